This design comes from an exercise in tuning for a short achievable clock period and few clock cycles on the open sky130 flow, not from production work. At most, simulation tests tie the RTL to the original design; equivalence was not proved. The runs stand in the order in which they began. Some may have run side by side, so a run need not build on the results above it, and the first need not be the original design. The series may have gaps, and a smaller design here may also do less where the tests do not look. Function not checked in runs 1 and 3: the RTL went through the layout flow alone. Power is estimated from default activity; no workload was simulated.

**flow/design.v**
```verilog
`timescale 1ns / 1ns
module alu (
    input [3:0] op_code,
    input [31:0] operand1,
    input [31:0] operand2,
    output reg [31:0] result,
    output reg branch
);
    always @(*) begin
        result = 32'h0;
        branch = 0;
        case (op_code)
            4'h0: result = operand1 + operand2;
            4'h1: result = operand1 - operand2;
            4'h2: result = operand1 & operand2;
            4'h3: result = operand1 | operand2;
            4'h4: result = operand1 ^ operand2;
            4'h5: result = operand1 << operand2[4:0];
            4'h6: result = $signed(operand1) >>> operand2[4:0];
            4'h7: result = operand1 >> operand2[4:0];
            4'h8: if ($signed(operand1) < $signed(operand2)) result = 32'h1;
            4'h9: if (operand1 < operand2) result = 32'h1;
            4'ha: if (operand1 == operand2) branch = 1;
            4'hb: if (operand1 != operand2) branch = 1;
            4'hc: if ($signed(operand1) >= $signed(operand2)) branch = 1;
            4'hd: if (operand1 >= operand2) branch = 1;
            4'he: if ($signed(operand1) < $signed(operand2)) branch = 1;
            4'hf: if (operand1 < operand2) branch = 1;
        endcase
    end
endmodule
`timescale 1ns / 1ns
module controller (
    input  [31:0] inst,
    output [ 2:0] d_con,
    output [ 8:0] e_con,
    output [ 6:0] m_con,
    output [ 5:0] w_con
);
    wire [6:0] opcode, funct7;
    wire [2:0] funct3;
    assign opcode = inst[6:0];
    assign funct3 = inst[14:12];
    assign funct7 = inst[31:25];
    reg [2:0] imm_type;
    assign d_con = imm_type;
    reg [3:0] alu_opcode;
    reg alu_pc, alu_imm, write_imm, jalx, branch_target_sel;
    assign e_con[3:0] = alu_opcode;
    assign e_con[4]   = alu_pc;
    assign e_con[5]   = alu_imm;
    assign e_con[6]   = write_imm;
    assign e_con[7]   = jalx;
    assign e_con[8]   = branch_target_sel;
    reg [1:0] reg_write_sel, mem_read_en;
    reg [1:0] mem_write_en;
    reg mem_sign;
    assign m_con[1:0] = reg_write_sel;
    assign m_con[3:2] = mem_read_en;
    assign m_con[5:4] = mem_write_en;
    assign m_con [6] = mem_sign;
    reg regfile_we;
    assign w_con[4:0] = inst[11:7];
    assign w_con[5] = regfile_we;
    always @(*) begin
        case (opcode)
            7'b0000011: begin   
                imm_type   = 3'b000;
                alu_opcode = 0;
                alu_pc = 0;
                alu_imm = 1;
                write_imm = 0;
                jalx = 0;
                reg_write_sel = 2'b10;
                branch_target_sel = 0;
                mem_write_en = 0;
                regfile_we = 1;
                case (funct3)
                    3'b000: begin  
                        mem_read_en = 2'b01;
                        mem_sign = 1;
                    end
                    3'b001: begin  
                        mem_read_en = 2'b10;
                        mem_sign = 1;
                    end
                    3'b010: begin  
                        mem_read_en = 2'b11;
                        mem_sign = 1;
                    end
                    3'b100: begin  
                        mem_read_en = 2'b01;
                        mem_sign = 0;
                    end
                    3'b101: begin  
                        mem_read_en = 2'b10;
                        mem_sign = 0;
                    end
                    default: begin
                        mem_read_en = 0;
                        mem_sign = 0;
                    end
                endcase
            end
            7'b0001111: begin   
                imm_type   = 0;
                alu_opcode = 0;
                alu_pc = 0;
                alu_imm = 0;
                write_imm = 0;
                jalx = 0;
                reg_write_sel = 0;
                branch_target_sel = 0;
                mem_read_en = 0;
                mem_write_en = 0;
                regfile_we = 0;
                mem_sign = 0;
                case (funct3)
                    3'b000:  ;   
                    3'b001:  ;   
                    default: ;
                endcase
            end
            7'b0010011: begin   
                imm_type = 3'b000;
                alu_pc = 0;
                alu_imm = 1;
                write_imm = 0;
                jalx = 0;
                reg_write_sel = 2'b01;
                branch_target_sel = 0;
                mem_read_en = 0;
                mem_write_en = 0;
                regfile_we = 1;
                mem_sign = 0;
                case (funct3)
                    3'b000: alu_opcode = 0;   
                    3'b001: alu_opcode = 5;   
                    3'b010: alu_opcode = 8;   
                    3'b011: alu_opcode = 9;   
                    3'b100: alu_opcode = 4;   
                    3'b101:
                    case (funct7)
                        7'b0000000: alu_opcode = 7;   
                        7'b0100000: alu_opcode = 6;   
                        default: alu_opcode = 0;
                    endcase
                    3'b110: alu_opcode = 3;   
                    3'b111: alu_opcode = 2;   
                endcase
            end
            7'b0010111: begin   
                imm_type   = 3'b011;
                alu_opcode = 0;
                alu_pc = 1;
                alu_imm = 1;
                write_imm = 0;
                jalx = 0;
                reg_write_sel = 2'b01;
                branch_target_sel = 0;
                mem_read_en = 0;
                mem_write_en = 0;
                regfile_we = 1;
                mem_sign = 0;
            end
            7'b0100011: begin   
                imm_type   = 3'b001;
                alu_opcode = 0;
                alu_pc = 0;
                alu_imm = 1;
                write_imm = 0;
                jalx = 0;
                reg_write_sel = 0;
                branch_target_sel = 0;
                mem_read_en = 0;
                regfile_we = 0;
                mem_sign = 1;
                case (funct3)
                    3'b000: mem_write_en = 2'b01;  
                    3'b001: mem_write_en = 2'b10;  
                    3'b010: mem_write_en = 2'b11;  
                    default: mem_write_en = 0;
                endcase
            end
            7'b0110011: begin   
                imm_type = 0;
                alu_pc = 0;
                alu_imm = 0;
                write_imm = 0;
                jalx = 0;
                reg_write_sel = 2'b01;
                branch_target_sel = 0;
                mem_read_en = 0;
                mem_write_en = 0;
                regfile_we = 1;
                mem_sign = 0;
                case (funct3)
                    3'b000:
                    case (funct7)
                        7'b0000000: alu_opcode = 0;   
                        7'b0100000: alu_opcode = 1;   
                        default: alu_opcode = 0;
                    endcase
                    3'b001: alu_opcode = 5;   
                    3'b010: alu_opcode = 8;   
                    3'b011: alu_opcode = 9;   
                    3'b100: alu_opcode = 4;   
                    3'b101:
                    case (funct7)
                        7'b0000000: alu_opcode = 7;   
                        7'b0100000: alu_opcode = 6;   
                        default: alu_opcode = 0;
                    endcase
                    3'b110: alu_opcode = 3;   
                    3'b111: alu_opcode = 2;   
                endcase
            end
            7'b0110111: begin   
                imm_type   = 3'b011;
                alu_opcode = 0;
                alu_pc = 0;
                alu_imm = 0;
                write_imm = 1;
                jalx = 0;
                reg_write_sel = 2'b01;
                branch_target_sel = 0;
                mem_read_en = 0;
                mem_write_en = 0;
                regfile_we = 1;
                mem_sign = 0;
            end
            7'b1100011: begin   
                imm_type = 3'b010;
                alu_pc = 0;
                alu_imm = 0;
                write_imm = 0;
                jalx = 0;
                reg_write_sel = 0;
                branch_target_sel = 0;
                mem_read_en = 0;
                mem_write_en = 0;
                regfile_we = 0;
                mem_sign = 0;
                case (funct3)
                    3'b000:  alu_opcode = 4'ha;   
                    3'b001:  alu_opcode = 4'hb;   
                    3'b100:  alu_opcode = 4'he;   
                    3'b101:  alu_opcode = 4'hc;   
                    3'b110:  alu_opcode = 4'hf;   
                    3'b111:  alu_opcode = 4'hd;   
                    default: alu_opcode = 0;
                endcase
            end
            7'b1100111: begin   
                imm_type   = 3'b000;
                alu_opcode = 0;
                alu_pc = 0;
                alu_imm = 1;
                write_imm = 0;
                jalx = 1;
                reg_write_sel = 2'b00;
                branch_target_sel = 1;
                mem_read_en = 0;
                mem_write_en = 0;
                regfile_we = 1;
                mem_sign = 0;
            end
            7'b1101111: begin   
                imm_type   = 3'b100;
                alu_opcode = 0;
                alu_pc = 0;
                alu_imm = 0;
                write_imm = 0;
                jalx = 1;
                reg_write_sel = 2'b00;
                branch_target_sel = 0;
                mem_read_en = 0;
                mem_write_en = 0;
                regfile_we = 1;
                mem_sign = 0;
            end
            7'b1110011: begin   
                imm_type   = 3'b000;
                alu_opcode = 0;
                alu_pc = 0;
                alu_imm = 0;
                write_imm = 0;
                jalx = 0;
                reg_write_sel = 0;
                branch_target_sel = 0;
                mem_read_en = 0;
                mem_write_en = 0;
                regfile_we = 0;
                mem_sign = 0;
                case (funct3)
                    3'b000:
                    case (funct7)
                        7'b0000000: ;   
                        7'b0000001: ;   
                        default: ;
                    endcase
                    3'b001: ;   
                    3'b010: ;   
                    3'b011: ;   
                    3'b101: ;   
                    3'b110: ;   
                    3'b111: ;   
                    default: ;
                endcase
            end
            default begin
                imm_type   = 3'b000;
                alu_opcode = 0;
                alu_pc = 0;
                alu_imm = 0;
                write_imm = 0;
                jalx = 0;
                reg_write_sel = 0;
                branch_target_sel = 0;
                mem_read_en = 0;
                mem_write_en = 0;
                regfile_we = 0;
                mem_sign = 0;
            end
        endcase
    end
endmodule
`timescale 1ns / 1ns
module forwarding_unit (
    input em_regfile_we,
    input [4:0] em_rd,
    input mw_regfile_we,
    input [4:0] mw_rd,
    input [4:0] rs1,
    input [4:0] rs2,
    output reg [1:0] forward1,
    output reg [1:0] forward2
);
    always @(*) begin
        forward1 = 0;
        forward2 = 0;
        if (em_regfile_we && |em_rd && em_rd == rs1) forward1 = 2'b10;
        else if (mw_regfile_we && |mw_rd && mw_rd == rs1) forward1 = 2'b01;
        if (em_regfile_we && |em_rd && em_rd == rs2) forward2 = 2'b10;
        else if (mw_regfile_we && |mw_rd && mw_rd == rs2) forward2 = 2'b01;
    end
endmodule
`timescale 1ns / 1ns
module hazard_unit (
    input de_mem_read_en,
    input rs2_valid,
    input [4:0] de_rd,
    input [4:0] rs1,
    input [4:0] rs2,
    output stall
);
    assign stall = de_mem_read_en & (de_rd == rs1 | (de_rd == rs2 & rs2_valid));
endmodule
`timescale 1ns / 1ns
module imm_gen (
    input [31:0] inst,
    input [2:0] imm_type,
    output reg [31:0] imm
);
    always @(*) begin
        case (imm_type)
            3'b000:  imm = {{21{inst[31]}}, inst[30:25], inst[24:20]};
            3'b001:  imm = {{21{inst[31]}}, inst[30:25], inst[11:7]};
            3'b010:  imm = {{20{inst[31]}}, inst[7], inst[30:25], inst[11:8], 1'b0};
            3'b011:  imm = {inst[31:12], 12'b0};
            3'b100:  imm = {{12{inst[31]}}, inst[19:12], inst[20], inst[30:21], 1'b0};
            default: imm = 0;
        endcase
    end
endmodule
`timescale 1ns / 1ns
module reg_file (
    input clk,
    input we,
    input [4:0] rs1,
    input [4:0] rs2,
    input [4:0] rd,
    input [31:0] rd_in,
    output reg [31:0] rs1_out,
    output reg [31:0] rs2_out
);
    reg [31:0] regfile[1:31];
    always @(posedge clk) if (we && rd != 0) regfile[rd] <= rd_in;
    always @(*) begin
        if (|rs1) begin
            if (we && rs1 == rd) rs1_out = rd_in;
            else rs1_out = regfile[rs1];
        end else rs1_out = 0;
        if (|rs2) begin
            if (we && rs2 == rd) rs2_out = rd_in;
            else rs2_out = regfile[rs2];
        end else rs2_out = 0;
    end
endmodule
`timescale 1ns / 1ns
module d_stage (
    input clk,
    input rst,
    input flush,
    input [31:0] inst,
    input [31:0] rs1_out,
    input [31:0] rs2_out,
    input [31:0] pc,
    output reg [31:0] opr1,
    output reg [31:0] opr2,
    output reg [31:0] imm,
    output reg [31:0] pc_out,
    output [4:0] rs1,
    output [4:0] rs2,
    output reg [5:0] w_con,
    output reg [8:0] e_con,
    output reg [6:0] m_con,
    output reg [4:0] de_rs1,
    output reg [4:0] de_rs2,
    output stall
);
    wire [2:0] imm_type;
    wire [8:0] e_con_wire;
    wire [6:0] m_con_wire;
    wire [5:0] w_con_wire;
    wire [31:0] imm_wire;
    assign rs1 = inst[19:15];
    assign rs2 = inst[24:20];
    controller controller_0 (
        .inst (inst),
        .d_con(imm_type),
        .e_con(e_con_wire),
        .m_con(m_con_wire),
        .w_con(w_con_wire)
    );
    hazard_unit hazard_detector (
        .de_mem_read_en(w_con[5]),
        .rs2_valid(~e_con_wire[5]),
        .de_rd(w_con[4:0]),
        .rs1(rs1),
        .rs2(rs2),
        .stall(stall)
    );
    imm_gen imm_generator (
        .inst(inst),
        .imm_type(imm_type),
        .imm(imm_wire)
    );
    always @(posedge clk) begin
        if (rst | stall | flush) begin
            e_con <= 0;
            m_con <= 0;
            w_con <= 0;
        end else begin
            e_con <= e_con_wire;
            m_con <= m_con_wire;
            w_con <= w_con_wire;
        end
        opr1 <= rs1_out;
        opr2 <= rs2_out;
        imm <= imm_wire;
        pc_out <= pc;
        de_rs1 <= rs1;
        de_rs2 <= rs2;
    end
endmodule
`timescale 1ns / 1ns
module e_stage (
    input clk,
    input rst,
    input [31:0] opr1,
    input [31:0] opr2,
    input [31:0] imm,
    input [31:0] pc,
    input [8:0] e_con,
    input [6:0] m_con_in,
    input [5:0] w_con_in,
    input em_regfile_we,
    input [4:0] em_rd,
    input mw_regfile_we,
    input [4:0] mw_rd,
    input [4:0] rs1,
    input [4:0] rs2,
    input [31:0] em_data,
    input [31:0] mw_data,
    output reg branch,
    output reg [31:0] alu_result,
    output reg [31:0] branch_target,
    output reg [31:0] write_data,
    output reg [31:0] pc_out,
    output reg [5:0] w_con_out,
    output reg [6:0] m_con_out,
    output reg [4:0] em_rs2
);
    wire [3:0] alu_opcode;
    wire alu_pc, alu_imm, branch_wire, write_imm, jalx, branch_target_sel;
    wire [1:0] forward1, forward2;
    wire [31:0] result_wire;
    reg [31:0] operand1, operand2, opr1_wire, opr2_wire;
    assign alu_opcode = e_con[3:0];
    assign alu_pc = e_con[4];
    assign alu_imm = e_con[5];
    assign write_imm = e_con[6];
    assign jalx = e_con[7];
    assign branch_target_sel = e_con[8];
    forwarding_unit forwarding_unit_0 (
        .em_regfile_we(em_regfile_we),
        .em_rd(em_rd),
        .mw_regfile_we(mw_regfile_we),
        .mw_rd(mw_rd),
        .rs1(rs1),
        .rs2(rs2),
        .forward1(forward1),
        .forward2(forward2)
    );
    always @(*) begin
        case (forward1)
            2'b00: opr1_wire = opr1;
            2'b10: opr1_wire = em_data;
            2'b01: opr1_wire = mw_data;
            default opr1_wire = opr1;
        endcase
        case (forward2)
            2'b00: opr2_wire = opr2;
            2'b10: opr2_wire = em_data;
            2'b01: opr2_wire = mw_data;
            default: opr2_wire = opr2;
        endcase
        if (alu_pc) operand1 = pc;
        else operand1 = opr1_wire;
        if (alu_imm) operand2 = imm;
        else operand2 = opr2_wire;
        branch = jalx | branch_wire;
        if (branch_target_sel) branch_target = {result_wire[31:1], 1'b0};
        else branch_target = imm + pc;
    end
    alu alu_0 (
        .op_code (alu_opcode),
        .operand1(operand1),
        .operand2(operand2),
        .result  (result_wire),
        .branch  (branch_wire)
    );
    always @(posedge clk) begin
        if (rst) begin
            m_con_out <= 0;
            w_con_out <= 0;
        end else begin
            m_con_out <= m_con_in;
            w_con_out <= w_con_in;
        end
        write_data <= opr2_wire;
        pc_out <= pc;
        em_rs2 <= rs2;
        if (write_imm) alu_result <= imm;
        else alu_result <= result_wire;
    end
endmodule
`timescale 1ns / 1ns
module m_stage (
    input clk,
    input rst,
    input [31:0] alu_result,
    input [31:0] pc,
    input [6:0] m_con,
    input [5:0] w_con_in,
    output [31:0] data_addr,
    output [1:0] mem_read_en,
    output [1:0] mem_write_en,
    input [31:0] mem_data_l,
    output reg [31:0] reg_write_data,
    output reg [5:0] w_con_out
);
    wire mem_sign;
    wire [1:0] reg_write_sel;
    assign reg_write_sel = m_con[1:0];
    assign mem_read_en = m_con[3:2];
    assign mem_write_en = m_con[5:4];
    assign mem_sign = m_con[6];
    assign data_addr = alu_result;
    always @(posedge clk) begin
        case (reg_write_sel)
            2'b00:   reg_write_data <= pc + 4;
            2'b01:   reg_write_data <= alu_result;
            2'b10:   begin
                if (mem_sign) begin
                    case (mem_read_en)
                        2'b11: reg_write_data <= mem_data_l;
                        2'b10: reg_write_data <= {{16{mem_data_l[15]}}, mem_data_l[15:0]};
                        2'b01: reg_write_data <= {{24{mem_data_l[7]}}, mem_data_l[7:0]};
                        2'b00: reg_write_data <= 0;
                    endcase
                end else reg_write_data <= mem_data_l;
            end
            default: reg_write_data <= 0;
        endcase
        if (rst) w_con_out <= 0;
        else w_con_out <= w_con_in;
    end
endmodule
`timescale 1ns / 1ns
module datapath (
    input clk,
    input rst,
    input [31:0] data_in,
    input [31:0] inst_in,
    output [1:0] read_en,
    output [1:0] write_en,
    output [31:0] data_addr,
    output reg [31:0] inst_addr,
    output reg [31:0] data_out
);
    wire stall, branch;
    wire [31:0] branch_target;
    wire [5:0] mw_w_con;
    wire regfile_we;
    wire [4:0] rs1, rs2, rd;
    wire [31:0] rd_in, rs1_out, rs2_out;
    reg_file regfile (
        .clk(clk),
        .we(regfile_we),
        .rs1(rs1),
        .rs2(rs2),
        .rd(rd),
        .rd_in(rd_in),
        .rs1_out(rs1_out),
        .rs2_out(rs2_out)
    );
    wire pc_sel;
    reg [31:0] pc, inst_reg, pc_wire, fd_pc;
    always @(posedge clk) begin
        if (rst) begin
            pc <= 0;
            inst_reg <= 0;
            fd_pc <= 0;
        end else if (branch) begin
            pc <= branch_target + 4;
            inst_reg <= inst_in;
            fd_pc <= branch_target;
        end else if (stall) begin
            pc <= pc;
            inst_reg <= inst_reg;
            fd_pc <= fd_pc;
        end else begin
            pc <= pc + 4;
            inst_reg <= inst_in;
            fd_pc <= pc;
        end
    end
    always @(*) begin
        if (branch) inst_addr = branch_target;
        else inst_addr = pc;
    end
    wire [31:0] opr1, opr2, imm, de_pc;
    wire [8:0] de_e_con;
    wire [7:0] de_m_con;
    wire [6:0] de_w_con;
    wire [4:0] de_rs1, de_rs2;
    d_stage decode (
        .clk(clk),
        .rst(rst),
        .flush(branch),
        .inst(inst_reg),
        .rs1_out(rs1_out),
        .rs2_out(rs2_out),
        .pc(fd_pc),
        .opr1(opr1),
        .opr2(opr2),
        .imm(imm),
        .pc_out(de_pc),
        .rs1(rs1),
        .rs2(rs2),
        .e_con(de_e_con),
        .m_con(de_m_con),
        .w_con(de_w_con),
        .de_rs1(de_rs1),
        .de_rs2(de_rs2),
        .stall(stall)
    );
    wire [31:0] alu_result, em_pc, write_data_wire;
    wire [6:0] em_m_con;
    wire [5:0] em_w_con;
    wire [4:0] em_rs2;
    e_stage execute (
        .clk(clk),
        .rst(rst),
        .opr1(opr1),
        .opr2(opr2),
        .imm(imm),
        .pc(de_pc),
        .e_con(de_e_con),
        .m_con_in(de_m_con),
        .w_con_in(de_w_con),
        .em_regfile_we(em_w_con[5]),
        .em_rd(em_w_con[4:0]),
        .mw_regfile_we(mw_w_con[5]),
        .mw_rd(mw_w_con[4:0]),
        .rs1(de_rs1),
        .rs2(de_rs2),
        .em_data(alu_result),
        .mw_data(rd_in),
        .branch(branch),
        .alu_result(alu_result),
        .branch_target(branch_target),
        .write_data(write_data_wire),
        .pc_out(em_pc),
        .m_con_out(em_m_con),
        .w_con_out(em_w_con),
        .em_rs2(em_rs2)
    );
    m_stage memory (
        .clk(clk),
        .rst(rst),
        .alu_result(alu_result),
        .pc(em_pc),
        .m_con(em_m_con),
        .w_con_in(em_w_con),
        .data_addr(data_addr),
        .mem_read_en(read_en),
        .mem_write_en(write_en),
        .mem_data_l(data_in),
        .reg_write_data(rd_in),
        .w_con_out(mw_w_con)
    );
    always @(*) begin
        if (regfile_we & (|rd) & rd == em_rs2) data_out = rd_in;
        else data_out = write_data_wire;
    end
    assign rd = mw_w_con[4:0];
    assign regfile_we = mw_w_con[5];
endmodule
```
**flow/run.sh**
```bash
#!/bin/bash
# synth_recipe.tcl (not shown) runs the flow's synth.tcl, then flattens the netlist and writes it again
# the make line also repeats each setting of config.mk as NAME=value (left out here)
make -C /OpenROAD-flow-scripts/flow DESIGN_CONFIG=/design/flow/config.mk WORK_HOME=/design/flow/orfs CLKGATE_MAP_FILE= SYNTH_SCRIPT=/design/flow/synth_recipe.tcl finish
```
**flow/config.mk**
```make
export PLATFORM = sky130hd
export DESIGN_NAME = datapath
export DESIGN_NICKNAME = datapath
export VERILOG_FILES = /design/flow/design.v
export SDC_FILE = /design/flow/constraint.sdc
export NUM_CORES = 4
export LEC_CHECK = 0
export CAP_MARGIN = 20
export CORE_MARGIN = 2
export CORE_UTILIZATION = 40
export PLACE_DENSITY = 0.6
export SETUP_SLACK_MARGIN = 0.2
export SLEW_MARGIN = 20
```
**flow/constraint.sdc**
```tcl
create_clock -name core_clock -period 10.0 [get_ports {clk}]
set_input_delay 2.0000 -clock core_clock [delete_from_list [all_inputs] [get_ports {clk}]]
set_output_delay 2.0000 -clock core_clock [all_outputs]
set_load 0.01 [all_outputs]
```
==> results of run 1 <==
==> cells in the mapped netlist, types with 40 or more instances <==
master | number | share of area
sky130_fd_sc_hd__o21ai_0 | 280 | 0.019
sky130_fd_sc_hd__a221oi_1 | 98 | 0.012
sky130_fd_sc_hd__nand2_1 | 369 | 0.019
sky130_fd_sc_hd__edfxtp_1 | 992 | 0.40
sky130_fd_sc_hd__clkbuf_1 | 325 | 0.016
sky130_fd_sc_hd__mux2i_1 | 246 | 0.033
sky130_fd_sc_hd__buf_1 | 88 | 0.0045
sky130_fd_sc_hd__mux4_2 | 450 | 0.14
sky130_fd_sc_hd__a311oi_1 | 43 | 0.0051
sky130_fd_sc_hd__nor3_1 | 194 | 0.013
sky130_fd_sc_hd__xnor2_1 | 93 | 0.011
sky130_fd_sc_hd__a211oi_1 | 106 | 0.011
sky130_fd_sc_hd__xor2_1 | 43 | 0.0051
sky130_fd_sc_hd__nor2_1 | 411 | 0.021
sky130_fd_sc_hd__a21o_1 | 49 | 0.0050
sky130_fd_sc_hd__mux2_2 | 139 | 0.021
sky130_fd_sc_hd__o221ai_1 | 63 | 0.0075
sky130_fd_sc_hd__a31oi_1 | 45 | 0.0038
sky130_fd_sc_hd__nor2b_1 | 73 | 0.0062
sky130_fd_sc_hd__inv_1 | 147 | 0.0075
sky130_fd_sc_hd__nand3_1 | 127 | 0.0086
sky130_fd_sc_hd__a21oi_1 | 434 | 0.029
sky130_fd_sc_hd__dfxtp_1 | 408 | 0.11
sky130_fd_sc_hd__and2_1 | 43 | 0.0036
sky130_fd_sc_hd__ha_1 | 130 | 0.022
sky130_fd_sc_hd__nor4_1 | 62 | 0.0052
sky130_fd_sc_hd__o211ai_1 | 40 | 0.0041
==> metrics by stage <==
step	TNS, ps	util
after global routing	0	0.4713
after floorplan	0	-
after CTS	0	0.4691
final	0	0.4714
after global placement	0	0.4400
after detailed placement	-34.05	0.4400
==> area by class of cell <==
class,count,area [um2]
sequential,1400,38010
multi-input combinational,3991,34520
fill,16490,96990
clock inverter,76,820.8
tap,2464,3083
clock buffer,211,4239
antenna,6,15.01
inverter,153,579.3
timing repair buffer,624,5228
==> cell families (layout without fill, tap and decap cells) <==
group | count (synthesis) | after routing | share of synthesized area
other | 0 | 6 | 0
XOR/XNOR | 136 | 136 | 0.01611
flip-flops | 1400 | 1400 | 0.5132
multiplexers | 836 | 836 | 0.1917
adder cells (fa/ha/maj) | 133 | 133 | 0.02280
AO/OA/AOI/OAI | 1460 | 1460 | 0.1321
buffers and inverters | 614 | 1064 | 0.03272
AND/OR/NAND/NOR | 1424 | 1426 | 0.09137
==> repair_timing <==
item / CTS / global route
setup buffers: 11 / 16
endpoints found under the setup margin: 32 / 32
gates cloned: 2 / 0
pin swaps: 8 / 13
resized for setup: 44 / 64
==> worst min path at each step <==
stage,endpoint,cells past startpoint
floorplan,decode.de_rs1[0]$_DFF_P_,0
global placement,decode.pc_out[21]$_DFF_P_,0
detailed placement,decode.pc_out[24]$_DFF_P_,0
CTS,decode.pc_out[15]$_DFF_P_,0
global route,decode.pc_out[15]$_DFF_P_,0
finish,decode.pc_out[15]$_DFF_P_,0
==> worst max-delay path, delay by kind of cell, from the launching register on <==
kind	cells	cell delay (ps)
AO/OA/AOI/OAI	10	3350
adder cells (fa/ha/maj)	1	300
buffers and inverters	9	1920
flip-flops	1	330
AND/OR/NAND/NOR	4	970
==> power groups by stage <==
stage / sequential (mW) / clock, mW / combinational, mW
floorplan: 6.54 / 0 / 1.62
global placement: 6.82 / 0 / 3.24
detailed placement: 6.81 / 0 / 3.21
CTS: 6.69 / 5.79 / 3.25
finish: 6.72 / 5.73 / 3.41
global route: 6.68 / 6.02 / 3.50
==> routing by layer <==
| metal | GRT usage | routed length (um) |
|---|---|---|
| met5 | 0 | 198 |
| met4 | 0.2007 | 22140 |
| met3 | 0.08762 | 34970 |
| met2 | 0.5186 | 146300 |
| met1 | 0.4858 | 136600 |
==> impl_metrics.json, run 1 <==
{
  "status": "complete, no violations",
  "worstPathCellList": "buf_4 -> or3_4 -> o311ai_4 -> buf_6 -> o21ai_0 -> a311oi_2 -> nor2_2 -> inv_1 -> ha_1 -> buf_4 -> and3_1 -> a311o_1 -> o2111ai_1 -> a21oi_1 -> o21ai_0 -> nor3_1 -> o41ai_1 -> buf_4 -> o211ai_1 -> buf_4 -> a222oi_1 -> buf_4 -> inv_1 -> clkdlybuf4s50_1",
  "p_comb_frac": 0.215,
  "final_cell_mix": "992 x sky130_fd_sc_hd__edfxtp_1, 450 x sky130_fd_sc_hd__mux4_2, 447 x sky130_fd_sc_hd__buf_4",
  "cts_num_sinks": 1400,
  "switching_share": 0.3219,
  "cts_htree_levels": 4,
  "final_min_period_over_clock_period": 0.9728,
  "powerDensity_mw_per_mm2": 183.4,
  "worstSetupEndpointType": "output port",
  "vdd_drop_max_uv": 191.0,
  "vias": 58910,
  "postSynthAreaPerCell_um2": 12.32,
  "detail_route.first_pass.iterations": 8,
  "gp_congestion": 1.105,
  "arrival_ps": 7730,
  "final_cell_area_mm2": 0.08649,
  "min-delay-start": "fd_pc[15]$_SDFFE_PP0P_",
  "final_max_slew_viol_count": 0,
  "grt_pass1_wl_um": 463700,
  "postPlaceCellArea_mm2": 0.08072,
  "crit_reg_reg_startpoint": "memory.w_con_out[2]$_SDFF_PP0_",
  "p_total_mw": 15.86,
  "initial_utilization": 0.4031,
  "timing.critical_path.slowest_stage_cell": "sky130_fd_sc_hd__o41ai_1",
  "hold_violations": 0,
  "drt_total_wl_um": 340200,
  "dp_hpwl_um": 237100,
  "yosys_register_bits": 1400,
  "f_max_mhz": 102.8,
  "max_cap_violations": 0,
  "finalCriticalPeriod_ps": 9728,
  "max_stage_delay_ps": 590,
  "power.sequential.fraction": 0.423,
  "cts_inserted_buffers": 154,
  "routedWlPerCell_um": 38.12,
  "clk_transition_reported_paths_ps": 60,
  "number_of_rows_in_the_core_area": 157,
  "crit_path_frequent_cell": "sky130_fd_sc_hd__buf_4",
  "largest-register": "regfile.regfile",
  "synth_edf_count": 992,
  "first_iter_violations": 8560,
  "timing.critical_path.to": "inst_addr[23]",
  "reg2reg_setup_slack_ps": 1790,
  "io_pins": 166,
  "power_switching_mw": 5.105,
  "reg2reg_path_depth": 31,
  "ctsLongestPathBuffers": 3,
  "ctsRootBufferMaster": "sky130_fd_sc_hd__clkbuf_16",
  "die-area_mm2": 0.1884,
  "worst_slack_ps": 271.5,
  "setup_viol": 0,
  "grt_pass1_vias": 57000,
  "holdBufCountCts": 0,
  "synthesis.area_mm2": 0.07396,
  "p_leak_nw": 29.65,
  "globalRoute.totalOverflow": 0,
  "synth_fp_nets": 6202,
  "yosys_warnings": 13,
  "routed_via_density": 6.600,
  "area.growth.synth_to_final_pct": 16.94,
  "intPower_mw": 10.75,
  "fin_worst_skew_ps": 59.12,
  "final-instance-count-excl-fill": 8925,
  "core_region_area_mm2": 0.1835,
  "post_synthesis_sequential_area_ratio": 0.5132,
  "fraction_of_layout_cells_with_a_size_suffix_above_1": 0.2333,
  "post-place-cells": 8602,
  "track_usage": 0.3563,
  "rsz0062_at_grt": "yes",
  "route.antenna.remaining_nets": 0,
  "worst-slew-pin-transition_ps": 1342,
  "largest_reg_flops": 992,
  "cts_tree": "done",
  "crit_type": "register to output port",
  "synthFlopType": "sky130_fd_sc_hd__edfxtp_1",
  "placement.io_buffers": 165,
  "clock_power_share": 0.362,
  "clock_insertion_delay_worst_skew_ps": 840,
  "grt_max_degree": 89,
  "critical_path_required_ps": 8000,
  "timing.slew.headroom": 0.09620,
  "whs_ps": 340.4,
  "antenna_found_initial": 29,
  "synthArstFlopShare": 0,
  "synth_cells": 6003,
  "nNetsFinal": 6523,
  "final_routed_drc_violation_total": 0,
  "critPathMaxFanout": 19,
  "die_x_um": 434.0,
  "hold_path.class": "register to register",
  "chipHeight_um": 434.0,
  "crit_start": "memory.w_con_out[3]$_SDFF_PP0_",
  "place_ws_ps": -34.05,
  "regToRegEndpoint": "pc[24]$_SDFFE_PP0P_",
  "startpoint_types": "register",
  "mostFrequentLayoutCell": "sky130_fd_sc_hd__edfxtp_1",
  "ys_types": 112
}
==> run 2: changes to the inputs <==
==> flow/design.v (replaced) <==
`timescale 1ns / 1ns
module datapath (
    input clk,
    input rst,
    input [31:0] data_in,
    input [31:0] inst_in,
    output [1:0] read_en,
    output [1:0] write_en,
    output [31:0] data_addr,
    output [31:0] inst_addr,
    output [31:0] data_out
);
    wire stall;                  
    wire redirect;               
    wire [31:0] redirect_pc;
    reg [31:0] rf[1:31];
    reg [31:0] pc;
    assign inst_addr = pc;
    wire [6:0] f_opc = inst_in[6:0];
    wire [2:0] f_f3 = inst_in[14:12];
    wire f_jal = (f_opc == 7'b1101111);
    wire f_br = (f_opc == 7'b1100011);
    wire f_same = (inst_in[19:15] == inst_in[24:20]);
    reg f_hint;
    always @(*) begin
        case (f_f3)
            3'b000:  f_hint = f_same;                   
            3'b001:  f_hint = ~f_same;                  
            3'b100:  f_hint = ~f_same;                  
            3'b101:  f_hint = 1'b1;                     
            3'b110:  f_hint = ~f_same;                  
            3'b111:  f_hint = f_same | inst_in[31];     
            default: f_hint = 1'b0;
        endcase
    end
    wire f_take = f_jal | (f_br & (f_hint | (inst_in[31] & ~f_same)));
    wire [31:0] f_immb = {{20{inst_in[31]}}, inst_in[7], inst_in[30:25], inst_in[11:8], 1'b0};
    wire [31:0] f_immj = {{12{inst_in[31]}}, inst_in[19:12], inst_in[20], inst_in[30:21], 1'b0};
    wire [31:0] f_imm = inst_in[3] ? f_immj : f_immb;
    wire [31:0] f_target = pc + f_imm;
    wire [31:0] pc_base = redirect ? redirect_pc : (stall ? pc : pc + 32'd4);
    wire f_use_target = f_take & ~stall & ~redirect;
    always @(posedge clk) begin
        if (rst) pc <= 32'd0;
        else if (f_use_target) pc <= f_target;
        else pc <= pc_base;
    end
    reg d_valid, d_pred;
    reg [31:0] d_ir, d_pc;
    always @(posedge clk) begin
        if (rst | redirect) d_valid <= 1'b0;
        else if (~stall) d_valid <= 1'b1;
        if (~stall) begin
            d_ir <= inst_in;
            d_pc <= pc;
            d_pred <= f_take;
        end
    end
    wire [6:0] d_opc = d_ir[6:0];
    wire [2:0] d_f3 = d_ir[14:12];
    wire [4:0] d_rs1 = d_ir[19:15];
    wire [4:0] d_rs2 = d_ir[24:20];
    wire [4:0] d_rd = d_ir[11:7];
    wire d_lui = (d_opc == 7'b0110111);
    wire d_auipc = (d_opc == 7'b0010111);
    wire d_jal = (d_opc == 7'b1101111);
    wire d_jalr = (d_opc == 7'b1100111);
    wire d_br = (d_opc == 7'b1100011);
    wire d_ld = (d_opc == 7'b0000011);
    wire d_st = (d_opc == 7'b0100011);
    wire d_opi = (d_opc == 7'b0010011);
    wire d_opr = (d_opc == 7'b0110011);
    wire d_use1 = d_jalr | d_br | d_ld | d_st | d_opi | d_opr;
    wire d_use2 = d_br | d_opr;          
    wire d_we = (d_lui | d_auipc | d_jal | d_jalr | d_ld | d_opi | d_opr) & (|d_rd);
    wire [31:0] d_immi = {{20{d_ir[31]}}, d_ir[31:20]};
    wire [31:0] d_imms = {{20{d_ir[31]}}, d_ir[31:25], d_ir[11:7]};
    wire [31:0] d_immb = {{20{d_ir[31]}}, d_ir[7], d_ir[30:25], d_ir[11:8], 1'b0};
    wire [31:0] d_immu = {d_ir[31:12], 12'b0};
    reg w_we;
    reg [4:0] w_rd;
    reg [31:0] w_data;
    wire [31:0] d_r1 = (d_rs1 == 5'd0) ? 32'd0 :
                       (w_we && w_rd == d_rs1) ? w_data : rf[d_rs1];
    wire [31:0] d_r2 = (d_rs2 == 5'd0) ? 32'd0 :
                       (w_we && w_rd == d_rs2) ? w_data : rf[d_rs2];
    wire [31:0] d_a = d_lui ? 32'd0 : d_auipc ? d_pc : d_r1;
    wire [31:0] d_b = (d_opr | d_br) ? d_r2 :
                      (d_lui | d_auipc) ? d_immu :
                      d_st ? d_imms : d_immi;
    wire [31:0] d_pc4 = d_pc + 32'd4;
    wire [31:0] d_alt = d_pred ? d_pc4 : d_pc + d_immb;
    reg e_we, e_ld;
    reg [4:0] e_rd;
    reg m_we;
    reg [4:0] m_rd;
    assign stall = d_valid & e_ld & e_we &
                   ((d_use1 & (d_rs1 == e_rd)) | (d_use2 & (d_rs2 == e_rd)));
    wire d_a_reg = d_use1 & (|d_rs1);
    wire d_b_reg = d_use2 & (|d_rs2);
    wire d_s_reg = d_st & (|d_rs2);
    wire e_hit1 = e_we & (e_rd == d_rs1);
    wire e_hit2 = e_we & (e_rd == d_rs2);
    wire m_hit1 = m_we & (m_rd == d_rs1);
    wire m_hit2 = m_we & (m_rd == d_rs2);
    wire d_alu = d_opi | d_opr;
    wire d_sub = (d_opr & d_f3 == 3'b000 & d_ir[30]) | (d_alu & (d_f3 == 3'b010 | d_f3 == 3'b011)) | d_br;
    wire d_link = d_jal | d_jalr;
    wire d_sel_add = ~d_link & (~d_alu | d_f3 == 3'b000);
    wire d_sel_sll = d_alu & d_f3 == 3'b001;
    wire d_sel_slt = d_alu & d_f3 == 3'b010;
    wire d_sel_sltu = d_alu & d_f3 == 3'b011;
    wire d_sel_xor = d_alu & d_f3 == 3'b100;
    wire d_sel_sr = d_alu & d_f3 == 3'b101;
    wire d_sel_or = d_alu & d_f3 == 3'b110;
    wire d_sel_and = d_alu & d_f3 == 3'b111;
    wire [1:0] d_rsize = (d_f3 == 3'b000 | d_f3 == 3'b100) ? 2'b01 :
                         (d_f3 == 3'b001 | d_f3 == 3'b101) ? 2'b10 :
                         (d_f3 == 3'b010) ? 2'b11 : 2'b00;
    wire [1:0] d_wsize = (d_f3 == 3'b000) ? 2'b01 :
                         (d_f3 == 3'b001) ? 2'b10 :
                         (d_f3 == 3'b010) ? 2'b11 : 2'b00;
    wire d_go = d_valid & ~stall & ~redirect;
    reg e_st, e_br, e_jalr, e_pred;
    reg [1:0] e_size;
    reg e_sign;
    reg [2:0] e_f3;
    reg e_sub, e_arith;
    reg e_sel_add, e_sel_sll, e_sel_slt, e_sel_sltu, e_sel_xor, e_sel_sr, e_sel_or, e_sel_and, e_sel_link;
    reg e_fa_e, e_fa_m, e_fb_e, e_fb_m, e_fs_e, e_fs_l, e_fs_m;
    reg [31:0] e_a, e_b, e_s, e_pc4, e_alt;
    always @(posedge clk) begin
        if (rst | ~d_go) begin
            e_we <= 1'b0;
            e_ld <= 1'b0;
            e_st <= 1'b0;
            e_br <= 1'b0;
            e_jalr <= 1'b0;
        end else begin
            e_we <= d_we;
            e_ld <= d_ld;
            e_st <= d_st;
            e_br <= d_br;
            e_jalr <= d_jalr;
        end
        e_rd <= d_rd;
        e_pred <= d_pred;
        e_size <= d_ld ? d_rsize : d_wsize;
        e_sign <= ~d_f3[2];
        e_f3 <= d_f3;
        e_sub <= d_sub;
        e_arith <= d_ir[30];
        e_sel_add <= d_sel_add;
        e_sel_sll <= d_sel_sll;
        e_sel_slt <= d_sel_slt;
        e_sel_sltu <= d_sel_sltu;
        e_sel_xor <= d_sel_xor;
        e_sel_sr <= d_sel_sr;
        e_sel_or <= d_sel_or;
        e_sel_and <= d_sel_and;
        e_sel_link <= d_link;
        e_fa_e <= d_a_reg & e_hit1;
        e_fa_m <= d_a_reg & ~e_hit1 & m_hit1;
        e_fb_e <= d_b_reg & e_hit2;
        e_fb_m <= d_b_reg & ~e_hit2 & m_hit2;
        e_fs_e <= d_s_reg & e_hit2 & ~e_ld;
        e_fs_l <= d_s_reg & e_hit2 & e_ld;
        e_fs_m <= d_s_reg & ~e_hit2 & m_hit2;
        e_a <= d_a;
        e_b <= d_b;
        e_s <= d_r2;
        e_pc4 <= d_pc4;
        e_alt <= d_alt;
    end
    reg [31:0] m_res;
    reg m_ld, m_sign;
    reg [1:0] m_rden, m_wren;
    wire [31:0] ld_ext;
    wire [31:0] a = e_fa_e ? m_res : e_fa_m ? w_data : e_a;
    wire [31:0] b = e_fb_e ? m_res : e_fb_m ? w_data : e_b;
    wire [31:0] s = e_fs_e ? m_res : e_fs_l ? ld_ext : e_fs_m ? w_data : e_s;
    wire [32:0] sum = {1'b0, a} + {1'b0, b ^ {32{e_sub}}} + {32'd0, e_sub};
    wire ltu = ~sum[32];
    wire lt = (a[31] ^ b[31]) ? a[31] : sum[31];
    wire eq = (a == b);
    wire [31:0] sll = a << b[4:0];
    wire [32:0] sr33 = $signed({e_arith & a[31], a}) >>> b[4:0];
    wire [31:0] e_result =
        ({32{e_sel_add}} & sum[31:0]) |
        ({32{e_sel_sll}} & sll) |
        ({32{e_sel_slt}} & {31'd0, lt}) |
        ({32{e_sel_sltu}} & {31'd0, ltu}) |
        ({32{e_sel_xor}} & (a ^ b)) |
        ({32{e_sel_sr}} & sr33[31:0]) |
        ({32{e_sel_or}} & (a | b)) |
        ({32{e_sel_and}} & (a & b)) |
        ({32{e_sel_link}} & e_pc4);
    reg taken;
    always @(*) begin
        case (e_f3)
            3'b000:  taken = eq;
            3'b001:  taken = ~eq;
            3'b100:  taken = lt;
            3'b101:  taken = ~lt;
            3'b110:  taken = ltu;
            3'b111:  taken = ~ltu;
            default: taken = 1'b0;
        endcase
    end
    assign redirect = (e_br & (taken ^ e_pred)) | e_jalr;
    assign redirect_pc = e_jalr ? {sum[31:1], 1'b0} : e_alt;
    reg [31:0] m_sd;
    always @(posedge clk) begin
        if (rst) begin
            m_we <= 1'b0;
            m_ld <= 1'b0;
            m_rden <= 2'b00;
            m_wren <= 2'b00;
        end else begin
            m_we <= e_we;
            m_ld <= e_ld;
            m_rden <= e_ld ? e_size : 2'b00;
            m_wren <= e_st ? e_size : 2'b00;
        end
        m_rd <= e_rd;
        m_sign <= e_sign;
        m_res <= e_result;
        m_sd <= s;
    end
    assign data_addr = m_res;
    assign data_out = m_sd;
    assign read_en = m_rden;
    assign write_en = m_wren;
    assign ld_ext = (m_sign & m_rden == 2'b01) ? {{24{data_in[7]}}, data_in[7:0]} :
                    (m_sign & m_rden == 2'b10) ? {{16{data_in[15]}}, data_in[15:0]} :
                    data_in;
    always @(posedge clk) begin
        if (rst) w_we <= 1'b0;
        else w_we <= m_we;
        w_rd <= m_rd;
        w_data <= m_ld ? ld_ext : m_res;
    end
    always @(posedge clk) begin
        if (w_we) rf[w_rd] <= w_data;
    end
endmodule
--- a/flow/config.mk
+++ b/flow/config.mk
@@ -5,9 +5,10 @@
 export SDC_FILE = /design/flow/constraint.sdc
 export NUM_CORES = 4
 export LEC_CHECK = 0
+export ABC_CLOCK_PERIOD_IN_PS = 3000
 export CAP_MARGIN = 20
 export CORE_MARGIN = 2
 export CORE_UTILIZATION = 40
 export PLACE_DENSITY = 0.6
-export SETUP_SLACK_MARGIN = 0.2
+export SETUP_SLACK_MARGIN = 5
 export SLEW_MARGIN = 20
==> run 2 against run 1 <==
Clock power increased by 3.7%. Total power rose by 0.97%. Worst hold slack worse by 5.8 ps. Sequential power rose by 11%.
==> impl_metrics.json, run 2 <==
{
  "hold_path.class": "register to register",
  "synth_cells": 5476,
  "largest_reg_flops": 992,
  "crit_type": "register to register",
  "cts_inserted_buffers": 153,
  "p_leak_nw": 28.57,
  "largest-register": "rf",
  "final-instance-count-excl-fill": 8086,
  "grt_pass1_wl_um": 372200,
  "track_usage": 0.2816,
  "dp_hpwl_um": 173800,
  "drt_total_wl_um": 264700,
  "synth_xor_area_frac": 0.02400,
  "postSynthAreaPerCell_um2": 13.26,
  "hold_violations": 0,
  "synth_common_cells": "1057 x sky130_fd_sc_hd__edfxtp_1, 552 x sky130_fd_sc_hd__mux4_2, 459 x sky130_fd_sc_hd__nand2_1, 431 x sky130_fd_sc_hd__nor2_1, 351 x sky130_fd_sc_hd__dfxtp_1",
  "grt_pass1_vias": 50230,
  "antenna_found_initial": 8,
  "highest_routing_layer_actually_used": "met5",
  "rsz0062_at_grt": "no",
  "buffers_inverters_on_critical_path": 2,
  "detail_route.first_pass.iterations": 6,
  "clk_transition_reported_paths_ps": 60,
  "post_synthesis_sequential_area_ratio": 0.5339,
  "setup_viol": 0,
  "mostFrequentLayoutCell": "sky130_fd_sc_hd__edfxtp_1",
  "synth_compound_area_frac": 0.1016,
  "max_cap_violations": 0,
  "area.growth.synth_to_final_pct": 14.75,
  "final_max_slew_viol_count": 0,
  "gp_congestion": 0.9658,
  "synthFlopType": "sky130_fd_sc_hd__edfxtp_1",
  "final_cell_mix": "1057 x sky130_fd_sc_hd__edfxtp_1, 552 x sky130_fd_sc_hd__mux4_2, 457 x sky130_fd_sc_hd__nand2_1",
  "routedWlPerCell_um": 32.74,
  "critical_path_required_ps": 10680,
  "routed_length_on_met3_um": 21410,
  "chipHeight_um": 430.1,
  "layout_fillers": 15910,
  "postPlaceCellArea_mm2": 0.07711,
  "synthTopCellsByArea": "sky130_fd_sc_hd__edfxtp_1 44%, sky130_fd_sc_hd__mux4_2 17%, sky130_fd_sc_hd__dfxtp_1 9.7%, sky130_fd_sc_hd__mux2i_1 3.2%, sky130_fd_sc_hd__ha_1 2.7%",
  "core_region_area_mm2": 0.1805,
  "post_synth_adder_cell_area": 0.02805,
  "ys_types": 93,
  "setup-tns-final_ps": 0,
  "timing.critical_path.slowest_stage_cell": "sky130_fd_sc_hd__a311oi_1",
  "status": "complete, no violations",
  "vias": 50950,
  "startpoint_types": "register",
  "crit_path_frequent_cell": "sky130_fd_sc_hd__a21oi_1",
  "arrival_ps": 5580,
  "yosys.area_share.simple": 0.07321,
  "synthMuxAreaShare": 0.2122,
  "clock_insertion_delay_worst_skew_ps": 850,
  "crit_family": "compound AO/OA/AOI/OAI gates",
  "synth_fp_nets": 5703,
  "synth_top_area_share": 0.4371,
  "initial_utilization": 0.4022,
  "synthesis.area_mm2": 0.07261,
  "largest_family_of_logic_cells_by_synthesized_area": "multiplexers",
  "number_of_rows_in_the_core_area": 156,
  "worstPathCellList": "bufbuf_16 -> mux2i_1 -> nor2_1 -> a21oi_1 -> xnor2_1 -> ha_1 -> a21oi_1 -> o21ai_0 -> a311oi_1 -> and3b_1 -> o21ai_1 -> nand3_4 -> nor3_4 -> buf_2 -> or4_1 -> a31oi_2 -> a211oi_2",
  "final_routed_drc_violation_total": 0,
  "m1WireLength_um": 96950,
  "synthMostInstantiatedCell": "sky130_fd_sc_hd__edfxtp_1",
  "ctsLongestPathBuffers": 3,
  "routed_via_density": 6.301,
  "cts_tree": "done",
  "yosys_warnings": 1,
  "fraction_of_layout_cells_with_a_size_suffix_above_1": 0.2070,
  "route.antenna.remaining_nets": 0,
  "synth_top_area_cell": "sky130_fd_sc_hd__edfxtp_1",
  "vdd_drop_max_uv": 176.9,
  "grt_max_degree": 129,
  "f_max_mhz": 203.8,
  "worst-slew-pin-transition_ps": 1307,
  "holdBufCountCts": 0,
  "io_pins": 166,
  "die_x_um": 430.1,
  "post-place-cells": 7755,
  "placement.io_buffers": 165,
  "final_min_period_over_clock_period": 0.4907,
  "yosys_register_bits": 1408,
  "ctsRootBufferMaster": "sky130_fd_sc_hd__clkbuf_16",
  "nNetsFinal": 5822,
  "worstSetupEndpointType": "register",
  "synth_edf_count": 1057,
  "cts_htree_levels": 4,
  "synthArstFlopShare": 0,
  "cts_num_sinks": 1408,
  "detailroute.wirelength.met2_um": 125400,
  "finalCriticalPeriod_ps": 4907,
  "powerDensity_mw_per_mm2": 192.2,
  "fin_worst_skew_ps": 60.85,
  "max_stage_delay_ps": 610,
  "timing.slew.headroom": 0.1260,
  "whs_ps": 334.7,
  "final_cell_area_mm2": 0.08332,
  "die-area_mm2": 0.1850,
  "globalRoute.totalOverflow": 0,
  "critPathMaxFanout": 16,
  "first_iter_violations": 6308
}
[run 2: cell types whose count changed in the layout (fill, tap and decap cells not counted), moves of 36 or more]
cell | previous run | this run
sky130_fd_sc_hd__a21oi_1 | 426 | 305
sky130_fd_sc_hd__a221oi_1 | 91 | 15
sky130_fd_sc_hd__buf_4 | 447 | 156
sky130_fd_sc_hd__dfxtp_1 | 392 | 321
sky130_fd_sc_hd__edfxtp_1 | 992 | 1057
sky130_fd_sc_hd__inv_1 | 145 | 109
sky130_fd_sc_hd__mux2_2 | 139 | 53
sky130_fd_sc_hd__mux4_2 | 450 | 552
sky130_fd_sc_hd__nand2_1 | 364 | 457
sky130_fd_sc_hd__nand3_1 | 127 | 88
sky130_fd_sc_hd__nor2b_1 | 70 | 19
sky130_fd_sc_hd__nor3_1 | 187 | 47
sky130_fd_sc_hd__o221ai_1 | 63 | 4
[run 2: path summary, 6_finish.rpt]
check                      start                  end  slack [ps]  cells past startpoint
setup / recovery  e_fb_m$_DFF_P_  pc[31]$_SDFFE_PP0P_        5090                     17
hold / removal    e_sign$_DFF_P_       m_sign$_DFF_P_         330                      0
setup reg to reg  e_fb_m$_DFF_P_  pc[31]$_SDFFE_PP0P_        5090                     17
hold reg to reg   e_sign$_DFF_P_       m_sign$_DFF_P_         330                      0
[run 2: cells by family (layout without fill, tap and decap cells)]
kind of cell / count (synthesis) / in the layout
and+or+nand+nor: 1215 / 1217
adders and majority gates: 161 / 161
buffers and inverters: 502 / 737
AOI/OAI and AO/OA: 1151 / 1152
DFF: 1408 / 1408
muxes: 840 / 840
other: 0 / 2
xor gates and xnor gates: 199 / 199
[run 2: layout make-up]
class	instances	area (um2)	area share
tap	2370	2965	0.03559
sequential	1408	38850	0.4662
timing repair buffer	349	3321	0.03985
multi-input combinational	3569	32510	0.3902
clock buffer	191	4113	0.04936
antenna	2	5.005	0.00006007
clock inverter	83	1131	0.01357
inverter	114	427.9	0.005136
[run 2: metal layers]
layer,up-vias,global-route usage
met1,25960,0.3452
met3,707,0.05023
li1,21620,-
met4,4,0.1916
met5,-,0
met2,2667,0.4550
[run 2: worst reg2reg max path, cell delays in order, from the launching register on]
cell,delay (ps)
sky130_fd_sc_hd__dfxtp_2,390
sky130_fd_sc_hd__bufbuf_16,350
sky130_fd_sc_hd__mux2i_1,300
sky130_fd_sc_hd__nor2_1,90
sky130_fd_sc_hd__a21oi_1,440
sky130_fd_sc_hd__xnor2_1,140
sky130_fd_sc_hd__ha_1,430
sky130_fd_sc_hd__a21oi_1,260
sky130_fd_sc_hd__o21ai_0,110
sky130_fd_sc_hd__a311oi_1,610
sky130_fd_sc_hd__and3b_1,240
sky130_fd_sc_hd__o21ai_1,110
sky130_fd_sc_hd__nand3_4,210
sky130_fd_sc_hd__nor3_4,80
sky130_fd_sc_hd__buf_2,170
sky130_fd_sc_hd__or4_1,530
sky130_fd_sc_hd__a31oi_2,250
sky130_fd_sc_hd__a211oi_2,50
[run 2: where the power goes]
group          internal (mW)  switching (mW)
Combinational          0.917            1.71
Sequential              6.98           0.466
Clock                   3.46            2.48
[run 2: repair_timing]
item                       CTS  global route
buffers inserted            16            30
setup endpoints to repair   44            40
gates resized for setup     52            72
cloned                       4             3
pin swaps                   11            17
[run 2: metrics by stage]
stage | util | setup slack, ps | total power [mW]
floorplan | - | 5004 | 8.688
global placement | 0.4271 | 3149 | 10.03
detailed placement | 0.4271 | 3132 | 10.05
CTS | 0.4583 | 4981 | 15.97
global route | 0.4615 | 4926 | 16.44
finish | 0.4615 | 5093 | 16.01
Testbench counts for the RTL of run 2, summed over its fixed seeds: cycles 93,449.
==> run 3: changes to the inputs <==
--- a/flow/design.v
+++ b/flow/design.v
@@ -1,3 +1,25 @@
+`timescale 1ns / 1ns
+module br_cmp (
+    input [31:0] a,
+    input [31:0] b,
+    input [2:0] f3,
+    output reg taken
+);
+    wire eq = (a == b);
+    wire lt = ($signed(a) < $signed(b));
+    wire ltu = (a < b);
+    always @(*) begin
+        case (f3)
+            3'b000:  taken = eq;
+            3'b001:  taken = ~eq;
+            3'b100:  taken = lt;
+            3'b101:  taken = ~lt;
+            3'b110:  taken = ltu;
+            3'b111:  taken = ~ltu;
+            default: taken = 1'b0;
+        endcase
+    end
+endmodule
 `timescale 1ns / 1ns
 module datapath (
     input clk,
@@ -34,16 +56,27 @@
         endcase
     end
     wire f_take = f_jal | (f_br & (f_hint | (inst_in[31] & ~f_same)));
-    wire [31:0] f_immb = {{20{inst_in[31]}}, inst_in[7], inst_in[30:25], inst_in[11:8], 1'b0};
-    wire [31:0] f_immj = {{12{inst_in[31]}}, inst_in[19:12], inst_in[20], inst_in[30:21], 1'b0};
-    wire [31:0] f_imm = inst_in[3] ? f_immj : f_immb;
-    wire [31:0] f_target = pc + f_imm;
-    wire [31:0] pc_base = redirect ? redirect_pc : (stall ? pc : pc + 32'd4);
-    wire f_use_target = f_take & ~stall & ~redirect;
+    wire [11:0] f_offb = {inst_in[31], inst_in[7], inst_in[30:25], inst_in[11:8]};                
+    wire [19:0] f_offj = {inst_in[31], inst_in[19:12], inst_in[20], inst_in[30:21]};              
+    wire [12:0] f_lowb = {1'b0, pc[12:1]} + {1'b0, f_offb};
+    wire [20:0] f_lowj = {1'b0, pc[20:1]} + {1'b0, f_offj};
+    wire [18:0] pc_hib = pc[31:13];
+    wire [18:0] pc_hib_inc = pc[31:13] + 19'd1;
+    wire [18:0] pc_hib_dec = pc[31:13] - 19'd1;
+    wire [10:0] pc_hij = pc[31:21];
+    wire [10:0] pc_hij_inc = pc[31:21] + 11'd1;
+    wire [10:0] pc_hij_dec = pc[31:21] - 11'd1;
+    wire [18:0] f_upb = (inst_in[31] == f_lowb[12]) ? pc_hib : (f_lowb[12] ? pc_hib_inc : pc_hib_dec);
+    wire [10:0] f_upj = (inst_in[31] == f_lowj[20]) ? pc_hij : (f_lowj[20] ? pc_hij_inc : pc_hij_dec);
+    wire [31:0] f_targb = {f_upb, f_lowb[11:0], 1'b0};
+    wire [31:0] f_targj = {f_upj, f_lowj[19:0], 1'b0};
+    wire [31:0] f_target = inst_in[3] ? f_targj : f_targb;
+    wire [31:0] pc_seq = stall ? pc : pc + 32'd4;
+    wire [31:0] pc_fetch = (f_take & ~stall) ? f_target : pc_seq;
     always @(posedge clk) begin
         if (rst) pc <= 32'd0;
-        else if (f_use_target) pc <= f_target;
-        else pc <= pc_base;
+        else if (redirect) pc <= redirect_pc;
+        else pc <= pc_fetch;
     end
     reg d_valid, d_pred;
     reg [31:0] d_ir, d_pc;
@@ -182,7 +215,6 @@
     wire [32:0] sum = {1'b0, a} + {1'b0, b ^ {32{e_sub}}} + {32'd0, e_sub};
     wire ltu = ~sum[32];
     wire lt = (a[31] ^ b[31]) ? a[31] : sum[31];
-    wire eq = (a == b);
     wire [31:0] sll = a << b[4:0];
     wire [32:0] sr33 = $signed({e_arith & a[31], a}) >>> b[4:0];
     wire [31:0] e_result =
@@ -195,20 +227,27 @@
         ({32{e_sel_or}} & (a | b)) |
         ({32{e_sel_and}} & (a & b)) |
         ({32{e_sel_link}} & e_pc4);
-    reg taken;
-    always @(*) begin
-        case (e_f3)
-            3'b000:  taken = eq;
-            3'b001:  taken = ~eq;
-            3'b100:  taken = lt;
-            3'b101:  taken = ~lt;
-            3'b110:  taken = ltu;
-            3'b111:  taken = ~ltu;
-            default: taken = 1'b0;
-        endcase
-    end
+    wire t_ee, t_em, t_er, t_me, t_mm, t_mr, t_re, t_rm, t_rr;
+    br_cmp c_ee (.a(m_res),  .b(m_res),  .f3(e_f3), .taken(t_ee));
+    br_cmp c_em (.a(m_res),  .b(w_data), .f3(e_f3), .taken(t_em));
+    br_cmp c_er (.a(m_res),  .b(e_b),    .f3(e_f3), .taken(t_er));
+    br_cmp c_me (.a(w_data), .b(m_res),  .f3(e_f3), .taken(t_me));
+    br_cmp c_mm (.a(w_data), .b(w_data), .f3(e_f3), .taken(t_mm));
+    br_cmp c_mr (.a(w_data), .b(e_b),    .f3(e_f3), .taken(t_mr));
+    br_cmp c_re (.a(e_a),    .b(m_res),  .f3(e_f3), .taken(t_re));
+    br_cmp c_rm (.a(e_a),    .b(w_data), .f3(e_f3), .taken(t_rm));
+    br_cmp c_rr (.a(e_a),    .b(e_b),    .f3(e_f3), .taken(t_rr));
+    wire e_fa_r = ~e_fa_e & ~e_fa_m;
+    wire e_fb_r = ~e_fb_e & ~e_fb_m;
+    wire taken = (e_fa_e & e_fb_e & t_ee) | (e_fa_e & e_fb_m & t_em) | (e_fa_e & e_fb_r & t_er) |
+                 (e_fa_m & e_fb_e & t_me) | (e_fa_m & e_fb_m & t_mm) | (e_fa_m & e_fb_r & t_mr) |
+                 (e_fa_r & e_fb_e & t_re) | (e_fa_r & e_fb_m & t_rm) | (e_fa_r & e_fb_r & t_rr);
+    wire [31:0] j_e = m_res + e_b;
+    wire [31:0] j_m = w_data + e_b;
+    wire [31:0] j_r = e_a + e_b;
+    wire [31:0] j_target = e_fa_e ? j_e : e_fa_m ? j_m : j_r;
     assign redirect = (e_br & (taken ^ e_pred)) | e_jalr;
-    assign redirect_pc = e_jalr ? {sum[31:1], 1'b0} : e_alt;
+    assign redirect_pc = e_jalr ? {j_target[31:1], 1'b0} : e_alt;
     reg [31:0] m_sd;
     always @(posedge clk) begin
         if (rst) begin
==> flow/flow/run.sh (new file) <==
#!/bin/bash
set -euo pipefail
MARGIN=7
sed -E "s/SETUP_SLACK_MARGIN=[0-9.]+/SETUP_SLACK_MARGIN=${MARGIN}/" standard.sh > standard_margin.sh
grep -q "SETUP_SLACK_MARGIN=${MARGIN}" standard_margin.sh
bash standard_margin.sh > make_finish.log 2>&1
==> flow/standard.sh (new file) <==
#!/bin/bash
# synth_recipe.tcl (not shown) runs the flow's synth.tcl, then flattens the netlist and writes it again
# the make line also repeats each setting of config.mk as NAME=value (left out here)
make -C /OpenROAD-flow-scripts/flow DESIGN_CONFIG=/design/flow/config.mk WORK_HOME=/design/flow/orfs CLKGATE_MAP_FILE= SYNTH_SCRIPT=/design/flow/synth_recipe.tcl "${@:-finish}"
removed: flow/run.sh
==> run 3 against run 2 <==
Largest cell class is now multi-input gates. Synthesized area grew 10%. Sequential power is 3.9% higher. Critical endpoint unchanged. Synthesized cell count increased by 18%. Highest routed layer unchanged. Still clean.
==> impl_metrics.json, run 3 <==
{
  "synthArstFlopShare": 0,
  "detail_route.first_pass.iterations": 6,
  "synthTopCellsByArea": "sky130_fd_sc_hd__edfxtp_1 40%, sky130_fd_sc_hd__mux4_2 15%, sky130_fd_sc_hd__dfxtp_1 8.8%, sky130_fd_sc_hd__ha_1 6.8%, sky130_fd_sc_hd__mux2i_1 3.4%",
  "area.growth.synth_to_final_pct": 23.82,
  "postSynthAreaPerCell_um2": 12.34,
  "rsz0062_at_grt": "yes",
  "routed_via_density": 6.431,
  "reg2reg_setup_slack_ps": 5060,
  "crit_type": "primary input to register",
  "yosys_warnings": 2,
  "hold_path_end": "m_sign$_DFF_P_",
  "crit_family": "compound AO/OA/AOI/OAI gates",
  "fin_worst_skew_ps": 70.17,
  "chipHeight_um": 451.3,
  "timing.slew.headroom": 0.2388,
  "synth_fp_nets": 6990,
  "post_synthesis_sequential_area_ratio": 0.4845,
  "initial_utilization": 0.4016,
  "critical_path_required_ps": 10740,
  "min-delay-start": "e_sign$_DFF_P_",
  "critPathMaxFanout": 4,
  "hold_path.class": "register to register",
  "routedWlPerCell_um": 33.97,
  "finalCriticalPeriod_ps": 5348,
  "nNetsFinal": 7511,
  "core_region_area_mm2": 0.1992,
  "grt_max_degree": 68,
  "io_pins": 166,
  "hold_violations": 0,
  "largest_reg_flops": 992,
  "reg2reg_path_depth": 16,
  "clock_insertion_delay_worst_skew_ps": 870,
  "final_routed_drc_violation_total": 0,
  "route.antenna.remaining_nets": 0,
  "worstSetupEndpointType": "register",
  "grt_pass1_vias": 60740,
  "synth_top_area_share": 0.3967,
  "first_iter_violations": 8127,
  "synthMostInstantiatedCell": "sky130_fd_sc_hd__edfxtp_1",
  "setup_viol": 0,
  "fraction_of_layout_cells_with_a_size_suffix_above_1": 0.2964,
  "status": "complete, no violations",
  "synth_common_cells": "1057 x sky130_fd_sc_hd__edfxtp_1, 534 x sky130_fd_sc_hd__mux4_2, 483 x sky130_fd_sc_hd__nand2_1, 462 x sky130_fd_sc_hd__nor2_1, 446 x sky130_fd_sc_hd__a21oi_1",
  "die_x_um": 451.3,
  "clk_transition_reported_paths_ps": 60,
  "cts_htree_levels": 4,
  "cts_tree": "done",
  "grt_pass1_wl_um": 458700,
  "synth_cells": 6483,
  "cts_num_sinks": 1408,
  "synth_top_area_cell": "sky130_fd_sc_hd__edfxtp_1",
  "ctsLongestPathBuffers": 3,
  "p_leak_nw": 35.94,
  "yosys_register_bits": 1408,
  "synthFlopType": "sky130_fd_sc_hd__edfxtp_1",
  "buffers_inverters_on_critical_path": 5,
  "vdd_drop_max_uv": 191.4,
  "number_of_rows_in_the_core_area": 164,
  "timing.critical_path.slowest_stage_cell": "sky130_fd_sc_hd__fa_2",
  "vias": 62970,
  "synthesis.area_mm2": 0.08002,
  "globalRoute.totalOverflow": 0,
  "antenna_found_initial": 21,
  "layout_fillers": 17110,
  "drt_total_wl_um": 332600,
  "mostFrequentLayoutCell": "sky130_fd_sc_hd__edfxtp_1",
  "largest-register": "rf",
  "placement.io_buffers": 165,
  "arrival_ps": 6090,
  "cts_inserted_buffers": 157,
  "max_cap_violations": 0,
  "setup-tns-final_ps": 0,
  "min_delay_path_depth": 0,
  "ctsRootBufferMaster": "sky130_fd_sc_hd__clkbuf_16",
  "holdBufCountCts": 0,
  "whs_ps": 342.6,
  "startpoint_types": "primary input",
  "final_min_period_over_clock_period": 0.5348,
  "regToRegEndpoint": "pc[30]$_SDFFE_PP0P_",
  "worst-slew-pin-transition_ps": 1138,
  "final_cell_mix": "1057 x sky130_fd_sc_hd__edfxtp_1, 534 x sky130_fd_sc_hd__mux4_2, 477 x sky130_fd_sc_hd__nand2_1",
  "powerDensity_mw_per_mm2": 184.4,
  "f_max_mhz": 187.0,
  "gp_congestion": 0.9564,
  "synth_edf_count": 1057,
  "track_usage": 0.3160,
  "max_stage_delay_ps": 340,
  "die-area_mm2": 0.2036,
  "dp_hpwl_um": 205000,
  "crit_reg_reg_startpoint": "e_fa_m$_DFF_P_",
  "worstSetupPathDepth": 25,
  "ys_types": 92,
  "final_max_slew_viol_count": 0
}
-- run 3: changes by cell type after synthesis, moves of 25 or more --
cell / previous run / this run
sky130_fd_sc_hd__nand4_1: 24 / 50
sky130_fd_sc_hd__a211oi_1: 126 / 235
sky130_fd_sc_hd__ha_1: 158 / 434
sky130_fd_sc_hd__a21oi_1: 323 / 446
sky130_fd_sc_hd__o21ai_0: 294 / 356
sky130_fd_sc_hd__nor2_1: 431 / 462
sky130_fd_sc_hd__mux2i_1: 232 / 274
sky130_fd_sc_hd__mux2_2: 53 / 18
sky130_fd_sc_hd__a21o_1: 51 / 76
sky130_fd_sc_hd__inv_1: 110 / 222
-- run 3: logic make-up (layout without fill, tap and decap cells) --
logic type	count (synthesis)	after routing	share of synthesized area
AOI/OAI and AO/OA	1554	1554	0.1246
DFF	1408	1408	0.4845
and+or+nand+nor	1398	1399	0.07928
muxes	826	826	0.1871
buffers and inverters	629	1274	0.03004
adders and majority gates	441	441	0.06962
xor gates and xnor gates	227	227	0.02485
other	0	7	0
-- run 3: metal layers --
metal	global-route usage	vias to the layer above	part of all wire
met2	0.4961	3722	0.46
met4	0.2020	4	0.075
met3	0.06367	792	0.096
met5	0	-	0.000084
li1	-	26420	-
met1	0.3992	32040	0.37
-- run 3: layout make-up --
class,instances,area [um2],area share
clock inverters,81,985.9,0.009951
diodes,7,17.52,0.0001768
flip-flops and latches,1408,39230,0.3959
repair buffers,764,8508,0.08587
well taps,2656,3323,0.03354
clock buffers,203,4289,0.04329
multi-input cells,4447,41860,0.4225
inverters,226,869.6,0.008777
-- run 3: how the worst max path moves through the flow --
stage / start / end
after global placement: inst_in[8] / pc[30]$_SDFFE_PP0P_
after CTS: inst_in[8] / pc[31]$_SDFFE_PP0P_
after floorplan: inst_in[8] / pc[31]$_SDFFE_PP0P_
final: inst_in[8] / pc[31]$_SDFFE_PP0P_
after global routing: inst_in[8] / pc[31]$_SDFFE_PP0P_
after detailed placement: inst_in[8] / pc[30]$_SDFFE_PP0P_
-- run 3: repair_timing --
item / in CTS / in global routing
pin swaps: 155 / 134
endpoints found under the setup margin: 416 / 263
cloned: 28 / 9
resized for setup: 1145 / 272
buffers inserted: 324 / 116
-- run 3: worst register-to-register path, stage by stage, from the launching register on --
cell and delay [ps]:
sky130_fd_sc_hd__dfxtp_4 370, sky130_fd_sc_hd__buf_12 110, sky130_fd_sc_hd__mux2i_1 190, sky130_fd_sc_hd__o21a_1 260, sky130_fd_sc_hd__inv_2 130, sky130_fd_sc_hd__ha_1 370
sky130_fd_sc_hd__a2111o_1 420, sky130_fd_sc_hd__o211ai_1 440, sky130_fd_sc_hd__a21oi_1 150, sky130_fd_sc_hd__a211oi_2 600, sky130_fd_sc_hd__o211ai_1 220, sky130_fd_sc_hd__and4b_1 260
sky130_fd_sc_hd__a2111oi_1 580, sky130_fd_sc_hd__a21oi_1 170, sky130_fd_sc_hd__xnor2_1 270, sky130_fd_sc_hd__a21oi_1 110, sky130_fd_sc_hd__o31a_1 130
-- run 3: where the power goes --
part / internal (mW) / switching, mW
combinational: 1.91 / 2.65
clock: 3.36 / 2.61
sequential: 6.96 / 0.777
-- run 3: metrics by stage --
step                      area, um2    util  instances  worst slack, ps  power (mW)
after floorplan               80880       -       6483             4133       9.575
after global placement        85390  0.4286       9024             2517       11.14
after detailed placement      85400  0.4286       9024             2546       11.20
after CTS                     96920  0.4864       9660             4542       17.92
after global routing          99070  0.4972       9788             4453       18.81
final                         99080  0.4973       9792             4652       18.27
==> run 4: changes to the inputs <==
--- a/flow/design.v
+++ b/flow/design.v
@@ -19,6 +19,30 @@
             default: taken = 1'b0;
         endcase
     end
+endmodule
+`timescale 1ns / 1ns
+module ks_add #(
+    parameter W = 32
+) (
+    input  [W-1:0] a,
+    input  [W-1:0] b,
+    output [W-1:0] s
+);
+    wire [W-1:0] ones = {W{1'b1}};
+    wire [W-1:0] g0 = a & b;
+    wire [W-1:0] p0 = a ^ b;
+    wire [W-1:0] g1 = g0 | (p0 & (g0 << 1));
+    wire [W-1:0] q1 = p0 & ((p0 << 1) | ~(ones << 1));
+    wire [W-1:0] g2 = g1 | (q1 & (g1 << 2));
+    wire [W-1:0] q2 = q1 & ((q1 << 2) | ~(ones << 2));
+    wire [W-1:0] g3 = g2 | (q2 & (g2 << 4));
+    wire [W-1:0] q3 = q2 & ((q2 << 4) | ~(ones << 4));
+    wire [W-1:0] g4 = g3 | (q3 & (g3 << 8));
+    wire [W-1:0] q4 = q3 & ((q3 << 8) | ~(ones << 8));
+    wire [W-1:0] g5 = g4 | (q4 & (g4 << 16));
+    wire [W-1:0] q5 = q4 & ((q4 << 16) | ~(ones << 16));
+    wire [W-1:0] g6 = g5 | (q5 & (g5 << 32));
+    assign s = p0 ^ (g6 << 1);
 endmodule
 `timescale 1ns / 1ns
 module datapath (
@@ -56,21 +80,11 @@
         endcase
     end
     wire f_take = f_jal | (f_br & (f_hint | (inst_in[31] & ~f_same)));
-    wire [11:0] f_offb = {inst_in[31], inst_in[7], inst_in[30:25], inst_in[11:8]};                
-    wire [19:0] f_offj = {inst_in[31], inst_in[19:12], inst_in[20], inst_in[30:21]};              
-    wire [12:0] f_lowb = {1'b0, pc[12:1]} + {1'b0, f_offb};
-    wire [20:0] f_lowj = {1'b0, pc[20:1]} + {1'b0, f_offj};
-    wire [18:0] pc_hib = pc[31:13];
-    wire [18:0] pc_hib_inc = pc[31:13] + 19'd1;
-    wire [18:0] pc_hib_dec = pc[31:13] - 19'd1;
-    wire [10:0] pc_hij = pc[31:21];
-    wire [10:0] pc_hij_inc = pc[31:21] + 11'd1;
-    wire [10:0] pc_hij_dec = pc[31:21] - 11'd1;
-    wire [18:0] f_upb = (inst_in[31] == f_lowb[12]) ? pc_hib : (f_lowb[12] ? pc_hib_inc : pc_hib_dec);
-    wire [10:0] f_upj = (inst_in[31] == f_lowj[20]) ? pc_hij : (f_lowj[20] ? pc_hij_inc : pc_hij_dec);
-    wire [31:0] f_targb = {f_upb, f_lowb[11:0], 1'b0};
-    wire [31:0] f_targj = {f_upj, f_lowj[19:0], 1'b0};
-    wire [31:0] f_target = inst_in[3] ? f_targj : f_targb;
+    wire [31:0] f_immb = {{20{inst_in[31]}}, inst_in[7], inst_in[30:25], inst_in[11:8], 1'b0};
+    wire [31:0] f_immj = {{12{inst_in[31]}}, inst_in[19:12], inst_in[20], inst_in[30:21], 1'b0};
+    wire [31:0] f_imm = inst_in[3] ? f_immj : f_immb;
+    wire [31:0] f_target;
+    ks_add #(.W(32)) f_add (.a(pc), .b(f_imm), .s(f_target));
     wire [31:0] pc_seq = stall ? pc : pc + 32'd4;
     wire [31:0] pc_fetch = (f_take & ~stall) ? f_target : pc_seq;
     always @(posedge clk) begin
@@ -212,7 +226,9 @@
     wire [31:0] a = e_fa_e ? m_res : e_fa_m ? w_data : e_a;
     wire [31:0] b = e_fb_e ? m_res : e_fb_m ? w_data : e_b;
     wire [31:0] s = e_fs_e ? m_res : e_fs_l ? ld_ext : e_fs_m ? w_data : e_s;
-    wire [32:0] sum = {1'b0, a} + {1'b0, b ^ {32{e_sub}}} + {32'd0, e_sub};
+    wire [33:0] sum_x;
+    ks_add #(.W(34)) alu_add (.a({1'b0, a, e_sub}), .b({1'b0, b ^ {32{e_sub}}, e_sub}), .s(sum_x));
+    wire [32:0] sum = sum_x[33:1];
     wire ltu = ~sum[32];
     wire lt = (a[31] ^ b[31]) ? a[31] : sum[31];
     wire [31:0] sll = a << b[4:0];
@@ -242,9 +258,10 @@
     wire taken = (e_fa_e & e_fb_e & t_ee) | (e_fa_e & e_fb_m & t_em) | (e_fa_e & e_fb_r & t_er) |
                  (e_fa_m & e_fb_e & t_me) | (e_fa_m & e_fb_m & t_mm) | (e_fa_m & e_fb_r & t_mr) |
                  (e_fa_r & e_fb_e & t_re) | (e_fa_r & e_fb_m & t_rm) | (e_fa_r & e_fb_r & t_rr);
-    wire [31:0] j_e = m_res + e_b;
-    wire [31:0] j_m = w_data + e_b;
-    wire [31:0] j_r = e_a + e_b;
+    wire [31:0] j_e, j_m, j_r;
+    ks_add #(.W(32)) j_add_e (.a(m_res), .b(e_b), .s(j_e));
+    ks_add #(.W(32)) j_add_m (.a(w_data), .b(e_b), .s(j_m));
+    ks_add #(.W(32)) j_add_r (.a(e_a), .b(e_b), .s(j_r));
     wire [31:0] j_target = e_fa_e ? j_e : e_fa_m ? j_m : j_r;
     assign redirect = (e_br & (taken ^ e_pred)) | e_jalr;
     assign redirect_pc = e_jalr ? {j_target[31:1], 1'b0} : e_alt;
==> run 4 against run 3 <==
Synthesized cell count increased by 7.4%. Count of clock-buffer cells in the layout shrank 11. Final cell count increased by 6.8%. Routed wire length is 8.8% higher. Clock skew grew 9.3 ps. Via count is 8.3% higher. Worst hold slack lost 13 ps. Highest routed layer unchanged.
==> impl_metrics.json, run 4 <==
{
  "crit_type": "register to register",
  "routedWlPerCell_um": 34.59,
  "vias": 68200,
  "f_max_mhz": 228.1,
  "worstSetupEndpointType": "register",
  "yosys_register_bits": 1408,
  "status": "complete, no violations",
  "cts_tree": "done",
  "routed_via_density": 6.520,
  "layout_fillers": 17510,
  "drt_total_wl_um": 361800,
  "grt_pass1_vias": 65490,
  "synth_top_area_share": 0.3825,
  "powerDensity_mw_per_mm2": 190.5,
  "nNetsFinal": 8172,
  "dp_hpwl_um": 214400,
  "hold_violations": 0,
  "synth_edf_count": 1057,
  "gp_congestion": 1.022,
  "io_pins": 166,
  "final_routed_drc_violation_total": 0,
  "area.growth.synth_to_final_pct": 26.40,
  "max_cap_violations": 0,
  "worst_slack_ps": 5617,
  "number_of_rows_in_the_core_area": 167,
  "detail_route.first_pass.iterations": 8,
  "synth_common_cells": "1057 x sky130_fd_sc_hd__edfxtp_1, 545 x sky130_fd_sc_hd__nor2_1, 532 x sky130_fd_sc_hd__mux4_2, 526 x sky130_fd_sc_hd__nand2_1, 489 x sky130_fd_sc_hd__a21oi_1",
  "postSynthAreaPerCell_um2": 11.92,
  "synthesis.area_mm2": 0.08297,
  "grt_max_degree": 69,
  "grt_pass1_wl_um": 495900,
  "holdBufCountCts": 0,
  "fin_worst_skew_ps": 79.48,
  "largest-register": "rf",
  "use_met1": 0.4144,
  "hold_path.class": "register to register",
  "die-area_mm2": 0.2111,
  "finalCriticalPeriod_ps": 4383,
  "synth_top_area_cell": "sky130_fd_sc_hd__edfxtp_1",
  "top_usage_layer": "met2",
  "post_synthesis_sequential_area_ratio": 0.4672,
  "ctsRootBufferMaster": "sky130_fd_sc_hd__clkbuf_16",
  "ctsLongestPathBuffers": 3,
  "vdd_drop_max_uv": 190.3,
  "worst-slew-pin-transition_ps": 1292,
  "clk_transition_reported_paths_ps": 60,
  "yosys_warnings": 2,
  "final_max_slew_viol_count": 0,
  "multi_input_comb_area_mm2": 0.04575,
  "initial_utilization": 0.4015,
  "mostFrequentLayoutCell": "sky130_fd_sc_hd__edfxtp_1",
  "timing.slew.headroom": 0.1370,
  "setup-tns-final_ps": 0,
  "arrival_ps": 5050,
  "chipHeight_um": 459.5,
  "place_ws_ps": 3777,
  "synthFlopType": "sky130_fd_sc_hd__edfxtp_1",
  "final_cell_mix": "1057 x sky130_fd_sc_hd__edfxtp_1, 532 x sky130_fd_sc_hd__mux4_2, 513 x sky130_fd_sc_hd__buf_4",
  "finish.utilization": 0.5075,
  "grt_use_met3": 0.07350,
  "placement.io_buffers": 165,
  "ys_types": 100,
  "cts_inserted_buffers": 157,
  "cts_num_sinks": 1408,
  "clock_insertion_delay_worst_skew_ps": 850,
  "first_iter_violations": 9278,
  "largest_reg_flops": 992,
  "antenna_found_initial": 21,
  "synthTopCellsByArea": "sky130_fd_sc_hd__edfxtp_1 38%, sky130_fd_sc_hd__mux4_2 14%, sky130_fd_sc_hd__dfxtp_1 8.5%, sky130_fd_sc_hd__ha_1 7.2%, sky130_fd_sc_hd__mux2i_1 3.1%",
  "setup_viol": 0,
  "critical_path_required_ps": 10670,
  "fraction_of_layout_cells_with_a_size_suffix_above_1": 0.3320,
  "synthArstFlopShare": 0,
  "layout.area.seq_mm2": 0.03930,
  "die_x_um": 459.5,
  "cts_htree_levels": 4,
  "route.antenna.remaining_nets": 0,
  "gr-usage-met2": 0.5142,
  "synth_fp_nets": 7510,
  "critPathMaxFanout": 7,
  "globalRoute.totalOverflow": 0,
  "startpoint_types": "register",
  "core_region_area_mm2": 0.2067,
  "final_min_period_over_clock_period": 0.4383,
  "rsz0062_at_grt": "yes",
  "synthMostInstantiatedCell": "sky130_fd_sc_hd__edfxtp_1",
  "p_leak_nw": 38.22,
  "track_usage": 0.3312,
  "synth_cells": 6963
}
## run 4: changes by cell type after synthesis, sizes merged, moves of 18 or more
cell    previous run  this run
a211oi           235       260
a21oi            447       489
a311oi             4        23
clkbuf           288       337
ha               434       476
inv              224       292
mux2              18        37
mux2i            274       256
nand2            483       527
nor2             463       546
nor3              51        71
o21bai            13        35
o31ai             11        34
xnor2            135       169
## run 4: routing by layer
| metal | routed length (um) | part of all wire |
|---|---|---|
| met1 | 130800 | 0.36 |
| met2 | 162400 | 0.45 |
| met3 | 37970 | 0.10 |
| met4 | 30570 | 0.084 |
| met5 | 48 | 0.00013 |
## run 4: repair_timing
item | CTS | global route
gates cloned | 39 | 11
buffers inserted | 442 | 152
resized for setup | 1473 | 343
pin swaps | 204 | 126
endpoints found under the setup margin | 395 | 301
## run 4: cell families after synthesis
kind of cell	count (synthesis)	synth area share
AOI/OAI and AO/OA	1713	0.1341
xor gates and xnor gates	252	0.02660
adders and majority gates	481	0.07298
buffers and inverters	731	0.03526
DFF	1408	0.4672
muxes	825	0.1803
and+or+nand+nor	1553	0.08355
## run 4: worst paths after layout
check                             to         startpoint  depth (start not counted)  slack (ps)
setup reg to reg  pc[7]$_SDFFE_PP0P_  w_data[6]$_DFF_P_                         15        5620
hold / removal        m_sign$_DFF_P_     e_sign$_DFF_P_                          0         330
setup / recovery  pc[7]$_SDFFE_PP0P_  w_data[6]$_DFF_P_                         15        5620
hold reg to reg       m_sign$_DFF_P_     e_sign$_DFF_P_                          0         330
## run 4: power breakdown
part           internal [mW]  switching [mW]
registers               6.95           0.490
clock network           3.29            2.59
logic                   2.68            3.98
## run 4: critical path: stages (launching register included)
cell and delay, ps:
sky130_fd_sc_hd__dfxtp_4 380, sky130_fd_sc_hd__buf_4 210, sky130_fd_sc_hd__ha_1 330, sky130_fd_sc_hd__nand4_1 250, sky130_fd_sc_hd__or3_4 440, sky130_fd_sc_hd__nor3_4 290, sky130_fd_sc_hd__a21oi_1 170, sky130_fd_sc_hd__o2111ai_1 220
sky130_fd_sc_hd__or3_4 170, sky130_fd_sc_hd__o311ai_4 120, sky130_fd_sc_hd__or4_4 490, sky130_fd_sc_hd__o31a_4 380, sky130_fd_sc_hd__nor2_8 220, sky130_fd_sc_hd__buf_12 170, sky130_fd_sc_hd__o221ai_2 90, sky130_fd_sc_hd__a311oi_1 300
## run 4: layout make-up
cell class                      count  area share
Multi-Input combinational cell   4827      0.4362
Antenna cell                       10   0.0002386
Clock buffer                      192     0.03919
Timing Repair Buffer              937     0.09639
Clock inverter                     88    0.009663
Sequential cell                  1408      0.3747
Inverter                          294     0.01140
Tap cell                         2704     0.03226
## run 4: per-stage QoR
stage                     std cells  hold WS (ps)  cell area [um2]  total power [mW]
after global placement         9526         317.1            88330             12.08
after CTS                     10290         330.3           102000             19.41
after floorplan                6963         309.6            84020             10.26
after global routing          10460         345.7           104900             20.54
final                         10460         329.8           104900             19.98
after detailed placement       9526         320.7            88340             12.13
Testbench counts for the RTL of run 4, summed over its fixed seeds: cycles 93,449.
==> run 5: changes to the inputs <==
==> flow/design.v: back to that of run 2 <==
==> run 5 against run 4 <==
Still clean on timing, DRC and antenna. Sequential power about the same. Worst hold slack better by 3.2 ps. Synthesized area down 12%. Register-to-register slack worse by 230 ps. Global-route usage down 3.3 points. Via count down 20%. Setup slack worse by 230 ps. Flip-flop and latch count unchanged. Non-clock buffer count down 189. Synthesized cell count down 21%. Fmax down 4.9%. Combinational power down 47%. Critical path type unchanged. Critical endpoint is now pc[16]$_SDFFE_PP0P_.
==> impl_metrics.json, run 5 <==
{
  "status": "complete, no violations",
  "synth_common_cells": "1057 x sky130_fd_sc_hd__edfxtp_1, 552 x sky130_fd_sc_hd__mux4_2, 459 x sky130_fd_sc_hd__nand2_1, 431 x sky130_fd_sc_hd__nor2_1, 351 x sky130_fd_sc_hd__dfxtp_1",
  "initial_utilization": 0.4022,
  "clk_transition_reported_paths_ps": 60,
  "dp_hpwl_um": 170700,
  "cts_tree": "done",
  "max_cap_violations": 0,
  "grt_max_degree": 82,
  "grt_pass1_wl_um": 392500,
  "synth_top_area_share": 0.4371,
  "ctsRootBufferMaster": "sky130_fd_sc_hd__clkbuf_16",
  "arrival_ps": 5340,
  "use_met1": 0.3661,
  "power_switching_mw": 4.973,
  "synthMostInstantiatedCell": "sky130_fd_sc_hd__edfxtp_1",
  "buffers_inverters_on_critical_path": 3,
  "post-place-cells": 7744,
  "first_iter_violations": 7054,
  "io_pins": 166,
  "route.antenna.remaining_nets": 0,
  "setup-tns-final_ps": 0,
  "hold_path.class": "register to register",
  "fin_worst_skew_ps": 47.71,
  "startpoint_types": "register",
  "grt_use_met3": 0.05891,
  "detail_route.first_pass.iterations": 6,
  "setup_viol": 0,
  "gr-usage-met2": 0.4806,
  "nNetsFinal": 6230,
  "finalCriticalPeriod_ps": 4611,
  "intPower_mw": 11.50,
  "number_of_rows_in_the_core_area": 156,
  "power.sequential.fraction": 0.453,
  "powerDensity_mw_per_mm2": 180.5,
  "postSynthAreaPerCell_um2": 13.26,
  "vdd_drop_max_uv": 182.1,
  "worst-slew-pin-transition_ps": 1212,
  "critical_path_required_ps": 10730,
  "synthTopCellsByArea": "sky130_fd_sc_hd__edfxtp_1 44%, sky130_fd_sc_hd__mux4_2 17%, sky130_fd_sc_hd__dfxtp_1 9.7%, sky130_fd_sc_hd__mux2i_1 3.2%, sky130_fd_sc_hd__ha_1 2.7%",
  "die-area_mm2": 0.1850,
  "timing.slew.headroom": 0.1861,
  "cts_num_sinks": 1408,
  "fraction_of_layout_cells_with_a_size_suffix_above_1": 0.3570,
  "synth_cells": 5476,
  "timing.critical_path.slowest_stage_cell": "sky130_fd_sc_hd__ha_1",
  "worstPathCellList": "bufbuf_16 -> mux2i_2 -> o21a_2 -> inv_1 -> ha_1 -> a21oi_1 -> o21ai_0 -> a311oi_2 -> and3b_1 -> o21ai_4 -> nand3_4 -> buf_6 -> or3_4 -> nand3_4 -> o221a_4 -> a211oi_2",
  "chipHeight_um": 430.1,
  "antenna_found_initial": 10,
  "post_synthesis_sequential_area_ratio": 0.5339,
  "synthFlopType": "sky130_fd_sc_hd__edfxtp_1",
  "routedWlPerCell_um": 33.67,
  "vias": 54380,
  "cts_inserted_buffers": 150,
  "p_total_mw": 16.47,
  "core_region_area_mm2": 0.1805,
  "worst_slack_ps": 5389,
  "switching_share": 0.3019,
  "p_leak_nw": 31.93,
  "placement.io_buffers": 165,
  "clock_power_share": 0.332,
  "final_routed_drc_violation_total": 0,
  "mostFrequentLayoutCell": "sky130_fd_sc_hd__edfxtp_1",
  "ctsLongestPathBuffers": 3,
  "critPathMaxFanout": 16,
  "die_x_um": 430.1,
  "synth_top_area_cell": "sky130_fd_sc_hd__edfxtp_1",
  "clock_insertion_delay_worst_skew_ps": 830,
  "rsz0062_at_grt": "yes",
  "synthArstFlopShare": 0,
  "area.growth.synth_to_final_pct": 25.63,
  "cts_htree_levels": 4,
  "synthesis.area_mm2": 0.07261,
  "crit_family": "compound AO/OA/AOI/OAI gates",
  "final_cell_mix": "1057 x sky130_fd_sc_hd__edfxtp_1, 552 x sky130_fd_sc_hd__mux4_2, 440 x sky130_fd_sc_hd__nand2_1",
  "grt_pass1_vias": 52700,
  "final_max_slew_viol_count": 0,
  "ys_types": 93,
  "synth_fp_nets": 5703,
  "globalRoute.totalOverflow": 0,
  "finish.utilization": 0.5053,
  "max_stage_delay_ps": 490,
  "hold_violations": 0,
  "final-instance-count-excl-fill": 8497,
  "yosys_warnings": 1,
  "top_usage_layer": "met2",
  "largest-register": "rf",
  "yosys_register_bits": 1408,
  "worstSetupEndpointType": "register",
  "place_ws_ps": 3644,
  "final_min_period_over_clock_period": 0.4611,
  "gp_congestion": 0.9810,
  "synth_edf_count": 1057,
  "crit_type": "register to register",
  "crit_path_frequent_cell": "sky130_fd_sc_hd__nand3_4",
  "f_max_mhz": 216.9,
  "largest_reg_flops": 992,
  "routed_via_density": 6.399,
  "p_comb_frac": 0.214,
  "track_usage": 0.2980,
  "drt_total_wl_um": 286100
}
## run 5: changes by cell type in the layout (fill, tap and decap cells not counted), sizes merged, moves of 22 or more
cell    change
a21oi     -165
o21bai     -25
xnor2      -43
nand3      -25
inv       -166
nand4      -26
nor2      -113
o21ai      -70
buf       -197
nand2      -68
ha        -318
mux2i      -22
a211oi    -134
nand2b     -26
## run 5: metal layers
metal | share of wire | wire length, um | vias up
met2 | 0.47 | 133900 | 3197
li1 | - | - | 22550
met1 | 0.36 | 103400 | 27730
met3 | 0.091 | 25960 | 893
met4 | 0.080 | 22880 | 4
met5 | 0.000098 | 28 | -
## run 5: repair_timing
action | CTS | global route
resized for setup | 1231 | 318
hold buffers | 0 | 0
setup buffers | 297 | 123
pin swaps | 147 | 163
cloned | 43 | 14
setup endpoints to repair | 390 | 313
## run 5: logic make-up after synthesis
| kind of cell | after synthesis | synth area share |
|---|---|---|
| adders and majority gates | 161 | 0.02805 |
| muxes | 840 | 0.2122 |
| xor gates and xnor gates | 199 | 0.02400 |
| buffers and inverters | 502 | 0.02697 |
| DFF | 1408 | 0.5339 |
| AOI/OAI and AO/OA | 1151 | 0.1016 |
| and+or+nand+nor | 1215 | 0.07321 |
## run 5: per-stage QoR
step / hold slack, ps / area, um2
3_3_place_gp: 315.8 / 77440
3_5_place_dp: 313.6 / 77450
5_1_grt: 328.0 / 91220
2_1_floorplan: 309.6 / 73350
4_1_cts: 326.3 / 88770
6_report: 333.0 / 91230
## run 5: power by group through the flow
stage / clock network (mW) / registers [mW] / logic (mW)
after CTS: 5.52 / 7.44 / 3.24
after global routing: 5.76 / 7.47 / 3.64
after detailed placement: 0 / 7.65 / 2.41
after floorplan: 0 / 7.52 / 1.20
after global placement: 0 / 7.64 / 2.39
final: 5.47 / 7.47 / 3.53
## run 5: worst register-to-register path: cells and delay by family, from the launching register on
kind	cells	cell delay, ps
adders and majority gates	1	490
DFF	1	390
muxes	1	290
buffers and inverters	3	670
and+or+nand+nor	4	850
AOI/OAI and AO/OA	7	1850
## run 5: final timing paths
| path | endpoint | cells past startpoint | start | slack (ps) |
|---|---|---|---|---|
| hold / removal | m_sign$_DFF_P_ | 0 | e_sign$_DFF_P_ | 330 |
| setup reg to reg | pc[16]$_SDFFE_PP0P_ | 16 | e_fa_m$_DFF_P_ | 5390 |
| hold reg to reg | m_sign$_DFF_P_ | 0 | e_sign$_DFF_P_ | 330 |
| setup / recovery | pc[16]$_SDFFE_PP0P_ | 16 | e_fa_m$_DFF_P_ | 5390 |
## run 5: final cells by class
type                            instances  area [um2]
Antenna cell                            3       7.507
Clock buffer                          203        4076
Clock inverter                         70       630.6
Fill cell                           15040       89320
Inverter                              114       449.2
Multi-Input combinational cell       3580       35630
Sequential cell                      1408       39140
Tap cell                             2370        2965
Timing Repair Buffer                  748        8319
Timing Repair inverter                  1       7.507
Testbench counts for the RTL of run 5, summed over its fixed seeds: cycles 93,449.
==> run 6: changes to the inputs <==
==> flow/design.v: back to that of run 4 <==
==> flow/flow/run.sh (replaced) <==
#!/bin/bash
set -euo pipefail
MARGIN=7
sed -E "s/SETUP_SLACK_MARGIN=[0-9.]+/SETUP_SLACK_MARGIN=${MARGIN} MATCH_CELL_FOOTPRINT=0/" standard.sh > standard_margin.sh
grep -q "SETUP_SLACK_MARGIN=${MARGIN} MATCH_CELL_FOOTPRINT=0" standard_margin.sh
bash standard_margin.sh > make_finish.log 2>&1
==> run 6 against run 5 <==
Setup slack improved by 160 ps. Register-to-register slack improved by 160 ps. Die area increased by 14%. Synthesized area increased by 14%. Global-route usage increased by 3.7 points. Sequential share of layout area decreased by 5.4 points. Non-clock buffer count increased by 167.
==> impl_metrics.json, run 6 <==
{
  "grt_pass1_wl_um": 499700,
  "detail_route.first_pass.iterations": 6,
  "core_region_area_mm2": 0.2067,
  "yosys_register_bits": 1408,
  "dp_hpwl_um": 217800,
  "p_leak_nw": 38.28,
  "grt_max_degree": 98,
  "critPathMaxFanout": 12,
  "route.antenna.remaining_nets": 0,
  "synth_fp_nets": 7510,
  "synth_top_area_cell": "sky130_fd_sc_hd__edfxtp_1",
  "clk_transition_reported_paths_ps": 70,
  "final_cell_mix": "1057 x sky130_fd_sc_hd__edfxtp_1, 532 x sky130_fd_sc_hd__mux4_2, 507 x sky130_fd_sc_hd__nand2_1",
  "power_switching_mw": 7.011,
  "synth_edf_count": 1057,
  "switching_share": 0.3553,
  "cts_inserted_buffers": 157,
  "cts_tree": "done",
  "critical_path_required_ps": 10720,
  "synth_cells": 6963,
  "vias": 68020,
  "reg2reg_setup_slack_ps": 5550,
  "crit_reg_reg_startpoint": "e_b[6]$_DFF_P_",
  "intPower_mw": 12.72,
  "crit_start": "e_b[6]$_DFF_P_",
  "track_usage": 0.3352,
  "multi_input_comb_area_mm2": 0.04561,
  "worst-slew-pin-transition_ps": 1243,
  "antenna_found_initial": 21,
  "setup-tns-final_ps": 0,
  "routedWlPerCell_um": 35.10,
  "yosys_warnings": 2,
  "fraction_of_layout_cells_with_a_size_suffix_above_1": 0.3257,
  "gp_congestion": 1.018,
  "synthFlopType": "sky130_fd_sc_hd__edfxtp_1",
  "placement.io_buffers": 165,
  "max_stage_delay_ps": 590,
  "final-instance-count-excl-fill": 10450,
  "synth_common_cells": "1057 x sky130_fd_sc_hd__edfxtp_1, 545 x sky130_fd_sc_hd__nor2_1, 532 x sky130_fd_sc_hd__mux4_2, 526 x sky130_fd_sc_hd__nand2_1, 489 x sky130_fd_sc_hd__a21oi_1",
  "timing.critical_path.slowest_stage_cell": "sky130_fd_sc_hd__or4_4",
  "post_synthesis_sequential_area_ratio": 0.4672,
  "holdBufCountCts": 0,
  "startpoint_types": "register",
  "worstPathCellList": "inv_1 -> ha_2 -> nand4_1 -> or4_4 -> o221ai_4 -> a21oi_4 -> mux2_2 -> o311ai_2 -> or4_4 -> buf_6 -> o31ai_4 -> buf_6 -> nand2_8 -> buf_12 -> a211o_1 -> a311oi_1",
  "synthesis.area_mm2": 0.08297,
  "globalRoute.totalOverflow": 0,
  "post-place-cells": 9534,
  "ctsRootBufferMaster": "sky130_fd_sc_hd__clkbuf_16",
  "mostFrequentLayoutCell": "sky130_fd_sc_hd__edfxtp_1",
  "power.sequential.fraction": 0.376,
  "cts_htree_levels": 4,
  "ctsLongestPathBuffers": 3,
  "finalCriticalPeriod_ps": 4451,
  "hold_path.class": "register to register",
  "rsz0062_at_grt": "yes",
  "routed_via_density": 6.508,
  "largest-register": "rf",
  "largest_reg_flops": 992,
  "arrival_ps": 5170,
  "ys_types": 100,
  "number_of_rows_in_the_core_area": 167,
  "vdd_drop_max_uv": 213.0,
  "postSynthAreaPerCell_um2": 11.92,
  "hold_violations": 0,
  "cts_num_sinks": 1408,
  "layout_fillers": 17630,
  "synthMostInstantiatedCell": "sky130_fd_sc_hd__edfxtp_1",
  "clock_power_share": 0.291,
  "die_x_um": 459.5,
  "final_routed_drc_violation_total": 0,
  "synthArstFlopShare": 0,
  "timing.critical_path.to": "pc[19]$_SDFFE_PP0P_",
  "first_iter_violations": 8742,
  "fin_worst_skew_ps": 73.28,
  "setup_viol": 0,
  "final_min_period_over_clock_period": 0.4451,
  "nNetsFinal": 8153,
  "timing.slew.headroom": 0.1473,
  "area.growth.synth_to_final_pct": 26.22,
  "drt_total_wl_um": 366900,
  "crit_type": "register to register",
  "regToRegEndpoint": "pc[19]$_SDFFE_PP0P_",
  "io_pins": 166,
  "synth_top_area_share": 0.3825,
  "status": "complete, no violations",
  "buffers_inverters_on_critical_path": 4,
  "synthTopCellsByArea": "sky130_fd_sc_hd__edfxtp_1 38%, sky130_fd_sc_hd__mux4_2 14%, sky130_fd_sc_hd__dfxtp_1 8.5%, sky130_fd_sc_hd__ha_1 7.2%, sky130_fd_sc_hd__mux2i_1 3.1%",
  "reg2reg_path_depth": 16,
  "die-area_mm2": 0.2111,
  "worstSetupPathDepth": 16,
  "clock_insertion_delay_worst_skew_ps": 850,
  "initial_utilization": 0.4015,
  "p_comb_frac": 0.334,
  "chipHeight_um": 459.5,
  "layout.area.seq_mm2": 0.03926,
  "f_max_mhz": 224.7,
  "max_cap_violations": 0,
  "powerDensity_mw_per_mm2": 188.4,
  "worstSetupEndpointType": "register",
  "final_max_slew_viol_count": 0,
  "crit_family": "simple AND/OR/NAND/NOR gates",
  "grt_pass1_vias": 65570
}
==> run 6: final cells by class <==
cell class | instances | area share
multi-input cells | 4829 | 0.4355
well taps | 2704 | 0.03231
diodes | 13 | 0.0003106
repair buffers | 915 | 0.09773
flip-flops and latches | 1408 | 0.3749
repair inverters | 1 | 0.0001075
clock inverters | 86 | 0.007133
clock buffers | 202 | 0.04072
inverters | 294 | 0.01127
==> run 6: worst reg2reg max path: cells and delay by family, from the launching register on <==
family	cells	cell delay, ps
AND/OR/NAND/NOR	4	1400
AO/OA/AOI/OAI	6	1310
adder cells (fa/ha/maj)	1	410
buffers and inverters	4	580
multiplexers	1	270
flip-flops	1	390
==> run 6: cells by family after synthesis <==
| group | share of synthesized area |
|---|---|
| buffers and inverters | 0.03526 |
| AO/OA/AOI/OAI | 0.1341 |
| AND/OR/NAND/NOR | 0.08355 |
| flip-flops | 0.4672 |
| multiplexers | 0.1803 |
| adder cells (fa/ha/maj) | 0.07298 |
| XOR/XNOR | 0.02660 |
==> run 6: power groups by stage <==
stage | Clock, mW | Combinational (mW) | Sequential (mW)
detailed placement | 0 | 4.21 | 7.97
finish | 5.74 | 6.58 | 7.41
global placement | 0 | 4.21 | 7.94
CTS | 5.77 | 5.89 | 7.43
floorplan | 0 | 2.72 | 7.53
global route | 6.00 | 6.88 | 7.41
==> run 6: worst min-delay path by stage <==
stage | startpoint | endpoint | slack, ps | cells after the start
2_1_floorplan | e_sign$_DFF_P_ | m_sign$_DFF_P_ | 310 | 0
3_3_place_gp | e_sign$_DFF_P_ | m_sign$_DFF_P_ | 320 | 0
3_5_place_dp | e_sign$_DFF_P_ | m_sign$_DFF_P_ | 310 | 0
4_1_cts | e_sign$_DFF_P_ | m_sign$_DFF_P_ | 350 | 0
5_1_grt | e_sign$_DFF_P_ | m_sign$_DFF_P_ | 360 | 0
6_report | e_sign$_DFF_P_ | m_sign$_DFF_P_ | 350 | 0
==> run 6: timing repair <==
item                       in CTS  in global routing
pin swaps                     204                185
gates resized for setup      1318                371
gates cloned                   59                 17
setup buffers                 393                148
setup endpoints to repair     389                396
==> run 6: routing by layer <==
metal	vias to the layer above	wire (um)	global-route usage
li1	28260	-	-
met1	34540	133600	0.4210
met2	4191	167400	0.5297
met3	1026	34620	0.05786
met4	8	31300	0.2275
met5	-	43	0
==> run 6: metrics by stage <==
step	hold slack [ps]	utilization	setup slack, ps	power, mW	area, um2
after global routing	359.3	0.5066	5493	20.29	104700
after floorplan	309.6	-	5061	10.25	83950
final	350.0	0.5068	5549	19.73	104700
after detailed placement	313.6	0.4277	3687	12.17	88390
after global placement	319.5	0.4276	3642	12.15	88370
after CTS	353.0	0.4920	5622	19.09	101700
Testbench counts for the RTL of run 6, summed over its fixed seeds: cycles 93,449.
==> run 7: changes to the inputs <==
--- a/flow/design.v
+++ b/flow/design.v
@@ -57,8 +57,10 @@
     output [31:0] data_out
 );
     wire stall;                  
-    wire redirect;               
+    wire mispredict;             
     wire [31:0] redirect_pc;
+    reg redirect;                
+    reg [31:0] redirect_q;
     reg [31:0] rf[1:31];
     reg [31:0] pc;
     assign inst_addr = pc;
@@ -82,14 +84,15 @@
     wire f_take = f_jal | (f_br & (f_hint | (inst_in[31] & ~f_same)));
     wire [31:0] f_immb = {{20{inst_in[31]}}, inst_in[7], inst_in[30:25], inst_in[11:8], 1'b0};
     wire [31:0] f_immj = {{12{inst_in[31]}}, inst_in[19:12], inst_in[20], inst_in[30:21], 1'b0};
-    wire [31:0] f_imm = inst_in[3] ? f_immj : f_immb;
-    wire [31:0] f_target;
-    ks_add #(.W(32)) f_add (.a(pc), .b(f_imm), .s(f_target));
+    wire [31:0] f_targb, f_targj;
+    ks_add #(.W(32)) f_add_b (.a(pc), .b(f_immb), .s(f_targb));
+    ks_add #(.W(32)) f_add_j (.a(pc), .b(f_immj), .s(f_targj));
+    wire [31:0] f_target = inst_in[3] ? f_targj : f_targb;
     wire [31:0] pc_seq = stall ? pc : pc + 32'd4;
     wire [31:0] pc_fetch = (f_take & ~stall) ? f_target : pc_seq;
     always @(posedge clk) begin
         if (rst) pc <= 32'd0;
-        else if (redirect) pc <= redirect_pc;
+        else if (redirect) pc <= redirect_q;
         else pc <= pc_fetch;
     end
     reg d_valid, d_pred;
@@ -263,8 +266,13 @@
     ks_add #(.W(32)) j_add_m (.a(w_data), .b(e_b), .s(j_m));
     ks_add #(.W(32)) j_add_r (.a(e_a), .b(e_b), .s(j_r));
     wire [31:0] j_target = e_fa_e ? j_e : e_fa_m ? j_m : j_r;
-    assign redirect = (e_br & (taken ^ e_pred)) | e_jalr;
+    assign mispredict = ((e_br & (taken ^ e_pred)) | e_jalr) & ~redirect;
     assign redirect_pc = e_jalr ? {j_target[31:1], 1'b0} : e_alt;
+    always @(posedge clk) begin
+        if (rst) redirect <= 1'b0;
+        else redirect <= mispredict;
+        redirect_q <= redirect_pc;
+    end
     reg [31:0] m_sd;
     always @(posedge clk) begin
         if (rst) begin
@@ -273,10 +281,10 @@
             m_rden <= 2'b00;
             m_wren <= 2'b00;
         end else begin
-            m_we <= e_we;
-            m_ld <= e_ld;
-            m_rden <= e_ld ? e_size : 2'b00;
-            m_wren <= e_st ? e_size : 2'b00;
+            m_we <= e_we & ~redirect;
+            m_ld <= e_ld & ~redirect;
+            m_rden <= (e_ld & ~redirect) ? e_size : 2'b00;
+            m_wren <= (e_st & ~redirect) ? e_size : 2'b00;
         end
         m_rd <= e_rd;
         m_sign <= e_sign;
==> run 7 against run 6 <==
Still clean on timing, DRC and antenna. Critical path type unchanged. Critical endpoint is now redirect$_SDFF_PP0_. Sequential share of layout area grew 0.13 points. Total power grew 2.1%. Routed wire length is 0.15% lower.
==> impl_metrics.json, run 7 <==
{
  "ctsRootBufferMaster": "sky130_fd_sc_hd__clkbuf_16",
  "startpoint_types": "register",
  "reg2reg_path_depth": 12,
  "io_pins": 166,
  "grt_max_degree": 68,
  "initial_utilization": 0.4013,
  "hold_path.class": "register to register",
  "grt_use_met3": 0.04853,
  "cts_tree": "done",
  "timing.slew.headroom": 0.1355,
  "yosys_register_bits": 1441,
  "max_cap_violations": 0,
  "yosys.area_share.simple": 0.08181,
  "gp_congestion": 0.9931,
  "drt_total_wl_um": 366400,
  "area.growth.synth_to_final_pct": 25.11,
  "reg2reg_setup_slack_ps": 6140,
  "fraction_of_layout_cells_with_a_size_suffix_above_1": 0.3270,
  "final_cell_mix": "1057 x sky130_fd_sc_hd__edfxtp_1, 534 x sky130_fd_sc_hd__mux4_2, 473 x sky130_fd_sc_hd__nand2_1",
  "cts_inserted_buffers": 159,
  "worstSetupEndpointType": "register",
  "synth_fp_nets": 7672,
  "nNetsFinal": 8225,
  "post_synthesis_sequential_area_ratio": 0.4647,
  "final_max_slew_viol_count": 0,
  "routedWlPerCell_um": 34.48,
  "synth_common_cells": "1057 x sky130_fd_sc_hd__edfxtp_1, 534 x sky130_fd_sc_hd__mux4_2, 521 x sky130_fd_sc_hd__nor2_1, 503 x sky130_fd_sc_hd__a21oi_1, 491 x sky130_fd_sc_hd__nand2_1",
  "first_iter_violations": 9139,
  "synth_top_area_cell": "sky130_fd_sc_hd__edfxtp_1",
  "route.antenna.remaining_nets": 0,
  "gr-usage-met2": 0.5179,
  "synth_edf_count": 1057,
  "ys_types": 93,
  "largest-register": "rf",
  "final_routed_drc_violation_total": 0,
  "globalRoute.totalOverflow": 0,
  "dp_hpwl_um": 230300,
  "hold_path_end": "m_sign$_DFF_P_",
  "setup-tns-final_ps": 0,
  "powerDensity_mw_per_mm2": 189.7,
  "synthMostInstantiatedCell": "sky130_fd_sc_hd__edfxtp_1",
  "min_delay_path_depth": 0,
  "grt_pass1_vias": 66300,
  "grt_pass1_wl_um": 505000,
  "top_usage_layer": "met2",
  "clk_transition_reported_paths_ps": 60,
  "synth_top_area_share": 0.3741,
  "critical_path_required_ps": 10780,
  "crit_type": "register to register",
  "mostFrequentLayoutCell": "sky130_fd_sc_hd__edfxtp_1",
  "synth_compound_area_frac": 0.1333,
  "crit_reg_reg_startpoint": "m_res[31]$_DFF_P_",
  "regToRegEndpoint": "redirect$_SDFF_PP0_",
  "synthArstFlopShare": 0,
  "min-delay-start": "e_sign$_DFF_P_",
  "finalCriticalPeriod_ps": 3856,
  "placement.io_buffers": 165,
  "largest_reg_flops": 992,
  "hold_violations": 0,
  "clock_insertion_delay_worst_skew_ps": 850,
  "core_region_area_mm2": 0.2115,
  "die_x_um": 464.6,
  "layout_fillers": 18350,
  "status": "complete, no violations",
  "yosys_warnings": 2,
  "p_leak_nw": 38.67,
  "largest_family_of_logic_cells_by_synthesized_area": "multiplexers",
  "final_min_period_over_clock_period": 0.3856,
  "arrival_ps": 4630,
  "vdd_drop_max_uv": 216.9,
  "use_met1": 0.4242,
  "finish.utilization": 0.5020,
  "antenna_found_initial": 20,
  "worst-slew-pin-transition_ps": 1292,
  "cts_num_sinks": 1441,
  "cts_htree_levels": 4,
  "synth_cells": 7111,
  "die-area_mm2": 0.2158,
  "critPathMaxFanout": 7,
  "synth_xor_area_frac": 0.02622,
  "detail_route.first_pass.iterations": 6,
  "ctsLongestPathBuffers": 3,
  "chipHeight_um": 464.6,
  "holdBufCountCts": 0,
  "setup_viol": 0,
  "synthTopCellsByArea": "sky130_fd_sc_hd__edfxtp_1 37%, sky130_fd_sc_hd__mux4_2 14%, sky130_fd_sc_hd__dfxtp_1 9.1%, sky130_fd_sc_hd__ha_1 7.2%, sky130_fd_sc_hd__mux2i_1 4.0%",
  "synthFlopType": "sky130_fd_sc_hd__edfxtp_1",
  "routed_via_density": 6.458,
  "number_of_rows_in_the_core_area": 169,
  "post_synth_adder_cell_area": 0.07352,
  "f_max_mhz": 259.3,
  "rsz0062_at_grt": "yes",
  "postSynthAreaPerCell_um2": 11.93,
  "track_usage": 0.3282,
  "fin_worst_skew_ps": 30.85,
  "synthesis.area_mm2": 0.08485,
  "synthMuxAreaShare": 0.1865,
  "vias": 68620
}
## run 7: changes by cell type after synthesis, sizes merged, moves of 20 or more
cell	before	now
mux2i	256	341
o21ai	369	317
nand2	527	491
buf	99	134
dfxtp	351	384
clkbuf	337	305
nor2	546	521
nand4	50	74
a22oi	22	45
o21a	33	54
a311oi	23	3
## run 7: what timing repair did
item,in CTS,in global routing
setup endpoints to repair,431,287
cloned,33,11
pin swaps,275,184
buffers inserted,399,93
gates resized for setup,1467,281
## run 7: through the flow
step	setup WS, ps	instances	hold slack (ps)	cell area, um2	power (mW)
2_1_floorplan	5694	7111	309.6	85960	10.63
3_3_place_gp	4577	9787	315.5	90530	12.61
3_5_place_dp	4561	9788	319.3	90550	12.64
4_1_cts	6197	10510	332.5	103900	19.69
5_1_grt	6059	10620	333.9	106100	20.75
6_report	6144	10620	331.2	106200	20.14
## run 7: metal layers
layer,share of wire,wire length (um)
met5,0.000085,31
met4,0.076,27860
met3,0.087,31920
met2,0.46,167400
met1,0.38,139100
## run 7: critical path, cell delays in order, from the launching register on
cell                       delay (ps)
sky130_fd_sc_hd__dfxtp_4          350
sky130_fd_sc_hd__buf_12           150
sky130_fd_sc_hd__buf_4            140
sky130_fd_sc_hd__ha_4             360
sky130_fd_sc_hd__nand4_1          220
sky130_fd_sc_hd__or4b_4           620
sky130_fd_sc_hd__a31o_1           290
sky130_fd_sc_hd__o211ai_1         240
sky130_fd_sc_hd__xnor2_1          170
sky130_fd_sc_hd__a211o_1          280
sky130_fd_sc_hd__a311o_2          460
sky130_fd_sc_hd__or4_1            420
sky130_fd_sc_hd__nand3_1           70
## run 7: cells by family (layout without fill, tap and decap cells)
| kind of cell | count (synthesis) | after routing |
|---|---|---|
| buffers and inverters | 748 | 1428 |
| DFF | 1441 | 1441 |
| muxes | 909 | 909 |
| xor gates and xnor gates | 254 | 254 |
| AOI/OAI and AO/OA | 1731 | 1731 |
| other | 0 | 10 |
| and+or+nand+nor | 1533 | 1535 |
| adders and majority gates | 495 | 495 |
## run 7: final cells by class
| class | count | area [um2] | share of cell area |
|---|---|---|---|
| Inverter | 309 | 1252 | 0.01180 |
| Antenna cell | 10 | 25.02 | 0.0002357 |
| Timing Repair Buffer | 827 | 8692 | 0.08188 |
| Clock inverter | 92 | 849.6 | 0.008003 |
| Multi-Input combinational cell | 4924 | 47520 | 0.4477 |
| Sequential cell | 1441 | 39930 | 0.3761 |
| Timing Repair inverter | 2 | 21.27 | 0.0002004 |
| Clock buffer | 198 | 4332 | 0.04080 |
| Tap cell | 2821 | 3530 | 0.03325 |
## run 7: power by group
part	switching [mW]	total [mW]	internal (mW)
registers	0.820	7.95	7.13
clock network	2.62	5.92	3.31
logic	3.75	6.27	2.53
## run 7: how the worst max path moves through the flow
stage,from,to,slack [ps],cells after the start
2_1_floorplan,inst_in[21],pc[29]$_SDFFE_PP0P_,5690,13
3_3_place_gp,inst_in[19],pc[29]$_SDFFE_PP0P_,4580,11
3_5_place_dp,inst_in[19],pc[29]$_SDFFE_PP0P_,4560,11
4_1_cts,inst_in[21],pc[31]$_SDFFE_PP0P_,6200,14
5_1_grt,e_fb_m$_DFF_P_,m_res[29]$_DFF_P_,6060,16
6_report,m_res[31]$_DFF_P_,redirect$_SDFF_PP0_,6140,12
Testbench counts for the RTL of run 7, summed over its fixed seeds: cycles 96,728.
==> run 8: changes to the inputs <==
--- a/flow/design.v
+++ b/flow/design.v
@@ -178,7 +178,7 @@
     reg e_sub, e_arith;
     reg e_sel_add, e_sel_sll, e_sel_slt, e_sel_sltu, e_sel_xor, e_sel_sr, e_sel_or, e_sel_and, e_sel_link;
     reg e_fa_e, e_fa_m, e_fb_e, e_fb_m, e_fs_e, e_fs_l, e_fs_m;
-    reg [31:0] e_a, e_b, e_s, e_pc4, e_alt;
+    reg [31:0] e_a, e_b, e_bx, e_s, e_pc4, e_alt;
     always @(posedge clk) begin
         if (rst | ~d_go) begin
             e_we <= 1'b0;
@@ -218,6 +218,7 @@
         e_fs_m <= d_s_reg & ~e_hit2 & m_hit2;
         e_a <= d_a;
         e_b <= d_b;
+        e_bx <= d_b ^ {32{d_sub}};
         e_s <= d_r2;
         e_pc4 <= d_pc4;
         e_alt <= d_alt;
@@ -229,15 +230,16 @@
     wire [31:0] a = e_fa_e ? m_res : e_fa_m ? w_data : e_a;
     wire [31:0] b = e_fb_e ? m_res : e_fb_m ? w_data : e_b;
     wire [31:0] s = e_fs_e ? m_res : e_fs_l ? ld_ext : e_fs_m ? w_data : e_s;
+    wire [31:0] subv = {32{e_sub}};
+    wire [31:0] bx = e_fb_e ? (m_res ^ subv) : e_fb_m ? (w_data ^ subv) : e_bx;
     wire [33:0] sum_x;
-    ks_add #(.W(34)) alu_add (.a({1'b0, a, e_sub}), .b({1'b0, b ^ {32{e_sub}}, e_sub}), .s(sum_x));
+    ks_add #(.W(34)) alu_add (.a({1'b0, a, e_sub}), .b({1'b0, bx, e_sub}), .s(sum_x));
     wire [32:0] sum = sum_x[33:1];
     wire ltu = ~sum[32];
     wire lt = (a[31] ^ b[31]) ? a[31] : sum[31];
     wire [31:0] sll = a << b[4:0];
     wire [32:0] sr33 = $signed({e_arith & a[31], a}) >>> b[4:0];
-    wire [31:0] e_result =
-        ({32{e_sel_add}} & sum[31:0]) |
+    wire [31:0] e_other =
         ({32{e_sel_sll}} & sll) |
         ({32{e_sel_slt}} & {31'd0, lt}) |
         ({32{e_sel_sltu}} & {31'd0, ltu}) |
@@ -246,6 +248,7 @@
         ({32{e_sel_or}} & (a | b)) |
         ({32{e_sel_and}} & (a & b)) |
         ({32{e_sel_link}} & e_pc4);
+    wire [31:0] e_result = e_sel_add ? sum[31:0] : e_other;
     wire t_ee, t_em, t_er, t_me, t_mm, t_mr, t_re, t_rm, t_rr;
     br_cmp c_ee (.a(m_res),  .b(m_res),  .f3(e_f3), .taken(t_ee));
     br_cmp c_em (.a(m_res),  .b(w_data), .f3(e_f3), .taken(t_em));
==> run 8 against run 7 <==
Synthesized cell count increased by 2.3%. Final cell count is 3.4% higher. Die area up 1.6%. Critical path type is now primary input to register. Largest cell class unchanged. Largest power group unchanged. Highest routed layer unchanged.
==> impl_metrics.json, run 8 <==
{
  "status": "complete, no violations",
  "final_cell_area_mm2": 0.1109,
  "io_pins": 166,
  "grt_max_degree": 99,
  "whs_ps": 344.5,
  "synthTopCellsByArea": "sky130_fd_sc_hd__edfxtp_1 37%, sky130_fd_sc_hd__mux4_2 13%, sky130_fd_sc_hd__dfxtp_1 9.7%, sky130_fd_sc_hd__ha_1 7.1%, sky130_fd_sc_hd__mux2i_1 3.3%",
  "final_min_period_over_clock_period": 0.4059,
  "final_routed_drc_violation_total": 0,
  "cts_inserted_buffers": 166,
  "globalRoute.totalOverflow": 0,
  "fraction_of_layout_cells_with_a_size_suffix_above_1": 0.3405,
  "grt_pass1_vias": 68580,
  "setup-tns-final_ps": 0,
  "clk_transition_reported_paths_ps": 60,
  "area.growth.synth_to_final_pct": 28.60,
  "power.sequential.fraction": 0.365,
  "max_cap_violations": 0,
  "nNetsFinal": 8555,
  "layout_fillers": 18230,
  "vdd_drop_max_uv": 220.1,
  "worst_slack_ps": 5942,
  "vias": 71140,
  "cts_htree_levels": 4,
  "regToRegEndpoint": "redirect_q[28]$_DFF_P_",
  "holdBufCountCts": 0,
  "largest_reg_flops": 992,
  "synthMostInstantiatedCell": "sky130_fd_sc_hd__edfxtp_1",
  "route.antenna.remaining_nets": 0,
  "synthesis.area_mm2": 0.08620,
  "postPlaceCellArea_mm2": 0.09189,
  "crit_reg_reg_startpoint": "m_res[0]$_DFF_P_",
  "cts_tree": "done",
  "synth_top_area_share": 0.3682,
  "f_max_mhz": 246.4,
  "fin_worst_skew_ps": 41.19,
  "routed_via_density": 6.478,
  "finish.utilization": 0.5170,
  "synth_edf_count": 1057,
  "cts_num_sinks": 1473,
  "antenna_found_initial": 26,
  "detail_route.first_pass.iterations": 8,
  "intPower_mw": 13.83,
  "drt_total_wl_um": 383700,
  "reg2reg_path_depth": 14,
  "min-delay-start": "e_sign$_DFF_P_",
  "p_comb_frac": 0.341,
  "hold_path_end": "m_sign$_DFF_P_",
  "finalCriticalPeriod_ps": 4059,
  "yosys_register_bits": 1473,
  "chipHeight_um": 468.2,
  "power_switching_mw": 7.816,
  "min_delay_path_depth": 0,
  "p_leak_nw": 40.67,
  "postSynthAreaPerCell_um2": 11.85,
  "reg2reg_setup_slack_ps": 6060,
  "die-area_mm2": 0.2192,
  "clock_power_share": 0.294,
  "synth_cells": 7273,
  "clock_insertion_delay_worst_skew_ps": 860,
  "largest-register": "rf",
  "synth_common_cells": "1057 x sky130_fd_sc_hd__edfxtp_1, 563 x sky130_fd_sc_hd__a21oi_1, 524 x sky130_fd_sc_hd__nor2_1, 512 x sky130_fd_sc_hd__mux4_2, 492 x sky130_fd_sc_hd__nand2_1",
  "number_of_rows_in_the_core_area": 170,
  "timing.slew.headroom": 0.2265,
  "setup_viol": 0,
  "worstSetupEndpointType": "register",
  "gp_congestion": 1.012,
  "worst-slew-pin-transition_ps": 1157,
  "startpoint_types": "primary input",
  "post_synthesis_sequential_area_ratio": 0.4648,
  "crit_type": "primary input to register",
  "ctsLongestPathBuffers": 3,
  "rsz0062_at_grt": "yes",
  "place_ws_ps": 4269,
  "ctsRootBufferMaster": "sky130_fd_sc_hd__clkbuf_16",
  "synthArstFlopShare": 0,
  "synth_fp_nets": 7835,
  "die_x_um": 468.2,
  "final_cell_mix": "1057 x sky130_fd_sc_hd__edfxtp_1, 539 x sky130_fd_sc_hd__buf_4, 512 x sky130_fd_sc_hd__mux4_2",
  "synthFlopType": "sky130_fd_sc_hd__edfxtp_1",
  "grt_pass1_wl_um": 524000,
  "first_iter_violations": 9631,
  "hold_path.class": "register to register",
  "placement.io_buffers": 165,
  "arrival_ps": 4770,
  "initial_utilization": 0.4020,
  "critPathMaxFanout": 3,
  "final_max_slew_viol_count": 0,
  "hold_violations": 0,
  "powerDensity_mw_per_mm2": 195.3,
  "dp_hpwl_um": 230600,
  "mostFrequentLayoutCell": "sky130_fd_sc_hd__edfxtp_1",
  "routedWlPerCell_um": 34.94,
  "critical_path_required_ps": 10710,
  "core_region_area_mm2": 0.2144,
  "switching_share": 0.3611,
  "yosys_warnings": 2,
  "ys_types": 103,
  "track_usage": 0.3379,
  "synth_top_area_cell": "sky130_fd_sc_hd__edfxtp_1"
}
[run 8: cell count changes after synthesis, sizes merged, moves of 41 or more]
cell / change
a211oi: +94
a21oi: +61
mux2i: -56
nand3: -41
xnor2: +41
xor2: +49
[run 8: cells by family after synthesis]
kind of cell    share of synthesized area
buf+inv                           0.03391
compound gates                     0.1406
fa+ha+maj                         0.07261
flops                              0.4648
mux                                0.1739
simple gates                      0.07917
xor+xnor                          0.03495
[run 8: cell type report]
| class | count | area [um2] | area share |
|---|---|---|---|
| Multi-Input combinational cell | 5045 | 48810 | 0.4403 |
| Timing Repair inverter | 4 | 55.05 | 0.0004966 |
| Tap cell | 2838 | 3551 | 0.03203 |
| Antenna cell | 11 | 27.53 | 0.0002483 |
| Sequential cell | 1473 | 40580 | 0.3661 |
| Clock inverter | 94 | 1065 | 0.009605 |
| Inverter | 298 | 1236 | 0.01115 |
| Timing Repair Buffer | 1005 | 11020 | 0.09942 |
| Clock buffer | 214 | 4512 | 0.04070 |
[run 8: worst max-delay path by stage]
stage | depth (start not counted) | to | slack, ps | start
2_1_floorplan | 14 | pc[29]$_SDFFE_PP0P_ | 5520 | inst_in[21]
3_3_place_gp | 15 | pc[29]$_SDFFE_PP0P_ | 4260 | inst_in[21]
3_5_place_dp | 15 | pc[29]$_SDFFE_PP0P_ | 4270 | inst_in[21]
4_1_cts | 15 | pc[29]$_SDFFE_PP0P_ | 6070 | inst_in[21]
5_1_grt | 15 | pc[29]$_SDFFE_PP0P_ | 5810 | inst_in[21]
6_report | 15 | pc[29]$_SDFFE_PP0P_ | 5940 | inst_in[21]
[run 8: through the flow]
step	instances	power [mW]
floorplan	7273	10.97
global placement	9961	13.09
detailed placement	9961	13.12
CTS	10770	20.86
global route	10980	22.21
finish	10980	21.65
[run 8: routing by layer]
layer / global-route usage / vias to the layer above / wire (um)
li1: - / 29500 / -
met1: 0.4257 / 35880 / 139800
met2: 0.5257 / 4626 / 173800
met3: 0.07203 / 1131 / 40040
met4: 0.2205 / 10 / 29960
met5: 0 / - / 65
[run 8: critical path: stages]
cell	delay, ps
sky130_fd_sc_hd__buf_8	80
sky130_fd_sc_hd__ha_4	140
sky130_fd_sc_hd__inv_2	40
sky130_fd_sc_hd__fa_2	340
sky130_fd_sc_hd__nand2b_4	160
sky130_fd_sc_hd__a211oi_4	290
sky130_fd_sc_hd__o211ai_1	200
sky130_fd_sc_hd__a31oi_2	240
sky130_fd_sc_hd__a21oi_2	100
sky130_fd_sc_hd__a21oi_2	200
sky130_fd_sc_hd__a41oi_2	170
sky130_fd_sc_hd__a211o_1	330
sky130_fd_sc_hd__xnor2_1	140
sky130_fd_sc_hd__a211oi_1	250
sky130_fd_sc_hd__nor3_1	80
[run 8: power by group through the flow]
stage | logic (mW) | clock network [mW] | registers, mW
floorplan | 3.04 | 0 | 7.92
global placement | 4.66 | 0 | 8.43
detailed placement | 4.67 | 0 | 8.44
CTS | 6.56 | 6.39 | 7.91
global route | 7.67 | 6.63 | 7.91
finish | 7.37 | 6.36 | 7.91
[run 8: repair_timing]
| item | 4_1_cts | 5_1_grt |
|---|---|---|
| cloned | 46 | 16 |
| pin swaps | 267 | 292 |
| resized for setup | 1449 | 458 |
| buffers inserted | 452 | 187 |
| setup endpoints to repair | 450 | 317 |
Testbench counts for the RTL of run 8, summed over its fixed seeds: cycles 96,728.
==> run 9: changes to the inputs <==
--- a/flow/design.v
+++ b/flow/design.v
@@ -3,22 +3,16 @@
     input [31:0] a,
     input [31:0] b,
     input [2:0] f3,
-    output reg taken
+    output taken
 );
     wire eq = (a == b);
-    wire lt = ($signed(a) < $signed(b));
-    wire ltu = (a < b);
-    always @(*) begin
-        case (f3)
-            3'b000:  taken = eq;
-            3'b001:  taken = ~eq;
-            3'b100:  taken = lt;
-            3'b101:  taken = ~lt;
-            3'b110:  taken = ltu;
-            3'b111:  taken = ~ltu;
-            default: taken = 1'b0;
-        endcase
-    end
+    wire flip = ~f3[1];
+    wire [31:0] as = {a[31] ^ flip, a[30:0]};
+    wire [31:0] bs = {b[31] ^ flip, b[30:0]};
+    wire [33:0] d;
+    ks_add #(.W(34)) sub (.a({1'b0, as, 1'b1}), .b({1'b0, ~bs, 1'b1}), .s(d));
+    wire lt = ~d[33];
+    assign taken = f3[2] ? (lt ^ f3[0]) : (~f3[1] & (eq ^ f3[0]));
 endmodule
 `timescale 1ns / 1ns
 module ks_add #(
@@ -58,9 +52,9 @@
 );
     wire stall;                  
     wire mispredict;             
-    wire [31:0] redirect_pc;
     reg redirect;                
-    reg [31:0] redirect_q;
+    reg redirect_j;              
+    reg [31:0] redirect_jq, redirect_bq;
     reg [31:0] rf[1:31];
     reg [31:0] pc;
     assign inst_addr = pc;
@@ -84,15 +78,26 @@
     wire f_take = f_jal | (f_br & (f_hint | (inst_in[31] & ~f_same)));
     wire [31:0] f_immb = {{20{inst_in[31]}}, inst_in[7], inst_in[30:25], inst_in[11:8], 1'b0};
     wire [31:0] f_immj = {{12{inst_in[31]}}, inst_in[19:12], inst_in[20], inst_in[30:21], 1'b0};
-    wire [31:0] f_targb, f_targj;
-    ks_add #(.W(32)) f_add_b (.a(pc), .b(f_immb), .s(f_targb));
-    ks_add #(.W(32)) f_add_j (.a(pc), .b(f_immj), .s(f_targj));
+    wire [12:0] f_lowb;
+    wire [20:0] f_lowj;
+    ks_add #(.W(13)) f_add_b (.a({1'b0, pc[12:1]}), .b({1'b0, f_immb[12:1]}), .s(f_lowb));
+    ks_add #(.W(21)) f_add_j (.a({1'b0, pc[20:1]}), .b({1'b0, f_immj[20:1]}), .s(f_lowj));
+    wire [18:0] pc_hib_inc, pc_hib_dec;
+    wire [10:0] pc_hij_inc, pc_hij_dec;
+    ks_add #(.W(19)) hib_inc (.a(pc[31:13]), .b(19'd1), .s(pc_hib_inc));
+    ks_add #(.W(19)) hib_dec (.a(pc[31:13]), .b({19{1'b1}}), .s(pc_hib_dec));
+    ks_add #(.W(11)) hij_inc (.a(pc[31:21]), .b(11'd1), .s(pc_hij_inc));
+    ks_add #(.W(11)) hij_dec (.a(pc[31:21]), .b({11{1'b1}}), .s(pc_hij_dec));
+    wire [18:0] f_upb = (inst_in[31] == f_lowb[12]) ? pc[31:13] : (f_lowb[12] ? pc_hib_inc : pc_hib_dec);
+    wire [10:0] f_upj = (inst_in[31] == f_lowj[20]) ? pc[31:21] : (f_lowj[20] ? pc_hij_inc : pc_hij_dec);
+    wire [31:0] f_targb = {f_upb, f_lowb[11:0], 1'b0};
+    wire [31:0] f_targj = {f_upj, f_lowj[19:0], 1'b0};
     wire [31:0] f_target = inst_in[3] ? f_targj : f_targb;
     wire [31:0] pc_seq = stall ? pc : pc + 32'd4;
     wire [31:0] pc_fetch = (f_take & ~stall) ? f_target : pc_seq;
     always @(posedge clk) begin
         if (rst) pc <= 32'd0;
-        else if (redirect) pc <= redirect_q;
+        else if (redirect) pc <= redirect_j ? redirect_jq : redirect_bq;
         else pc <= pc_fetch;
     end
     reg d_valid, d_pred;
@@ -270,11 +275,12 @@
     ks_add #(.W(32)) j_add_r (.a(e_a), .b(e_b), .s(j_r));
     wire [31:0] j_target = e_fa_e ? j_e : e_fa_m ? j_m : j_r;
     assign mispredict = ((e_br & (taken ^ e_pred)) | e_jalr) & ~redirect;
-    assign redirect_pc = e_jalr ? {j_target[31:1], 1'b0} : e_alt;
     always @(posedge clk) begin
         if (rst) redirect <= 1'b0;
         else redirect <= mispredict;
-        redirect_q <= redirect_pc;
+        redirect_j <= e_jalr;
+        redirect_jq <= {j_target[31:1], 1'b0};
+        redirect_bq <= e_alt;
     end
     reg [31:0] m_sd;
     always @(posedge clk) begin
==> run 9 against run 8 <==
Still clean. Non-clock buffer count grew 71. Sequential power grew 2%. Count of clock-buffer cells in the layout shrank 2. Utilization grew 0.54 points. Clock skew grew 37 ps. Combinational power grew 6.1%. Die area grew 0.75%. Clock power grew 3%. Fmax shrank 3.8%. Total power grew 3.3%. Final cell count grew 1.0%.
==> impl_metrics.json, run 9 <==
{
  "placement.io_buffers": 165,
  "rsz0062_at_grt": "yes",
  "synth_top_area_share": 0.3655,
  "cts_inserted_buffers": 167,
  "timing.slew.headroom": 0.05553,
  "cts_htree_levels": 4,
  "dp_hpwl_um": 247300,
  "critical_path_required_ps": 10740,
  "intPower_mw": 14.26,
  "yosys_warnings": 1,
  "synthesis.area_mm2": 0.08685,
  "startpoint_types": "primary input",
  "drt_total_wl_um": 407500,
  "hold_path.class": "register to register",
  "fraction_of_layout_cells_with_a_size_suffix_above_1": 0.3572,
  "fin_worst_skew_ps": 78.69,
  "finalCriticalPeriod_ps": 4219,
  "grt_pass1_wl_um": 552600,
  "gp_congestion": 1.048,
  "ctsRootBufferMaster": "sky130_fd_sc_hd__clkbuf_16",
  "routedWlPerCell_um": 36.74,
  "postSynthAreaPerCell_um2": 11.87,
  "hold_violations": 0,
  "chipHeight_um": 470.0,
  "p_total_mw": 22.37,
  "crit_reg_reg_startpoint": "e_fa_m$_DFF_P_",
  "max_cap_violations": 0,
  "area.growth.synth_to_final_pct": 30.23,
  "postPlaceCellArea_mm2": 0.09250,
  "mostFrequentLayoutCell": "sky130_fd_sc_hd__edfxtp_1",
  "clock_insertion_delay_worst_skew_ps": 860,
  "powerDensity_mw_per_mm2": 197.8,
  "first_iter_violations": 9286,
  "cts_tree": "done",
  "detail_route.first_pass.iterations": 6,
  "synthMostInstantiatedCell": "sky130_fd_sc_hd__edfxtp_1",
  "place_ws_ps": 4035,
  "synth_fp_nets": 7862,
  "largest_reg_flops": 992,
  "worstSetupEndpointType": "register",
  "route.antenna.remaining_nets": 0,
  "die_x_um": 470.0,
  "setup-tns-final_ps": 0,
  "synthTopCellsByArea": "sky130_fd_sc_hd__edfxtp_1 37%, sky130_fd_sc_hd__mux4_2 13%, sky130_fd_sc_hd__dfxtp_1 10%, sky130_fd_sc_hd__ha_1 6.8%, sky130_fd_sc_hd__mux2i_1 3.7%",
  "die-area_mm2": 0.2209,
  "routed_via_density": 6.493,
  "globalRoute.totalOverflow": 0,
  "synth_edf_count": 1057,
  "vdd_drop_max_uv": 200.9,
  "final_min_period_over_clock_period": 0.4219,
  "synth_top_area_cell": "sky130_fd_sc_hd__edfxtp_1",
  "core_region_area_mm2": 0.2165,
  "whs_ps": 316.4,
  "initial_utilization": 0.4011,
  "clock_power_share": 0.292,
  "crit_start": "inst_in[21]",
  "f_max_mhz": 237.0,
  "io_pins": 166,
  "finish.utilization": 0.5224,
  "post-place-cells": 10020,
  "synthArstFlopShare": 0,
  "grt_pass1_vias": 69080,
  "final-instance-count-excl-fill": 11090,
  "synthFlopType": "sky130_fd_sc_hd__edfxtp_1",
  "setup_viol": 0,
  "worst-slew-pin-transition_ps": 1412,
  "vias": 72030,
  "largest-register": "rf",
  "p_leak_nw": 41.45,
  "ctsLongestPathBuffers": 3,
  "ys_types": 101,
  "critPathMaxFanout": 4,
  "post_synthesis_sequential_area_ratio": 0.4687,
  "switching_share": 0.3626,
  "number_of_rows_in_the_core_area": 171,
  "arrival_ps": 4960,
  "final_cell_area_mm2": 0.1131,
  "status": "complete, no violations",
  "worst_slack_ps": 5781,
  "cts_num_sinks": 1505,
  "nNetsFinal": 8629,
  "p_comb_frac": 0.349,
  "final_max_slew_viol_count": 0,
  "yosys_register_bits": 1505,
  "antenna_found_initial": 25,
  "clk_transition_reported_paths_ps": 60,
  "track_usage": 0.3555,
  "min-delay-start": "e_alt[12]$_DFF_P_",
  "power.sequential.fraction": 0.359,
  "grt_max_degree": 80,
  "final_routed_drc_violation_total": 0,
  "synth_common_cells": "1057 x sky130_fd_sc_hd__edfxtp_1, 520 x sky130_fd_sc_hd__nor2_1, 512 x sky130_fd_sc_hd__mux4_2, 505 x sky130_fd_sc_hd__a21oi_1, 486 x sky130_fd_sc_hd__nand2_1",
  "crit_type": "primary input to register",
  "final_cell_mix": "1057 x sky130_fd_sc_hd__edfxtp_1, 549 x sky130_fd_sc_hd__buf_4, 512 x sky130_fd_sc_hd__mux4_2",
  "power_switching_mw": 8.110,
  "synth_cells": 7320
}
==> run 9: final cells by class <==
cell class	count	area [um2]
clock buffers	212	4546
clock inverters	98	1199
diodes	11	27.53
inverters	298	1217
repair buffers	1076	12140
flip-flops and latches	1505	41190
fillers	18380	103400
well taps	2854	3571
multi-input cells	5039	49220
==> run 9: power by group through the flow <==
stage	Combinational, mW	Sequential (mW)	Clock [mW]
2_1_floorplan	2.93	8.07	0
4_1_cts	7.13	8.01	6.55
6_report	7.82	8.03	6.53
3_5_place_dp	4.95	8.47	0
3_3_place_gp	4.95	8.45	0
5_1_grt	8.11	8.02	6.79
==> run 9: metal layers <==
metal | track usage | vias up | part of all wire
li1 | - | 29690 | -
met1 | 0.4456 | 36620 | 0.37
met2 | 0.5525 | 4586 | 0.45
met3 | 0.07406 | 1127 | 0.097
met5 | 0 | - | 0.00010
met4 | 0.2443 | 8 | 0.083
==> run 9: logic make-up (layout without fill, tap and decap cells) <==
| logic type | count (synthesis) | after routing | share of synthesized area |
|---|---|---|---|
| xor+xnor | 333 | 333 | 0.03380 |
| other cells | 0 | 11 | 0 |
| fa+ha+maj | 476 | 476 | 0.06918 |
| simple gates | 1522 | 1525 | 0.08017 |
| compound gates | 1822 | 1824 | 0.1372 |
| mux | 881 | 881 | 0.1760 |
| buf+inv | 781 | 1684 | 0.03495 |
| flops | 1505 | 1505 | 0.4687 |
==> run 9: worst paths after layout <==
path / endpoint / slack [ps] / depth (start not counted)
setup / recovery: pc[31]$_SDFFE_PP0P_ / 5780 / 16
hold / removal: redirect_bq[12]$_DFF_P_ / 320 / 0
setup reg to reg: m_res[0]$_DFF_P_ / 5970 / 18
hold reg to reg: redirect_bq[12]$_DFF_P_ / 320 / 0
==> run 9: what timing repair did <==
action                     in CTS  in global routing
pin swaps                     306                289
buffers inserted              482                208
gates resized for setup      1808                424
setup endpoints to repair     536                383
gates cloned                   46                 12
hold buffers                    0                  0
==> run 9: worst max-delay path, cell delays in order <==
cell                        delay (ps)
sky130_fd_sc_hd__buf_8             100
sky130_fd_sc_hd__ha_4              150
sky130_fd_sc_hd__inv_2              50
sky130_fd_sc_hd__fa_2              180
sky130_fd_sc_hd__and2b_2           240
sky130_fd_sc_hd__o221ai_4          210
sky130_fd_sc_hd__a21o_4            190
sky130_fd_sc_hd__a31oi_4           120
sky130_fd_sc_hd__a2111oi_4         450
sky130_fd_sc_hd__or2_4             260
sky130_fd_sc_hd__buf_4             130
sky130_fd_sc_hd__nand2_1            50
sky130_fd_sc_hd__a311oi_2          250
sky130_fd_sc_hd__a21oi_1            80
sky130_fd_sc_hd__or3_1             340
sky130_fd_sc_hd__a31oi_1           150
Testbench counts for the RTL of run 9, summed over its fixed seeds: cycles 96,728.
==> run 10: changes to the inputs <==
==> flow/design.v: back to that of run 7 <==
--- a/flow/config.mk
+++ b/flow/config.mk
@@ -8,7 +8,7 @@
 export ABC_CLOCK_PERIOD_IN_PS = 3000
 export CAP_MARGIN = 20
 export CORE_MARGIN = 2
-export CORE_UTILIZATION = 40
-export PLACE_DENSITY = 0.6
+export CORE_UTILIZATION = 45
+export PLACE_DENSITY = 0.65
 export SETUP_SLACK_MARGIN = 5
 export SLEW_MARGIN = 20
==> run 10 against run 9 <==
Total power down 8.6%. Sequential share of layout area up 0.95 points. Routed wire length down 11%. Via count down 2.4%. Critical path depth up 4. Largest cell class unchanged. Critical path type is now register to register. Highest routed layer unchanged. Utilization up 4.8 points. Die area down 13%. Count of clock-buffer cells in the layout down 9. Still clean. Synthesized cell count down 2.9%. Worst hold slack better by 12 ps. Clock skew down 24 ps.
==> impl_metrics.json, run 10 <==
{
  "largest_reg_flops": 992,
  "track_usage": 0.3616,
  "timing.slew.headroom": 0.1550,
  "switching_share": 0.3546,
  "critPathMaxFanout": 6,
  "max_cap_violations": 0,
  "mostFrequentLayoutCell": "sky130_fd_sc_hd__edfxtp_1",
  "critical_path_required_ps": 10710,
  "hold_violations": 0,
  "worstPathCellList": "clkbuf_16 -> buf_4 -> mux2i_1 -> nor2_1 -> a21oi_2 -> xnor2_1 -> ha_1 -> buf_6 -> a21o_1 -> a21o_1 -> a21o_1 -> a31oi_4 -> o31ai_4 -> buf_12 -> buf_8 -> a31o_4 -> a21oi_4 -> a21oi_2 -> xor2_1 -> a221o_1",
  "cts_tree": "done",
  "crit_family": "compound AO/OA/AOI/OAI gates",
  "die-area_mm2": 0.1921,
  "rsz0062_at_grt": "yes",
  "clock_insertion_delay_worst_skew_ps": 840,
  "routed_via_density": 6.777,
  "whs_ps": 328.4,
  "synth_top_area_share": 0.3741,
  "cts_htree_levels": 4,
  "dp_hpwl_um": 216000,
  "yosys_warnings": 2,
  "fin_worst_skew_ps": 54.48,
  "ctsLongestPathBuffers": 3,
  "p_leak_nw": 39.22,
  "area.growth.synth_to_final_pct": 26.03,
  "power_switching_mw": 7.251,
  "powerDensity_mw_per_mm2": 191.2,
  "first_iter_violations": 9629,
  "worstSetupEndpointType": "register",
  "drt_total_wl_um": 363000,
  "synth_common_cells": "1057 x sky130_fd_sc_hd__edfxtp_1, 534 x sky130_fd_sc_hd__mux4_2, 521 x sky130_fd_sc_hd__nor2_1, 503 x sky130_fd_sc_hd__a21oi_1, 491 x sky130_fd_sc_hd__nand2_1",
  "setup-tns-final_ps": 0,
  "timing.critical_path.slowest_stage_cell": "sky130_fd_sc_hd__dfxtp_4",
  "final_cell_mix": "1057 x sky130_fd_sc_hd__edfxtp_1, 534 x sky130_fd_sc_hd__mux4_2, 493 x sky130_fd_sc_hd__buf_4",
  "synthArstFlopShare": 0,
  "ys_types": 93,
  "largest-register": "rf",
  "antenna_found_initial": 22,
  "power.sequential.fraction": 0.383,
  "layout_fillers": 14950,
  "multi_input_comb_area_mm2": 0.04760,
  "post_synthesis_sequential_area_ratio": 0.4647,
  "yosys_register_bits": 1441,
  "setup_viol": 0,
  "intPower_mw": 13.19,
  "core_region_area_mm2": 0.1876,
  "die_x_um": 438.2,
  "holdBufCountCts": 0,
  "io_pins": 166,
  "synth_cells": 7111,
  "buffers_inverters_on_critical_path": 5,
  "routedWlPerCell_um": 34.97,
  "grt_max_degree": 65,
  "vdd_drop_max_uv": 151.6,
  "crit_type": "register to register",
  "synthesis.area_mm2": 0.08485,
  "cts_num_sinks": 1441,
  "max_stage_delay_ps": 440,
  "synth_fp_nets": 7672,
  "postSynthAreaPerCell_um2": 11.93,
  "hold_path.class": "register to register",
  "synth_edf_count": 1057,
  "chipHeight_um": 438.2,
  "arrival_ps": 4690,
  "vias": 70330,
  "finalCriticalPeriod_ps": 3988,
  "ctsRootBufferMaster": "sky130_fd_sc_hd__clkbuf_16",
  "synthTopCellsByArea": "sky130_fd_sc_hd__edfxtp_1 37%, sky130_fd_sc_hd__mux4_2 14%, sky130_fd_sc_hd__dfxtp_1 9.1%, sky130_fd_sc_hd__ha_1 7.2%, sky130_fd_sc_hd__mux2i_1 4.0%",
  "synthFlopType": "sky130_fd_sc_hd__edfxtp_1",
  "synth_top_area_cell": "sky130_fd_sc_hd__edfxtp_1",
  "synthMostInstantiatedCell": "sky130_fd_sc_hd__edfxtp_1",
  "startpoint_types": "register",
  "final_min_period_over_clock_period": 0.3988,
  "nNetsFinal": 8301,
  "route.antenna.remaining_nets": 0,
  "p_comb_frac": 0.324,
  "detail_route.first_pass.iterations": 10,
  "clock_power_share": 0.293,
  "clk_transition_reported_paths_ps": 60,
  "fraction_of_layout_cells_with_a_size_suffix_above_1": 0.3310,
  "number_of_rows_in_the_core_area": 159,
  "grt_pass1_vias": 67010,
  "initial_utilization": 0.4523,
  "f_max_mhz": 250.8,
  "grt_pass1_wl_um": 495700,
  "layout.area.seq_mm2": 0.03996,
  "final_routed_drc_violation_total": 0,
  "gp_congestion": 1.030,
  "final_max_slew_viol_count": 0,
  "placement.io_buffers": 165,
  "status": "complete, no violations",
  "worst-slew-pin-transition_ps": 1258,
  "cts_inserted_buffers": 157,
  "globalRoute.totalOverflow": 0,
  "crit_path_frequent_cell": "sky130_fd_sc_hd__a21o_1",
  "p_total_mw": 20.44
}
[run 10: cell types whose count changed after synthesis, moves of 27 or more]
| cell | change |
|---|---|
| sky130_fd_sc_hd__a211oi_1 | -75 |
| sky130_fd_sc_hd__a221oi_1 | -30 |
| sky130_fd_sc_hd__clkbuf_1 | -34 |
| sky130_fd_sc_hd__dfxtp_1 | -64 |
| sky130_fd_sc_hd__nand3_1 | +40 |
| sky130_fd_sc_hd__nor2b_1 | -27 |
| sky130_fd_sc_hd__o21ai_0 | -51 |
| sky130_fd_sc_hd__xnor2_1 | -31 |
| sky130_fd_sc_hd__xor2_1 | -47 |
[run 10: worst paths after layout]
kind,startpoint,endpoint,slack [ps],cells past startpoint
setup / recovery,e_fb_m$_DFF_P_,m_res[24]$_DFF_P_,6010,20
hold / removal,e_sign$_DFF_P_,m_sign$_DFF_P_,330,0
setup reg to reg,e_fb_m$_DFF_P_,m_res[24]$_DFF_P_,6010,20
hold reg to reg,e_sign$_DFF_P_,m_sign$_DFF_P_,330,0
[run 10: kinds of logic after synthesis]
logic type,count (synthesis),synth area share
xor gates and xnor gates,254,0.02622
DFF,1441,0.4647
and+or+nand+nor,1533,0.08181
muxes,909,0.1865
buffers and inverters,748,0.03400
adders and majority gates,495,0.07352
AOI/OAI and AO/OA,1731,0.1333
[run 10: through the flow]
stage	util	area (um2)	setup slack, ps	cells
floorplan	-	85960	5694	7111
global placement	0.4798	90020	4630	9446
detailed placement	0.4798	90020	4646	9446
CTS	0.5517	103500	6141	10180
global route	0.5699	106900	5941	10370
finish	0.5701	106900	6012	10380
[run 10: routing by layer]
metal | wire length [um] | GRT usage | share of wire | vias to the layer above
met4 | 30390 | 0.2356 | 0.084 | 4
met5 | 27 | 0 | 0.000074 | -
met2 | 164100 | 0.5710 | 0.45 | 5120
met3 | 39930 | 0.07330 | 0.11 | 1201
li1 | - | - | - | 28840
met1 | 128500 | 0.4525 | 0.35 | 35160
[run 10: cell type report]
cell class	instances	share of cell area
inverters	309	0.01156
multi-input cells	4924	0.4451
flip-flops and latches	1441	0.3737
clock buffers	203	0.04022
repair inverters	2	0.0002574
well taps	2495	0.02919
diodes	12	0.0002808
repair buffers	905	0.09094
clock inverters	87	0.008786
[run 10: repair_timing]
action                                   CTS  global route
pin swaps                                279           256
buffers inserted                         402           175
endpoints found under the setup margin   440           281
cloned                                    44             9
gates resized for setup                 1383           375
[run 10: power groups by stage]
stage	sequential (mW)	combinational (mW)	clock [mW]
global route	7.83	6.92	6.24
detailed placement	8.34	4.17	0
global placement	8.31	4.14	0
CTS	7.87	5.78	5.99
finish	7.83	6.63	5.99
floorplan	7.74	2.89	0
Testbench counts for the RTL of run 10, summed over its fixed seeds: cycles 96,728.
==> run 11: changes to the inputs <==
==> flow/flow/run.sh (replaced) <==
#!/bin/bash
set -euo pipefail
MARGIN=6.3
sed -E "s/SETUP_SLACK_MARGIN=[0-9.]+/SETUP_SLACK_MARGIN=${MARGIN} MATCH_CELL_FOOTPRINT=0/" standard.sh > standard_margin.sh
grep -q "SETUP_SLACK_MARGIN=${MARGIN} MATCH_CELL_FOOTPRINT=0" standard_margin.sh
bash standard_margin.sh > make_finish.log 2>&1
--- a/flow/config.mk
+++ b/flow/config.mk
@@ -8,7 +8,7 @@
 export ABC_CLOCK_PERIOD_IN_PS = 3000
 export CAP_MARGIN = 20
 export CORE_MARGIN = 2
-export CORE_UTILIZATION = 45
-export PLACE_DENSITY = 0.65
+export CORE_UTILIZATION = 40
+export PLACE_DENSITY = 0.6
 export SETUP_SLACK_MARGIN = 5
 export SLEW_MARGIN = 20
==> run 11 against run 10 <==
Final cell count down 0.43%. Register-to-register slack better by 96 ps. Cell area down 5.6%. Total power down 4.5%.
==> impl_metrics.json, run 11 <==
{
  "status": "complete, no violations",
  "die-area_mm2": 0.2158,
  "postPlaceCellArea_mm2": 0.09039,
  "final_max_slew_viol_count": 0,
  "vdd_drop_max_uv": 191.7,
  "largest-register": "rf",
  "final_routed_drc_violation_total": 0,
  "setup_viol": 0,
  "globalRoute.totalOverflow": 0,
  "core_region_area_mm2": 0.2115,
  "max_cap_violations": 0,
  "postSynthAreaPerCell_um2": 11.93,
  "critical_path_required_ps": 10780,
  "mostFrequentLayoutCell": "sky130_fd_sc_hd__edfxtp_1",
  "yosys_register_bits": 1441,
  "cts_tree": "done",
  "grt_pass1_wl_um": 477200,
  "largest_reg_flops": 992,
  "dp_hpwl_um": 225800,
  "final_cell_area_mm2": 0.1009,
  "cts_inserted_buffers": 158,
  "nNetsFinal": 7939,
  "synth_xor_area_frac": 0.02622,
  "synth_common_cells": "1057 x sky130_fd_sc_hd__edfxtp_1, 534 x sky130_fd_sc_hd__mux4_2, 521 x sky130_fd_sc_hd__nor2_1, 503 x sky130_fd_sc_hd__a21oi_1, 491 x sky130_fd_sc_hd__nand2_1",
  "holdBufCountCts": 0,
  "yosys_warnings": 2,
  "synth_top_area_share": 0.3741,
  "rsz0062_at_grt": "yes",
  "ctsRootBufferMaster": "sky130_fd_sc_hd__clkbuf_16",
  "hold_path.class": "register to register",
  "antenna_found_initial": 21,
  "cts_htree_levels": 4,
  "clock_insertion_delay_worst_skew_ps": 890,
  "arrival_ps": 4670,
  "post_synth_adder_cell_area": 0.07352,
  "vias": 66210,
  "fraction_of_layout_cells_with_a_size_suffix_above_1": 0.2277,
  "ys_types": 93,
  "routedWlPerCell_um": 33.30,
  "p_leak_nw": 37.64,
  "synth_compound_area_frac": 0.1333,
  "worstSetupEndpointType": "register",
  "post_synthesis_sequential_area_ratio": 0.4647,
  "final_cell_mix": "1057 x sky130_fd_sc_hd__edfxtp_1, 534 x sky130_fd_sc_hd__mux4_2, 485 x sky130_fd_sc_hd__nand2_1",
  "finalCriticalPeriod_ps": 3892,
  "synthMostInstantiatedCell": "sky130_fd_sc_hd__edfxtp_1",
  "drt_total_wl_um": 344100,
  "crit_type": "register to register",
  "fin_worst_skew_ps": 58.96,
  "f_max_mhz": 256.9,
  "io_pins": 166,
  "placement.io_buffers": 165,
  "synthArstFlopShare": 0,
  "clk_transition_reported_paths_ps": 60,
  "cts_num_sinks": 1441,
  "number_of_rows_in_the_core_area": 169,
  "powerDensity_mw_per_mm2": 193.4,
  "die_x_um": 464.6,
  "area.growth.synth_to_final_pct": 18.93,
  "grt_max_degree": 99,
  "track_usage": 0.3071,
  "synth_edf_count": 1057,
  "synthMuxAreaShare": 0.1865,
  "ctsLongestPathBuffers": 3,
  "critPathMaxFanout": 6,
  "detail_route.first_pass.iterations": 8,
  "first_iter_violations": 8341,
  "synth_top_area_cell": "sky130_fd_sc_hd__edfxtp_1",
  "setup-tns-final_ps": 0,
  "worst-slew-pin-transition_ps": 1202,
  "synthTopCellsByArea": "sky130_fd_sc_hd__edfxtp_1 37%, sky130_fd_sc_hd__mux4_2 14%, sky130_fd_sc_hd__dfxtp_1 9.1%, sky130_fd_sc_hd__ha_1 7.2%, sky130_fd_sc_hd__mux2i_1 4.0%",
  "grt_pass1_vias": 64110,
  "routed_via_density": 6.408,
  "chipHeight_um": 464.6,
  "synthesis.area_mm2": 0.08485,
  "final_min_period_over_clock_period": 0.3892,
  "startpoint_types": "register",
  "gp_congestion": 1.009,
  "synthFlopType": "sky130_fd_sc_hd__edfxtp_1",
  "hold_violations": 0,
  "synth_fp_nets": 7672,
  "route.antenna.remaining_nets": 0,
  "timing.slew.headroom": 0.1963,
  "initial_utilization": 0.4013,
  "yosys.area_share.simple": 0.08181,
  "synth_cells": 7111,
  "largest_family_of_logic_cells_by_synthesized_area": "multiplexers"
}
-- run 11: cell type report --
cell class | instances | area, um2
fill | 18790 | 110500
multi-input combinational | 4924 | 45080
sequential | 1441 | 39750
timing repair buffer | 544 | 6072
clock buffer | 193 | 4156
tap | 2821 | 3530
inverter | 309 | 1214
clock inverter | 90 | 1081
antenna | 11 | 27.53
-- run 11: cells by family after synthesis --
kind of cell | count (synthesis)
fa+ha+maj | 495
simple gates | 1533
mux | 909
compound gates | 1731
buf+inv | 748
flops | 1441
xor+xnor | 254
-- run 11: per-layer routing --
metal | routed length (um) | global-route usage | up-vias
li1 | - | - | 28110
met1 | 131100 | 0.3914 | 33630
met2 | 159800 | 0.4914 | 3641
met3 | 28280 | 0.04702 | 832
met4 | 24780 | 0.1905 | 2
met5 | 12 | 0 | -
-- run 11: where the power goes --
| group | total, mW | switching, mW | internal (mW) |
|---|---|---|---|
| clock | 6.02 | 2.66 | 3.36 |
| sequential | 7.46 | 0.373 | 7.09 |
| combinational | 6.04 | 3.78 | 2.26 |
| total | 19.5 | 6.81 | 12.7 |
-- run 11: timing repair --
item / 4_1_cts / 5_1_grt
cloned: 16 / 13
setup endpoints to repair: 321 / 94
resized for setup: 538 / 284
setup buffers: 99 / 92
pin swaps: 52 / 116
-- run 11: through the flow --
stage,utilization,worst slack [ps],total power [mW],instances,hold slack (ps)
2_1_floorplan,-,5694,10.53,7111,309.6
3_3_place_gp,0.4273,4616,12.54,9817,314.8
3_5_place_dp,0.4275,4586,12.58,9819,312.8
4_1_cts,0.4668,6024,19.01,10220,328.9
5_1_grt,0.4772,5982,20.15,10330,344.7
6_report,0.4773,6108,19.52,10330,327.5
-- run 11: critical path, stage by stage (launching register included) --
cell,delay [ps]
sky130_fd_sc_hd__dfxtp_2,460
sky130_fd_sc_hd__inv_1,200
sky130_fd_sc_hd__ha_4,370
sky130_fd_sc_hd__nand4_2,130
sky130_fd_sc_hd__or4b_4,640
sky130_fd_sc_hd__a31o_1,290
sky130_fd_sc_hd__o211ai_1,210
sky130_fd_sc_hd__xnor2_1,170
sky130_fd_sc_hd__a211o_1,280
sky130_fd_sc_hd__a311o_2,450
sky130_fd_sc_hd__or4_1,550
sky130_fd_sc_hd__nand3_1,80
-- run 11: worst paths after layout --
kind              startpoint                  end  slack (ps)  cells after the start
max          e_b[27]$_DFF_P_  redirect$_SDFF_PP0_        6110                     11
min           e_sign$_DFF_P_       m_sign$_DFF_P_         330                      0
max reg2reg  e_b[27]$_DFF_P_  redirect$_SDFF_PP0_        6110                     11
min reg2reg   e_sign$_DFF_P_       m_sign$_DFF_P_         330                      0
==> run 12: changes to the inputs <==
==> flow/flow/run.sh (replaced) <==
#!/bin/bash
set -euo pipefail
MARGIN=7
sed -E "s/SETUP_SLACK_MARGIN=[0-9.]+/SETUP_SLACK_MARGIN=${MARGIN} MATCH_CELL_FOOTPRINT=0/" standard.sh > standard_margin.sh
grep -q "SETUP_SLACK_MARGIN=${MARGIN} MATCH_CELL_FOOTPRINT=0" standard_margin.sh
bash standard_margin.sh > make_finish.log 2>&1
--- a/flow/config.mk
+++ b/flow/config.mk
@@ -5,7 +5,7 @@
 export SDC_FILE = /design/flow/constraint.sdc
 export NUM_CORES = 4
 export LEC_CHECK = 0
-export ABC_CLOCK_PERIOD_IN_PS = 3000
+export ABC_CLOCK_PERIOD_IN_PS = 2000
 export CAP_MARGIN = 20
 export CORE_MARGIN = 2
 export CORE_UTILIZATION = 40
==> run 12 against run 11 <==
Register-to-register slack improved by 40 ps. Utilization is 2.5 points higher. Flip-flop and latch count unchanged. Fmax is 0.94% higher. Routed wire length up 6.5%. Synthesized area did not move. Setup slack improved by 36 ps.
==> impl_metrics.json, run 12 <==
{
  "die-area_mm2": 0.2158,
  "detail_route.first_pass.iterations": 6,
  "hold_violations": 0,
  "synth_top_area_share": 0.3741,
  "core_region_area_mm2": 0.2115,
  "clock_power_share": 0.294,
  "ys_types": 93,
  "synthMostInstantiatedCell": "sky130_fd_sc_hd__edfxtp_1",
  "first_iter_violations": 9139,
  "min_delay_path_depth": 0,
  "startpoint_types": "register",
  "io_pins": 166,
  "ctsRootBufferMaster": "sky130_fd_sc_hd__clkbuf_16",
  "postSynthAreaPerCell_um2": 11.93,
  "nNetsFinal": 8225,
  "globalRoute.totalOverflow": 0,
  "grt_pass1_wl_um": 505000,
  "worst_slack_ps": 6144,
  "reg2reg_setup_slack_ps": 6140,
  "post_synthesis_sequential_area_ratio": 0.4647,
  "yosys_warnings": 2,
  "cts_htree_levels": 4,
  "crit_family": "simple AND/OR/NAND/NOR gates",
  "setup_viol": 0,
  "route.antenna.remaining_nets": 0,
  "crit_type": "register to register",
  "largest_reg_flops": 992,
  "placement.io_buffers": 165,
  "area.growth.synth_to_final_pct": 25.11,
  "finalCriticalPeriod_ps": 3856,
  "timing.critical_path.slowest_stage_cell": "sky130_fd_sc_hd__or4b_4",
  "track_usage": 0.3282,
  "cts_tree": "done",
  "final_max_slew_viol_count": 0,
  "gp_congestion": 0.9931,
  "cts_inserted_buffers": 159,
  "rsz0062_at_grt": "yes",
  "grt_pass1_vias": 66300,
  "fin_worst_skew_ps": 30.85,
  "worst-slew-pin-transition_ps": 1292,
  "worstPathCellList": "buf_12 -> buf_4 -> ha_4 -> nand4_1 -> or4b_4 -> a31o_1 -> o211ai_1 -> xnor2_1 -> a211o_1 -> a311o_2 -> or4_1 -> nand3_1",
  "power.sequential.fraction": 0.395,
  "p_leak_nw": 38.67,
  "final_min_period_over_clock_period": 0.3856,
  "number_of_rows_in_the_core_area": 169,
  "synthFlopType": "sky130_fd_sc_hd__edfxtp_1",
  "max_stage_delay_ps": 620,
  "largest-register": "rf",
  "initial_utilization": 0.4013,
  "synthArstFlopShare": 0,
  "critPathMaxFanout": 7,
  "antenna_found_initial": 20,
  "routed_via_density": 6.458,
  "crit_reg_reg_startpoint": "m_res[31]$_DFF_P_",
  "powerDensity_mw_per_mm2": 189.7,
  "grt_max_degree": 68,
  "intPower_mw": 12.96,
  "final_routed_drc_violation_total": 0,
  "regToRegEndpoint": "redirect$_SDFF_PP0_",
  "fraction_of_layout_cells_with_a_size_suffix_above_1": 0.3270,
  "routedWlPerCell_um": 34.48,
  "reg2reg_path_depth": 12,
  "hold_path_end": "m_sign$_DFF_P_",
  "vdd_drop_max_uv": 216.9,
  "power_switching_mw": 7.181,
  "mostFrequentLayoutCell": "sky130_fd_sc_hd__edfxtp_1",
  "die_x_um": 464.6,
  "status": "complete, no violations",
  "synth_edf_count": 1057,
  "place_ws_ps": 4561,
  "final_cell_mix": "1057 x sky130_fd_sc_hd__edfxtp_1, 534 x sky130_fd_sc_hd__mux4_2, 473 x sky130_fd_sc_hd__nand2_1",
  "yosys_register_bits": 1441,
  "postPlaceCellArea_mm2": 0.09055,
  "worstSetupEndpointType": "register",
  "switching_share": 0.3565,
  "cts_num_sinks": 1441,
  "synthesis.area_mm2": 0.08485,
  "synth_top_area_cell": "sky130_fd_sc_hd__edfxtp_1",
  "final_cell_area_mm2": 0.1062,
  "timing.slew.headroom": 0.1355,
  "setup-tns-final_ps": 0,
  "min-delay-start": "e_sign$_DFF_P_",
  "synth_common_cells": "1057 x sky130_fd_sc_hd__edfxtp_1, 534 x sky130_fd_sc_hd__mux4_2, 521 x sky130_fd_sc_hd__nor2_1, 503 x sky130_fd_sc_hd__a21oi_1, 491 x sky130_fd_sc_hd__nand2_1",
  "hold_path.class": "register to register",
  "drt_total_wl_um": 366400,
  "chipHeight_um": 464.6,
  "dp_hpwl_um": 230300,
  "critical_path_required_ps": 10780,
  "clock_insertion_delay_worst_skew_ps": 850,
  "clk_transition_reported_paths_ps": 60,
  "arrival_ps": 4630,
  "whs_ps": 331.2,
  "synth_cells": 7111,
  "p_comb_frac": 0.311,
  "synthTopCellsByArea": "sky130_fd_sc_hd__edfxtp_1 37%, sky130_fd_sc_hd__mux4_2 14%, sky130_fd_sc_hd__dfxtp_1 9.1%, sky130_fd_sc_hd__ha_1 7.2%, sky130_fd_sc_hd__mux2i_1 4.0%",
  "max_cap_violations": 0,
  "finish.utilization": 0.5020,
  "ctsLongestPathBuffers": 3,
  "vias": 68620,
  "f_max_mhz": 259.3,
  "synth_fp_nets": 7672,
  "buffers_inverters_on_critical_path": 2,
  "layout_fillers": 18350
}
[run 12: kinds of logic (layout without fill, tap and decap cells)]
family          Yosys count  count (layout)  share of synthesized area
compound gates         1731            1731                     0.1333
simple gates           1533            1535                    0.08181
flops                  1441            1441                     0.4647
mux                     909             909                     0.1865
buf+inv                 748            1428                    0.03400
fa+ha+maj               495             495                    0.07352
xor+xnor                254             254                    0.02622
other cells               0              10                          0
[run 12: how the worst max path moves through the flow]
stage / start / end / slack [ps] / depth (start not counted)
2_1_floorplan: inst_in[21] / pc[29]$_SDFFE_PP0P_ / 5690 / 13
3_3_place_gp: inst_in[19] / pc[29]$_SDFFE_PP0P_ / 4580 / 11
3_5_place_dp: inst_in[19] / pc[29]$_SDFFE_PP0P_ / 4560 / 11
4_1_cts: inst_in[21] / pc[31]$_SDFFE_PP0P_ / 6200 / 14
5_1_grt: e_fb_m$_DFF_P_ / m_res[29]$_DFF_P_ / 6060 / 16
6_report: m_res[31]$_DFF_P_ / redirect$_SDFF_PP0_ / 6140 / 12
[run 12: final cells by class]
class,count,area (um2),share of cell area
Multi-Input combinational cell,4924,47520,0.4477
Clock inverter,92,849.6,0.008003
Tap cell,2821,3530,0.03325
Timing Repair inverter,2,21.27,0.0002004
Antenna cell,10,25.02,0.0002357
Sequential cell,1441,39930,0.3761
Timing Repair Buffer,827,8692,0.08188
Clock buffer,198,4332,0.04080
Inverter,309,1252,0.01180
[run 12: routing by layer]
metal / vias to the layer above / share of wire / global-route usage
li1: 28670 / - / -
met1: 34920 / 0.38 / 0.4242
met2: 4054 / 0.46 / 0.5179
met3: 967 / 0.087 / 0.04853
met4: 4 / 0.076 / 0.2075
met5: - / 0.000085 / 0
[run 12: power by group through the flow]
| stage | registers [mW] | clock network, mW | logic (mW) |
|---|---|---|---|
| finish | 7.95 | 5.92 | 6.27 |
| global route | 7.96 | 6.21 | 6.58 |
| CTS | 7.92 | 5.97 | 5.79 |
| detailed placement | 8.38 | 0 | 4.25 |
| global placement | 8.36 | 0 | 4.25 |
| floorplan | 7.74 | 0 | 2.89 |
[run 12: through the flow]
stage	total power [mW]	instances
after global routing	20.75	10620
after floorplan	10.63	7111
after CTS	19.69	10510
after global placement	12.61	9787
final	20.14	10620
after detailed placement	12.64	9788
[run 12: what timing repair did]
action / CTS / global route
setup buffers: 399 / 93
resized for setup: 1467 / 281
hold buffers: 0 / 0
gates cloned: 33 / 11
endpoints found under the setup margin: 431 / 287
pin swaps: 275 / 184

-- separate check: timing with driven ports --
No port has a modelled driver above. Below, the same layouts with a new extraction and two added sets of constraints. Step 1 (the two cells are an assumption about what drives the block):
set clk [get_ports {clk}]
set_driving_cell -lib_cell sky130_fd_sc_hd__clkbuf_16 $clk
set_driving_cell -lib_cell sky130_fd_sc_hd__buf_2 [delete_from_list [all_inputs] $clk]
Step 2 adds t to the input delays and takes it off the output delays; t is the mean of the earliest and latest rising clock arrival at the registers after step 1. Input paths then give back, and output paths get back, about the clock's delay inside the block. Three values: no drivers, after step 1, after step 2; two values: the first two.
run	t, ns	setup slack, ns	clock arrival spread, ns	worst data-port slew with drivers (ns)
run 1	0.899	0.272 / 0.185 / 1.085	0.059 / 0.059	0.12
run 2	0.902	5.093 / 5.093 / 4.317	0.075 / 0.076	0.08
run 3	0.913	4.652 / 4.687 / 3.774	0.074 / 0.074	0.16
run 4	0.895	5.617 / 5.617 / 4.829	0.085 / 0.086	0.06
run 5	0.888	5.389 / 5.389 / 4.643	0.052 / 0.052	0.08
run 6	0.893	5.549 / 5.549 / 4.746	0.081 / 0.081	0.06
run 7	0.919	6.144 / 6.144 / 5.344	0.041 / 0.042	0.11
run 8	0.927	5.941 / 5.972 / 5.045	0.050 / 0.050	0.18
run 9	0.905	5.781 / 5.824 / 4.918	0.079 / 0.079	0.05
run 10	0.901	6.012 / 6.012 / 5.370	0.056 / 0.057	0.10
run 11	0.943	6.108 / 6.108 / 5.224	0.061 / 0.060	0.08
run 12	0.919	6.144 / 6.144 / 5.344	0.041 / 0.042	0.11
After both steps every run listed still meets setup and hold. The setup slack of run 8, which loses most, moves by +0.031 ns with the drivers and by -0.896 ns with both steps.
